Context: an optimization exercise on an open-source flow, tuned for small area. The choices shown serve that exercise and are no tape-out recipe.
Where RTL was checked, it was by simulation tests only, not by an equivalence proof against the original.
Order is by start time. A run may have started before the one above it ended, and the first run may already hold edits.
The series may have gaps, and a smaller design here may also do less where the tests do not look.
No functional check of the RTL was part of runs 4 to 6.
Power is estimated from default activity; no workload was simulated.

### flow/config.mk
export PLATFORM = sky130hd
export DESIGN_NAME = snn_wrapper
export DESIGN_NICKNAME = snn_wrapper
export VERILOG_FILES = /design/flow/design.v
export SDC_FILE = /design/flow/constraint.sdc
export NUM_CORES = 4
export LEC_CHECK = 0
export CAP_MARGIN = 20
export CORE_MARGIN = 2
export CORE_UTILIZATION = 40
export PLACE_DENSITY = 0.6
export SLEW_MARGIN = 20
export SYNTH_MEMORY_MAX_BITS = 16384
### flow/constraint.sdc
create_clock -name core_clock -period 10.0 [get_ports {clk}]
set_input_delay 2.0000 -clock core_clock [delete_from_list [all_inputs] [get_ports {clk}]]
set_output_delay 2.0000 -clock core_clock [all_outputs]
set_load 0.01 [all_outputs]
### flow/design.v
`timescale 1ns / 1ps
module clock_divider #(
    parameter DIV_FACTOR = 2   
)(
    input wire clk,            
    input wire reset,          
    output reg clk_out        
);
    reg [$clog2(DIV_FACTOR)-1:0] counter; 
    always @(posedge clk) begin
        if (reset) begin
            counter <= 0;
            clk_out <= 0;
        end else begin
            if (clk_out) begin
                clk_out <= 0;
            end else if (counter == DIV_FACTOR - 1) begin
                counter <= 0;
                clk_out <= 1;
            end else begin
                counter <= counter + 1;
            end
        end
    end
endmodule
`timescale 1ns / 1ps
`timescale 1ns / 1ps
module input_layer (
    input sys_clk,              
    input snn_clk,              
    input rst,
    input din,                  
    output reg spike        
);
always @(posedge sys_clk) begin
    if (rst)
        spike <= 0;
    else if (snn_clk)
        spike <= din;   
    else
        spike <= 0;     
end
endmodule
`timescale 1ns / 1ps
module hidden_layer   #(
        parameter SHIFT_VALUE = 2,
        parameter signed THRESHOLD = 100
    )
    (
        input sys_clk,
        input snn_clk,
        input boot_mode,
        input data_ready,
        input rst,
        input signed [15:0] din,
        output reg spike
    );
    localparam signed [20:0] THRESHOLD_S = THRESHOLD;  
    reg signed [20:0] saved_value;
    reg signed [15:0] bias;
    reg signed [20:0] v_mem;
    always @(posedge sys_clk) begin
        if(rst)begin
            saved_value <= 32'sd0;
            v_mem <= 32'sd0;
            spike <= 0;
        end
        else if (boot_mode && data_ready)  bias <= din;      
        else if (snn_clk) begin  
            v_mem <= v_mem + ((saved_value + bias - v_mem) >>> SHIFT_VALUE);
            saved_value <= 32'sd0;
            if (v_mem >= THRESHOLD_S) begin  
                spike <= 1;
                v_mem <= 32'sd0;
            end
            else spike <= 0;
        end      
        else if(data_ready) begin
            spike <= 0;
            saved_value <= saved_value + din;
        end
        else spike <= 0;
    end
endmodule
`timescale 1ns / 1ps
module output_layer
    #(
        parameter SHIFT_VALUE = 2,
        parameter signed THRESHOLD = 100
    )
    (
        input sys_clk,
        input snn_clk,
        input boot_mode,
        input data_ready,
        input rst,
        input signed [15:0] din,
        output reg spike
    );
    localparam signed [20:0] THRESHOLD_S = THRESHOLD;  
    reg signed [20:0] saved_value;
    reg signed [15:0] bias;
    reg signed [20:0] vth;
    always @(posedge sys_clk) begin
        if(rst)begin
            saved_value <= 32'sd0;
            vth <= 32'sd0;
            spike <= 0;
        end
        else if (boot_mode && data_ready) begin
            bias <= din;
        end
        else if (snn_clk) begin
            vth <= vth + ((saved_value + bias - vth) >>> SHIFT_VALUE);  
            saved_value <= 32'sd0;
            if (vth >= THRESHOLD_S) begin
                spike <= 1;
                vth <= 32'sd0;
            end
            else spike <= 0;
        end      
        else if(data_ready) begin
            spike <= 0;
            saved_value <= saved_value + din;
        end
        else spike <= 0;
    end
endmodule
`timescale 1ns / 1ps
module neuron_top #(
        parameter CLK_DIV_FACTOR = 1000,
        parameter NUM_INPUT_NEURONS = 8,
        parameter NUM_HIDDEN_NEURONS = 30,
        parameter NUM_OUTPUT_NEURONS = 4,
        parameter THRESHOLD = 16'h2000,
        parameter SHIFT_VALUE = 7
    )
    (
        input sys_clk,
        input rst,
        input boot_mode,
        input signed [31 :0]  i_output_neurons,
        input signed [31 :0]  i_hidden_neurons,
        input [NUM_INPUT_NEURONS - 1:0]  i_input_neurons,
        input data_ready_a,
        input data_ready_b,
        input data_start_a,
        input data_start_b,
        output [NUM_HIDDEN_NEURONS - 1:0] o_hidden_spike,
        output [NUM_OUTPUT_NEURONS - 1:0] o_output_spike,
        output [NUM_INPUT_NEURONS - 1: 0] o_input_spike
    );
    wire snn_clk;  
    wire spike_o_test;
    reg [63: 0]  i_output_packed;
    reg [479:0]  i_hidden_packed;
    reg hidden_in_filling;
    reg save_data_a;
    always @(posedge sys_clk) begin
        if (rst) begin
            hidden_in_filling <= 0;
            save_data_a <= 0;
        end
        else if(data_start_a) begin
            hidden_in_filling <= 1;
            i_hidden_packed[479:448] <= i_hidden_neurons;
            save_data_a <= 0;
        end 
        else if (data_ready_a) begin
            save_data_a <= 1;
            hidden_in_filling <= 0;       
        end
        else if (hidden_in_filling) begin
            i_hidden_packed <= i_hidden_packed >> 32;
            i_hidden_packed[479:448] <= i_hidden_neurons;
        end
        else save_data_a <= 0;
    end
    reg output_in_filling;
    reg save_data_b;
    always @(posedge sys_clk) begin
        if (rst) begin
            output_in_filling <= 0;
            save_data_b <= 0;
        end
        else if(data_start_b) begin
            output_in_filling <= 1;
            i_output_packed[31: 0] <= i_output_neurons;
            save_data_b <= 0;
        end 
        else if (data_ready_b) begin
            save_data_b <= 1;
            output_in_filling <= 0;       
        end
        else if (output_in_filling) begin
            i_output_packed[63: 32] <= i_output_neurons;
        end
        else save_data_b <= 0;
    end
    genvar i;
    generate
    for (i = 0; i < NUM_OUTPUT_NEURONS; i = i+1) begin
        output_layer
        #(
            .SHIFT_VALUE(SHIFT_VALUE),
            .THRESHOLD(THRESHOLD)
        ) output_neuron_inst
        (
            .sys_clk(sys_clk),
            .snn_clk(snn_clk),
            .boot_mode(boot_mode),
            .data_ready(save_data_b),
            .rst(rst),
            .din(i_output_packed[i*16 + 15 : i*16]),
            .spike(o_output_spike[i])
        );
    end
    for (i = 0; i < NUM_HIDDEN_NEURONS; i = i+1) begin
        hidden_layer
        #(
            .SHIFT_VALUE(SHIFT_VALUE),
            .THRESHOLD(THRESHOLD)
        ) hidden_neuron_inst
        (
            .sys_clk(sys_clk),
            .snn_clk(snn_clk),
            .boot_mode(boot_mode),
            .data_ready(save_data_a),
            .rst(rst),
            .din(i_hidden_packed[i*16 + 15 : i*16]),
            .spike(o_hidden_spike[i])
        );
    end
    for (i = 0; i < NUM_INPUT_NEURONS; i = i+1) begin
        input_layer input_neuron_inst
        (
            .sys_clk(sys_clk),
            .snn_clk(snn_clk),
            .rst(rst),
            .din(i_input_neurons[i]),
            .spike(o_input_spike[i])
        );
    end
    endgenerate
    clock_divider#(
                    .DIV_FACTOR(CLK_DIV_FACTOR)   
    )   clk_div_inst(
                    .clk(sys_clk),            
                    .reset(rst),          
                    .clk_out(snn_clk)        
                    );
endmodule
`timescale 1ns / 1ps
module edge_detection(
    input clk,  
    input rst,  
    input boot_mode,
    input [29:0] hidden_neuron_spike_out,  
    input [7:0] input_neuron_spike_out,    
    output reg [29:0] hidden_layer_edge,  
    output reg [7:0] input_layer_edge     
);
    reg [7:0]  input_prev_state;
    reg [29:0] hidden_prev_state;
    always @(posedge clk) begin
        if(rst) begin
            hidden_layer_edge   <= 0;
            hidden_prev_state   <= 0;
            input_layer_edge    <= 0;
            input_prev_state    <= 0;
        end
        else if (!boot_mode) begin
            hidden_layer_edge <= hidden_neuron_spike_out & ~hidden_prev_state;  
            hidden_prev_state <= hidden_neuron_spike_out;  
            input_layer_edge <= input_neuron_spike_out & ~input_prev_state;  
            input_prev_state <= input_neuron_spike_out;  
        end
    end
endmodule
`timescale 1ns / 1ps
module port_a_addr(
        input clk,
        input rst,
        input boot_mode,  
        input [7:0] edge_detected,
        output reg [9:0] addr_a,
        output reg port_a_start_out,  
        output reg port_a_done  
    );
    reg [7:0] port_a_queue;
    reg start_port_a_access;
    reg port_a_accessing_memory;
    reg [12:0] base_addr;
    reg [7:0] port_a_counter;
    reg [7:0] port_a_outputting_counter;
    reg fetch_start;
    reg fetch_ready;
    always @(posedge clk) begin 
        if(rst) begin
            port_a_counter <= 0;
            port_a_accessing_memory <= 0;
            addr_a <= 0;
            fetch_ready <= 1;
            fetch_start <= 0;
        end 
        else if(fetch_ready) begin
            fetch_ready <= 0;
            fetch_start <= 1;
        end
        else if (start_port_a_access || (boot_mode == 1 && fetch_start)) begin 
            port_a_accessing_memory <= 1;  
            addr_a <= base_addr;  
            port_a_counter <= 1;  
            fetch_start <= 0;
        end
        else if (port_a_counter > 14 || !port_a_accessing_memory) begin
             port_a_counter <= 0;  
             port_a_accessing_memory <= 0;  
             addr_a <= 0;
        end
        else begin
            addr_a <= base_addr + port_a_counter;  
            port_a_counter <= port_a_counter + 1;  
        end
    end
    always @(posedge clk) begin
        if (rst) begin
            port_a_start_out <= 0;
            port_a_done <= 0;
            port_a_outputting_counter <= 0;
        end
        else if(port_a_counter == 2) begin
            port_a_start_out <= 1;
            port_a_done <= 0;
            port_a_outputting_counter <= 1;
        end
        else if (port_a_outputting_counter > 14) begin
            port_a_start_out <= 0;
            port_a_done <= 1;
            port_a_outputting_counter <= 0;
        end
        else if (port_a_outputting_counter != 0) begin
            port_a_start_out <= 0;
            port_a_outputting_counter <= port_a_outputting_counter + 1;
        end
        else begin 
            port_a_done <= 0;
            port_a_outputting_counter <= 0;
            port_a_start_out <= 0;
        end
    end
    always @(posedge clk) begin
        if (rst) begin
                port_a_queue <= 0;
                base_addr <= 120;
                start_port_a_access <= 0;
            end
        else if (edge_detected != 0 && !boot_mode)
            port_a_queue <= port_a_queue | edge_detected;
        else if(!boot_mode && !start_port_a_access && !port_a_accessing_memory && port_a_queue != 0 && !port_a_accessing_memory) begin
            start_port_a_access <= 1;
            casex (port_a_queue)
                8'bxxxxxxx1: begin 
                                base_addr <= 0;
                                port_a_queue[0] <= 0;
                            end
                8'bxxxxxx1x: begin
                                base_addr <= 15;
                                port_a_queue[1] <= 0;
                            end
                8'bxxxxx1xx: begin
                                base_addr <= 30;
                                port_a_queue[2] <= 0;
                            end
                8'bxxxx1xxx: begin 
                                base_addr <= 45;
                                port_a_queue[3] <= 0;
                            end
                8'bxxx1xxxx: begin
                                base_addr <= 60;
                                port_a_queue[4] <= 0;
                            end
                8'bxx1xxxxx: begin 
                                base_addr <= 75;
                                port_a_queue[5] <= 0;
                            end
                8'bx1xxxxxx: begin 
                                base_addr <= 90;
                                port_a_queue[6] <= 0;
                            end
                8'b1xxxxxxx: begin 
                                base_addr <= 105;
                                port_a_queue[7] <= 0;
                            end
                default : base_addr <= 0;
            endcase
        end
        else start_port_a_access <= 0;
    end 
endmodule
`timescale 1ns / 1ps
module port_b_addr(
        input clk,
        input rst,
        input boot_mode,  
        input [29:0] edge_detected,
        output reg [9:0] addr_b,
        output reg port_b_start_out,  
        output reg port_b_done  
    );
    reg [29:0] port_b_queue;
    reg start_port_b_access;
    reg port_b_accessing_memory;
    reg [12:0] base_addr;
    reg [1:0] port_b_counter;
    reg [1:0] port_b_outputting_counter;
    reg fetch_start;
    reg fetch_ready;
    always @(posedge clk) begin
        if(rst) begin
            port_b_counter <= 0;
            port_b_accessing_memory <= 0;
            addr_b <= 0;
            fetch_ready <= 1;
            fetch_start <= 0;
        end
        else if(fetch_ready) begin
            fetch_ready <= 0;
            fetch_start <= 1;
        end
        else if (start_port_b_access || (boot_mode == 1 && fetch_start)) begin
            port_b_accessing_memory <= 1;  
            addr_b <= base_addr;  
            port_b_counter <= 1;  
            fetch_start <= 0;
        end
        else if (port_b_counter > 1 || !port_b_accessing_memory) begin
             port_b_counter <= 0;  
             port_b_accessing_memory <= 0;  
             addr_b <= 0;
        end
        else begin
            addr_b <= base_addr + port_b_counter;  
            port_b_counter <= port_b_counter + 1;  
        end
    end
    always @(posedge clk) begin
        if (rst) begin
            port_b_start_out <= 0;
            port_b_done <= 0;
            port_b_outputting_counter <= 0;
        end
        if(port_b_counter == 2) begin
            port_b_start_out <= 1;
            port_b_done <= 0;
            port_b_outputting_counter <= 1;
        end
        else if (port_b_outputting_counter > 1) begin
            port_b_start_out <= 0;
            port_b_done <= 1;
            port_b_outputting_counter <= 0;
        end
        else if (port_b_outputting_counter != 0) begin
            port_b_outputting_counter <= port_b_outputting_counter + 1;
            port_b_start_out <= 0;
        end
        else begin 
            port_b_done <= 0;
            port_b_outputting_counter <= 0;
            port_b_start_out<= 0;
        end
    end
    always @(posedge clk) begin
        if (rst) begin
            port_b_queue <= 0;
            base_addr <= 60;
            start_port_b_access <= 0;
        end
        else if (edge_detected != 0)
            port_b_queue <= port_b_queue | edge_detected;
    else if(!start_port_b_access && !port_b_accessing_memory && port_b_queue != 0 && !port_b_accessing_memory) begin
        start_port_b_access <= 1;
        casex (port_b_queue)
            30'bxxxxxxxxxxxxxxxxxxxxxxxxxxxxx1: begin
                base_addr <= 0;
                port_b_queue[0] <= 0;
            end
            30'bxxxxxxxxxxxxxxxxxxxxxxxxxxxx1x: begin
                base_addr <= 2;
                port_b_queue[1] <= 0;
            end
            30'bxxxxxxxxxxxxxxxxxxxxxxxxxxx1xx: begin
                base_addr <= 4;
                port_b_queue[2] <= 0;
            end
            30'bxxxxxxxxxxxxxxxxxxxxxxxxxx1xxx: begin
                base_addr <= 6;
                port_b_queue[3] <= 0;
            end
            30'bxxxxxxxxxxxxxxxxxxxxxxxxx1xxxx: begin
                base_addr <= 8;
                port_b_queue[4] <= 0;
            end
            30'bxxxxxxxxxxxxxxxxxxxxxxxx1xxxxx: begin
                base_addr <= 10;
                port_b_queue[5] <= 0;
            end
            30'bxxxxxxxxxxxxxxxxxxxxxxx1xxxxxx: begin
                base_addr <= 12;
                port_b_queue[6] <= 0;
            end
            30'bxxxxxxxxxxxxxxxxxxxxxx1xxxxxxx: begin
                base_addr <= 14;
                port_b_queue[7] <= 0;
            end
            30'bxxxxxxxxxxxxxxxxxxxxx1xxxxxxxx: begin
                base_addr <= 16;
                port_b_queue[8] <= 0;
            end
            30'bxxxxxxxxxxxxxxxxxxxx1xxxxxxxxx: begin
                base_addr <= 18;
                port_b_queue[9] <= 0;
            end
            30'bxxxxxxxxxxxxxxxxxxx1xxxxxxxxxx: begin
                base_addr <= 20;
                port_b_queue[10] <= 0;
            end
            30'bxxxxxxxxxxxxxxxxxx1xxxxxxxxxxx: begin
                base_addr <= 22;
                port_b_queue[11] <= 0;
            end
            30'bxxxxxxxxxxxxxxxxx1xxxxxxxxxxxx: begin
                base_addr <= 24;
                port_b_queue[12] <= 0;
            end
            30'bxxxxxxxxxxxxxxxx1xxxxxxxxxxxxx: begin
                base_addr <= 26;
                port_b_queue[13] <= 0;
            end
            30'bxxxxxxxxxxxxxxx1xxxxxxxxxxxxxx: begin
                base_addr <= 28;
                port_b_queue[14] <= 0;
            end
            30'bxxxxxxxxxxxxxx1xxxxxxxxxxxxxxx: begin
                base_addr <= 30;
                port_b_queue[15] <= 0;
            end
            30'bxxxxxxxxxxxxx1xxxxxxxxxxxxxxxx: begin
                base_addr <= 32;
                port_b_queue[16] <= 0;
            end
            30'bxxxxxxxxxxxx1xxxxxxxxxxxxxxxxx: begin
                base_addr <= 34;
                port_b_queue[17] <= 0;
            end
            30'bxxxxxxxxxxx1xxxxxxxxxxxxxxxxxx: begin
                base_addr <= 36;
                port_b_queue[18] <= 0;
            end
            30'bxxxxxxxxxx1xxxxxxxxxxxxxxxxxxx: begin
                base_addr <= 38;
                port_b_queue[19] <= 0;
            end
            30'bxxxxxxxxx1xxxxxxxxxxxxxxxxxxxx: begin
                base_addr <= 40;
                port_b_queue[20] <= 0;
            end
            30'bxxxxxxxx1xxxxxxxxxxxxxxxxxxxxx: begin
                base_addr <= 42;
                port_b_queue[21] <= 0;
            end
            30'bxxxxxxx1xxxxxxxxxxxxxxxxxxxxxx: begin
                base_addr <= 44;
                port_b_queue[22] <= 0;
            end
            30'bxxxxxx1xxxxxxxxxxxxxxxxxxxxxxx: begin
                base_addr <= 46;
                port_b_queue[23] <= 0;
            end
            30'bxxxxx1xxxxxxxxxxxxxxxxxxxxxxxx: begin
                base_addr <= 48;
                port_b_queue[24] <= 0;
            end
            30'bxxxx1xxxxxxxxxxxxxxxxxxxxxxxxx: begin
                base_addr <= 50;
                port_b_queue[25] <= 0;
            end
            30'bxxx1xxxxxxxxxxxxxxxxxxxxxxxxxx: begin
                base_addr <= 52;
                port_b_queue[26] <= 0;
            end
            30'bxx1xxxxxxxxxxxxxxxxxxxxxxxxxxx: begin
                base_addr <= 54;
                port_b_queue[27] <= 0;
            end
            30'bx1xxxxxxxxxxxxxxxxxxxxxxxxxxxx: begin
                base_addr <= 56;
                port_b_queue[28] <= 0;
            end
            30'b1xxxxxxxxxxxxxxxxxxxxxxxxxxxxx: begin
                base_addr <= 58;
                port_b_queue[29] <= 0;
            end
            default: base_addr <= 0;
            endcase
        end
        else start_port_b_access <= 0;
    end
endmodule
`timescale 1ns / 1ps
module bram_wrapper(
    input clk,
    input [9:0] addr_a,
    input [9:0] addr_b,
    input we,
    output reg [31:0] dout_a,
    output reg [31:0] dout_b
);
    reg [9:0] addr_a_q;
    reg [9:0] addr_b_q;
    function [31:0] rom_word;
        input [9:0] addr;
        begin
            case (addr)
            10'd0: rom_word = 32'h299af70d;
            10'd1: rom_word = 32'hec8602a6;
            10'd2: rom_word = 32'h1c8d1bfd;
            10'd3: rom_word = 32'hf4e30a2a;
            10'd4: rom_word = 32'h1fc71d74;
            10'd5: rom_word = 32'hf204f8f9;
            10'd6: rom_word = 32'h078cfba9;
            10'd7: rom_word = 32'hf92f1c89;
            10'd8: rom_word = 32'hf2c52120;
            10'd9: rom_word = 32'h2dc6f009;
            10'd10: rom_word = 32'h0555f505;
            10'd11: rom_word = 32'hefe004b4;
            10'd12: rom_word = 32'h1f5c09a4;
            10'd13: rom_word = 32'h19d72762;
            10'd14: rom_word = 32'hfaa6f063;
            10'd15: rom_word = 32'h071d05d3;
            10'd16: rom_word = 32'h0ba1fc14;
            10'd17: rom_word = 32'hfb53f09d;
            10'd18: rom_word = 32'h1b91fde4;
            10'd19: rom_word = 32'h276df78d;
            10'd20: rom_word = 32'h25251005;
            10'd21: rom_word = 32'h15f40301;
            10'd22: rom_word = 32'h26e525a4;
            10'd23: rom_word = 32'hf5bb1f8e;
            10'd24: rom_word = 32'hf01c23b6;
            10'd25: rom_word = 32'h0bc916de;
            10'd26: rom_word = 32'h09821888;
            10'd27: rom_word = 32'h01111469;
            10'd28: rom_word = 32'h16dc104d;
            10'd29: rom_word = 32'h1aae1222;
            10'd30: rom_word = 32'hff41f622;
            10'd31: rom_word = 32'h0f9b0fc1;
            10'd32: rom_word = 32'hec83ff76;
            10'd33: rom_word = 32'h00261966;
            10'd34: rom_word = 32'h1d942cc3;
            10'd35: rom_word = 32'h2e45186a;
            10'd36: rom_word = 32'h13c20c00;
            10'd37: rom_word = 32'h2d23ef9a;
            10'd38: rom_word = 32'hf0b620a9;
            10'd39: rom_word = 32'h06f606cc;
            10'd40: rom_word = 32'h07c906ad;
            10'd41: rom_word = 32'h253bfed3;
            10'd42: rom_word = 32'h0d8dffd1;
            10'd43: rom_word = 32'hedec2dc1;
            10'd44: rom_word = 32'h2401f890;
            10'd45: rom_word = 32'hfeae057a;
            10'd46: rom_word = 32'h0b030286;
            10'd47: rom_word = 32'h0daa14cc;
            10'd48: rom_word = 32'h1569fdf0;
            10'd49: rom_word = 32'hffbd1afa;
            10'd50: rom_word = 32'h09ce1efd;
            10'd51: rom_word = 32'h0410262b;
            10'd52: rom_word = 32'h2dbef663;
            10'd53: rom_word = 32'h0b420015;
            10'd54: rom_word = 32'h14d42213;
            10'd55: rom_word = 32'hedbe09ad;
            10'd56: rom_word = 32'h2e9319a7;
            10'd57: rom_word = 32'h1bbf1a34;
            10'd58: rom_word = 32'h29552eb4;
            10'd59: rom_word = 32'h0dbb1631;
            10'd60: rom_word = 32'hff95f500;
            10'd61: rom_word = 32'h2d6413d6;
            10'd62: rom_word = 32'h231b268e;
            10'd63: rom_word = 32'h16d821e2;
            10'd64: rom_word = 32'hfb8a16d6;
            10'd65: rom_word = 32'h00640c52;
            10'd66: rom_word = 32'hfb010d6a;
            10'd67: rom_word = 32'h0a1a173d;
            10'd68: rom_word = 32'h2be1ff5d;
            10'd69: rom_word = 32'h2e4003de;
            10'd70: rom_word = 32'hf97ef5cb;
            10'd71: rom_word = 32'h0e1003f1;
            10'd72: rom_word = 32'hf4251956;
            10'd73: rom_word = 32'hfc05ed64;
            10'd74: rom_word = 32'h12841786;
            10'd75: rom_word = 32'h0df90954;
            10'd76: rom_word = 32'h05220ee8;
            10'd77: rom_word = 32'h1f8bf36d;
            10'd78: rom_word = 32'h10cf23e5;
            10'd79: rom_word = 32'h15290e81;
            10'd80: rom_word = 32'h0fe905d6;
            10'd81: rom_word = 32'hf3722736;
            10'd82: rom_word = 32'hef771a3c;
            10'd83: rom_word = 32'hff93281d;
            10'd84: rom_word = 32'h1e85f92b;
            10'd85: rom_word = 32'h193e1fa4;
            10'd86: rom_word = 32'hf2bc21ee;
            10'd87: rom_word = 32'h1151f7d4;
            10'd88: rom_word = 32'hf944f7c4;
            10'd89: rom_word = 32'h2b64232b;
            10'd90: rom_word = 32'hf82b1bd2;
            10'd91: rom_word = 32'hfb1b0ce7;
            10'd92: rom_word = 32'h1b64178e;
            10'd93: rom_word = 32'heffc2ede;
            10'd94: rom_word = 32'h274cfd16;
            10'd95: rom_word = 32'hfae013cd;
            10'd96: rom_word = 32'h0d711892;
            10'd97: rom_word = 32'hfc6d0dae;
            10'd98: rom_word = 32'hec9d2afd;
            10'd99: rom_word = 32'h128214fe;
            10'd100: rom_word = 32'hf24f0d2f;
            10'd101: rom_word = 32'hed52edf4;
            10'd102: rom_word = 32'h134b136d;
            10'd103: rom_word = 32'hf13f242e;
            10'd104: rom_word = 32'h1c2f0251;
            10'd105: rom_word = 32'h19da16d3;
            10'd106: rom_word = 32'hfdf4fda7;
            10'd107: rom_word = 32'h0a7f0010;
            10'd108: rom_word = 32'hf00c0e63;
            10'd109: rom_word = 32'h29732c42;
            10'd110: rom_word = 32'h041e2899;
            10'd111: rom_word = 32'h0aca063f;
            10'd112: rom_word = 32'h2197fa69;
            10'd113: rom_word = 32'hff551077;
            10'd114: rom_word = 32'h0ffefbb5;
            10'd115: rom_word = 32'h0b030f22;
            10'd116: rom_word = 32'h2216f3d1;
            10'd117: rom_word = 32'h1c7dfd8b;
            10'd118: rom_word = 32'h072a085b;
            10'd119: rom_word = 32'h2e67f239;
            10'd120: rom_word = 32'h0089fa2a;
            10'd121: rom_word = 32'hff9105ea;
            10'd122: rom_word = 32'hf66d02bf;
            10'd123: rom_word = 32'hffcff7df;
            10'd124: rom_word = 32'hf6fafa94;
            10'd125: rom_word = 32'h017cfcc5;
            10'd126: rom_word = 32'hfeccfaf9;
            10'd127: rom_word = 32'h0a70ff72;
            10'd128: rom_word = 32'hfa45f6b9;
            10'd129: rom_word = 32'hfab0f895;
            10'd130: rom_word = 32'hf68b0c56;
            10'd131: rom_word = 32'hfd16fab0;
            10'd132: rom_word = 32'h05c0fb27;
            10'd133: rom_word = 32'h08f00a03;
            10'd134: rom_word = 32'hf94dfb01;
            10'd135: rom_word = 32'heb432aca;
            10'd136: rom_word = 32'h2bc1feb6;
            10'd137: rom_word = 32'hf2f6f861;
            10'd138: rom_word = 32'h0dbbece1;
            10'd139: rom_word = 32'h35f8fec7;
            10'd140: rom_word = 32'hf4b21368;
            10'd141: rom_word = 32'h2e8b0cd4;
            10'd142: rom_word = 32'h242e19b3;
            10'd143: rom_word = 32'hfa09042d;
            10'd144: rom_word = 32'h2baa0ea4;
            10'd145: rom_word = 32'h33e1fd7d;
            10'd146: rom_word = 32'h0ba600b7;
            10'd147: rom_word = 32'h002a29a2;
            10'd148: rom_word = 32'h0cd20bdb;
            10'd149: rom_word = 32'hf8b53670;
            10'd150: rom_word = 32'h20982d2e;
            10'd151: rom_word = 32'h1c6313ba;
            10'd152: rom_word = 32'h35c2e8ed;
            10'd153: rom_word = 32'hf5e2fb46;
            10'd154: rom_word = 32'h3615f3d3;
            10'd155: rom_word = 32'heac5fd41;
            10'd156: rom_word = 32'h0b5d0fd5;
            10'd157: rom_word = 32'h2cedf654;
            10'd158: rom_word = 32'hfed02980;
            10'd159: rom_word = 32'h257b2193;
            10'd160: rom_word = 32'h205d19a7;
            10'd161: rom_word = 32'h35c832bd;
            10'd162: rom_word = 32'h1766f38a;
            10'd163: rom_word = 32'h1e590dcb;
            10'd164: rom_word = 32'hf3f1f511;
            10'd165: rom_word = 32'hfac91169;
            10'd166: rom_word = 32'h3501f329;
            10'd167: rom_word = 32'h0ffe2f52;
            10'd168: rom_word = 32'h3060f1ec;
            10'd169: rom_word = 32'he5d1e70c;
            10'd170: rom_word = 32'heed5060b;
            10'd171: rom_word = 32'h09cd0c7d;
            10'd172: rom_word = 32'hf61a0d38;
            10'd173: rom_word = 32'h1eb2e53d;
            10'd174: rom_word = 32'hedc026bc;
            10'd175: rom_word = 32'hffa82cdc;
            10'd176: rom_word = 32'hea0f312d;
            10'd177: rom_word = 32'hf5b20ff9;
            10'd178: rom_word = 32'h270128c6;
            10'd179: rom_word = 32'h355011ec;
            10'd180: rom_word = 32'h2b0c0f58;
            10'd181: rom_word = 32'hfd9a04ea;
            10'd182: rom_word = 32'hf40133d3;
            10'd183: rom_word = 32'h1fd6f45d;
            10'd184: rom_word = 32'h2fd4fc74;
            10'd185: rom_word = 32'h2749eb3c;
            10'd186: rom_word = 32'hf18c0c4f;
            10'd187: rom_word = 32'h0014f716;
            10'd188: rom_word = 32'hfc100d6a;
            10'd189: rom_word = 32'h1c272650;
            10'd190: rom_word = 32'h176cfbd9;
            10'd191: rom_word = 32'hf42222b5;
            10'd192: rom_word = 32'hfcb608db;
            10'd193: rom_word = 32'hfd34f9ff;
            10'd194: rom_word = 32'h36552fd3;
            10'd195: rom_word = 32'hfb150477;
            10'd196: rom_word = 32'hfabf0120;
            default: rom_word = 32'h00000000;
            endcase
        end
    endfunction
    always @(posedge clk) begin
        addr_a_q <= addr_a;
        addr_b_q <= addr_b;
        dout_a <= rom_word(addr_a_q);
        dout_b <= rom_word(addr_b_q);
    end
endmodule
`timescale 1ns / 1ps
module bram_ctrl_wrapper_24(
    input clk,  
    input rst,  
    input [29:0] hidden_neuron_spike_out,  
    input [7:0] input_neuron_spike_out,    
    input boot_mode,
    output [31:0] dout_a,
    output [31:0] dout_b,
    output port_a_start,
    output port_a_done,
    output port_b_start,
    output port_b_done
);
    parameter BOOT_CYCLES = 100;
    parameter PORTB_ADDR_START = 135;
    wire [29:0]     hidden_layer_edge;
    wire [7:0]      input_layer_edge;
    wire [9:0]     addr_a;
    wire [9:0]     addr_b;
    edge_detection spike_train_edge_detection_inst(
            .clk(clk),                      
            .rst(rst),                      
            .boot_mode(boot_mode),          
            .hidden_neuron_spike_out(hidden_neuron_spike_out),  
            .input_neuron_spike_out(input_neuron_spike_out),   
            .hidden_layer_edge(hidden_layer_edge),        
            .input_layer_edge(input_layer_edge)          
    );
    port_a_addr port_a_addr_inst (
            .clk(clk),  
            .rst(rst),  
            .boot_mode(boot_mode),          
            .edge_detected(input_layer_edge),  
            .addr_a(addr_a),  
            .port_a_start_out(port_a_start),  
            .port_a_done(port_a_done)  
    );
    port_b_addr port_b_addr_inst (
            .clk(clk),  
            .rst(rst),  
            .boot_mode(boot_mode),
            .edge_detected(hidden_layer_edge),  
            .addr_b(addr_b),  
            .port_b_start_out(port_b_start),  
            .port_b_done(port_b_done)  
  );
    wire [9:0] addrb_shifted;
    assign addrb_shifted = addr_b + PORTB_ADDR_START;
      bram_wrapper bram_i
   (.addr_a(addr_a),
    .addr_b(addrb_shifted),
    .clk(clk),
    .dout_a(dout_a),
    .dout_b(dout_b),
    .we(1'b0)
    );
endmodule
`timescale 1ns / 1ps
module snn_wrapper(
        input clk,
        input rst,
        input [7:0] i_input_neurons,
        output [3:0] o_output_spike,
        output [29:0] o_hidden_spike
    );
    parameter CLK_DIV_FACTOR = 1000;
    parameter NUM_INPUT_NEURONS = 8;
    parameter NUM_HIDDEN_NEURONS = 30;
    parameter NUM_OUTPUT_NEURONS = 4;
    parameter THRESHOLD = 16'h1000;
    parameter SHIFT_VALUE = 4;
    wire [7:0] o_input_spike;  
    wire signed [31:0] dout_a;  
    wire signed [31:0] dout_b;  
    wire port_a_start, data_ready_b, port_b_start, data_ready_a;  
    reg boot_mode;
    reg [7:0] boot_counter;
    always @(posedge clk) begin 
        if (rst) begin
            boot_mode <= 1;
            boot_counter <= 0; 
        end
        else if(boot_mode == 1 && boot_counter < 100)
            boot_counter <= boot_counter + 1;
        else begin
            boot_mode <= 0;
            boot_counter <= 0;
        end
    end 
    bram_ctrl_wrapper_24 u_bram_ctrl_wrapper_24 (
    .clk                (clk),                   
    .rst                (rst),                   
    .boot_mode          (boot_mode),              
    .hidden_neuron_spike_out (o_hidden_spike),  
    .input_neuron_spike_out  (o_input_spike),   
    .dout_a                  (dout_a),                 
    .dout_b                  (dout_b),                 
    .port_a_start            (port_a_start),           
    .port_a_done             (data_ready_a),            
    .port_b_start            (port_b_start),           
    .port_b_done             (data_ready_b)             
);
    neuron_top #(
    .CLK_DIV_FACTOR(CLK_DIV_FACTOR),         
    .NUM_INPUT_NEURONS(NUM_INPUT_NEURONS),         
    .NUM_HIDDEN_NEURONS(NUM_HIDDEN_NEURONS),       
    .NUM_OUTPUT_NEURONS(NUM_OUTPUT_NEURONS),         
    .THRESHOLD(THRESHOLD),
    .SHIFT_VALUE(SHIFT_VALUE)
) u_neuron_top (
    .sys_clk(clk),                      
    .rst(rst),                              
    .boot_mode(boot_mode),                  
    .i_output_neurons(dout_b),    
    .i_hidden_neurons(dout_a),    
    .i_input_neurons(i_input_neurons),      
    .data_start_a(port_a_start),            
    .data_ready_a(data_ready_a),           
    .data_start_b(port_b_start),
    .data_ready_b(data_ready_b),
    .o_hidden_spike(o_hidden_spike),        
    .o_output_spike(o_output_spike),        
    .o_input_spike(o_input_spike)           
);
endmodule
### flow/run.sh
#!/bin/bash
# synth_recipe.tcl (not shown) runs the flow's synth.tcl, then flattens the netlist and writes it again
# the make line also repeats each setting of config.mk as NAME=value (left out here)
make -C /OpenROAD-flow-scripts/flow DESIGN_CONFIG=/design/flow/config.mk WORK_HOME=/design/flow/orfs CLKGATE_MAP_FILE= SYNTH_SCRIPT=/design/flow/synth_recipe.tcl finish
==> impl_results.md, run 1 <==
* Clk buf depth at 4
* Hold_buf cts at 0
* Post-synthesis sequential area ratio at 31.43%
* Crit path max-delay family: compound AO/OA/AOI/OAI gates
* Drc violations at 0
* Clk Latency, worst-skew pair at 0.99 ns
* Top cells by area, synth: dfxtp_1 17%, edfxtp_1 15%, ha_1 13%, fa_1 6.9%, inv_1 5.1%
* Vias per cell at 5.587
* Net Sw Power at 8.332 mW
* Vias post-DR at 173842
* Final core occ at 43.92%
* Max H-tree Level at 5
* Post-Syn Area per Cell at 8.643 um^2
* Slowest cell on the critical path: a2111oi_1
* Share of cells above drive strength 1 at 4.336%
* Layout Skew at 0.05935 ns
* Antenna Nets Post-Route at 0
* Max Cap Violations at 0
* Ys async rst share at 0%
* Row count at 265
* Initial core utilization at 40.10%
* Clk pwr share at 44.7%
* Crit share post-route at 58.40%
* WL final at 617900 um
* Worst Tran Pin Value at 1.210 ns
* Commonest non-fill, non-tap cell in the layout: inv_1
* Cells after Synth at 24135
* Core area at 520200 um^2
* Slew headroom at 19.03%
* Number of global-route vias before repair at 167754
* Crit start category: register
* Gp weighted congestion at 1.021
* Worst VDD drop at 136.4 uV
* WL/cell at 19.86 um
* Num ports at 44
* First-pass GRT wire length at 965900 um
* Largest stage delay on the critical path at 0.57 ns
* CP dominant cell by count: a21oi_1
* Die area at 527300 um^2
* DP Wirelength at 440800 um
* DRT iter0 DRCs at 13249
* Pint at 21.27 mW
* HP Class: reg2reg
* Synthesized cell area at 208600 um^2
* Slew Limit Fails at 0
* Crit path cell chain: inv_1 > fa_1 > inv_1 > ha_1 > and3b_1 > o21ai_0 > a21oi_1 > or3_1 > a21o_1 > a21o_1 > a21oi_1 > xnor2_1 > ha_1 > a2111oi_1 > nor4_1 > nor4_1 > o31ai_1 > o41ai_1 > o21ai_0 > xnor2_1 > or3_1 > a21oi_1
* CTS tree: done
* Total clock sinks at 2765
* GR Overflow Total at 0
* Gate power share at 15.0%
* Post-synth top flop: dfxtp_1
* CP arrival at 6.74 ns
* Final setup fails at 0
* CTS resizes at 0
* RSZ-0062 raised after global routing: no
* Crit path required time at 10.90 ns
* Minimum clock period at 5.840 ns
* Setup bufs post-CTS at 0
* Pleak at 97.80 nW
* EDFF count, synth at 1020
* Critical path endpoint category: register
* Clk slew on worst S/H paths at 0.06 ns
* Highest-count cells in the layout ignoring fill and taps: 2854 x inv_1, 2769 x nor2_1, 2111 x ha_1
* Hold WS at 0.3473 ns
* Critical path fanouts, max at 5
* Number of antenna violations at the first check in global routing at 23
* Syn-to-layout area delta at 9.542%
* Height of the chip at 726.2 um
* Power Density at 129.5 nW/um^2
* Seq pwr share at 40.3%
* Final Hold Viols at 0
* Fill cells at 51041
* Top cell type's share of synthesized area at 16.75%
* Total CTS buffers at 340
* Tot GR Track Use at 22.68%
* Setup CP Type: reg2reg
* Buf/Inv on CP at 2
* Fmax at 171.2 MHz
* Count of cell types in the netlist at 97
* #FFs+latches synth at 2765
* Ys Warns at 10
* Root Driver: clkbuf_16
* Status: timing/DRC/antenna clean
* Pre-antenna DRT Iters at 10
* Largest area contributor in the netlist: dfxtp_1
* PortBufs at 43
* Final nets at 26708
* Sw Ratio at 28.15%
* Die width at 726.2 um
* Largest net degree at the start of global routing at 197
-- logic make-up after synthesis --
logic type,share of synthesized area [%]
buf+inv,6.809
compound gates,20.26
flops,31.43
fa+ha+maj,19.52
xor+xnor,6.793
other cells,0.001798
simple gates,14.86
mux,0.3287
-- metrics by stage --
| step | TNS (ns) | cell area, um^2 | setup slack (ns) | power, mW | std cells |
|---|---|---|---|---|---|
| 2_1_floorplan | -2611.24 | 208700 | -6.217 | 15.39 | 24138 |
| 3_3_place_gp | 0 | 216500 | 4.195 | 16.47 | 30467 |
| 3_5_place_dp | 0 | 216500 | 4.212 | 16.50 | 30470 |
| 4_1_cts | 0 | 228400 | 4.178 | 29.89 | 31107 |
| 5_1_grt | 0 | 228500 | 3.646 | 30.86 | 31110 |
| 6_report | 0 | 228500 | 4.160 | 29.60 | 31114 |
-- state kept, by name, summed over array words and instances (netlist names), 7 cells and up, named ones only --
signal and cells:
u_neuron_top.genblk2.hidden_neuron_inst.saved_value 630, u_bram_ctrl_wrapper_24.bram_i.dout_a 30, u_neuron_top.genblk2.hidden_neuron_inst.bias 450, boot_counter 8, u_neuron_top.genblk2.hidden_neuron_inst.spike 30, u_bram_ctrl_wrapper_24.port_a_addr_inst.base_addr 7
u_neuron_top.genblk3.input_neuron_inst.spike 8, u_neuron_top.i_output_packed 60, u_neuron_top.genblk2.hidden_neuron_inst.v_mem 630, u_neuron_top.genblk1.output_neuron_inst.saved_value 84, u_bram_ctrl_wrapper_24.bram_i.addr_a_q 9, u_bram_ctrl_wrapper_24.port_b_addr_inst.addr_b 7
u_bram_ctrl_wrapper_24.port_b_addr_inst.port_b_queue 30, u_bram_ctrl_wrapper_24.port_a_addr_inst.addr_a 9, u_bram_ctrl_wrapper_24.port_a_addr_inst.port_a_counter 8, u_neuron_top.genblk1.output_neuron_inst.bias 60, u_neuron_top.i_hidden_packed 450, u_neuron_top.clk_div_inst.counter 10
u_bram_ctrl_wrapper_24.bram_i.dout_b 30, u_neuron_top.genblk1.output_neuron_inst.vth 84, u_bram_ctrl_wrapper_24.bram_i.addr_b_q 9, u_bram_ctrl_wrapper_24.port_a_addr_inst.port_a_queue 8
-- power groups by stage --
stage | Sequential (mW) | Combinational [mW] | Clock [mW]
4_1_cts | 11.9 | 4.36 | 13.6
5_1_grt | 11.9 | 4.90 | 14.0
6_report | 11.9 | 4.44 | 13.2
2_1_floorplan | 12.1 | 3.28 | 0
3_3_place_gp | 12.2 | 4.30 | 0
3_5_place_dp | 12.2 | 4.33 | 0
-- routing by layer --
metal / up-vias / wire length, um / track usage (%)
met1: 83185 / 277900 / 30.46
met5: - / 88 / 0
met2: 4634 / 273100 / 36.48
met4: 12 / 25330 / 8.259
met3: 1290 / 41540 / 4.050
li1: 84721 / - / -
-- final timing paths --
check / endpoint / slack [ns] / depth (start not counted)
hold reg to reg: u_bram_ctrl_wrapper_24.bram_i.addr_a_q[2]$_DFF_P_ / 0.35 / 0
setup / recovery: register / 4.16 / 22
setup reg to reg: register / 4.16 / 22
hold / removal: u_bram_ctrl_wrapper_24.bram_i.addr_a_q[2]$_DFF_P_ / 0.35 / 0
-- area by class of cell --
| type | count | area, um^2 | area share (%) |
|---|---|---|---|
| well taps | 6942 | 8686 | 3.801 |
| multi-input cells | 17623 | 129100 | 56.49 |
| repair buffers | 275 | 2417 | 1.058 |
| clock inverters | 191 | 2572 | 1.126 |
| clock buffers | 446 | 9356 | 4.095 |
| inverters | 2867 | 10760 | 4.710 |
| diodes | 5 | 12.51 | 0.005475 |
| flip-flops and latches | 2765 | 65610 | 28.71 |
-- Yosys cell counts (178+ instances only) --
cell type     n
inv_1      2854
nor2_1     2805
ha_1       2111
dfxtp_1    1745
a21oi_1    1632
nand2_1    1196
xnor2_1    1103
o21ai_0    1087
edfxtp_1   1020
a22oi_1     907
clkbuf_1    761
nor3_1      722
fa_1        715
xor2_1      515
a21o_1      507
nand3_1     432
a31oi_1     309
nor2b_1     291
o21a_1      272
a211oi_1    257
nand2b_1    245
or3_1       206
and3_1      181
o21bai_1    178
==> inputs of run 2 (changes only) <==
==> flow/design.v (replaced) <==
module lif_serial #(
    parameter N   = 30,    
    parameter W   = 15,    
    parameter NK  = 8,     
    parameter CB  = 4,     
    parameter JB  = 5,
    parameter IB  = 4,
    parameter ANY = 0,     
    parameter ARM0 = 0     
) (
    input               clk,
    input               rst,
    input               fresh,
    input               start,      
    input  [NK-1:0]     g,          
    input  [NK:0]       rom,        
    output reg [JB-1:0] j,
    output reg [IB-1:0] i,
    output              p,          
    output              pwe,
    output              done        
);
    localparam L  = N * W;
    localparam ZI = (12 + 4) % W;   
    reg [L-5:0] F;         
    reg [3:0]   dl;        
    reg         rd_act, wr_act, armed;
    reg [1:0]   wc;        
    reg [CB-1:0] creg;     
    reg         breg;      
    reg         yreg;      
    reg [3:0]   dh;        
    reg         preg;      
    wire bnd  = (i == W - 1);
    wire last = ANY ? (wc == N - 1) : (j == N - 1);
    wire u = (fresh && rd_act) ? (i == 12) : F[0];
    integer k;
    reg [CB:0] col;
    always @* begin
        col = rom[NK];
        for (k = 0; k < NK; k = k + 1)
            col = col + (g[k] & rom[k]);
    end
    wire [CB:0]   sum  = col + ((i == 0) ? {CB{1'b0}} : creg);
    wire [CB-1:0] cnxt = sum[CB:1];
    wire          xb   = sum[0];
    wire [1:0]    ds   = xb + !u + ((i == 0) ? 1'b1 : breg);
    wire [CB+1:0] dhi  = {2'b00, cnxt} - {1'b0, col} + u - 1'b1 + ds[1];
    wire dd = (i < 4) ? dh[i[1:0]] : ds[0];
    wire ud = dl[3];
    wire [1:0] ys = ud + dd + ((i == 4) ? 1'b0 : yreg);
    wire wbit = preg ? (i == ZI) : ys[0];
    wire rin  = wr_act ? wbit : ud;
    generate
        if (W == 15) begin : g15
            assign p = !fresh && !F[11] && F[10];               
        end else begin : g16
            assign p = !fresh && !F[12] && (F[11] || F[10]);    
        end
    endgenerate
    assign pwe  = rd_act && (i == 3);
    assign done = rd_act && bnd && last;
    always @(posedge clk) begin
        F    <= {rin, F[L-5:1]};
        dl   <= {dl[2:0], u};
        creg <= cnxt;
        breg <= ds[1];
        yreg <= ys[1];
        if (bnd) dh <= dhi[3:0];
        if (i == 3) preg <= p;
        if (rst) begin
            i <= 0;
            j <= 0;
            rd_act <= 1'b0;
            wr_act <= 1'b0;
            armed  <= ARM0;
            wc     <= 2'd0;
        end else begin
            i <= bnd ? {IB{1'b0}} : i + 1'b1;
            if (bnd) j <= (j == N - 1) ? {JB{1'b0}} : j + 1'b1;
            if (i == 3) wr_act <= rd_act;
            if (start) armed <= 1'b1;
            if (bnd) begin
                if (ANY) begin
                    if (rd_act) begin
                        wc <= wc + 1'b1;
                        if (last) rd_act <= 1'b0;
                    end else if (armed) begin
                        rd_act <= 1'b1;
                        armed  <= 1'b0;
                        wc     <= 2'd0;
                    end
                end else if (j == N - 1) begin
                    rd_act <= armed;
                    if (armed) armed <= 1'b0;
                end
            end
        end
    end
endmodule
module snn_rom_h(
    input [4:0] j,
    input [3:0] i,
    output reg [8:0] d
);
    always @* begin
        case ({j, i})
        9'd0: d = 9'h083;
        9'd1: d = 9'h1ce;
        9'd2: d = 9'h021;
        9'd3: d = 9'h109;
        9'd4: d = 9'h0ea;
        9'd5: d = 9'h10c;
        9'd6: d = 9'h0ea;
        9'd7: d = 9'h0c2;
        9'd8: d = 9'h07b;
        9'd9: d = 9'h1c5;
        9'd10: d = 9'h09f;
        9'd11: d = 9'h160;
        9'd12: d = 9'h0d5;
        9'd13: d = 9'h015;
        9'd14: d = 9'h015;
        9'd16: d = 9'h176;
        9'd17: d = 9'h0c9;
        9'd18: d = 9'h01a;
        9'd19: d = 9'h1eb;
        9'd20: d = 9'h0b3;
        9'd21: d = 9'h068;
        9'd22: d = 9'h0a4;
        9'd23: d = 9'h1b9;
        9'd24: d = 9'h0b7;
        9'd25: d = 9'h01e;
        9'd26: d = 9'h03e;
        9'd27: d = 9'h0fd;
        9'd28: d = 9'h1dc;
        9'd29: d = 9'h05d;
        9'd30: d = 9'h05c;
        9'd32: d = 9'h0c4;
        9'd33: d = 9'h1d9;
        9'd34: d = 9'h0db;
        9'd35: d = 9'h120;
        9'd36: d = 9'h012;
        9'd37: d = 9'h1e1;
        9'd38: d = 9'h174;
        9'd39: d = 9'h1fd;
        9'd40: d = 9'h194;
        9'd41: d = 9'h03d;
        9'd42: d = 9'h1e6;
        9'd43: d = 9'h0e6;
        9'd44: d = 9'h192;
        9'd45: d = 9'h082;
        9'd46: d = 9'h082;
        9'd48: d = 9'h14e;
        9'd49: d = 9'h06d;
        9'd50: d = 9'h091;
        9'd51: d = 9'h044;
        9'd52: d = 9'h1c4;
        9'd53: d = 9'h0b2;
        9'd54: d = 9'h090;
        9'd55: d = 9'h187;
        9'd56: d = 9'h1fe;
        9'd57: d = 9'h14e;
        9'd58: d = 9'h1b5;
        9'd59: d = 9'h1df;
        9'd60: d = 9'h0c0;
        9'd61: d = 9'h0d1;
        9'd62: d = 9'h0c1;
        9'd64: d = 9'h123;
        9'd65: d = 9'h154;
        9'd66: d = 9'h17f;
        9'd67: d = 9'h17b;
        9'd68: d = 9'h187;
        9'd69: d = 9'h125;
        9'd70: d = 9'h02d;
        9'd71: d = 9'h15b;
        9'd72: d = 9'h065;
        9'd73: d = 9'h175;
        9'd74: d = 9'h05c;
        9'd75: d = 9'h005;
        9'd76: d = 9'h16f;
        9'd77: d = 9'h036;
        9'd78: d = 9'h026;
        9'd80: d = 9'h1b7;
        9'd81: d = 9'h0be;
        9'd82: d = 9'h1c1;
        9'd83: d = 9'h1b9;
        9'd84: d = 9'h092;
        9'd85: d = 9'h1c8;
        9'd86: d = 9'h1c2;
        9'd87: d = 9'h02d;
        9'd88: d = 9'h07a;
        9'd89: d = 9'h1f2;
        9'd90: d = 9'h12d;
        9'd91: d = 9'h0ef;
        9'd92: d = 9'h063;
        9'd93: d = 9'h016;
        9'd94: d = 9'h006;
        9'd96: d = 9'h1a0;
        9'd97: d = 9'h1d5;
        9'd98: d = 9'h166;
        9'd99: d = 9'h141;
        9'd100: d = 9'h148;
        9'd101: d = 9'h0bf;
        9'd102: d = 9'h1fe;
        9'd103: d = 9'h17a;
        9'd104: d = 9'h13e;
        9'd105: d = 9'h1e1;
        9'd106: d = 9'h1ca;
        9'd107: d = 9'h0cf;
        9'd108: d = 9'h00e;
        9'd109: d = 9'h07a;
        9'd110: d = 9'h00a;
        9'd112: d = 9'h12b;
        9'd113: d = 9'h125;
        9'd114: d = 9'h1e4;
        9'd115: d = 9'h1f8;
        9'd116: d = 9'h052;
        9'd117: d = 9'h04d;
        9'd118: d = 9'h179;
        9'd119: d = 9'h173;
        9'd120: d = 9'h14a;
        9'd121: d = 9'h152;
        9'd122: d = 9'h159;
        9'd123: d = 9'h142;
        9'd124: d = 9'h0bb;
        9'd125: d = 9'h0c1;
        9'd126: d = 9'h0c1;
        9'd128: d = 9'h026;
        9'd129: d = 9'h0dc;
        9'd130: d = 9'h153;
        9'd131: d = 9'h00a;
        9'd132: d = 9'h159;
        9'd133: d = 9'h009;
        9'd134: d = 9'h09d;
        9'd135: d = 9'h13e;
        9'd136: d = 9'h043;
        9'd137: d = 9'h13a;
        9'd138: d = 9'h0f7;
        9'd139: d = 9'h1ed;
        9'd140: d = 9'h05b;
        9'd141: d = 9'h0c6;
        9'd142: d = 9'h042;
        9'd144: d = 9'h0ab;
        9'd145: d = 9'h191;
        9'd146: d = 9'h04f;
        9'd147: d = 9'h17a;
        9'd148: d = 9'h18c;
        9'd149: d = 9'h1aa;
        9'd150: d = 9'h1c3;
        9'd151: d = 9'h11d;
        9'd152: d = 9'h0ff;
        9'd153: d = 9'h15b;
        9'd154: d = 9'h16f;
        9'd155: d = 9'h09d;
        9'd156: d = 9'h03d;
        9'd157: d = 9'h0da;
        9'd158: d = 9'h018;
        9'd160: d = 9'h1cb;
        9'd161: d = 9'h034;
        9'd162: d = 9'h16a;
        9'd163: d = 9'h0cd;
        9'd164: d = 9'h0b9;
        9'd165: d = 9'h00d;
        9'd166: d = 9'h17d;
        9'd167: d = 9'h1e9;
        9'd168: d = 9'h060;
        9'd169: d = 9'h048;
        9'd170: d = 9'h138;
        9'd171: d = 9'h19d;
        9'd172: d = 9'h04f;
        9'd173: d = 9'h081;
        9'd174: d = 9'h001;
        9'd176: d = 9'h026;
        9'd177: d = 9'h088;
        9'd178: d = 9'h19f;
        9'd179: d = 9'h1a8;
        9'd180: d = 9'h180;
        9'd181: d = 9'h172;
        9'd182: d = 9'h17c;
        9'd183: d = 9'h068;
        9'd184: d = 9'h12a;
        9'd185: d = 9'h065;
        9'd186: d = 9'h0a6;
        9'd187: d = 9'h06c;
        9'd188: d = 9'h141;
        9'd189: d = 9'h047;
        9'd190: d = 9'h041;
        9'd192: d = 9'h18b;
        9'd193: d = 9'h0f8;
        9'd194: d = 9'h0a0;
        9'd195: d = 9'h199;
        9'd196: d = 9'h1e0;
        9'd197: d = 9'h1b9;
        9'd198: d = 9'h110;
        9'd199: d = 9'h141;
        9'd200: d = 9'h033;
        9'd201: d = 9'h1ab;
        9'd202: d = 9'h0bc;
        9'd203: d = 9'h155;
        9'd204: d = 9'h041;
        9'd205: d = 9'h029;
        9'd206: d = 9'h001;
        9'd208: d = 9'h050;
        9'd209: d = 9'h0a4;
        9'd210: d = 9'h103;
        9'd211: d = 9'h181;
        9'd212: d = 9'h06a;
        9'd213: d = 9'h062;
        9'd214: d = 9'h1e6;
        9'd215: d = 9'h187;
        9'd216: d = 9'h077;
        9'd217: d = 9'h1b5;
        9'd218: d = 9'h14b;
        9'd219: d = 9'h1d0;
        9'd220: d = 9'h036;
        9'd221: d = 9'h030;
        9'd222: d = 9'h030;
        9'd224: d = 9'h099;
        9'd225: d = 9'h14c;
        9'd226: d = 9'h072;
        9'd227: d = 9'h0f5;
        9'd228: d = 9'h134;
        9'd229: d = 9'h1fa;
        9'd230: d = 9'h188;
        9'd231: d = 9'h047;
        9'd232: d = 9'h156;
        9'd233: d = 9'h1bc;
        9'd234: d = 9'h15f;
        9'd235: d = 9'h1e5;
        9'd236: d = 9'h0b9;
        9'd237: d = 9'h08e;
        9'd238: d = 9'h08c;
        9'd240: d = 9'h0e7;
        9'd241: d = 9'h0bd;
        9'd242: d = 9'h0eb;
        9'd243: d = 9'h059;
        9'd244: d = 9'h1b8;
        9'd245: d = 9'h16f;
        9'd246: d = 9'h162;
        9'd247: d = 9'h08a;
        9'd248: d = 9'h0ad;
        9'd249: d = 9'h132;
        9'd250: d = 9'h06e;
        9'd251: d = 9'h17d;
        9'd252: d = 9'h141;
        9'd253: d = 9'h0ef;
        9'd254: d = 9'h061;
        9'd256: d = 9'h1fc;
        9'd257: d = 9'h082;
        9'd258: d = 9'h0fa;
        9'd259: d = 9'h176;
        9'd260: d = 9'h1f8;
        9'd261: d = 9'h1c5;
        9'd262: d = 9'h0d0;
        9'd263: d = 9'h146;
        9'd264: d = 9'h013;
        9'd265: d = 9'h152;
        9'd266: d = 9'h112;
        9'd267: d = 9'h072;
        9'd268: d = 9'h092;
        9'd269: d = 9'h075;
        9'd270: d = 9'h010;
        9'd272: d = 9'h1f3;
        9'd273: d = 9'h02e;
        9'd274: d = 9'h1c5;
        9'd275: d = 9'h042;
        9'd276: d = 9'h0e6;
        9'd277: d = 9'h016;
        9'd278: d = 9'h199;
        9'd279: d = 9'h077;
        9'd280: d = 9'h0ba;
        9'd281: d = 9'h1b9;
        9'd282: d = 9'h0e2;
        9'd283: d = 9'h1f8;
        9'd284: d = 9'h0a7;
        9'd285: d = 9'h0f7;
        9'd286: d = 9'h0e7;
        9'd288: d = 9'h1a9;
        9'd289: d = 9'h07a;
        9'd290: d = 9'h1d6;
        9'd291: d = 9'h075;
        9'd292: d = 9'h1da;
        9'd293: d = 9'h0e2;
        9'd294: d = 9'h054;
        9'd295: d = 9'h1d6;
        9'd296: d = 9'h0b2;
        9'd297: d = 9'h09e;
        9'd298: d = 9'h044;
        9'd299: d = 9'h1a0;
        9'd300: d = 9'h0e1;
        9'd301: d = 9'h0ab;
        9'd302: d = 9'h0a1;
        9'd304: d = 9'h020;
        9'd305: d = 9'h0c5;
        9'd306: d = 9'h0af;
        9'd307: d = 9'h082;
        9'd308: d = 9'h18e;
        9'd309: d = 9'h184;
        9'd310: d = 9'h09d;
        9'd311: d = 9'h1ed;
        9'd312: d = 9'h081;
        9'd313: d = 9'h1f4;
        9'd314: d = 9'h0bd;
        9'd315: d = 9'h1b1;
        9'd316: d = 9'h06a;
        9'd317: d = 9'h013;
        9'd318: d = 9'h002;
        9'd320: d = 9'h05d;
        9'd321: d = 9'h1d2;
        9'd322: d = 9'h16f;
        9'd323: d = 9'h05e;
        9'd324: d = 9'h102;
        9'd325: d = 9'h0ec;
        9'd326: d = 9'h112;
        9'd327: d = 9'h03e;
        9'd328: d = 9'h0f9;
        9'd329: d = 9'h0a6;
        9'd330: d = 9'h1f7;
        9'd331: d = 9'h1e8;
        9'd332: d = 9'h133;
        9'd333: d = 9'h011;
        9'd334: d = 9'h011;
        9'd336: d = 9'h1c7;
        9'd337: d = 9'h1f8;
        9'd338: d = 9'h079;
        9'd339: d = 9'h17e;
        9'd340: d = 9'h039;
        9'd341: d = 9'h038;
        9'd342: d = 9'h057;
        9'd343: d = 9'h10e;
        9'd344: d = 9'h0bf;
        9'd345: d = 9'h1c6;
        9'd346: d = 9'h10d;
        9'd347: d = 9'h0ba;
        9'd348: d = 9'h070;
        9'd349: d = 9'h058;
        9'd350: d = 9'h058;
        9'd352: d = 9'h09c;
        9'd353: d = 9'h02c;
        9'd354: d = 9'h069;
        9'd355: d = 9'h022;
        9'd356: d = 9'h1d5;
        9'd357: d = 9'h179;
        9'd358: d = 9'h0f4;
        9'd359: d = 9'h1ff;
        9'd360: d = 9'h0f8;
        9'd361: d = 9'h194;
        9'd362: d = 9'h045;
        9'd363: d = 9'h14e;
        9'd364: d = 9'h08e;
        9'd365: d = 9'h0e4;
        9'd366: d = 9'h0c4;
        9'd368: d = 9'h00c;
        9'd369: d = 9'h1ce;
        9'd370: d = 9'h1a0;
        9'd371: d = 9'h024;
        9'd372: d = 9'h1fc;
        9'd373: d = 9'h025;
        9'd374: d = 9'h041;
        9'd375: d = 9'h02b;
        9'd376: d = 9'h147;
        9'd377: d = 9'h0b9;
        9'd378: d = 9'h15d;
        9'd379: d = 9'h15b;
        9'd380: d = 9'h020;
        9'd381: d = 9'h0ed;
        9'd382: d = 9'h061;
        9'd384: d = 9'h1c6;
        9'd385: d = 9'h190;
        9'd386: d = 9'h179;
        9'd387: d = 9'h0c2;
        9'd388: d = 9'h03c;
        9'd389: d = 9'h14b;
        9'd390: d = 9'h076;
        9'd391: d = 9'h0a5;
        9'd392: d = 9'h1f5;
        9'd393: d = 9'h16c;
        9'd394: d = 9'h0a6;
        9'd395: d = 9'h19d;
        9'd396: d = 9'h0fe;
        9'd397: d = 9'h0a4;
        9'd398: d = 9'h0a4;
        9'd400: d = 9'h0fe;
        9'd401: d = 9'h048;
        9'd402: d = 9'h09d;
        9'd403: d = 9'h0cd;
        9'd404: d = 9'h0ab;
        9'd405: d = 9'h098;
        9'd406: d = 9'h1e1;
        9'd407: d = 9'h10c;
        9'd408: d = 9'h16f;
        9'd409: d = 9'h049;
        9'd410: d = 9'h195;
        9'd411: d = 9'h08d;
        9'd412: d = 9'h1f9;
        9'd413: d = 9'h010;
        9'd414: d = 9'h010;
        9'd416: d = 9'h186;
        9'd417: d = 9'h1c1;
        9'd418: d = 9'h07a;
        9'd419: d = 9'h0c2;
        9'd420: d = 9'h088;
        9'd421: d = 9'h059;
        9'd422: d = 9'h0b7;
        9'd423: d = 9'h02c;
        9'd424: d = 9'h035;
        9'd425: d = 9'h129;
        9'd426: d = 9'h07d;
        9'd427: d = 9'h19c;
        9'd428: d = 9'h122;
        9'd429: d = 9'h07d;
        9'd430: d = 9'h030;
        9'd432: d = 9'h059;
        9'd433: d = 9'h0c1;
        9'd434: d = 9'h07f;
        9'd435: d = 9'h0c6;
        9'd436: d = 9'h14b;
        9'd437: d = 9'h1c4;
        9'd438: d = 9'h12f;
        9'd439: d = 9'h107;
        9'd440: d = 9'h0ed;
        9'd441: d = 9'h082;
        9'd442: d = 9'h096;
        9'd443: d = 9'h13d;
        9'd444: d = 9'h173;
        9'd445: d = 9'h07c;
        9'd446: d = 9'h074;
        9'd448: d = 9'h1e9;
        9'd449: d = 9'h033;
        9'd450: d = 9'h010;
        9'd451: d = 9'h0a0;
        9'd452: d = 9'h0cc;
        9'd453: d = 9'h0ab;
        9'd454: d = 9'h041;
        9'd455: d = 9'h014;
        9'd456: d = 9'h130;
        9'd457: d = 9'h1fa;
        9'd458: d = 9'h018;
        9'd459: d = 9'h104;
        9'd460: d = 9'h09f;
        9'd461: d = 9'h0a5;
        9'd462: d = 9'h085;
        9'd464: d = 9'h1cc;
        9'd465: d = 9'h0cb;
        9'd466: d = 9'h1f3;
        9'd467: d = 9'h14a;
        9'd468: d = 9'h008;
        9'd469: d = 9'h0eb;
        9'd470: d = 9'h1a0;
        9'd471: d = 9'h01b;
        9'd472: d = 9'h128;
        9'd473: d = 9'h0b3;
        9'd474: d = 9'h0cc;
        9'd475: d = 9'h1eb;
        9'd476: d = 9'h053;
        9'd477: d = 9'h0a5;
        9'd478: d = 9'h001;
        default: d = 9'h0;
        endcase
    end
endmodule
module snn_rom_o(
    input [1:0] j,
    input [3:0] i,
    output reg [30:0] d
);
    always @* begin
        case ({j, i})
        6'd0: d = 31'h712cf436;
        6'd1: d = 31'h64815345;
        6'd2: d = 31'h775e2a3c;
        6'd3: d = 31'h23fee131;
        6'd4: d = 31'h7f3d39a8;
        6'd5: d = 31'h72eca1f2;
        6'd6: d = 31'h69f5ceaf;
        6'd7: d = 31'h30f0714d;
        6'd8: d = 31'h266bd760;
        6'd9: d = 31'h1e232b85;
        6'd10: d = 31'h4dbf4cbc;
        6'd11: d = 31'h2235466f;
        6'd12: d = 31'h6540afa6;
        6'd13: d = 31'h3f1b3ee7;
        6'd14: d = 31'h270a0e26;
        6'd15: d = 31'h270a0e26;
        6'd16: d = 31'h4a06ddb9;
        6'd17: d = 31'h19a9134b;
        6'd18: d = 31'h6d050c82;
        6'd19: d = 31'h0295f85c;
        6'd20: d = 31'h65eb5086;
        6'd21: d = 31'h38391be6;
        6'd22: d = 31'h0347ff27;
        6'd23: d = 31'h01bfaeae;
        6'd24: d = 31'h63f73225;
        6'd25: d = 31'h4319c43b;
        6'd26: d = 31'h3bfb7b0c;
        6'd27: d = 31'h699dcd99;
        6'd28: d = 31'h39f8e3b6;
        6'd29: d = 31'h32f2bebf;
        6'd30: d = 31'h30b28693;
        6'd31: d = 31'h30b28693;
        6'd32: d = 31'h3a92d76a;
        6'd33: d = 31'h36a232e9;
        6'd34: d = 31'h033915b1;
        6'd35: d = 31'h1e5fa1c4;
        6'd36: d = 31'h39cc4669;
        6'd37: d = 31'h451d91bf;
        6'd38: d = 31'h3fe10746;
        6'd39: d = 31'h38a93f7b;
        6'd40: d = 31'h6cd5fecc;
        6'd41: d = 31'h28caa655;
        6'd42: d = 31'h274e4493;
        6'd43: d = 31'h3f641ddb;
        6'd44: d = 31'h4991f20d;
        6'd45: d = 31'h29b9eb83;
        6'd46: d = 31'h0901e303;
        6'd47: d = 31'h0901e303;
        6'd48: d = 31'h60b2d603;
        6'd49: d = 31'h5014217e;
        6'd50: d = 31'h7b523628;
        6'd51: d = 31'h4a54149a;
        6'd52: d = 31'h75065ec6;
        6'd53: d = 31'h5801603e;
        6'd54: d = 31'h290b7d41;
        6'd55: d = 31'h530a49f7;
        6'd56: d = 31'h0b68e533;
        6'd57: d = 31'h69766e31;
        6'd58: d = 31'h3daeab4e;
        6'd59: d = 31'h555a0c73;
        6'd60: d = 31'h3e85eb04;
        6'd61: d = 31'h37ffdb9d;
        6'd62: d = 31'h169e4804;
        6'd63: d = 31'h169e4804;
        default: d = 31'h0;
        endcase
    end
endmodule
`timescale 1ns / 1ps
module snn_wrapper(
        input clk,
        input rst,
        input [7:0] i_input_neurons,
        output [3:0] o_output_spike,
        output [29:0] o_hidden_spike
    );
    reg [9:0] tcnt;
    reg       tick_d;
    wire      tick = (tcnt == 10'd1000);
    always @(posedge clk) begin
        if (rst) begin
            tcnt   <= 10'd0;
            tick_d <= 1'b0;
        end else begin
            tcnt   <= tick ? 10'd0 : tcnt + 1'b1;
            tick_d <= tick;
        end
    end
    reg  [7:0]  in_s;      
    reg  [29:0] hs;        
    reg  [3:0]  os;        
    reg         fresh;     
    always @(posedge clk)
        if (tick) in_s <= i_input_neurons;
    assign o_hidden_spike = hs & {30{tick_d}};
    assign o_output_spike = os & {4{tick_d}};
    wire [1:0]  oj;
    wire [3:0]  oi;
    wire [30:0] orom;
    wire        op, opwe, odone;
    snn_rom_o u_rom_o (.j(oj), .i(oi), .d(orom));
    lif_serial #(.N(4), .W(16), .NK(30), .CB(5), .JB(2), .IB(4), .ANY(1), .ARM0(1)) u_out (
        .clk(clk), .rst(rst), .fresh(fresh),
        .start(tick_d),
        .g(hs & {30{!fresh}}), .rom(orom),
        .j(oj), .i(oi), .p(op), .pwe(opwe), .done(odone)
    );
    wire [4:0]  hj;
    wire [3:0]  hi;
    wire [8:0]  hrom;
    wire        hp, hpwe, hdone;
    snn_rom_h u_rom_h (.j(hj), .i(hi), .d(hrom));
    lif_serial #(.N(30), .W(15), .NK(8), .CB(4), .JB(5), .IB(4), .ANY(0)) u_hid (
        .clk(clk), .rst(rst), .fresh(fresh),
        .start(odone),
        .g(in_s & {8{!fresh}}), .rom(hrom),
        .j(hj), .i(hi), .p(hp), .pwe(hpwe), .done(hdone)
    );
    always @(posedge clk) begin
        if (opwe) os[oj] <= op;
        if (hpwe) hs[hj] <= hp;
        if (rst)
            fresh <= 1'b1;
        else if (hdone)
            fresh <= 1'b0;
    end
endmodule
==> run 2 against run 1 <==
First-iteration DRC count down 77%. Register-to-register slack got worse by 3.5 ns. Sequential power shrank 79%. Still clean. Largest cell class is now flip-flops and latches.
==> impl_results.md, run 2 <==
* Total CTS buffers at 55 (-84%)
* Commonest cells in the netlist: 562 x dfxtp_1, 165 x nand2_1, 154 x a21oi_1, 138 x o21ai_0, 135 x nor2_1
* Core area at 61940 um^2 (-88%)
* Layout Skew at 0.05055 ns (-0.008804 ns)
* Fmax at 107.6 MHz (-37%)
* Top cell type's share of synthesized area at 44.70% (+28 points)
* Slowest cell on the critical path: dfxtp_2
* Pre-antenna DRT Iters at 6 (-4)
* Vias per cell at 6.103 (+9.2%)
* Hold_buf cts at 0 (unchanged)
* DP Wirelength at 68670 um (-84%)
* DRT iter0 DRCs at 3076 (-77%)
* Top cells by area, synth: dfxtp_1 45%, edfxtp_1 6.2%, ha_1 3.6%, a21oi_1 3.1%, fa_1 3.0%
* Ys async rst share at 0% (unchanged)
* Buf/Inv on CP at 4 (+2)
* Setup CP Type: reg2reg
* Crit path max-delay family: adder cells
* EDFF count, synth at 52 (-95%)
* Slew Limit Fails at 0 (unchanged)
* CP arrival at 9.64 ns (+2.90 ns)
* GR Overflow Total at 0 (unchanged)
* Post-Syn Area per Cell at 10.03 um^2 (+16%)
* HP Class: reg2reg
* Critical path endpoint category: register
* Number of global-route vias before repair at 20115 (-88%)
* Root Driver: clkbuf_16
* Final Hold Viols at 0 (unchanged)
* Clk buf depth at 3 (-1)
* Met3 usage at 9.844% (+5.8 points)
* Row count at 91 (-66%)
* Gp weighted congestion at 1.084 (+6.2%)
* Post-synthesis sequential area ratio at 50.90% (+19 points)
* Drc violations at 0 (unchanged)
* Placed Instances at 3303 (-89%)
* Die width at 254.9 um (-65%)
* Total clock sinks at 614 (-78%)
* Largest regs: u_hid.F x446, u_out.F x60, hs x30
* Commonest non-fill, non-tap cell in the layout: dfxtp_1
* Pleak at 11.08 nW (-89%)
* Placed inst area at 26700 um^2 (-88%)
* Count of cell types in the netlist at 98 (+1.0%)
* Status: timing/DRC/antenna clean
* Hold WS at 0.2935 ns (-0.05375 ns)
* First-pass GRT wire length at 140500 um (-85%)
* Max FFs per register at 446
* Slew headroom at 24.94% (+5.9 points)
* PortBufs at 43 (unchanged)
* WL/cell at 28.52 um (+44%)
* Setup tns final at 0 ns (unchanged)
* Most frequent cell after synthesis: dfxtp_1
* Fill cells at 5829 (-89%)
* Number of antenna violations at the first check in global routing at 5 (-78%)
* Clk Latency, worst-skew pair at 0.62 ns (-0.37 ns)
* Num ports at 44 (unchanged)
* Die area at 64950 um^2 (-88%)
* WL final at 97230 um (-84%)
* Met2 Resource Use GR at 40.56% (+4.1 points)
* Met1 usage at 42.43% (+12 points)
* Vias post-DR at 20806 (-88%)
* Highest-count cells in the layout ignoring fill and taps: 553 x dfxtp_1, 165 x nand2_1, 154 x a21oi_1
* Cells after Synth at 2509 (-90%)
* Syn-to-layout area delta at 14.16%
* Largest area contributor in the netlist: dfxtp_1
* Share of cells above drive strength 1 at 11.56% (+7.2 points)
* CP dominant cell by count: fa_1
* Design area at 28740 um^2 (-87%)
* Tot GR Track Use at 29.70% (+7.0 points)
* Initial core utilization at 40.64% (+0.54 points)
* Critical path fanouts, max at 41 (+36)
* Crit path required time at 10.35 ns (-0.55 ns)
* Global routing's busiest layer: met1
* RSZ-0062 raised after global routing: no
* #FFs+latches synth at 614 (-78%)
* Crit share post-route at 92.90% (+35 points)
* Final Instance Count excl. Fillers at 3409 (-89%)
* Minimum clock period at 9.290 ns (+3.450 ns)
* Area taken by multi-input logic gates at 11040 um^2 (-91%)
* Final setup fails at 0 (unchanged)
* Largest stage delay on the critical path at 0.83 ns (+0.26 ns)
* Height of the chip at 254.9 um (-65%)
* Antenna Nets Post-Route at 0 (unchanged)
* Setup bufs post-CTS at 0 (unchanged)
* Ys Warns at 5 (-5)
* Power Density at 184.8 nW/um^2 (+43%)
* Max Cap Violations at 0 (unchanged)
* Largest Register: u_hid.F
* Synthesized cell area at 25170 um^2 (-88%)
* Final nets at 2644 (-90%)
* Sequential cell area at 12830 um^2 (-80%)
* Max H-tree Level at 2 (-3)
* Worst VDD drop at 232.0 uV (+70%)
* Tot Pwr at 5.310 mW (-82%)
* CTS resizes at 0 (unchanged)
* Post-synth top flop: dfxtp_1
* CTS tree: done
* Largest net degree at the start of global routing at 76 (-61%)
* Clk slew on worst S/H paths at 0.06 ns (about the same)
* Crit start category: register
* Worst Tran Pin Value at 1.118 ns (-0.09173 ns)
[run 2: cell families after synthesis]
group	share of synthesized area, %
AO/OA/AOI/OAI	19.35
AND/OR/NAND/NOR	14.13
flip-flops	50.90
buffers and inverters	5.294
adder cells (fa/ha/maj)	6.601
multiplexers	2.471
XOR/XNOR	1.253
[run 2: cell type report]
class / instances / area share [%]
Sequential cell: 614 / 44.65
Clock inverter: 19 / 1.106
Tap cell: 837 / 3.644
Inverter: 95 / 1.241
Timing Repair Buffer: 169 / 4.955
Multi-Input combinational cell: 1589 / 38.43
Clock buffer: 83 / 5.939
Antenna cell: 3 / 0.02613
[run 2: path summary, 6_finish.rpt]
check | startpoint | endpoint | slack [ns] | depth (start not counted)
setup / recovery | u_out.i[3]$_SDFF_PP0_ | u_out.dh[3]$_DFFE_PP_ | 0.71 | 28
hold / removal | u_hid.F[50]$_DFF_P_ | u_hid.F[49]$_DFF_P_ | 0.29 | 0
setup reg to reg | u_out.i[3]$_SDFF_PP0_ | u_out.dh[3]$_DFFE_PP_ | 0.71 | 28
hold reg to reg | u_hid.F[50]$_DFF_P_ | u_hid.F[49]$_DFF_P_ | 0.29 | 0
[run 2: per-stage QoR]
stage          worst slack (ns)  util [%]
2_1_floorplan             1.456         -
3_3_place_gp             0.8076     43.10
3_5_place_dp             0.8371     43.10
4_1_cts                  0.8034     46.37
5_1_grt                  0.2903     46.38
6_report                 0.7101     46.39
[run 2: power by group]
part	internal, mW	leakage (nW)	switching [mW]
clock	1.32	0.989	0.903
sequential	2.48	5.00	0.00849
combinational	0.183	5.09	0.410
total	3.99	11.1	1.32
[run 2: per-layer routing]
metal / part of all wire (%) / vias to the layer above
met3: 13 / 294
met1: 43 / 10059
met2: 39 / 1427
met5: 0.15 / -
li1: - / 9022
met4: 4.8 / 4
==> inputs of run 3 (changes only) <==
--- a/flow/config.mk
+++ b/flow/config.mk
@@ -7,2 +7,3 @@
 export LEC_CHECK = 0
+export ABC_AREA = 1
 export CAP_MARGIN = 20
@@ -10,2 +11,3 @@
 export CORE_UTILIZATION = 40
+export CTS_BUF_LIST = sky130_fd_sc_hd__clkbuf_4
 export PLACE_DENSITY = 0.6
==> run 3 against run 2 <==
Global-route usage increased by 3.0 points. Register-to-register slack improved by 0.07 ns. Final cell count increased by 13%. Clock power decreased by 6%. Clock skew increased by 0.056 ns. Sequential share of layout area increased by 2.2 points. Wire length increased by 1.9%. First-iteration DRC count decreased by 20%. Utilization increased by 0.12 points. Power decreased by 4.4%. Highest routed layer unchanged.
==> impl_results.md, run 3 <==
* Post-synth top flop: dfxtp_1
* Largest net degree at the start of global routing at 46 (-39%)
* Layout Skew at 0.1066 ns (+0.05608 ns)
* Highest routed layer: met5
* CP dominant cell by count: fa_1
* Core area at 58800 um^2 (-5.1%)
* Count of cell types in the netlist at 49 (-50%)
* Post-synthesis sequential area ratio at 53.98% (+3.1 points)
* Largest stage delay on the critical path at 0.65 ns (-0.18 ns)
* Status: timing/DRC/antenna clean
* Hold_buf cts at 0 (unchanged)
* EDFF count, synth at 52 (unchanged)
* Number of antenna violations at the first check in global routing at 8 (+3)
* Commonest cells in the netlist: 713 x nand2_1, 562 x dfxtp_1, 261 x inv_1, 244 x nand3_1, 227 x nor2_1
* Clk Latency, worst-skew pair at 0.98 ns (+0.36 ns)
* Gp weighted congestion at 1.082 (-0.21%)
* Tot GR Track Use at 32.67% (+3.0 points)
* Highest-count cells in the layout ignoring fill and taps: 713 x nand2_1, 558 x dfxtp_1, 259 x inv_1
* Vias per cell at 5.568 (-8.8%)
* Crit path required time at 10.65 ns (+0.30 ns)
* Critical path fanouts, max at 15 (-63%)
* Cells after Synth at 2802 (+12%)
* Max FFs per register at 446 (unchanged)
* PortBufs at 43 (unchanged)
* Most frequent cell after synthesis: nand2_1
* Total CTS buffers at 143 (+160%)
* Minimum clock period at 9.221 ns (-0.06856 ns)
* Worst Tran Pin Value at 1.074 ns (-0.04424 ns)
* Met3 wire length at 10970 um (-12%)
* First-pass GRT wire length at 144200 um (+2.7%)
* Vias post-DR at 21458 (+3.1%)
* Top cells by area, synth: dfxtp_1 47%, nand2_1 11%, edfxtp_1 6.6%, nand3_1 5.1%, inv_1 4.1%
* Root Driver: clkbuf_4
* Pre-antenna DRT Iters at 6 (unchanged)
* Largest Register: u_hid.F
* Share of cells above drive strength 1 at 11.80% (+0.24 points)
* Pleak at 12.45 nW (+12%)
* Final setup fails at 0 (unchanged)
* Antenna Nets Post-Route at 0 (unchanged)
* Max H-tree Level at 4 (+2)
* Fmax at 108.4 MHz (+0.74%)
* Reg2reg setup slack at 0.78 ns (+0.07 ns)
* Worst VDD drop at 194.5 uV (-16%)
* Setup tns final at 0 ns (unchanged)
* CP arrival at 9.88 ns (+0.24 ns)
* Met1 wire length at 41860 um (-0.44%)
* Clk buf depth at 3 (unchanged)
* Total clock sinks at 614 (unchanged)
* Drc violations at 0 (unchanged)
* Final nets at 3085 (+17%)
* HP Class: reg2reg
* CTS resizes at 0 (unchanged)
* Synthesized cell area at 23740 um^2 (-5.7%)
* Setup CP Type: reg2reg
* Commonest non-fill, non-tap cell in the layout: nand2_1
* Buf/Inv on CP at 6 (+2)
* Hold WS at 0.2659 ns (-0.02765 ns)
* WL final at 99080 um (+1.9%)
* Setup bufs post-CTS at 0 (unchanged)
* Max Cap Violations at 0 (unchanged)
* Slew Limit Fails at 0 (unchanged)
* Slew headroom at 27.63% (+2.7 points)
* WL/cell at 25.71 um (-9.9%)
* RSZ-0062 raised after global routing: no
* Num ports at 44 (unchanged)
* Slowest cell on the critical path: dfxtp_1
* Power Density at 185.6 nW/um^2 (+0.42%)
* Height of the chip at 247.6 um (-2.8%)
* DR WL met2 at 38900 um (+2.6%)
* Critical path endpoint category: register
* Syn-to-layout area delta at 15.21%
* Post-Syn Area per Cell at 8.471 um^2 (-16%)
* Top cell type's share of synthesized area at 47.40% (+2.7 points)
* Crit path max-delay family: adder cells
* DP Wirelength at 72070 um (+4.9%)
* Crit share post-route at 92.21% (-0.69 points)
* Ys async rst share at 0% (unchanged)
* Clk slew on worst S/H paths at 0.07 ns (about the same)
* Largest area contributor in the netlist: dfxtp_1
* Largest regs: u_hid.F x446, u_out.F x60, hs x30
* CTS tree: done
* Initial core utilization at 40.37% (-0.27 points)
* Ys Warns at 5 (unchanged)
* #FFs+latches synth at 614 (unchanged)
* Row count at 89 (-2.2%)
* DRT iter0 DRCs at 2450 (-20%)
* Number of global-route vias before repair at 21399 (+6.4%)
* Crit start category: register
* Die area at 61310 um^2 (-5.6%)
* Final Hold Viols at 0 (unchanged)
* GR Overflow Total at 0 (unchanged)
* Die width at 247.6 um (-2.8%)
run 3: cells by family (layout without fill, tap and decap cells):
group / Yosys count / count (layout) / synth area share, %
compound gates: 391 / 391 / 9.151
xor+xnor: 26 / 26 / 1.070
simple gates: 1270 / 1270 / 22.15
buf+inv: 383 / 656 / 6.304
flops: 614 / 614 / 53.98
fa+ha+maj: 110 / 110 / 7.000
mux: 8 / 8 / 0.3479
other cells: 0 / 6 / 0
run 3: path summary, 6_finish.rpt:
path | from | to | cells after the start
max | u_out.i[0]$_SDFF_PP0_ | u_out.dh[3]$_DFFE_PP_ | 32
min | u_hid.F[213]$_DFF_P_ | u_hid.F[212]$_DFF_P_ | 0
max reg2reg | u_out.i[0]$_SDFF_PP0_ | u_out.dh[3]$_DFFE_PP_ | 32
min reg2reg | u_hid.F[213]$_DFF_P_ | u_hid.F[212]$_DFF_P_ | 0
run 3: stage by stage:
stage          area, um^2  power (mW)  util, %  setup WS [ns]  instances
4_1_cts             27330       5.132    46.48         0.8806       3848
3_5_place_dp        25340       3.008    43.10         0.9579       3593
2_1_floorplan       23740       2.796        -          2.033       2802
5_1_grt             27340       5.320    46.50         0.2634       3851
3_3_place_gp        25340       3.028    43.10         0.9169       3593
6_report            27350       5.074    46.51         0.7787       3854
run 3: where the power goes:
group	internal (mW)	switching, mW	total (mW)
Clock	1.11	0.979	2.09
Combinational	0.122	0.375	0.497
Sequential	2.48	0.00859	2.49
run 3: cell type report:
| class | count | area (um^2) |
|---|---|---|
| Antenna cell | 6 | 15.01 |
| Clock buffer | 221 | 1659 |
| Clock inverter | 34 | 330.3 |
| Fill cell | 5840 | 31450 |
| Inverter | 269 | 1011 |
| Multi-Input combinational cell | 1805 | 9445 |
| Sequential cell | 614 | 12820 |
| Tap cell | 773 | 967.2 |
| Timing Repair Buffer | 132 | 1099 |
run 3: worst reg2reg max path: cells and delay by family (launching register included):
family | cells | cell delay, ns
adders and majority gates | 12 | 5.23
buffers and inverters | 6 | 0.86
xor gates and xnor gates | 4 | 0.76
AOI/OAI and AO/OA | 5 | 0.73
DFF | 1 | 0.65
and+or+nand+nor | 5 | 0.65
run 3: per-layer routing:
metal | vias to the layer above | global-route usage (%)
met3 | 417 | 9.699
met4 | 8 | 22.26
met1 | 10126 | 43.72
met2 | 1383 | 45.07
met5 | - | 0
li1 | 9524 | -
==> inputs of run 4 (changes only) <==
--- a/flow/design.v
+++ b/flow/design.v
@@ -1 +1,108 @@
+module snn_csa_h(
+    input  [8:0] b,
+    input  [3:0] c,
+    output [4:0] s
+);
+    wire w1 = b[0] ^ b[1] ^ b[2];
+    wire w2 = (b[0] & (b[1] | b[2])) | (b[1] & b[2]);
+    wire w3 = b[3] ^ b[4] ^ b[5];
+    wire w4 = (b[3] & (b[4] | b[5])) | (b[4] & b[5]);
+    wire w5 = b[6] ^ b[7] ^ b[8];
+    wire w6 = (b[6] & (b[7] | b[8])) | (b[7] & b[8]);
+    wire w7 = c[0] ^ w1 ^ w3;
+    wire w8 = (c[0] & (w1 | w3)) | (w1 & w3);
+    wire w9 = w5 ^ w7;
+    wire w10 = w5 & w7;
+    assign s[0] = w9;
+    wire w11 = c[1] ^ w2 ^ w4;
+    wire w12 = (c[1] & (w2 | w4)) | (w2 & w4);
+    wire w13 = w6 ^ w8 ^ w10;
+    wire w14 = (w6 & (w8 | w10)) | (w8 & w10);
+    wire w15 = w11 ^ w13;
+    wire w16 = w11 & w13;
+    assign s[1] = w15;
+    wire w17 = c[2] ^ w12 ^ w14;
+    wire w18 = (c[2] & (w12 | w14)) | (w12 & w14);
+    wire w19 = w16 ^ w17;
+    wire w20 = w16 & w17;
+    assign s[2] = w19;
+    wire w21 = c[3] ^ w18 ^ w20;
+    wire w22 = (c[3] & (w18 | w20)) | (w18 & w20);
+    assign s[3] = w21;
+    assign s[4] = w22;
+endmodule
+module snn_csa_o(
+    input  [30:0] b,
+    input  [4:0] c,
+    output [5:0] s
+);
+    wire w1 = b[0] ^ b[1] ^ b[2];
+    wire w2 = (b[0] & (b[1] | b[2])) | (b[1] & b[2]);
+    wire w3 = b[3] ^ b[4] ^ b[5];
+    wire w4 = (b[3] & (b[4] | b[5])) | (b[4] & b[5]);
+    wire w5 = b[6] ^ b[7] ^ b[8];
+    wire w6 = (b[6] & (b[7] | b[8])) | (b[7] & b[8]);
+    wire w7 = b[9] ^ b[10] ^ b[11];
+    wire w8 = (b[9] & (b[10] | b[11])) | (b[10] & b[11]);
+    wire w9 = b[12] ^ b[13] ^ b[14];
+    wire w10 = (b[12] & (b[13] | b[14])) | (b[13] & b[14]);
+    wire w11 = b[15] ^ b[16] ^ b[17];
+    wire w12 = (b[15] & (b[16] | b[17])) | (b[16] & b[17]);
+    wire w13 = b[18] ^ b[19] ^ b[20];
+    wire w14 = (b[18] & (b[19] | b[20])) | (b[19] & b[20]);
+    wire w15 = b[21] ^ b[22] ^ b[23];
+    wire w16 = (b[21] & (b[22] | b[23])) | (b[22] & b[23]);
+    wire w17 = b[24] ^ b[25] ^ b[26];
+    wire w18 = (b[24] & (b[25] | b[26])) | (b[25] & b[26]);
+    wire w19 = b[27] ^ b[28] ^ b[29];
+    wire w20 = (b[27] & (b[28] | b[29])) | (b[28] & b[29]);
+    wire w21 = b[30] ^ c[0] ^ w1;
+    wire w22 = (b[30] & (c[0] | w1)) | (c[0] & w1);
+    wire w23 = w3 ^ w5 ^ w7;
+    wire w24 = (w3 & (w5 | w7)) | (w5 & w7);
+    wire w25 = w9 ^ w11 ^ w13;
+    wire w26 = (w9 & (w11 | w13)) | (w11 & w13);
+    wire w27 = w15 ^ w17 ^ w19;
+    wire w28 = (w15 & (w17 | w19)) | (w17 & w19);
+    wire w29 = w21 ^ w23 ^ w25;
+    wire w30 = (w21 & (w23 | w25)) | (w23 & w25);
+    wire w31 = w27 ^ w29;
+    wire w32 = w27 & w29;
+    assign s[0] = w31;
+    wire w33 = c[1] ^ w2 ^ w4;
+    wire w34 = (c[1] & (w2 | w4)) | (w2 & w4);
+    wire w35 = w6 ^ w8 ^ w10;
+    wire w36 = (w6 & (w8 | w10)) | (w8 & w10);
+    wire w37 = w12 ^ w14 ^ w16;
+    wire w38 = (w12 & (w14 | w16)) | (w14 & w16);
+    wire w39 = w18 ^ w20 ^ w22;
+    wire w40 = (w18 & (w20 | w22)) | (w20 & w22);
+    wire w41 = w24 ^ w26 ^ w28;
+    wire w42 = (w24 & (w26 | w28)) | (w26 & w28);
+    wire w43 = w30 ^ w32 ^ w33;
+    wire w44 = (w30 & (w32 | w33)) | (w32 & w33);
+    wire w45 = w35 ^ w37 ^ w39;
+    wire w46 = (w35 & (w37 | w39)) | (w37 & w39);
+    wire w47 = w41 ^ w43 ^ w45;
+    wire w48 = (w41 & (w43 | w45)) | (w43 & w45);
+    assign s[1] = w47;
+    wire w49 = c[2] ^ w34 ^ w36;
+    wire w50 = (c[2] & (w34 | w36)) | (w34 & w36);
+    wire w51 = w38 ^ w40 ^ w42;
+    wire w52 = (w38 & (w40 | w42)) | (w40 & w42);
+    wire w53 = w44 ^ w46 ^ w48;
+    wire w54 = (w44 & (w46 | w48)) | (w46 & w48);
+    wire w55 = w49 ^ w51 ^ w53;
+    wire w56 = (w49 & (w51 | w53)) | (w51 & w53);
+    assign s[2] = w55;
+    wire w57 = c[3] ^ w50 ^ w52;
+    wire w58 = (c[3] & (w50 | w52)) | (w50 & w52);
+    wire w59 = w54 ^ w56 ^ w57;
+    wire w60 = (w54 & (w56 | w57)) | (w56 & w57);
+    assign s[3] = w59;
+    wire w61 = c[4] ^ w58 ^ w60;
+    wire w62 = (c[4] & (w58 | w60)) | (w58 & w60);
+    assign s[4] = w61;
+    assign s[5] = w62;
+endmodule
 module lif_serial #(
@@ -36,10 +143,12 @@
     wire u = (fresh && rd_act) ? (i == 12) : F[0];
-    integer k;
-    reg [CB:0] col;
-    always @* begin
-        col = rom[NK];
-        for (k = 0; k < NK; k = k + 1)
-            col = col + (g[k] & rom[k]);
-    end
-    wire [CB:0]   sum  = col + ((i == 0) ? {CB{1'b0}} : creg);
+    wire [NK:0]   cb   = {rom[NK], g & rom[NK-1:0]};
+    wire [CB-1:0] cin  = (i == 0) ? {CB{1'b0}} : creg;
+    wire [CB:0]   sum;                  
+    generate
+        if (NK == 8) begin : h
+            snn_csa_h u_sum (.b(cb), .c(cin), .s(sum));
+        end else begin : o
+            snn_csa_o u_sum (.b(cb), .c(cin), .s(sum));
+        end
+    endgenerate
     wire [CB-1:0] cnxt = sum[CB:1];
@@ -47,3 +156,3 @@
     wire [1:0]    ds   = xb + !u + ((i == 0) ? 1'b1 : breg);
-    wire [CB+1:0] dhi  = {2'b00, cnxt} - {1'b0, col} + u - 1'b1 + ds[1];
+    wire [CB+1:0] dhi  = {2'b00, creg} - (({1'b0, sum} + 1'b1) >> 1) + u - 1'b1 + ds[1];
     wire dd = (i < 4) ? dh[i[1:0]] : ds[0];
@@ -688,3 +797,3 @@
         if (opwe) os[oj] <= op;
-        if (hpwe) hs[hj] <= hp;
+        if (hpwe) hs <= {hp, hs[29:1]};    
         if (rst)
==> flow/flow/run.sh (new file) <==
#!/bin/bash
# Standard layout, with a smaller port buffer and a clock tree without dummy loads.
set -euo pipefail
bash standard.sh \
  "BUFFER_PORTS_ARGS=-buffer_cell sky130_fd_sc_hd__buf_1" \
  "CTS_ARGS=-sink_clustering_enable -repair_clock_nets -dont_use_dummy_load -buf_list sky130_fd_sc_hd__clkbuf_8 -sink_clustering_size 20 -sink_clustering_max_diameter 60" \
  finish > flow_make.log 2>&1
==> flow/standard.sh (new file) <==
#!/bin/bash
# synth_recipe.tcl (not shown) runs the flow's synth.tcl, then flattens the netlist and writes it again
# the make line also repeats each setting of config.mk as NAME=value (left out here)
make -C /OpenROAD-flow-scripts/flow DESIGN_CONFIG=/design/flow/config.mk WORK_HOME=/design/flow/orfs CLKGATE_MAP_FILE= SYNTH_SCRIPT=/design/flow/synth_recipe.tcl "${@:-finish}"
--- a/flow/config.mk
+++ b/flow/config.mk
@@ -11,3 +11,2 @@
 export CORE_UTILIZATION = 40
-export CTS_BUF_LIST = sky130_fd_sc_hd__clkbuf_4
 export PLACE_DENSITY = 0.6
removed: flow/run.sh
==> run 4 against run 3 <==
Highest routed layer unchanged. Still clean. Critical path type unchanged. Synthesized cell count shrank 6.9%. Clock skew fell by 0.038 ns. Setup slack improved by 0.34 ns. Register-to-register slack improved by 0.34 ns. Sequential share of layout area rose by 5.3 points. Largest cell class unchanged. Utilization down 3.2 points. Area after synthesis fell by 2.9%. Clock power decreased by 48%. Combinational power is 5.6% lower. Flip-flop and latch count is the same. Wire length down 12%. Critical path depth down 4.
==> impl_results.md, run 4 <==
* Status: timing/DRC/antenna clean
* #FFs+latches synth at 614 (unchanged)
* Post-synthesis sequential area ratio at 55.60% (+1.6 points)
* Max H-tree Level at 2 (-2)
* Gp weighted congestion at 1.094 (+1.1%)
* Count of cell types in the netlist at 51 (+4.1%)
* Crit path max-delay family: adder cells
* HP Class: reg2reg
* Synth Area in XOR/XNOR at 0.7222% (-0.35 points)
* Commonest non-fill, non-tap cell in the layout: nand2_1
* Slew Limit Fails at 0 (unchanged)
* Pint at 2.994 mW (-19%)
* Mux contribution to synthesized area at 0% (-0.35 points)
* Setup bufs post-CTS at 0 (unchanged)
* Hold_buf cts at 0 (unchanged)
* GR Overflow Total at 0 (unchanged)
* Vias post-DR at 19126 (-11%)
* Total CTS buffers at 45 (-69%)
* Root Driver: clkbuf_8
* Area share of fa/ha/maj cells after synthesis at 7.092% (+0.092 points)
* Synthesized cell area at 23040 um^2 (-2.9%)
* Highest-count cells in the layout ignoring fill and taps: 647 x nand2_1, 559 x dfxtp_1, 230 x inv_1
* Final nets at 2750 (-11%)
* Height of the chip at 244.0 um (-1.4%)
* Crit share post-route at 88.85% (-3.4 points)
* CTS tree: done
* Fmax at 112.6 MHz (+3.8%)
* Pleak at 10.79 nW (-13%)
* Post-Syn Area per Cell at 8.835 um^2 (+4.3%)
* Worst VDD drop at 153.5 uV (-21%)
* Top cells by area, synth: dfxtp_1 49%, nand2_1 11%, edfxtp_1 6.8%, nand3_1 4.7%, fa_1 4.0%
* Post-synthesis compound-gate area fraction at 8.031% (-1.1 points)
* Setup tns final at 0 ns (unchanged)
* Slowest cell on the critical path: o21ai_0
* Max Cap Violations at 0 (unchanged)
* Largest area contributor in the netlist: dfxtp_1
* Drc violations at 0 (unchanged)
* Net Sw Power at 1.053 mW (-23%)
* EDFF count, synth at 52 (unchanged)
* Die width at 244.0 um (-1.4%)
* Die area at 59540 um^2 (-2.9%)
* Ys async rst share at 0% (unchanged)
* Seq pwr share at 61.5% (+13 points)
* Top cell type's share of synthesized area at 48.83% (+1.4 points)
* Hold WS at 0.2844 ns (+0.01849 ns)
* Largest family of logic cells by synthesized area: simple AND/OR/NAND/NOR gates
* Vias per cell at 5.640 (+1.3%)
* Share of cells above drive strength 1 at 6.072% (-5.7 points)
* Critical path fanouts, max at 13 (-2)
* Initial core utilization at 40.63% (+0.26 points)
* Simple-Gate Fraction of Synth Area at 22.06% (-0.093 points)
* Cells after Synth at 2608 (-6.9%)
* Gate power share at 11.6% (+1.8 points)
* Largest net degree at the start of global routing at 55 (+20%)
* Layout Skew at 0.06856 ns (-0.03807 ns)
* Slew headroom at 29.05% (+1.4 points)
* DRT iter0 DRCs at 2539 (+3.6%)
* Buf/Inv on CP at 8 (+2)
* Worst Tran Pin Value at 1.060 ns (-0.01375 ns)
* Syn-to-layout area delta at 6.668%
* Clk buf depth at 3 (unchanged)
* Pre-antenna DRT Iters at 6 (unchanged)
* CP arrival at 9.26 ns (-0.62 ns)
* Final core occ at 43.34% (-3.2 points)
* CP dominant cell by count: fa_1
* Post-synth top flop: dfxtp_1
* Crit path required time at 10.37 ns (-0.28 ns)
* Num ports at 44 (unchanged)
* N_diodes at 0 (-6)
* Hold_sp: u_hid.F[437]$_DFF_P_
* DP Wirelength at 62130 um (-14%)
* WL final at 86740 um (-12%)
* Number of antenna violations at the first check in global routing at 2 (-6)
* Most frequent cell after synthesis: nand2_1
* Clk slew on worst S/H paths at 0.11 ns (+0.04 ns)
* RSZ-0062 raised after global routing: no
* Crit start category: register
* Tot GR Track Use at 29.02% (-3.6 points)
* Largest Register: u_hid.F
* Row count at 87 (-2.2%)
* Setup CP Type: reg2reg
* PortBufs at 43 (unchanged)
* Placed Instances at 3346 (-6.9%)
* Core area at 56710 um^2 (-3.5%)
* CP startpoint: u_out.i[0]$_SDFF_PP0_
* Clk pwr share at 26.9% (-14 points)
* Total clock sinks at 614 (unchanged)
* CTS resizes at 0 (unchanged)
* Number of global-route vias before repair at 18510 (-14%)
* First-pass GRT wire length at 126800 um (-12%)
* Clk Latency, worst-skew pair at 0.65 ns (-0.33 ns)
* Largest stage delay on the critical path at 0.69 ns (+0.04 ns)
* Commonest cells in the netlist: 647 x nand2_1, 562 x dfxtp_1, 230 x inv_1, 216 x nand3_1, 206 x nor2_1
* Largest regs: u_hid.F x446, u_out.F x60, hs x30
* Critical path endpoint category: register
* Final Instance Count excl. Fillers at 3391 (-12%)
* Minimum clock period at 8.885 ns (-0.3367 ns)
* Final Hold Viols at 0 (unchanged)
* WL/cell at 25.58 um (-0.50%)
* Worst reg2reg path startpoint: u_out.i[0]$_SDFF_PP0_
* Final setup fails at 0 (unchanged)
* Power Density at 164.7 nW/um^2 (-11%)
* Ys Warns at 5 (unchanged)
* Antenna Nets Post-Route at 0 (unchanged)
* Max FFs per register at 446 (unchanged)
* Sw Ratio at 26.01% (-0.84 points)
==> run 4: cell types whose count changed in the layout (fill, tap and decap cells not counted), sizes merged, moves of 24 or more <==
cell           delta
clkinv           -24
nand2            -43
a21oi            -34
o21ai            -31
clkbuf          -176
clkdlybuf4s50    -43
inv              -27
==> run 4: routing by layer <==
layer	track usage, %	routed length, um	vias to the layer above
met5	0	13	-
met4	17.43	6186	2
met3	6.376	9196	357
met2	42.17	35710	1304
met1	39.49	35640	9026
li1	-	-	8437
==> run 4: cell families (layout without fill, tap and decap cells) <==
| group | Yosys count | after routing |
|---|---|---|
| flops | 614 | 614 |
| simple gates | 1191 | 1191 |
| compound gates | 326 | 326 |
| fa+ha+maj | 103 | 103 |
| xor+xnor | 19 | 19 |
| buf+inv | 355 | 382 |
==> run 4: area by class of cell <==
class / instances / area (um^2)
clock buffer: 45 / 619.3
fill: 5702 / 32130
inverter: 248 / 934.6
multi-input combinational: 1639 / 8743
sequential: 614 / 12820
tap: 756 / 945.9
timing repair buffer: 89 / 519.2
==> run 4: worst reg2reg max path, delay by kind of cell, from the launching register on <==
family	cells	cell delay [ns]
DFF	1	0.65
xor gates and xnor gates	3	0.47
AOI/OAI and AO/OA	5	1.42
buffers and inverters	8	0.97
adders and majority gates	12	5.15
==> run 4: per-stage QoR <==
stage / instance area (um^2) / total power [mW] / setup WS [ns]
after floorplan: 23040 / 2.805 / 2.419
after global placement: 23960 / 3.001 / 1.188
after detailed placement: 23960 / 2.981 / 1.226
after CTS: 24580 / 4.079 / 1.205
after global routing: 24580 / 4.222 / 0.6841
final: 24580 / 4.047 / 1.115
==> run 4: final timing paths <==
check,to,slack (ns),cells past startpoint
worst max register to register,u_out.dh[3]$_DFFE_PP_,1.12,28
worst max-delay path,u_out.dh[3]$_DFFE_PP_,1.12,28
worst min register to register,u_hid.F[436]$_DFF_P_,0.28,0
worst min-delay path,u_hid.F[436]$_DFF_P_,0.28,0
==> run 4: power by group through the flow <==
stage               clock [mW]  sequential, mW  combinational (mW)
global placement             0            2.54               0.458
floorplan                    0            2.54               0.264
finish                    1.09            2.49               0.469
global route              1.24            2.49               0.489
detailed placement           0            2.54               0.438
CTS                       1.15            2.49               0.440
==> inputs of run 5 (changes only) <==
--- a/flow/design.v
+++ b/flow/design.v
@@ -1,34 +1 @@
-module snn_csa_h(
-    input  [8:0] b,
-    input  [3:0] c,
-    output [4:0] s
-);
-    wire w1 = b[0] ^ b[1] ^ b[2];
-    wire w2 = (b[0] & (b[1] | b[2])) | (b[1] & b[2]);
-    wire w3 = b[3] ^ b[4] ^ b[5];
-    wire w4 = (b[3] & (b[4] | b[5])) | (b[4] & b[5]);
-    wire w5 = b[6] ^ b[7] ^ b[8];
-    wire w6 = (b[6] & (b[7] | b[8])) | (b[7] & b[8]);
-    wire w7 = c[0] ^ w1 ^ w3;
-    wire w8 = (c[0] & (w1 | w3)) | (w1 & w3);
-    wire w9 = w5 ^ w7;
-    wire w10 = w5 & w7;
-    assign s[0] = w9;
-    wire w11 = c[1] ^ w2 ^ w4;
-    wire w12 = (c[1] & (w2 | w4)) | (w2 & w4);
-    wire w13 = w6 ^ w8 ^ w10;
-    wire w14 = (w6 & (w8 | w10)) | (w8 & w10);
-    wire w15 = w11 ^ w13;
-    wire w16 = w11 & w13;
-    assign s[1] = w15;
-    wire w17 = c[2] ^ w12 ^ w14;
-    wire w18 = (c[2] & (w12 | w14)) | (w12 & w14);
-    wire w19 = w16 ^ w17;
-    wire w20 = w16 & w17;
-    assign s[2] = w19;
-    wire w21 = c[3] ^ w18 ^ w20;
-    wire w22 = (c[3] & (w18 | w20)) | (w18 & w20);
-    assign s[3] = w21;
-    assign s[4] = w22;
-endmodule
 module snn_csa_o(
@@ -107,10 +74,8 @@
 endmodule
-module lif_serial #(
-    parameter N   = 30,    
-    parameter W   = 15,    
-    parameter NK  = 8,     
-    parameter CB  = 4,     
-    parameter JB  = 5,
-    parameter IB  = 4,
-    parameter ANY = 0,     
+module snn_ring #(
+    parameter N    = 30,   
+    parameter W    = 15,   
+    parameter JB   = 5,
+    parameter IB   = 4,
+    parameter ANY  = 0,    
     parameter ARM0 = 0     
@@ -121,43 +86,22 @@
     input               start,      
-    input  [NK-1:0]     g,          
-    input  [NK:0]       rom,        
+    input               wbit,       
     output reg [JB-1:0] j,
     output reg [IB-1:0] i,
+    output              u,          
+    output              ud,         
     output              p,          
-    output              pwe,
-    output              done        
+    output reg          rd,
+    output reg          wr,
+    output              done,       
+    output              wdone       
 );
-    localparam L  = N * W;
-    localparam ZI = (12 + 4) % W;   
+    localparam L = N * W;
     reg [L-5:0] F;         
     reg [3:0]   dl;        
-    reg         rd_act, wr_act, armed;
+    reg         armed;
     reg [1:0]   wc;        
-    reg [CB-1:0] creg;     
-    reg         breg;      
-    reg         yreg;      
-    reg [3:0]   dh;        
-    reg         preg;      
     wire bnd  = (i == W - 1);
     wire last = ANY ? (wc == N - 1) : (j == N - 1);
-    wire u = (fresh && rd_act) ? (i == 12) : F[0];
-    wire [NK:0]   cb   = {rom[NK], g & rom[NK-1:0]};
-    wire [CB-1:0] cin  = (i == 0) ? {CB{1'b0}} : creg;
-    wire [CB:0]   sum;                  
-    generate
-        if (NK == 8) begin : h
-            snn_csa_h u_sum (.b(cb), .c(cin), .s(sum));
-        end else begin : o
-            snn_csa_o u_sum (.b(cb), .c(cin), .s(sum));
-        end
-    endgenerate
-    wire [CB-1:0] cnxt = sum[CB:1];
-    wire          xb   = sum[0];
-    wire [1:0]    ds   = xb + !u + ((i == 0) ? 1'b1 : breg);
-    wire [CB+1:0] dhi  = {2'b00, creg} - (({1'b0, sum} + 1'b1) >> 1) + u - 1'b1 + ds[1];
-    wire dd = (i < 4) ? dh[i[1:0]] : ds[0];
-    wire ud = dl[3];
-    wire [1:0] ys = ud + dd + ((i == 4) ? 1'b0 : yreg);
-    wire wbit = preg ? (i == ZI) : ys[0];
-    wire rin  = wr_act ? wbit : ud;
+    assign u  = (fresh && rd) ? (i == 12) : F[0];
+    assign ud = dl[3];
     generate
@@ -169,19 +113,14 @@
     endgenerate
-    assign pwe  = rd_act && (i == 3);
-    assign done = rd_act && bnd && last;
+    assign done  = rd && bnd && last;
+    assign wdone = wr && !rd && (i == 3);
     always @(posedge clk) begin
-        F    <= {rin, F[L-5:1]};
-        dl   <= {dl[2:0], u};
-        creg <= cnxt;
-        breg <= ds[1];
-        yreg <= ys[1];
-        if (bnd) dh <= dhi[3:0];
-        if (i == 3) preg <= p;
+        F  <= {wr ? wbit : ud, F[L-5:1]};
+        dl <= {dl[2:0], u};
         if (rst) begin
-            i <= 0;
-            j <= 0;
-            rd_act <= 1'b0;
-            wr_act <= 1'b0;
-            armed  <= ARM0;
-            wc     <= 2'd0;
+            i     <= 0;
+            j     <= 0;
+            rd    <= 1'b0;
+            wr    <= 1'b0;
+            armed <= ARM0;
+            wc    <= 2'd0;
         end else begin
@@ -189,3 +128,3 @@
             if (bnd) j <= (j == N - 1) ? {JB{1'b0}} : j + 1'b1;
-            if (i == 3) wr_act <= rd_act;
+            if (i == 3) wr <= rd;
             if (start) armed <= 1'b1;
@@ -193,12 +132,12 @@
                 if (ANY) begin
-                    if (rd_act) begin
+                    if (rd) begin
                         wc <= wc + 1'b1;
-                        if (last) rd_act <= 1'b0;
+                        if (last) rd <= 1'b0;
                     end else if (armed) begin
-                        rd_act <= 1'b1;
-                        armed  <= 1'b0;
-                        wc     <= 2'd0;
+                        rd    <= 1'b1;
+                        armed <= 1'b0;
+                        wc    <= 2'd0;
                     end
                 end else if (j == N - 1) begin
-                    rd_act <= armed;
+                    rd <= armed;
                     if (armed) armed <= 1'b0;
@@ -755,11 +694,12 @@
     reg       tick_d;
-    wire      tick = (tcnt == 10'd1000);
+    wire      tick = (tcnt == 10'h3ac);
     always @(posedge clk) begin
-        if (rst) begin
-            tcnt   <= 10'd0;
+        if (rst || tick)
+            tcnt <= 10'h001;
+        else
+            tcnt <= {tcnt[8:0], tcnt[9] ^ tcnt[6]};
+        if (rst)
             tick_d <= 1'b0;
-        end else begin
-            tcnt   <= tick ? 10'd0 : tcnt + 1'b1;
+        else
             tick_d <= tick;
-        end
     end
@@ -773,12 +713,10 @@
     assign o_output_spike = os & {4{tick_d}};
+    wire        wbit;
     wire [1:0]  oj;
     wire [3:0]  oi;
-    wire [30:0] orom;
-    wire        op, opwe, odone;
-    snn_rom_o u_rom_o (.j(oj), .i(oi), .d(orom));
-    lif_serial #(.N(4), .W(16), .NK(30), .CB(5), .JB(2), .IB(4), .ANY(1), .ARM0(1)) u_out (
-        .clk(clk), .rst(rst), .fresh(fresh),
-        .start(tick_d),
-        .g(hs & {30{!fresh}}), .rom(orom),
-        .j(oj), .i(oi), .p(op), .pwe(opwe), .done(odone)
+    wire        ou, oud, op, ord, owr, owdone;
+    snn_ring #(.N(4), .W(16), .JB(2), .IB(4), .ANY(1), .ARM0(1)) u_oring (
+        .clk(clk), .rst(rst), .fresh(fresh), .start(tick_d), .wbit(wbit),
+        .j(oj), .i(oi), .u(ou), .ud(oud), .p(op), .rd(ord), .wr(owr),
+        .done(), .wdone(owdone)
     );
@@ -786,14 +724,43 @@
     wire [3:0]  hi;
+    wire        hu, hud, hp, hrd, hwr, hdone;
+    snn_ring #(.N(30), .W(15), .JB(5), .IB(4), .ANY(0), .ARM0(0)) u_hring (
+        .clk(clk), .rst(rst), .fresh(fresh), .start(owdone), .wbit(wbit),
+        .j(hj), .i(hi), .u(hu), .ud(hud), .p(hp), .rd(hrd), .wr(hwr),
+        .done(hdone), .wdone()
+    );
+    wire        om   = ord || owr;           
+    wire [3:0]  i    = om ? oi : hi;
+    wire        u    = om ? ou : hu;
+    wire        ud   = om ? oud : hud;
+    wire        bnd  = om ? (oi == 4'd15) : (hi == 4'd14);
+    wire        zi   = om ? (oi == 4'd0) : (hi == 4'd1);    
+    wire [30:0] orom;
     wire [8:0]  hrom;
-    wire        hp, hpwe, hdone;
+    snn_rom_o u_rom_o (.j(oj), .i(oi), .d(orom));
     snn_rom_h u_rom_h (.j(hj), .i(hi), .d(hrom));
-    lif_serial #(.N(30), .W(15), .NK(8), .CB(4), .JB(5), .IB(4), .ANY(0)) u_hid (
-        .clk(clk), .rst(rst), .fresh(fresh),
-        .start(odone),
-        .g(in_s & {8{!fresh}}), .rom(hrom),
-        .j(hj), .i(hi), .p(hp), .pwe(hpwe), .done(hdone)
-    );
+    wire [29:0] og = hs & orom[29:0] & {30{om && !fresh}};
+    wire [7:0]  hg = in_s & hrom[7:0] & {8{!om && !fresh}};
+    wire [30:0] cb = {om ? orom[30] : hrom[8], og[29:8], og[7:0] | hg};
+    reg  [4:0]  creg;      
+    reg         breg;      
+    reg         yreg;      
+    reg  [3:0]  dh;        
+    reg         preg;      
+    wire [4:0]  cin = (i == 4'd0) ? 5'd0 : creg;
+    wire [5:0]  sum;                     
+    snn_csa_o u_sum (.b(cb), .c(cin), .s(sum));
+    wire        xb  = sum[0];
+    wire [1:0]  ds  = xb + !u + ((i == 4'd0) ? 1'b1 : breg);
+    wire [6:0]  dhi = {2'b00, creg} - (({1'b0, sum} + 1'b1) >> 1) + u - 1'b1 + ds[1];
+    wire        dd  = (i < 4'd4) ? dh[i[1:0]] : ds[0];
+    wire [1:0]  ys  = ud + dd + ((i == 4'd4) ? 1'b0 : yreg);
+    assign wbit = preg ? zi : ys[0];
     always @(posedge clk) begin
-        if (opwe) os[oj] <= op;
-        if (hpwe) hs <= {hp, hs[29:1]};    
+        creg <= sum[5:1];
+        breg <= ds[1];
+        yreg <= ys[1];
+        if (bnd) dh <= dhi[3:0];
+        if (i == 4'd3) preg <= om ? op : hp;
+        if (ord && oi == 4'd3) os[oj] <= op;
+        if (hrd && hi == 4'd3) hs <= {hp, hs[29:1]};    
         if (rst)
==> run 5 against run 4 <==
Power down 2.0%. Highest routed layer is now met4. Sequential power down 2%. Combinational power up 3%. Still clean on timing, DRC and antenna.
==> impl_results.md, run 5 <==
* CP arrival at 9.80 ns (+0.54 ns)
* Post-Syn Area per Cell at 8.628 um^2 (-2.3%)
* Post-synthesis sequential area ratio at 56.08% (+0.48 points)
* Slowest cell on the critical path: nand2_1
* Clk Latency, worst-skew pair at 0.64 ns (about the same)
* PortBufs at 43 (unchanged)
* First-pass GRT wire length at 125800 um (-0.83%)
* Worst Tran Pin Value at 1.080 ns (+0.01979 ns)
* Clk buf depth at 3 (unchanged)
* Total CTS buffers at 42 (-6.7%)
* Largest regs: u_hring.F x446, u_oring.F x60, hs x30
* GR Overflow Total at 0 (unchanged)
* Placed inst area at 23420 um^2 (-2.2%)
* Largest area contributor in the netlist: dfxtp_1
* Fill cells at 5598 (-1.8%)
* Hold path endpoint: u_hring.F[347]$_DFF_P_
* Row count at 86 (-1.1%)
* Critical R2R Capture: dh[3]$_DFFE_PP_
* Critical path fanouts, max at 15 (+2)
* Die width at 240.5 um (-1.5%)
* Synthesized cell area at 22360 um^2 (-2.9%)
* Crit path required time at 10.36 ns (about the same)
* Worst VDD drop at 155.5 uV (+1.3%)
* Most frequent cell after synthesis: nand2_1
* Slew headroom at 27.07% (-2.0 points)
* Gp weighted congestion at 1.124 (+2.7%)
* Max H-tree Level at 2 (unchanged)
* Top cell type's share of synthesized area at 49.77% (+0.94 points)
* Commonest cells in the netlist: 655 x nand2_1, 556 x dfxtp_1, 303 x nand3_1, 220 x inv_1, 215 x nor2_1
* Largest net degree at the start of global routing at 47 (-15%)
* CP dominant cell by count: fa_1
* Hold_buf cts at 0 (unchanged)
* Antenna Nets Post-Route at 0 (unchanged)
* Largest stage delay on the critical path at 0.78 ns (+0.09 ns)
* Syn-to-layout area delta at 7.340%
* Setup CP Type: reg2reg
* DP Wirelength at 62900 um (+1.2%)
* Post-synth top flop: dfxtp_1
* Crit start category: register
* Vias post-DR at 19243 (+0.61%)
* Hold_sp: u_hring.F[348]$_DFF_P_
* Setup bufs post-CTS at 0 (unchanged)
* Cells after Synth at 2592 (-0.61%)
* Pleak at 10.60 nW (-1.7%)
* Minimum clock period at 9.436 ns (+0.5517 ns)
* RSZ-0062 raised after global routing: no
* Setup tns final at 0 ns (unchanged)
* Worst reg2reg path startpoint: u_hring.i[1]$_SDFF_PP0_
* Pre-antenna DRT Iters at 8 (+2)
* Number of global-route vias before repair at 18341 (-0.91%)
* Final Hold Viols at 0 (unchanged)
* Top cells by area, synth: dfxtp_1 50%, nand2_1 11%, nand3_1 6.8%, edfxtp_1 6.3%, inv_1 3.7%
* Ys async rst share at 0% (unchanged)
* Final setup fails at 0 (unchanged)
* Vias per cell at 5.697 (+1.0%)
* R2R depth at 34 (+21%)
* EDFF count, synth at 47 (-9.6%)
* Tot Pwr at 3.967 mW (-2.0%)
* #FFs+latches synth at 603 (-1.8%)
* Hold path cells at 0 (unchanged)
* Clk slew on worst S/H paths at 0.10 ns (about the same)
* Layout Skew at 0.1236 ns (+0.05508 ns)
* Final nets at 2720 (-1.1%)
* DRT iter0 DRCs at 2762 (+8.8%)
* Core area at 55200 um^2 (-2.7%)
* Slew Limit Fails at 0 (unchanged)
* CP startpoint: u_hring.i[1]$_SDFF_PP0_
* Power Density at 165.2 nW/um^2 (+0.36%)
* Largest Register: u_hring.F
* Drc violations at 0 (unchanged)
* Tot GR Track Use at 30.05% (+1.0 points)
* Initial core utilization at 40.51% (-0.12 points)
* Die area at 57820 um^2 (-2.9%)
* Design area at 24010 um^2 (-2.3%)
* Num ports at 44 (unchanged)
* Crit share post-route at 94.36% (+5.5 points)
* Highest-count cells in the layout ignoring fill and taps: 655 x nand2_1, 554 x dfxtp_1, 303 x nand3_1
* CTS resizes at 0 (unchanged)
* Final WS setup at 0.5637 ns (-0.5517 ns)
* Root Driver: clkbuf_8
* Critical path endpoint category: register
* HP Class: reg2reg
* Status: timing/DRC/antenna clean
* Share of cells above drive strength 1 at 5.556% (-0.52 points)
* Height of the chip at 240.5 um (-1.5%)
* Place WS at 0.7473 ns (-0.4785 ns)
* Count of cell types in the netlist at 55 (+7.8%)
* CTS tree: done
* Number of antenna violations at the first check in global routing at 3 (+1)
* Reg2reg setup slack at 0.56 ns (-0.55 ns)
* WL/cell at 25.73 um (+0.58%)
* Total clock sinks at 603 (-1.8%)
* Ys Warns at 5 (unchanged)
* Max Cap Violations at 0 (unchanged)
* Commonest non-fill, non-tap cell in the layout: nand2_1
* Max FFs per register at 446 (unchanged)
* WL final at 86920 um (+0.20%)
* Fmax at 106.0 MHz (-5.8%)
==> run 5: changes by cell type after synthesis, sizes merged, moves of 9 or more <==
cell    change
nand3      +87
nor3       +10
fa         -12
nand2      -10
o31ai      +10
inv        -19
o211ai      -9
ha         -11
nand4      -17
o21ai      -24
==> run 5: worst max path at each step <==
stage	end	slack, ns	depth (start not counted)
6_report	dh[3]$_DFFE_PP_	0.56	34
3_5_place_dp	dh[3]$_DFFE_PP_	0.75	34
5_1_grt	dh[3]$_DFFE_PP_	0.39	34
4_1_cts	dh[3]$_DFFE_PP_	0.81	34
3_3_place_gp	dh[3]$_DFFE_PP_	0.82	34
2_1_floorplan	dh[3]$_DFFE_PP_	2.34	36
==> run 5: where the power goes <==
part | internal [mW] | leakage [nW] | switching, mW
Clock | 0.377 | 0.302 | 0.665
Combinational | 0.117 | 5.39 | 0.368
Sequential | 2.43 | 4.91 | 0.00765
==> run 5: per-stage QoR <==
| step | std cells | hold slack, ns | util [%] |
|---|---|---|---|
| 2_1_floorplan | 2592 | 0.3096 | - |
| 5_1_grt | 3377 | 0.2709 | 43.48 |
| 4_1_cts | 3376 | 0.2561 | 43.48 |
| 6_report | 3378 | 0.2658 | 43.49 |
| 3_3_place_gp | 3334 | 0.3098 | 42.43 |
| 3_5_place_dp | 3334 | 0.3121 | 42.43 |
==> run 5: cell type report <==
cell class | count | area (um^2) | share of cell area (%)
multi-input combinational | 1645 | 8398 | 34.98
inverter | 229 | 862.1 | 3.591
clock buffer | 42 | 578.1 | 2.408
antenna | 2 | 5.005 | 0.02085
tap | 748 | 935.9 | 3.899
sequential | 603 | 12540 | 52.26
timing repair buffer | 109 | 681.9 | 2.841
==> run 5: cells by family (layout without fill, tap and decap cells) <==
group | Yosys count | in the layout | synth area share (%)
AND/OR/NAND/NOR | 1264 | 1264 | 23.93
flip-flops | 603 | 603 | 56.08
buffers and inverters | 344 | 380 | 6.412
AO/OA/AOI/OAI | 289 | 289 | 7.480
adder cells (fa/ha/maj) | 80 | 80 | 5.617
XOR/XNOR | 11 | 11 | 0.4308
multiplexers | 1 | 1 | 0.04476
other | 0 | 2 | 0
==> run 5: worst max-delay path, delay by kind of cell, from the launching register on <==
family / cells / cell delay [ns]
adder cells (fa/ha/maj): 12 / 5.07
AND/OR/NAND/NOR: 11 / 2.11
buffers and inverters: 7 / 0.78
flip-flops: 1 / 0.72
XOR/XNOR: 3 / 0.40
AO/OA/AOI/OAI: 1 / 0.19
==> run 5: per-layer routing <==
metal	vias to the layer above	share of wire [%]	global-route usage [%]
li1	8435	-	-
met1	9155	43	43.13
met2	1341	39	40.84
met3	312	12	7.646
met4	0	6.3	16.34
met5	-	0	0
==> inputs of run 6 (changes only) <==
==> flow/flow/run.sh (replaced) <==
#!/bin/bash
# Standard layout, with a smaller port buffer and a clock tree without dummy loads.
set -euo pipefail
bash standard.sh \
  "BUFFER_PORTS_ARGS=-buffer_cell sky130_fd_sc_hd__buf_1" \
  "CTS_ARGS=-sink_clustering_enable -repair_clock_nets -dont_use_dummy_load -buf_list sky130_fd_sc_hd__clkbuf_4 -sink_clustering_size 12 -sink_clustering_max_diameter 60" \
  finish > flow_make.log 2>&1
==> run 6 against run 5 <==
Still clean. Via count grew 0.20%. Global-route usage is essentially flat. Power shrank 3.0%. Area after synthesis is the same. First-iteration DRC count shrank 3.3%. Clock skew grew 0.090 ns. Final cell count grew 0.65%. Sequential share of layout area grew 0.26 points. Setup slack gained 0.18 ns. Critical path type unchanged. Critical endpoint unchanged.
==> impl_results.md, run 6 <==
* Status: timing/DRC/antenna clean
* CP arrival at 9.86 ns (+0.06 ns)
* Pre-antenna DRT Iters at 6 (-2)
* Count of cell types in the netlist at 55 (unchanged)
* Area share of fa/ha/maj cells after synthesis at 5.617% (unchanged)
* Worst reg2reg path startpoint: u_hring.i[1]$_SDFF_PP0_
* Largest stage delay on the critical path at 0.72 ns (-0.06 ns)
* Hold_sp: u_hring.F[91]$_DFF_P_
* Largest Register: u_hring.F
* Fill cells at 5612 (+0.25%)
* Clk buf depth at 3 (unchanged)
* Setup CP Type: reg2reg
* Vias per cell at 5.671 (-0.45%)
* Critical R2R Capture: dh[3]$_DFFE_PP_
* Commonest non-fill, non-tap cell in the layout: nand2_1
* Net Sw Power at 1.026 mW (-1.4%)
* Setup tns final at 0 ns (unchanged)
* Worst Tran Pin Value at 1.055 ns (-0.02471 ns)
* Final WS setup at 0.7435 ns (+0.1799 ns)
* Final nets at 2738 (+0.66%)
* Hold WS at 0.1952 ns (-0.07060 ns)
* Mux contribution to synthesized area at 0.04476% (unchanged)
* Number of global-route vias before repair at 18510 (+0.92%)
* Final setup fails at 0 (unchanged)
* RSZ-0062 raised after global routing: no
* Clk pwr share at 24.1% (-2.2 points)
* Max Cap Violations at 0 (unchanged)
* Setup bufs post-CTS at 0 (unchanged)
* Commonest cells in the netlist: 655 x nand2_1, 556 x dfxtp_1, 303 x nand3_1, 220 x inv_1, 215 x nor2_1
* Die area at 57820 um^2 (unchanged)
* Post-synthesis sequential area ratio at 56.08% (unchanged)
* Initial core utilization at 40.51% (unchanged)
* WL/cell at 25.50 um (-0.90%)
* Crit share post-route at 92.56% (-1.8 points)
* Clk slew on worst S/H paths at 0.11 ns (about the same)
* Ys Warns at 5 (unchanged)
* Gp weighted congestion at 1.124 (unchanged)
* CP startpoint: u_hring.i[1]$_SDFF_PP0_
* Tot Pwr at 3.849 mW (-3.0%)
* Slew Limit Fails at 0 (unchanged)
* Die width at 240.5 um (unchanged)
* Minimum clock period at 9.256 ns (-0.1799 ns)
* Row count at 86 (unchanged)
* Fmax at 108.0 MHz (+1.9%)
* Crit start category: register
* Slew headroom at 28.74% (+1.7 points)
* Share of cells above drive strength 1 at 6.198% (+0.64 points)
* Synth Area in XOR/XNOR at 0.4308% (unchanged)
* Largest net degree at the start of global routing at 47 (unchanged)
* Hold path cells at 0 (unchanged)
* Ys async rst share at 0% (unchanged)
* Pint at 2.823 mW (-3.5%)
* Height of the chip at 240.5 um (unchanged)
* Cells after Synth at 2592 (unchanged)
* Root Driver: clkbuf_4
* HP Class: reg2reg
* Critical path fanouts, max at 15 (unchanged)
* Max FFs per register at 446 (unchanged)
* #FFs+latches synth at 603 (unchanged)
* Largest area contributor in the netlist: dfxtp_1
* Reg2reg setup slack at 0.74 ns (+0.18 ns)
* Tot GR Track Use at 30.05% (about the same)
* Most frequent cell after synthesis: nand2_1
* Post-Syn Area per Cell at 8.628 um^2 (unchanged)
* Final Hold Viols at 0 (unchanged)
* Seq pwr share at 63.4% (+1.9 points)
* Post-synth top flop: dfxtp_1
* CTS tree: done
* Gate power share at 12.5% (+0.3 points)
* Total clock sinks at 603 (unchanged)
* DRT iter0 DRCs at 2671 (-3.3%)
* Sw Ratio at 26.67% (+0.42 points)
* Max H-tree Level at 2 (unchanged)
* Top cell type's share of synthesized area at 49.77% (unchanged)
* EDFF count, synth at 47 (unchanged)
* Simple-Gate Fraction of Synth Area at 23.93% (unchanged)
* Crit path required time at 10.61 ns (+0.25 ns)
* First-pass GRT wire length at 126100 um (+0.29%)
* Layout Skew at 0.2137 ns (+0.09001 ns)
* Hold path endpoint: u_hring.F[90]$_DFF_P_
* Core area at 55200 um^2 (unchanged)
* Total CTS buffers at 60 (+43%)
* Highest-count cells in the layout ignoring fill and taps: 655 x nand2_1, 554 x dfxtp_1, 303 x nand3_1
* Top cells by area, synth: dfxtp_1 50%, nand2_1 11%, nand3_1 6.8%, edfxtp_1 6.3%, inv_1 3.7%
* Largest regs: u_hring.F x446, u_oring.F x60, hs x30
* Slowest cell on the critical path: nand2_1
* Vias post-DR at 19282 (+0.20%)
* Largest family of logic cells by synthesized area: simple AND/OR/NAND/NOR gates
* Place WS at 0.7473 ns (unchanged)
* Post-synthesis compound-gate area fraction at 7.480% (unchanged)
* Worst VDD drop at 150.2 uV (-3.4%)
* PortBufs at 43 (unchanged)
* DP Wirelength at 62900 um (unchanged)
* Syn-to-layout area delta at 6.814%
* CP dominant cell by count: fa_1
* GR Overflow Total at 0 (unchanged)
* Antenna Nets Post-Route at 0 (unchanged)
* Drc violations at 0 (unchanged)
* Clk Latency, worst-skew pair at 0.85 ns (+0.21 ns)
* WL final at 86690 um (-0.26%)
* Critical path endpoint category: register
* Pleak at 10.57 nW (-0.24%)
* Synthesized cell area at 22360 um^2 (unchanged)
* CTS resizes at 0 (unchanged)
* Power Density at 161.1 nW/um^2 (-2.5%)
* Num ports at 44 (unchanged)
* R2R depth at 34 (unchanged)
* Hold_buf cts at 0 (unchanged)
* Number of antenna violations at the first check in global routing at 4 (+1)
## run 6: cell counts after synthesis
Identical to the previous run, type by type.
## run 6: cells by family after synthesis
| logic type | count (synthesis) |
|---|---|
| flip-flops | 603 |
| adder cells (fa/ha/maj) | 80 |
| XOR/XNOR | 11 |
| multiplexers | 1 |
| buffers and inverters | 344 |
| AND/OR/NAND/NOR | 1264 |
| AO/OA/AOI/OAI | 289 |
## run 6: power by group through the flow
stage	combinational, mW	sequential (mW)	clock [mW]
after floorplan	0.264	2.49	0
after global placement	0.469	2.49	0
after detailed placement	0.449	2.49	0
after CTS	0.451	2.44	0.992
after global routing	0.501	2.44	1.08
final	0.481	2.44	0.929
## run 6: through the flow
stage | utilization, % | instance area (um^2) | instances
finish | 43.27 | 23890 | 3400
global route | 43.26 | 23880 | 3397
CTS | 43.25 | 23870 | 3394
detailed placement | 42.43 | 23420 | 3334
global placement | 42.43 | 23420 | 3334
floorplan | - | 22360 | 2592
## run 6: critical path, delay by kind of cell (launching register included)
kind,cells,cell delay (ns)
adder cells (fa/ha/maj),12,5.06
XOR/XNOR,3,0.39
buffers and inverters,7,0.76
AO/OA/AOI/OAI,1,0.19
AND/OR/NAND/NOR,11,2.08
flip-flops,1,0.71
## run 6: cell type report
class                   count  area (um^2)  share of cell area [%]
repair buffers            109        681.9                   2.855
diodes                      6        15.01                 0.06285
clock buffers              60        450.4                   1.886
multi-input cells        1645         8398                   35.16
well taps                 748        935.9                   3.918
inverters                 229        862.1                   3.609
flip-flops and latches    603        12540                   52.51
## run 6: worst max-delay path by stage
stage,cells after the start,to,slack (ns)
global route,34,dh[3]$_DFFE_PP_,0.51
finish,34,dh[3]$_DFFE_PP_,0.74
global placement,34,dh[3]$_DFFE_PP_,0.82
detailed placement,34,dh[3]$_DFFE_PP_,0.75
CTS,34,dh[3]$_DFFE_PP_,0.96
floorplan,36,dh[3]$_DFFE_PP_,2.34
## run 6: metal layers
metal | vias to the layer above | global-route usage (%) | share of wire (%)
met2 | 1281 | 41.07 | 39
met4 | 0 | 15.66 | 5.8
met1 | 9213 | 42.90 | 43
met3 | 295 | 8.152 | 12
met5 | - | 0 | 0
li1 | 8493 | - | -
==> inputs of run 7 (changes only) <==
--- a/flow/design.v
+++ b/flow/design.v
@@ -170,2 +170,3 @@
         9'd14: d = 9'h015;
+        9'd15: d = 9'h015;
         9'd16: d = 9'h176;
@@ -185,2 +186,3 @@
         9'd30: d = 9'h05c;
+        9'd31: d = 9'h05c;
         9'd32: d = 9'h0c4;
@@ -200,2 +202,3 @@
         9'd46: d = 9'h082;
+        9'd47: d = 9'h082;
         9'd48: d = 9'h14e;
@@ -215,2 +218,3 @@
         9'd62: d = 9'h0c1;
+        9'd63: d = 9'h0c1;
         9'd64: d = 9'h123;
@@ -230,2 +234,3 @@
         9'd78: d = 9'h026;
+        9'd79: d = 9'h026;
         9'd80: d = 9'h1b7;
@@ -245,2 +250,3 @@
         9'd94: d = 9'h006;
+        9'd95: d = 9'h006;
         9'd96: d = 9'h1a0;
@@ -260,2 +266,3 @@
         9'd110: d = 9'h00a;
+        9'd111: d = 9'h00a;
         9'd112: d = 9'h12b;
@@ -275,2 +282,3 @@
         9'd126: d = 9'h0c1;
+        9'd127: d = 9'h0c1;
         9'd128: d = 9'h026;
@@ -290,2 +298,3 @@
         9'd142: d = 9'h042;
+        9'd143: d = 9'h042;
         9'd144: d = 9'h0ab;
@@ -305,2 +314,3 @@
         9'd158: d = 9'h018;
+        9'd159: d = 9'h018;
         9'd160: d = 9'h1cb;
@@ -320,2 +330,3 @@
         9'd174: d = 9'h001;
+        9'd175: d = 9'h001;
         9'd176: d = 9'h026;
@@ -335,2 +346,3 @@
         9'd190: d = 9'h041;
+        9'd191: d = 9'h041;
         9'd192: d = 9'h18b;
@@ -350,2 +362,3 @@
         9'd206: d = 9'h001;
+        9'd207: d = 9'h001;
         9'd208: d = 9'h050;
@@ -365,2 +378,3 @@
         9'd222: d = 9'h030;
+        9'd223: d = 9'h030;
         9'd224: d = 9'h099;
@@ -380,2 +394,3 @@
         9'd238: d = 9'h08c;
+        9'd239: d = 9'h08c;
         9'd240: d = 9'h0e7;
@@ -395,2 +410,3 @@
         9'd254: d = 9'h061;
+        9'd255: d = 9'h061;
         9'd256: d = 9'h1fc;
@@ -410,2 +426,3 @@
         9'd270: d = 9'h010;
+        9'd271: d = 9'h010;
         9'd272: d = 9'h1f3;
@@ -425,2 +442,3 @@
         9'd286: d = 9'h0e7;
+        9'd287: d = 9'h0e7;
         9'd288: d = 9'h1a9;
@@ -440,2 +458,3 @@
         9'd302: d = 9'h0a1;
+        9'd303: d = 9'h0a1;
         9'd304: d = 9'h020;
@@ -455,2 +474,3 @@
         9'd318: d = 9'h002;
+        9'd319: d = 9'h002;
         9'd320: d = 9'h05d;
@@ -470,2 +490,3 @@
         9'd334: d = 9'h011;
+        9'd335: d = 9'h011;
         9'd336: d = 9'h1c7;
@@ -485,2 +506,3 @@
         9'd350: d = 9'h058;
+        9'd351: d = 9'h058;
         9'd352: d = 9'h09c;
@@ -500,2 +522,3 @@
         9'd366: d = 9'h0c4;
+        9'd367: d = 9'h0c4;
         9'd368: d = 9'h00c;
@@ -515,2 +538,3 @@
         9'd382: d = 9'h061;
+        9'd383: d = 9'h061;
         9'd384: d = 9'h1c6;
@@ -530,2 +554,3 @@
         9'd398: d = 9'h0a4;
+        9'd399: d = 9'h0a4;
         9'd400: d = 9'h0fe;
@@ -545,2 +570,3 @@
         9'd414: d = 9'h010;
+        9'd415: d = 9'h010;
         9'd416: d = 9'h186;
@@ -560,2 +586,3 @@
         9'd430: d = 9'h030;
+        9'd431: d = 9'h030;
         9'd432: d = 9'h059;
@@ -575,2 +602,3 @@
         9'd446: d = 9'h074;
+        9'd447: d = 9'h074;
         9'd448: d = 9'h1e9;
@@ -590,2 +618,3 @@
         9'd462: d = 9'h085;
+        9'd463: d = 9'h085;
         9'd464: d = 9'h1cc;
@@ -605,2 +634,35 @@
         9'd478: d = 9'h001;
+        9'd479: d = 9'h001;
+        9'd480: d = 9'h099;
+        9'd481: d = 9'h14c;
+        9'd482: d = 9'h072;
+        9'd483: d = 9'h0f5;
+        9'd484: d = 9'h134;
+        9'd485: d = 9'h1fa;
+        9'd486: d = 9'h188;
+        9'd487: d = 9'h047;
+        9'd488: d = 9'h156;
+        9'd489: d = 9'h1bc;
+        9'd490: d = 9'h15f;
+        9'd491: d = 9'h1e5;
+        9'd492: d = 9'h0b9;
+        9'd493: d = 9'h08e;
+        9'd494: d = 9'h08c;
+        9'd495: d = 9'h08c;
+        9'd496: d = 9'h0e7;
+        9'd497: d = 9'h0bd;
+        9'd498: d = 9'h0eb;
+        9'd499: d = 9'h059;
+        9'd500: d = 9'h1b8;
+        9'd501: d = 9'h16f;
+        9'd502: d = 9'h162;
+        9'd503: d = 9'h08a;
+        9'd504: d = 9'h0ad;
+        9'd505: d = 9'h132;
+        9'd506: d = 9'h06e;
+        9'd507: d = 9'h17d;
+        9'd508: d = 9'h141;
+        9'd509: d = 9'h0ef;
+        9'd510: d = 9'h061;
+        9'd511: d = 9'h061;
         default: d = 9'h0;
==> flow/flow/run.sh (replaced) <==
#!/bin/bash
# Standard layout, with a smaller port buffer and a clock tree without dummy loads.
set -euo pipefail
bash standard.sh \
  "BUFFER_PORTS_ARGS=-buffer_cell sky130_fd_sc_hd__buf_1" \
  "CTS_ARGS=-sink_clustering_enable -repair_clock_nets -dont_use_dummy_load -buf_list sky130_fd_sc_hd__clkbuf_8 -sink_clustering_size 20 -sink_clustering_max_diameter 60" \
  finish > flow_make.log 2>&1
==> run 7 against run 6 <==
Flip-flop and latch count unchanged. Critical endpoint unchanged. Wire length up 2.1%. Die area down 0.15%. Largest cell class unchanged. Register-to-register slack worse by 0.09 ns. Area after synthesis down 0.15%. Power up 3.2%.
==> impl_results.md, run 7 <==
* Highest-count cells in the layout ignoring fill and taps: 653 x nand2_1, 553 x dfxtp_1, 298 x nand3_1
* Number of global-route vias before repair at 18295 (-1.2%)
* Largest regs: u_hring.F x446, u_oring.F x60, hs x30
* Minimum clock period at 9.342 ns (+0.08523 ns)
* Crit path max-delay family: adder cells
* Share of cells above drive strength 1 at 6.644% (+0.45 points)
* Commonest non-fill, non-tap cell in the layout: nand2_1
* Final setup fails at 0 (unchanged)
* Max FFs per register at 446 (unchanged)
* Syn-to-layout area delta at 8.797%
* Setup tns final at 0 ns (unchanged)
* Clk slew on worst S/H paths at 0.11 ns (about the same)
* DP Wirelength at 65670 um (+4.4%)
* WL/cell at 25.94 um (+1.7%)
* #FFs+latches synth at 603 (unchanged)
* Slowest cell on the critical path: dfxtp_1
* Post-Syn Area per Cell at 8.612 um^2 (-0.19%)
* DRT iter0 DRCs at 2600 (-2.7%)
* Top cells by area, synth: dfxtp_1 50%, nand2_1 11%, nand3_1 6.7%, edfxtp_1 6.3%, inv_1 4.0%
* Largest area contributor in the netlist: dfxtp_1
* Top cell type's share of synthesized area at 49.85% (+0.075 points)
* Setup CP Type: reg2reg
* Vias post-DR at 19102 (-0.93%)
* Slew headroom at 22.02% (-6.7 points)
* Antenna Nets Post-Route at 0 (unchanged)
* Final nets at 2758 (+0.73%)
* Tot GR Track Use at 30.73% (+0.68 points)
* Setup bufs post-CTS at 0 (unchanged)
* EDFF count, synth at 47 (unchanged)
* Status: timing/DRC/antenna clean
* Power Density at 163.5 nW/um^2 (+1.5%)
* Largest Register: u_hring.F
* Hold WS at 0.2865 ns (+0.09129 ns)
* Mux contribution to synthesized area at 0.08965% (+0.045 points)
* Placed inst area at 23730 um^2 (+1.3%)
* Core area at 55090 um^2 (-0.19%)
* Crit share post-route at 93.42% (+0.85 points)
* CP arrival at 9.67 ns (-0.19 ns)
* PortBufs at 43 (unchanged)
* Worst Tran Pin Value at 1.165 ns (+0.1099 ns)
* Critical path endpoint category: register
* Final Hold Viols at 0 (unchanged)
* Gp weighted congestion at 1.104 (-1.8%)
* Slew Limit Fails at 0 (unchanged)
* Post-synthesis compound-gate area fraction at 7.519% (+0.039 points)
* Crit start category: register
* Tot Pwr at 3.972 mW (+3.2%)
* Initial core utilization at 40.53% (about the same)
* Crit path required time at 10.32 ns (-0.29 ns)
* Root Driver: clkbuf_8
* Height of the chip at 240.3 um (about the same)
* First-pass GRT wire length at 127800 um (+1.3%)
* Clk buf depth at 3 (unchanged)
* Pre-antenna DRT Iters at 6 (unchanged)
* Commonest cells in the netlist: 653 x nand2_1, 556 x dfxtp_1, 298 x nand3_1, 235 x inv_1, 219 x nor2_1
* Count of cell types in the netlist at 48 (-13%)
* Sequential cell area at 12550 um^2 (about the same)
* Layout Skew at 0.1278 ns (-0.08582 ns)
* Drc violations at 0 (unchanged)
* Max Cap Violations at 0 (unchanged)
* CTS resizes at 0 (unchanged)
* Largest stage delay on the critical path at 0.79 ns (+0.07 ns)
* Clk Latency, worst-skew pair at 0.64 ns (-0.21 ns)
* Synthesized cell area at 22330 um^2 (-0.15%)
* RSZ-0062 raised after global routing: no
* Num ports at 44 (unchanged)
* Total CTS buffers at 41 (-32%)
* HP Class: reg2reg
* Largest net degree at the start of global routing at 87 (+85%)
* Largest family of logic cells by synthesized area: simple AND/OR/NAND/NOR gates
* Design area at 24290 um^2 (+1.7%)
* Fill cells at 5540 (-1.3%)
* Post-synth top flop: dfxtp_1
* Pleak at 10.86 nW (+2.7%)
* Max H-tree Level at 2 (unchanged)
* Hold_buf cts at 0 (unchanged)
* Number of antenna violations at the first check in global routing at 6 (+2)
* Worst VDD drop at 199.7 uV (+33%)
* Area share of fa/ha/maj cells after synthesis at 5.738% (+0.12 points)
* Most frequent cell after synthesis: nand2_1
* Critical path fanouts, max at 15 (unchanged)
* Die area at 57730 um^2 (-0.15%)
* WL final at 88540 um (+2.1%)
* CTS tree: done
* Ys Warns at 5 (unchanged)
* Row count at 86 (unchanged)
* Synth Area in XOR/XNOR at 0.3530% (-0.078 points)
* Area taken by multi-input logic gates at 8328 um^2 (-0.83%)
* Vias per cell at 5.597 (-1.3%)
* Fmax at 107.0 MHz (-0.91%)
* Simple-Gate Fraction of Synth Area at 23.51% (-0.43 points)
* Total clock sinks at 603 (unchanged)
* GR Overflow Total at 0 (unchanged)
* Buf/Inv on CP at 9 (+2)
* Die width at 240.3 um (about the same)
* Ys async rst share at 0% (unchanged)
* Cells after Synth at 2593 (+0.039%)
* Post-synthesis sequential area ratio at 56.17% (+0.085 points)
[run 7: final cells by class]
| cell class | instances | area share (%) |
|---|---|---|
| diodes | 1 | 0.01030 |
| clock buffers | 41 | 2.323 |
| inverters | 243 | 3.760 |
| multi-input cells | 1630 | 34.28 |
| flip-flops and latches | 603 | 51.64 |
| well taps | 748 | 3.852 |
| repair buffers | 147 | 4.136 |
[run 7: routing by layer]
| metal | up-vias | GRT usage, % | wire length [um] |
|---|---|---|---|
| met5 | - | 0 | 176 |
| met2 | 1227 | 41.53 | 34290 |
| met1 | 9068 | 43.76 | 38360 |
| met3 | 312 | 9.437 | 10570 |
| met4 | 14 | 15.64 | 5148 |
| li1 | 8481 | - | - |
[run 7: per-stage QoR]
stage | setup WS (ns) | std cells | util [%]
floorplan | 2.136 | 2593 | -
global placement | 0.9331 | 3371 | 43.07
detailed placement | 0.8937 | 3371 | 43.07
CTS | 0.8919 | 3412 | 44.09
global route | 0.3482 | 3412 | 44.09
finish | 0.6583 | 3413 | 44.10
[run 7: cell families after synthesis]
logic type,Yosys count
flops,603
simple gates,1251
mux,2
buf+inv,360
fa+ha+maj,82
compound gates,286
xor+xnor,9
[run 7: path summary, 6_finish.rpt]
kind,from,endpoint,slack [ns],depth (start not counted)
worst max register to register,u_hring.i[1]$_SDFF_PP0_,dh[3]$_DFFE_PP_,0.66,37
worst min-delay path,u_oring.F[57]$_DFF_P_,u_oring.F[56]$_DFF_P_,0.29,0
worst max-delay path,u_hring.i[1]$_SDFF_PP0_,dh[3]$_DFFE_PP_,0.66,37
worst min register to register,u_oring.F[57]$_DFF_P_,u_oring.F[56]$_DFF_P_,0.29,0
[run 7: power breakdown]
part | switching [mW] | total (mW) | internal, mW
clock network | 0.668 | 1.04 | 0.369
logic | 0.373 | 0.498 | 0.124
registers | 0.00603 | 2.44 | 2.43
total | 1.05 | 3.97 | 2.92
==> inputs of run 8 (changes only) <==
==> flow/flow/run.sh (replaced) <==
#!/bin/bash
# Standard layout, with a smaller port buffer and a clock tree without dummy loads.
set -euo pipefail
bash standard.sh \
  "BUFFER_PORTS_ARGS=-buffer_cell sky130_fd_sc_hd__buf_1" \
  "CTS_ARGS=-sink_clustering_enable -repair_clock_nets -dont_use_dummy_load -buf_list sky130_fd_sc_hd__clkbuf_4 -sink_clustering_size 10 -sink_clustering_max_diameter 40" \
  finish > flow_make.log 2>&1
--- a/flow/config.mk
+++ b/flow/config.mk
@@ -8,3 +8,3 @@
 export ABC_AREA = 1
-export CAP_MARGIN = 20
+export CAP_MARGIN = 10
 export CORE_MARGIN = 2
@@ -12,3 +12,3 @@
 export PLACE_DENSITY = 0.6
-export SLEW_MARGIN = 20
+export SLEW_MARGIN = 10
 export SYNTH_MEMORY_MAX_BITS = 16384
==> run 8 against run 7 <==
Power barely moved. Wire length grew 0.29%. Count of clock-buffer cells in the layout up 36. Sequential share of layout area barely moved. First-iteration DRC count up 2.6%. Register-to-register slack better by 0.07 ns. Fmax is 0.72% higher. Combinational power about the same. Flip-flop and latch count unchanged. Clock skew fell by 0.026 ns. Clock power is essentially flat.
==> impl_results.md, run 8 <==
* WL final at 88800 um (+0.29%)
* R2R depth at 37 (unchanged)
* Pleak at 10.92 nW (+0.55%)
* Vias post-DR at 19379 (+1.5%)
* Syn-to-layout area delta at 8.881% (about the same)
* EDFF count, synth at 47 (unchanged)
* Final setup fails at 0 (unchanged)
* Number of global-route vias before repair at 18603 (+1.7%)
* Die area at 57730 um^2 (unchanged)
* Reg2reg setup slack at 0.72 ns (+0.07 ns)
* GR Overflow Total at 0 (unchanged)
* Crit path required time at 10.52 ns (+0.20 ns)
* Post-Syn Area per Cell at 8.612 um^2 (unchanged)
* Count of cell types in the netlist at 48 (unchanged)
* Slew headroom at 13.47% (-8.6 points)
* Cells after Synth at 2593 (unchanged)
* Largest Register: u_hring.F
* Power Density at 163.3 nW/um^2 (-0.13%)
* Drc violations at 0 (unchanged)
* #FFs+latches synth at 603 (unchanged)
* Final nets at 2794 (+1.3%)
* WL/cell at 25.73 um (-0.82%)
* Fill cells at 5555 (+0.27%)
* CP startpoint: u_hring.i[1]$_SDFF_PP0_
* CP arrival at 9.79 ns (+0.12 ns)
* Worst Tran Pin Value at 1.293 ns (+0.1278 ns)
* Most frequent cell after synthesis: nand2_1
* Critical R2R Capture: dh[3]$_DFFE_PP_
* Slew Limit Fails at 0 (unchanged)
* Sequential cell area at 12550 um^2 (unchanged)
* Number of antenna violations at the first check in global routing at 5 (-1)
* Height of the chip at 240.3 um (unchanged)
* Die width at 240.3 um (unchanged)
* Largest area contributor in the netlist: dfxtp_1
* Post-synthesis sequential area ratio at 56.17% (unchanged)
* Pre-antenna DRT Iters at 6 (unchanged)
* Clk slew on worst S/H paths at 0.09 ns (-0.02 ns)
* Vias per cell at 5.615 (+0.33%)
* First-pass GRT wire length at 128300 um (+0.43%)
* Crit start category: register
* Layout Skew at 0.1013 ns (-0.02649 ns)
* Clk Latency, worst-skew pair at 0.79 ns (+0.15 ns)
* Status: timing/DRC/antenna clean
* Largest net degree at the start of global routing at 87 (unchanged)
* Worst reg2reg path startpoint: u_hring.i[1]$_SDFF_PP0_
* Ys Warns at 5 (unchanged)
* Clk buf depth at 3 (unchanged)
* Tot GR Track Use at 30.92% (+0.18 points)
* Synthesized cell area at 22330 um^2 (unchanged)
* Setup tns final at 0 ns (unchanged)
* Hold path endpoint: u_hring.F[407]$_DFF_P_
* Largest regs: u_hring.F x446, u_oring.F x60, hs x30
* Minimum clock period at 9.275 ns (-0.06636 ns)
* Setup CP Type: reg2reg
* Ys async rst share at 0% (unchanged)
* DP Wirelength at 65670 um (unchanged)
* Top cells by area, synth: dfxtp_1 50%, nand2_1 11%, nand3_1 6.7%, edfxtp_1 6.3%, inv_1 4.0%
* Highest-count cells in the layout ignoring fill and taps: 653 x nand2_1, 553 x dfxtp_1, 298 x nand3_1
* Critical path endpoint category: register
* Hold path cells at 0 (unchanged)
* Share of cells above drive strength 1 at 7.889% (+1.2 points)
* Top cell type's share of synthesized area at 49.85% (unchanged)
* Initial core utilization at 40.53% (unchanged)
* RSZ-0062 raised after global routing: no
* Core area at 55090 um^2 (unchanged)
* Max Cap Violations at 0 (unchanged)
* Crit share post-route at 92.75% (-0.66 points)
* Total clock sinks at 603 (unchanged)
* Hold_sp: u_hring.F[408]$_DFF_P_
* Worst VDD drop at 176.7 uV (-12%)
* Commonest non-fill, non-tap cell in the layout: nand2_1
* HP Class: reg2reg
* Tot Pwr at 3.970 mW (about the same)
* Post-synth top flop: dfxtp_1
* Setup bufs post-CTS at 0 (unchanged)
* Commonest cells in the netlist: 653 x nand2_1, 556 x dfxtp_1, 298 x nand3_1, 235 x inv_1, 219 x nor2_1
* DRT iter0 DRCs at 2667 (+2.6%)
* Hold_buf cts at 0 (unchanged)
* Max H-tree Level at 3 (+1)
* CTS tree: done
* Root Driver: clkbuf_4
* Largest stage delay on the critical path at 0.77 ns (-0.02 ns)
* Row count at 86 (unchanged)
* CTS resizes at 0 (unchanged)
* Slowest cell on the critical path: dfxtp_1
* Antenna Nets Post-Route at 0 (unchanged)
* Area taken by multi-input logic gates at 8328 um^2 (unchanged)
* Fmax at 107.8 MHz (+0.72%)
* Num ports at 44 (unchanged)
* Gp weighted congestion at 1.104 (unchanged)
* Total CTS buffers at 77 (+88%)
* Critical path fanouts, max at 15 (unchanged)
* PortBufs at 43 (unchanged)
* Final Hold Viols at 0 (unchanged)
* Max FFs per register at 446 (unchanged)
run 8: cell type report:
cell class / count / area share, %
multi-input cells: 1630 / 34.25
clock buffers: 77 / 2.378
well taps: 748 / 3.849
repair buffers: 147 / 4.132
flip-flops and latches: 603 / 51.60
diodes: 3 / 0.03088
inverters: 243 / 3.757
run 8: how the worst max path moves through the flow:
stage | endpoint | slack (ns) | depth (start not counted)
after floorplan | dh[3]$_DFFE_PP_ | 2.14 | 41
after global placement | dh[3]$_DFFE_PP_ | 0.93 | 37
after detailed placement | dh[3]$_DFFE_PP_ | 0.89 | 37
after CTS | dh[3]$_DFFE_PP_ | 0.94 | 37
after global routing | dh[3]$_DFFE_PP_ | 0.41 | 37
final | dh[3]$_DFFE_PP_ | 0.72 | 37
run 8: report_power, final:
group	switching, mW	internal (mW)
Sequential	0.00590	2.43
Combinational	0.374	0.124
Clock	0.681	0.354
run 8: per-layer routing:
layer / wire [um] / up-vias / track usage, %
met4: 5083 / 6 / 16.07
met2: 34170 / 1366 / 41.29
li1: - / 8593 / -
met1: 38090 / 9119 / 43.43
met3: 11420 / 295 / 10.86
met5: 35 / - / 0
run 8: metrics by stage:
step	std cells	worst slack [ns]	instance area (um^2)	hold slack [ns]	utilization, %
floorplan	2593	2.136	22330	0.3096	-
global placement	3371	0.9331	23730	0.3101	43.07
detailed placement	3371	0.8937	23730	0.3121	43.07
CTS	3448	0.9384	24310	0.2264	44.12
global route	3449	0.4148	24310	0.2260	44.12
finish	3451	0.7247	24310	0.2271	44.13
run 8: critical path: cells and delay by family (launching register included):
family | cells | cell delay (ns)
adders and majority gates | 12 | 4.91
and+or+nand+nor | 12 | 1.80
buffers and inverters | 9 | 0.89
DFF | 1 | 0.77
xor gates and xnor gates | 3 | 0.52
AOI/OAI and AO/OA | 1 | 0.21
run 8: kinds of logic (layout without fill, tap and decap cells):
logic type                 Yosys count  count (layout)  synth area share [%]
AOI/OAI and AO/OA                  286             286                 7.519
xor gates and xnor gates             9               9                0.3530
adders and majority gates           82              82                 5.738
buffers and inverters              360             467                 6.629
DFF                                603             603                 56.17
muxes                                2               2               0.08965
other                                0               3                     0
and+or+nand+nor                   1251            1251                 23.51
==> inputs of run 9 (changes only) <==
==> flow/flow/run.sh (replaced) <==
#!/bin/bash
# Standard layout, with a smaller port buffer and a clock tree without dummy loads.
set -euo pipefail
bash standard.sh \
  "BUFFER_PORTS_ARGS=-buffer_cell sky130_fd_sc_hd__buf_1" \
  "CTS_ARGS=-sink_clustering_enable -repair_clock_nets -dont_use_dummy_load -buf_list sky130_fd_sc_hd__clkbuf_8 -sink_clustering_size 20 -sink_clustering_max_diameter 60" \
  finish > flow_make.log 2>&1
--- a/flow/config.mk
+++ b/flow/config.mk
@@ -7,4 +7,3 @@
 export LEC_CHECK = 0
-export ABC_AREA = 1
-export CAP_MARGIN = 10
+export CAP_MARGIN = 20
 export CORE_MARGIN = 2
@@ -12,3 +11,3 @@
 export PLACE_DENSITY = 0.6
-export SLEW_MARGIN = 10
+export SLEW_MARGIN = 20
 export SYNTH_MEMORY_MAX_BITS = 16384
==> run 9 against run 8 <==
Still clean on timing, DRC and antenna. Power is 2.7% higher. Synthesized cell count is 8.7% lower. Register-to-register slack worse by 0.18 ns. Utilization is 0.61 points lower. Final cell count is 8.7% lower. Combinational power is 18% higher. First-iteration DRC count is 13% higher. Critical path depth is 9 lower. Clock power hardly changed. Wire length is 4.8% higher. Area after synthesis is 5.9% higher. Worst hold slack better by 0.056 ns.
==> impl_results.md, run 9 <==
* Status: timing/DRC/antenna clean
* Fmax at 105.8 MHz (-1.9%)
* Max FFs per register at 446 (unchanged)
* CP arrival at 9.82 ns (+0.03 ns)
* Post-synthesis sequential area ratio at 53.04% (-3.1 points)
* Gate power share at 14.4% (+1.9 points)
* Largest net degree at the start of global routing at 132 (+52%)
* Max H-tree Level at 2 (-1)
* Row count at 89 (+3.5%)
* Design area at 25540 um^2 (+5.0%)
* Crit share post-route at 94.54% (+1.8 points)
* Post-synth top flop: dfxtp_1
* CP dominant cell by count: fa_1
* Hold_buf cts at 0 (unchanged)
* WL final at 93070 um (+4.8%)
* Clk pwr share at 25.6% (-0.5 points)
* Largest stage delay on the critical path at 0.93 ns (+0.16 ns)
* Worst VDD drop at 160.8 uV (-9.0%)
* Final Hold Viols at 0 (unchanged)
* Layout Skew at 0.08127 ns (-0.02007 ns)
* Final setup fails at 0 (unchanged)
* Die area at 61080 um^2 (+5.8%)
* Syn-to-layout area delta at 8.006%
* Tot Pwr at 4.076 mW (+2.7%)
* Top cells by area, synth: dfxtp_1 47%, edfxtp_1 6.0%, a21oi_1 3.6%, o21ai_0 2.9%, fa_1 2.9%
* Count of cell types in the netlist at 92 (+92%)
* Total clock sinks at 603 (unchanged)
* WL/cell at 29.53 um (+15%)
* Final nets at 2467 (-12%)
* Vias post-DR at 20081 (+3.6%)
* First-pass GRT wire length at 135200 um (+5.4%)
* Ys async rst share at 0% (unchanged)
* Vias per cell at 6.371 (+13%)
* Ys Warns at 5 (unchanged)
* GR Overflow Total at 0 (unchanged)
* Worst Tran Pin Value at 1.080 ns (-0.2131 ns)
* Tot GR Track Use at 30.25% (-0.67 points)
* Clk buf depth at 3 (unchanged)
* Commonest non-fill, non-tap cell in the layout: dfxtp_1
* Synthesized cell area at 23650 um^2 (+5.9%)
* Met3 wire length at 11530 um (+1.0%)
* Largest regs: u_hring.F x446, u_oring.F x60, hs x30
* Root Driver: clkbuf_8
* Setup tns final at 0 ns (unchanged)
* Sw Ratio at 26.76% (+0.046 points)
* Die width at 247.1 um (+2.9%)
* CTS resizes at 0 (unchanged)
* Clk Latency, worst-skew pair at 0.63 ns (-0.16 ns)
* EDFF count, synth at 47 (unchanged)
* Max Cap Violations at 0 (unchanged)
* Number of global-route vias before repair at 19045 (+2.4%)
* #FFs+latches synth at 603 (unchanged)
* Slew Limit Fails at 0 (unchanged)
* Seq pwr share at 60.0% (-1.4 points)
* Post-Syn Area per Cell at 9.986 um^2 (+16%)
* Slowest cell on the critical path: a311oi_1
* Highest-count cells in the layout ignoring fill and taps: 547 x dfxtp_1, 171 x a21oi_1, 145 x nand2_1
* Most frequent cell after synthesis: dfxtp_1
* Total CTS buffers at 41 (-47%)
* Cells after Synth at 2368 (-8.7%)
* Height of the chip at 247.1 um (+2.9%)
* Slew headroom at 27.46% (+14 points)
* Gp weighted congestion at 1.067 (-3.3%)
* RSZ-0062 raised after global routing: no
* DR WL met2 at 37230 um (+9.0%)
* Net Sw Power at 1.091 mW (+2.8%)
* Num ports at 44 (unchanged)
* Met1 wire length at 38490 um (+1.1%)
* Power Density at 159.6 nW/um^2 (-2.3%)
* Final core occ at 43.52% (-0.61 points)
* Placed inst area at 24960 um^2 (+5.2%)
* CTS tree: done
* PortBufs at 43 (unchanged)
* Clk slew on worst S/H paths at 0.10 ns (about the same)
* Antenna Nets Post-Route at 0 (unchanged)
* Setup bufs post-CTS at 0 (unchanged)
* Crit start category: register
* Initial core utilization at 40.29% (-0.24 points)
* Largest Register: u_hring.F
* DP Wirelength at 63610 um (-3.1%)
* Highest routed layer: met5
* Pint at 2.985 mW (+2.6%)
* Pre-antenna DRT Iters at 6 (unchanged)
* Setup CP Type: reg2reg
* HP Class: reg2reg
* Largest area contributor in the netlist: dfxtp_1
* Pleak at 9.378 nW (-14%)
* Share of cells above drive strength 1 at 9.524% (+1.6 points)
* Core area at 58690 um^2 (+6.5%)
* Crit path required time at 10.36 ns (-0.16 ns)
* Commonest cells in the netlist: 556 x dfxtp_1, 171 x a21oi_1, 145 x nand2_1, 138 x o21ai_0, 121 x clkbuf_1
* Critical path fanouts, max at 60 (+45)
* Minimum clock period at 9.454 ns (+0.1790 ns)
* Top cell type's share of synthesized area at 47.07% (-2.8 points)
* Number of antenna violations at the first check in global routing at 5 (unchanged)
* DRT iter0 DRCs at 3025 (+13%)
* Critical path endpoint category: register
* Drc violations at 0 (unchanged)
## run 9: cell types whose count changed after synthesis, moves of 53 or more
| cell | change |
|---|---|
| inv_1 | -166 |
| a21oi_1 | +74 |
| and2_1 | +55 |
| nand3_1 | -249 |
| clkbuf_1 | +77 |
| nor2b_1 | +53 |
| nand2_1 | -508 |
| nor2_1 | -99 |
## run 9: kinds of logic (layout without fill, tap and decap cells)
kind of cell    Yosys count  after routing  share of synthesized area [%]
simple gates            644            644                          14.01
flops                   603            603                          53.04
other cells               0              6                              0
fa+ha+maj                82             82                          5.418
mux                      27             27                          1.492
buf+inv                 284            289                          5.048
xor+xnor                 13             13                         0.4815
compound gates          715            715                          20.51
## run 9: area by class of cell
cell class              instances  area, um^2
well taps                     773       967.2
inverters                      75       281.5
multi-input cells            1481        9948
flip-flops and latches        603       12560
diodes                          6       15.01
fillers                      5714       33150
clock buffers                  41       564.3
repair buffers                173        1200
## run 9: final timing paths
kind | startpoint | slack [ns] | endpoint | cells past startpoint
min | u_hring.F[421]$_DFF_P_ | 0.28 | u_hring.F[420]$_DFF_P_ | 0
min reg2reg | u_hring.F[421]$_DFF_P_ | 0.28 | u_hring.F[420]$_DFF_P_ | 0
max reg2reg | u_hring.i[3]$_SDFF_PP0_ | 0.55 | dh[3]$_DFFE_PP_ | 28
max | u_hring.i[3]$_SDFF_PP0_ | 0.55 | dh[3]$_DFFE_PP_ | 28
## run 9: stage by stage
stage	hold slack (ns)	cells	setup WS, ns
after global placement	0.3106	3105	0.8998
after floorplan	0.3096	2368	1.792
after CTS	0.2739	3146	1.170
after global routing	0.2716	3146	0.3234
after detailed placement	0.3121	3105	1.159
final	0.2830	3152	0.5456
## run 9: critical path, delay by kind of cell, from the launching register on
family | cells | cell delay [ns]
DFF | 1 | 0.90
adders and majority gates | 11 | 4.23
xor gates and xnor gates | 2 | 0.26
AOI/OAI and AO/OA | 4 | 1.93
buffers and inverters | 8 | 0.96
and+or+nand+nor | 3 | 0.84
## run 9: layer usage
metal  GRT usage (%)  up-vias
li1                -     8501
met1           41.67     9638
met2           41.98     1517
met3           9.985      421
met4           15.22        4
met5               0        -
## run 9: power groups by stage
stage               clock, mW  combinational [mW]  sequential, mW
CTS                      1.09               0.547            2.45
global placement            0               0.561            2.50
floorplan                   0               0.319            2.49
global route             1.19               0.599            2.45
finish                   1.04               0.588            2.45
detailed placement          0               0.544            2.50
==> inputs of run 10 (changes only) <==
--- a/flow/flow/run.sh
+++ b/flow/flow/run.sh
@@ -1,4 +1,15 @@
 #!/bin/bash
-# Standard layout, with a smaller port buffer and a clock tree without dummy loads.
+# Standard synthesis; its combinational logic re-mapped for area (flow/reabc.tcl);
+# then the standard layout, with a small port buffer and a clock tree without
+# dummy loads.  Each tool's output goes to a log file of its own here.
 set -euo pipefail
+R=orfs/results/$FLOW_PLATFORM/snn_wrapper/base
+bash standard.sh synth > flow_synth.log 2>&1
+cp $R/1_2_yosys.v flow_std_synth.v
+KEEP="sky130_fd_sc_hd__dfxtp_1 sky130_fd_sc_hd__edfxtp_1 sky130_fd_sc_hd__fa_1 sky130_fd_sc_hd__ha_1"
+YOSYS=$(command -v yosys || echo "$FLOW_HOME/../tools/install/yosys/bin/yosys")
+LIB=$FLOW_HOME/platforms/$FLOW_PLATFORM/lib/sky130_fd_sc_hd__tt_025C_1v80.lib \
+NETLIST=$R/1_2_yosys.v TOP=$FLOW_TOP KEEP_CELLS="$KEEP" ABC_SCRIPT=flow/area.abc \
+  "$YOSYS" -c flow/reabc.tcl > flow_reabc.log 2>&1
+rm -f $R/1_synth.odb $R/1_synth.sdc
 bash standard.sh \
==> flow/flow/area.abc (new file) <==
&get -n
&st
&dch -f
&nf -R 1000 -p -F 8 -A 4
&put
==> flow/flow/reabc.tcl (new file) <==
# Re-map the combinational logic of the standard synthesis netlist with an
# area-oriented ABC script.  Flip-flops (and the full/half adder cells) are
# kept as they are, instance for instance, so the registers keep the
# standard synthesis's names and cell types.
set lib $::env(LIB)
set net $::env(NETLIST)
yosys read_liberty -ignore_miss_func $lib
yosys setattr -mod -set blackbox 1 {*}$::env(KEEP_CELLS)
yosys read_verilog $net
yosys hierarchy -top $::env(TOP)
yosys flatten
yosys opt_clean
yosys abc -liberty $lib -dont_use sky130_fd_sc_hd__lpflow_* -dont_use sky130_fd_sc_hd__probe* -script $::env(ABC_SCRIPT)
yosys opt_clean -purge
yosys hilomap -singleton -hicell sky130_fd_sc_hd__conb_1 HI -locell sky130_fd_sc_hd__conb_1 LO
yosys splitnets
yosys opt_clean -purge
yosys stat -liberty $lib
yosys write_verilog -noattr -noexpr -nohex -nodec $net
--- a/flow/config.mk
+++ b/flow/config.mk
@@ -7,2 +7,3 @@
 export LEC_CHECK = 0
+export ABC_AREA = 1
 export CAP_MARGIN = 20
==> run 10 against run 9 <==
Still clean on timing, DRC and antenna. Sequential share of layout area is 1.7 points higher. Setup slack gained 0.21 ns. Clock skew increased by 0.041 ns. Utilization grew 4.4 points.
==> impl_results.md, run 10 <==
* Largest net degree at the start of global routing at 77 (-42%)
* Vias post-DR at 18448 (-8.1%)
* Sw Ratio at 26.21% (-0.55 points)
* Critical path fanouts, max at 17 (-72%)
* Row count at 83 (-6.7%)
* Setup CP Type: reg2reg
* Root Driver: clkbuf_8
* CTS resizes at 0 (unchanged)
* CTS tree: done
* Share of cells above drive strength 1 at 14.14% (+4.6 points)
* Worst Tran Pin Value at 1.001 ns (-0.07855 ns)
* Status: timing/DRC/antenna clean
* GR Overflow Total at 0 (unchanged)
* Hold_sp: u_hring.F[431]$_DFF_P_
* Core area at 51410 um^2 (-12%)
* R2R depth at 36 (+29%)
* Clk slew on worst S/H paths at 0.11 ns (about the same)
* Number of antenna violations at the first check in global routing at 2 (-3)
* DP Wirelength at 63670 um (+0.11%)
* Final WS setup at 0.7516 ns (+0.2060 ns)
* Synthesized cell area at 20820 um^2 (-12%)
* Max H-tree Level at 2 (unchanged)
* Reg2reg setup slack at 0.75 ns (+0.21 ns)
* Fmax at 108.1 MHz (+2.2%)
* CP arrival at 9.66 ns (-0.16 ns)
* Tot Pwr at 4.073 mW (about the same)
* Syn-to-layout area delta at 18.40%
* Antenna Nets Post-Route at 0 (unchanged)
* Max FFs per register at 446 (unchanged)
* Slew headroom at 32.99% (+5.5 points)
* Final Instance Count excl. Fillers at 3065 (-2.8%)
* Highest-count cells in the layout ignoring fill and taps: 550 x dfxtp_1, 279 x buf_4, 217 x nand2_1
* Final setup fails at 0 (unchanged)
* First-pass GRT wire length at 126000 um (-6.8%)
* Cells after Synth at 2014 (-15%)
* DRT iter0 DRCs at 2545 (-16%)
* Die area at 53890 um^2 (-12%)
* Placed Instances at 3022 (-2.7%)
* Seq pwr share at 59.8% (-0.2 points)
* Drc violations at 0 (unchanged)
* HP Class: reg2reg
* Minimum clock period at 9.248 ns (-0.2060 ns)
* Slew Limit Fails at 0 (unchanged)
* Setup tns final at 0 ns (unchanged)
* PortBufs at 43 (unchanged)
* Total CTS buffers at 42 (+2.4%)
* Final Hold Viols at 0 (unchanged)
* Final nets at 2478 (+0.45%)
* Gp weighted congestion at 1.129 (+5.8%)
* Pleak at 9.418 nW (+0.43%)
* Hold path endpoint: u_hring.F[430]$_DFF_P_
* Vias per cell at 6.019 (-5.5%)
* Tot GR Track Use at 32.37% (+2.1 points)
* Power Density at 165.2 nW/um^2 (+3.5%)
* Max Cap Violations at 0 (unchanged)
* Initial core utilization at 40.50% (+0.21 points)
* Critical path endpoint category: register
* Fill cells at 4852 (-15%)
* Clk Latency, worst-skew pair at 0.65 ns (+0.02 ns)
* Commonest non-fill, non-tap cell in the layout: dfxtp_1
* Place WS at 0.7976 ns (-0.3610 ns)
* Num ports at 44 (unchanged)
* Largest Register: u_hring.F
* Worst VDD drop at 193.9 uV (+21%)
* Setup bufs post-CTS at 0 (unchanged)
* Slowest cell on the critical path: fa_1
* Height of the chip at 232.1 um (-6.1%)
* Clk pwr share at 25.9% (+0.3 points)
* Worst reg2reg path startpoint: u_hring.i[0]$_SDFF_PP0_
* Number of global-route vias before repair at 17877 (-6.1%)
* Die width at 232.1 um (-6.1%)
* Design area at 24650 um^2 (-3.5%)
* Pre-antenna DRT Iters at 6 (unchanged)
* WL/cell at 28.72 um (-2.7%)
* Total clock sinks at 603 (unchanged)
* Ys Warns at 5 (unchanged)
* Hold path cells at 0 (unchanged)
* Placed inst area at 24070 um^2 (-3.6%)
* RSZ-0062 raised after global routing: no
* Largest stage delay on the critical path at 0.54 ns (-0.39 ns)
* Largest regs: u_hring.F x446, u_oring.F x60, hs x30
* Hold_buf cts at 0 (unchanged)
* Layout Skew at 0.1223 ns (+0.04106 ns)
* Clk buf depth at 3 (unchanged)
* WL final at 88030 um (-5.4%)
* Crit share post-route at 92.48% (-2.1 points)
* Crit start category: register
* Gate power share at 14.3% (about the same)
* Net Sw Power at 1.068 mW (-2.1%)
* Post-Syn Area per Cell at 10.34 um^2 (+3.5%)
* Critical R2R Capture: dh[3]$_DFFE_PP_
* Pint at 3.006 mW (+0.68%)
* Crit path required time at 10.41 ns (+0.05 ns)
==> run 10: critical path: cells and delay by family, from the launching register on <==
kind                       cells  cell delay (ns)
AOI/OAI and AO/OA              7             1.72
xor gates and xnor gates       3             0.42
adders and majority gates     12             4.76
buffers and inverters         12             1.62
DFF                            1             0.33
and+or+nand+nor                2             0.25
==> run 10: how the worst max path moves through the flow <==
| stage | startpoint | end | slack [ns] |
|---|---|---|---|
| floorplan | u_hring.i[3]$_SDFF_PP0_ | dh[3]$_DFFE_PP_ | 0.13 |
| global placement | u_hring.i[0]$_SDFF_PP0_ | dh[3]$_DFFE_PP_ | 0.70 |
| detailed placement | u_hring.i[0]$_SDFF_PP0_ | dh[3]$_DFFE_PP_ | 0.80 |
| CTS | u_hring.i[0]$_SDFF_PP0_ | dh[3]$_DFFE_PP_ | 0.90 |
| global route | u_hring.i[1]$_SDFF_PP0_ | dh[3]$_DFFE_PP_ | 0.55 |
| finish | u_hring.i[0]$_SDFF_PP0_ | dh[3]$_DFFE_PP_ | 0.75 |
==> run 10: layer usage <==
layer	vias to the layer above	GRT usage, %	part of all wire [%]
met5	-	0	0.015
met1	8841	45.70	43
met4	2	16.17	5.9
li1	7989	-	-
met3	333	11.69	13
met2	1283	43.04	39
==> run 10: layout make-up <==
type / instances / area, um^2 / area share, %
clock buffer: 42 / 578.1 / 2.345
inverter: 69 / 259.0 / 1.051
antenna: 1 / 2.502 / 0.01015
sequential: 603 / 12550 / 50.92
multi-input combinational: 1342 / 8031 / 32.58
tap: 680 / 850.8 / 3.452
timing repair buffer: 328 / 2376 / 9.639
==> run 10: per-stage QoR <==
stage / util (%) / hold slack, ns
final: 47.95 / 0.2898
after global routing: 47.95 / 0.2944
after CTS: 47.94 / 0.2883
after detailed placement: 46.82 / 0.3121
after global placement: 46.82 / 0.3096
after floorplan: - / 0.3096
==> run 10: power groups by stage <==
| stage | Combinational (mW) | Clock (mW) | Sequential [mW] |
|---|---|---|---|
| 6_report | 0.584 | 1.05 | 2.44 |
| 5_1_grt | 0.591 | 1.18 | 2.44 |
| 4_1_cts | 0.543 | 1.10 | 2.44 |
| 3_5_place_dp | 0.540 | 0 | 2.49 |
| 3_3_place_gp | 0.561 | 0 | 2.49 |
| 2_1_floorplan | 0.226 | 0 | 2.50 |
==> inputs of run 11 (changes only) <==
==> flow/flow/run.sh (replaced) <==
#!/bin/bash
# Standard layout, with a smaller port buffer and a clock tree without dummy loads.
set -euo pipefail
bash standard.sh \
  "BUFFER_PORTS_ARGS=-buffer_cell sky130_fd_sc_hd__buf_1" \
  "CTS_ARGS=-sink_clustering_enable -repair_clock_nets -dont_use_dummy_load -buf_list sky130_fd_sc_hd__clkbuf_8 -sink_clustering_size 20 -sink_clustering_max_diameter 60" \
  finish > flow_make.log 2>&1
--- a/flow/config.mk
+++ b/flow/config.mk
@@ -11,2 +11,3 @@
 export CORE_UTILIZATION = 40
+export GPL_TIMING_DRIVEN = 0
 export PLACE_DENSITY = 0.6
removed: flow/flow/area.abc
removed: flow/flow/reabc.tcl
==> run 11 against run 10 <==
The layout now fails its checks (negative setup slack). Worst hold slack lost 0.038 ns. Utilization decreased by 4.2 points. Fmax down 7.6%. Critical path type unchanged. Largest power group unchanged. Highest routed layer unchanged.
==> impl_results.md, run 11 <==
* Status: finished with violations
* SO Viols: negative setup slack
* Tot Pwr at 4.009 mW (-1.6%)
* Sequential cell area at 12540 um^2 (about the same)
* Commonest non-fill, non-tap cell in the layout: nand2_1
* RSZ-0062 raised after global routing: no
* Row count at 86 (+3.6%)
* Vias post-DR at 20220 (+9.6%)
* Max Cap Violations at 0 (unchanged)
* Area taken by multi-input logic gates at 8383 um^2 (+4.4%)
* CP dominant cell by count: inv_1
* #FFs+latches synth at 603
* Hold_buf cts at 0 (unchanged)
* CP arrival at 10.46 ns (+0.80 ns)
* Cells after Synth at 2593 (+29%)
* WL final at 112700 um (+28%)
* Count of cell types in the netlist at 48
* Most frequent cell after synthesis: nand2_1
* Number of global-route vias before repair at 19459 (+8.8%)
* Power Density at 166.2 nW/um^2 (+0.57%)
* Ys Warns at 5 (unchanged)
* Final nets at 2775 (+12%)
* Highest-count cells in the layout ignoring fill and taps: 645 x nand2_1, 555 x dfxtp_1, 297 x nand3_1
* Top cell type's share of synthesized area at 49.85%
* Syn-to-layout area delta at 8.040%
* Root Driver: clkbuf_8
* Height of the chip at 240.3 um (+3.5%)
* Max FFs per register at 446 (unchanged)
* Total clock sinks at 603 (unchanged)
* Post-synth top flop: dfxtp_1
* Drc violations at 0 (unchanged)
* Hold WS at 0.2514 ns (-0.03835 ns)
* Place WS at -0.4447 ns (-1.242 ns)
* Slew Limit Fails at 0 (unchanged)
* Critical path fanouts, max at 9 (-8)
* Die width at 240.3 um (+3.5%)
* Fmax at 99.87 MHz (-7.6%)
* Layout Skew at 0.1215 ns (-0.0008040 ns)
* Critical path endpoint category: register
* Clk Latency, worst-skew pair at 0.68 ns (+0.03 ns)
* Final WS setup at -0.01341 ns (-0.7650 ns)
* WL/cell at 32.85 um (+14%)
* Fill cells at 5405 (+11%)
* Worst reg2reg path startpoint: u_hring.i[1]$_SDFF_PP0_
* CTS tree: done
* Synthesized cell area at 22330 um^2 (+7.3%)
* Gp weighted congestion at 1.073 (-5.0%)
* Final setup fails at 1 (+1)
* Worst VDD drop at 186.4 uV (-3.8%)
* Crit share post-route at 100.1% (+7.6 points)
* Top cells by area, synth: dfxtp_1 50%, nand2_1 11%, nand3_1 6.7%, edfxtp_1 6.3%, inv_1 4.0%
* Number of antenna violations at the first check in global routing at 3 (+1)
* Vias per cell at 5.893 (-2.1%)
* Crit path required time at 10.45 ns (+0.04 ns)
* EDFF count, synth at 47
* Tot GR Track Use at 39.11% (+6.7 points)
* Largest area contributor in the netlist: dfxtp_1
* PortBufs at 42 (-2.3%)
* Pre-antenna DRT Iters at 7 (+1)
* Pleak at 10.71 nW (+14%)
* GR Overflow Total at 0 (unchanged)
* Largest stage delay on the critical path at 0.62 ns (+0.08 ns)
* Slew headroom at 18.52% (-14 points)
* Clk buf depth at 3 (unchanged)
* Num ports at 44 (unchanged)
* Core area at 55090 um^2 (+7.2%)
* Total CTS buffers at 40 (-4.8%)
* Largest Register: u_hring.F
* Die area at 57730 um^2 (+7.1%)
* Minimum clock period at 10.01 ns (+0.7650 ns)
* DP Wirelength at 84700 um (+33%)
* Crit start category: register
* DRT iter0 DRCs at 3171 (+25%)
* Setup CP Type: reg2reg
* Max H-tree Level at 2 (unchanged)
* Placed Instances at 3385 (+12%)
* Clk slew on worst S/H paths at 0.12 ns (about the same)
* Slowest cell on the critical path: fa_1
* Largest regs: u_hring.F x446, u_oring.F x60, hs x30
* Post-synthesis sequential area ratio at 56.17%
* Commonest cells in the netlist: 653 x nand2_1, 556 x dfxtp_1, 298 x nand3_1, 235 x inv_1, 219 x nor2_1
* First-pass GRT wire length at 154300 um (+23%)
* CP startpoint: u_hring.i[1]$_SDFF_PP0_
* Initial core utilization at 40.53% (about the same)
* Hold_sp: u_oring.F[57]$_DFF_P_
* Worst Tran Pin Value at 1.218 ns (+0.2162 ns)
* Antenna Nets Post-Route at 0 (unchanged)
* Final Instance Count excl. Fillers at 3431 (+12%)
* HP Class: reg2reg
* Ys async rst share at 0%
* Share of cells above drive strength 1 at 5.670% (-8.5 points)
* Post-Syn Area per Cell at 8.612 um^2 (-17%)
* Final Hold Viols at 0 (unchanged)
* Largest net degree at the start of global routing at 28 (-64%)
## run 11: path summary, 6_finish.rpt
| check | end | slack [ns] | cells after the start |
|---|---|---|---|
| worst min-delay path | u_oring.F[56]$_DFF_P_ | 0.25 | 0 |
| worst max-delay path | dh[3]$_DFFE_PP_ | -0.01 | 39 |
| worst max register to register | dh[3]$_DFFE_PP_ | -0.01 | 39 |
| worst min register to register | u_oring.F[56]$_DFF_P_ | 0.25 | 0 |
## run 11: critical path: cells and delay by family (launching register included)
family / cells / cell delay, ns
compound gates: 2 / 0.29
xor+xnor: 3 / 0.76
fa+ha+maj: 12 / 5.04
buf+inv: 12 / 1.55
flops: 1 / 0.47
simple gates: 10 / 1.77
## run 11: cells by family (layout without fill, tap and decap cells)
group	after synthesis	count (layout)	synth area share, %
buffers and inverters	360	448	6.629
DFF	603	603	56.17
xor gates and xnor gates	9	9	0.3530
adders and majority gates	82	82	5.738
AOI/OAI and AO/OA	286	286	7.519
other	0	2	0
muxes	2	2	0.08965
and+or+nand+nor	1251	1251	23.51
## run 11: cell type report
cell class / count / area share, %
antenna: 2 / 0.02074
buffer: 117 / 2.375
clock buffer: 40 / 2.282
inverter: 243 / 3.796
multi-input combinational: 1630 / 34.75
sequential: 603 / 51.99
tap: 748 / 3.879
timing repair buffer: 48 / 0.9076
## run 11: through the flow
step / instance area, um^2 / setup TNS [ns] / util (%)
global placement: 23420 / -0.3081 / 42.52
floorplan: 22330 / 0 / -
global route: 24120 / 0 / 43.78
detailed placement: 23470 / -0.4447 / 42.61
CTS: 24080 / 0 / 43.71
finish: 24130 / -0.01341 / 43.79
## run 11: layer usage
layer,track usage [%],wire [um],up-vias
li1,-,-,8532
met1,53.84,46930,9798
met2,55.28,45220,1544
met3,13.13,14340,342
met4,17.64,6179,4
met5,0,23,-
## run 11: repair_timing
item,in CTS,in global routing
setup endpoints to repair,1,1
buffers inserted,4,0
gates resized for setup,8,13
## run 11: power breakdown
part / internal, mW / switching [mW]
logic: 0.114 / 0.406
clock network: 0.361 / 0.687
registers: 2.43 / 0.00874
==> inputs of run 12 (changes only) <==
==> flow/flow/run.sh (replaced) <==
#!/bin/bash
# Standard synthesis; its combinational logic re-mapped for area (flow/reabc.tcl);
# then the standard layout, with a small port buffer and a clock tree without
# dummy loads.  Each tool's output goes to a log file of its own here.
set -euo pipefail
R=orfs/results/$FLOW_PLATFORM/snn_wrapper/base
bash standard.sh synth > flow_synth.log 2>&1
cp $R/1_2_yosys.v flow_std_synth.v
KEEP="sky130_fd_sc_hd__df* sky130_fd_sc_hd__edf* sky130_fd_sc_hd__sdf* sky130_fd_sc_hd__sedf* sky130_fd_sc_hd__dl*"
YOSYS=$(command -v yosys || echo "$FLOW_HOME/../tools/install/yosys/bin/yosys")
LIB=$FLOW_HOME/platforms/$FLOW_PLATFORM/lib/sky130_fd_sc_hd__tt_025C_1v80.lib \
NETLIST=$R/1_2_yosys.v TOP=$FLOW_TOP KEEP_CELLS="$KEEP" ABC_SCRIPT=flow/area.abc \
  "$YOSYS" -c flow/reabc.tcl > flow_reabc.log 2>&1
rm -f $R/1_synth.odb $R/1_synth.sdc
bash standard.sh \
  "BUFFER_PORTS_ARGS=-buffer_cell sky130_fd_sc_hd__buf_1" \
  "CTS_ARGS=-sink_clustering_enable -repair_clock_nets -dont_use_dummy_load -buf_list sky130_fd_sc_hd__clkbuf_8 -sink_clustering_size 16 -sink_clustering_max_diameter 50" \
  finish > flow_make.log 2>&1
==> flow/flow/area.abc (new file) <==
&get -n
&st
&dch -f
&nf -R 1000 -p -F 8 -A 4 -C 32
&put
==> flow/flow/reabc.tcl (new file) <==
# Re-map the combinational logic of the standard synthesis netlist with an
# area-oriented ABC script.  Flip-flops and latches (KEEP_CELLS) are
# kept as they are, instance for instance, so the registers keep the
# standard synthesis's names and cell types.
set lib $::env(LIB)
set net $::env(NETLIST)
yosys read_liberty -ignore_miss_func $lib
yosys setattr -mod -set blackbox 1 {*}$::env(KEEP_CELLS)
yosys read_verilog $net
yosys hierarchy -top $::env(TOP)
yosys flatten
yosys opt_clean
yosys abc -liberty $lib -dont_use sky130_fd_sc_hd__lpflow_* -dont_use sky130_fd_sc_hd__probe* -script $::env(ABC_SCRIPT)
yosys opt_clean -purge
yosys hilomap -singleton -hicell sky130_fd_sc_hd__conb_1 HI -locell sky130_fd_sc_hd__conb_1 LO
yosys splitnets
yosys opt_clean -purge
yosys stat -liberty $lib
yosys write_verilog -noattr -noexpr -nohex -nodec $net
==> run 12 against run 11 <==
Now clean on timing, DRC and antenna. Wire length decreased by 31%. Fmax is 4.6% higher. Flip-flop and latch count is the same. First-iteration DRC count is 26% lower. Utilization increased by 0.73 points. Combinational power is 41% lower. Clock skew fell by 0.043 ns. Clock power is 9.5% higher. Largest power group unchanged.
==> impl_results.md, run 12 <==
* HP Class: reg2reg
* CP arrival at 9.94 ns (-0.52 ns)
* Max H-tree Level at 2 (unchanged)
* Power Density at 175.3 nW/um^2 (+5.5%)
* Height of the chip at 228.8 um (-4.8%)
* Minimum clock period at 9.572 ns (-0.4416 ns)
* Row count at 82 (-4.7%)
* Synthesized cell area at 20210 um^2 (-9.5%)
* Commonest non-fill, non-tap cell in the layout: dfxtp_1
* Vias per cell at 6.143 (+4.2%)
* Critical path endpoint category: register
* Share of cells above drive strength 1 at 5.185% (-0.48 points)
* Largest stage delay on the critical path at 0.92 ns (+0.30 ns)
* PortBufs at 43 (+2.4%)
* Number of global-route vias before repair at 16309 (-16%)
* CTS resizes at 0 (-8)
* Core area at 50070 um^2 (-9.1%)
* Critical path fanouts, max at 26 (+17)
* Final WS setup at 0.4282 ns (+0.4416 ns)
* Crit start category: register
* Hold WS at 0.2711 ns (+0.01969 ns)
* Largest regs: u_hring.F x446, u_oring.F x60, hs x30
* Hold_buf cts at 0 (unchanged)
* Max FFs per register at 446 (unchanged)
* Root Driver: clkbuf_8
* DP Wirelength at 52270 um (-38%)
* First-pass GRT wire length at 112500 um (-27%)
* GR Overflow Total at 0 (unchanged)
* Slew headroom at 18.77% (+0.25 points)
* Die width at 228.8 um (-4.8%)
* Crit path required time at 10.36 ns (-0.09 ns)
* Crit share post-route at 95.72% (-4.4 points)
* Num ports at 44 (unchanged)
* Antenna Nets Post-Route at 0 (unchanged)
* Worst Tran Pin Value at 1.206 ns (-0.01198 ns)
* Place WS at 0.9156 ns (+1.360 ns)
* Total clock sinks at 603 (unchanged)
* Pleak at 7.771 nW (-27%)
* Fmax at 104.5 MHz (+4.6%)
* Layout Skew at 0.07846 ns (-0.04307 ns)
* RSZ-0062 raised after global routing: no
* Final Hold Viols at 0 (unchanged)
* Setup CP Type: reg2reg
* Fill cells at 4901 (-9.3%)
* Total CTS buffers at 53 (+33%)
* Syn-to-layout area delta at 10.28%
* Number of antenna violations at the first check in global routing at 1 (-2)
* Area taken by multi-input logic gates at 7686 um^2 (-8.3%)
* Status: timing/DRC/antenna clean
* Max Cap Violations at 0 (unchanged)
* Post-Syn Area per Cell at 10.24 um^2 (+19%)
* Largest net degree at the start of global routing at 66 (+140%)
* Setup tns final at 0 ns (+0.01341 ns)
* Setup bufs post-CTS at 0 (-4)
* Clk buf depth at 3 (unchanged)
* Largest Register: u_hring.F
* Die area at 52350 um^2 (-9.3%)
* CTS tree: done
* Cells after Synth at 1974 (-24%)
* Pre-antenna DRT Iters at 7 (unchanged)
* Initial core utilization at 40.37% (-0.16 points)
* Final setup fails at 0 (-1)
* Worst VDD drop at 169.4 uV (-9.1%)
* Drc violations at 0 (unchanged)
* Clk Latency, worst-skew pair at 0.64 ns (-0.04 ns)
* Highest-count cells in the layout ignoring fill and taps: 542 x dfxtp_1, 204 x nor2_1, 192 x nand2_1
* Clk slew on worst S/H paths at 0.08 ns (-0.04 ns)
* Ys Warns at 5 (unchanged)
* Sequential cell area at 12580 um^2 (+0.27%)
* Final nets at 2095 (-25%)
* WL final at 77450 um (-31%)
* Slew Limit Fails at 0 (unchanged)
* CP dominant cell by count: xnor2_1
* Final core occ at 44.52% (+0.73 points)
* WL/cell at 28.10 um (-14%)
* DRT iter0 DRCs at 2362 (-26%)
* Vias post-DR at 16929 (-16%)
* Tot GR Track Use at 29.03% (-10 points)
* Slowest cell on the critical path: nor2_1
* Gp weighted congestion at 1.028 (-4.1%)
==> run 12: path summary, 6_finish.rpt <==
kind / start / end / slack [ns] / cells after the start
hold / removal: u_hring.F[75]$_DFF_P_ / u_hring.F[74]$_DFF_P_ / 0.27 / 0
setup / recovery: u_hring.i[1]$_SDFF_PP0_ / dh[3]$_DFFE_PP_ / 0.43 / 31
hold reg to reg: u_hring.F[75]$_DFF_P_ / u_hring.F[74]$_DFF_P_ / 0.27 / 0
setup reg to reg: u_hring.i[1]$_SDFF_PP0_ / dh[3]$_DFFE_PP_ / 0.43 / 31
==> run 12: power by group <==
| group | leakage, nW | internal [mW] | switching (mW) |
|---|---|---|---|
| sequential | 4.91 | 2.43 | 0.0152 |
| combinational | 2.48 | 0.0791 | 0.228 |
| clock | 0.381 | 0.469 | 0.684 |
==> run 12: cell type report <==
type | instances | share of cell area [%]
Antenna cell | 1 | 0.01123
Clock buffer | 53 | 3.272
Inverter | 19 | 0.3311
Multi-Input combinational cell | 1352 | 34.48
Sequential cell | 603 | 56.42
Tap cell | 672 | 3.772
Timing Repair Buffer | 56 | 1.717
==> run 12: critical path: cells and delay by family, from the launching register on <==
family | cells | cell delay (ns)
AND/OR/NAND/NOR | 12 | 4.28
AO/OA/AOI/OAI | 7 | 1.57
adder cells (fa/ha/maj) | 1 | 0.38
flip-flops | 1 | 0.77
XOR/XNOR | 11 | 2.30
==> run 12: metrics by stage <==
| stage | cell area, um^2 | power, mW | std cells |
|---|---|---|---|
| floorplan | 20210 | 2.655 | 1974 |
| global placement | 21220 | 2.794 | 2689 |
| detailed placement | 21560 | 2.787 | 2702 |
| CTS | 22290 | 3.935 | 2755 |
| global route | 22290 | 4.061 | 2756 |
| finish | 22290 | 3.907 | 2756 |
==> run 12: routing by layer <==
layer	routed length (um)	share of wire (%)	global-route usage (%)	up-vias
met3	9414	12	9.706	244
li1	-	-	-	7415
met5	0	0	0	-
met4	3543	4.6	12.11	0
met1	34570	45	42.45	8117
met2	29920	39	38.67	1153
==> inputs of run 13 (changes only) <==
--- a/flow/design.v
+++ b/flow/design.v
@@ -808,3 +808,3 @@
     reg         yreg;      
-    reg  [3:0]  dh;        
+    reg  [2:0]  dh;        
     reg         preg;      
@@ -815,4 +815,4 @@
     wire [1:0]  ds  = xb + !u + ((i == 4'd0) ? 1'b1 : breg);
-    wire [6:0]  dhi = {2'b00, creg} - (({1'b0, sum} + 1'b1) >> 1) + u - 1'b1 + ds[1];
-    wire        dd  = (i < 4'd4) ? dh[i[1:0]] : ds[0];
+    wire [2:0]  dhi = creg[2:0] - ((sum[3:0] + 1'b1) >> 1) + u - 1'b1 + ds[1];
+    wire        dd  = (i < 4'd4) ? dh[(i[1:0] == 2'd3) ? 2'd2 : i[1:0]] : ds[0];
     wire [1:0]  ys  = ud + dd + ((i == 4'd4) ? 1'b0 : yreg);
@@ -823,3 +823,3 @@
         yreg <= ys[1];
-        if (bnd) dh <= dhi[3:0];
+        if (bnd) dh <= dhi;
         if (i == 4'd3) preg <= om ? op : hp;
--- a/flow/config.mk
+++ b/flow/config.mk
@@ -13,2 +13,3 @@
 export PLACE_DENSITY = 0.6
+export SETUP_SLACK_MARGIN = 0.2
 export SLEW_MARGIN = 20
==> run 13 against run 12 <==
Sequential power about the same. Area after synthesis decreased by 0.66%. Die area shrank 0.65%. Sequential share of layout area decreased by 0.098 points. Critical path depth unchanged. Setup slack better by 0.88 ns.
==> impl_results.md, run 13 <==
* Placed inst area at 21570 um^2 (about the same)
* Layout Skew at 0.08721 ns (+0.008747 ns)
* Synthesized cell area at 20080 um^2 (-0.66%)
* Commonest non-fill, non-tap cell in the layout: dfxtp_1
* Row count at 82 (unchanged)
* Die area at 52010 um^2 (-0.65%)
* WL final at 75730 um (-2.2%)
* Clk slew on worst S/H paths at 0.09 ns (about the same)
* Core area at 49860 um^2 (-0.41%)
* WL/cell at 27.64 um (-1.7%)
* PortBufs at 43 (unchanged)
* Ys Warns at 5 (unchanged)
* CTS resizes at 0 (unchanged)
* CP arrival at 9.07 ns (-0.87 ns)
* Critical path fanouts, max at 23 (-12%)
* Design area at 22260 um^2 (-0.13%)
* RSZ-0062 raised after global routing: no
* Setup CP Type: reg2reg
* Initial core utilization at 40.27% (-0.10 points)
* Tot Pwr at 3.891 mW (-0.41%)
* Pre-antenna DRT Iters at 6 (-1)
* Critical path endpoint category: register
* Largest regs: u_hring.F x446, u_oring.F x60, hs x30
* Height of the chip at 228.1 um (-0.33%)
* CP dominant cell by count: nor2_1
* Pleak at 7.906 nW (+1.7%)
* Slowest cell on the critical path: dfxtp_1
* Crit path required time at 10.37 ns (about the same)
* Antenna Nets Post-Route at 0 (unchanged)
* Final nets at 2080 (-0.72%)
* Total CTS buffers at 50 (-5.7%)
* Worst Tran Pin Value at 1.255 ns (+0.04908 ns)
* Max Cap Violations at 0 (unchanged)
* First-pass GRT wire length at 110500 um (-1.8%)
* Power Density at 174.8 nW/um^2 (-0.28%)
* Vias post-DR at 16776 (-0.90%)
* GR Overflow Total at 0 (unchanged)
* CTS tree: done
* Share of cells above drive strength 1 at 5.513% (+0.33 points)
* Crit share post-route at 86.94% (-8.8 points)
* Crit start category: register
* Final setup fails at 0 (unchanged)
* Final Hold Viols at 0 (unchanged)
* Syn-to-layout area delta at 10.87%
* Clk Latency, worst-skew pair at 0.64 ns (about the same)
* Setup bufs post-CTS at 0 (unchanged)
* Vias per cell at 6.123 (-0.33%)
* Highest-count cells in the layout ignoring fill and taps: 543 x dfxtp_1, 187 x nand2_1, 186 x nor2_1
* Hold_buf cts at 0 (unchanged)
* Max H-tree Level at 2 (unchanged)
* Total clock sinks at 602 (-0.17%)
* Gp weighted congestion at 1.020 (-0.74%)
* DRT iter0 DRCs at 2340 (-0.93%)
* Die width at 228.1 um (-0.33%)
* Drc violations at 0 (unchanged)
* Fmax at 115.0 MHz (+10%)
* Slew headroom at 16.24% (-2.5 points)
* Largest stage delay on the critical path at 1.15 ns (+0.23 ns)
* HP Class: reg2reg
* Clk buf depth at 3 (unchanged)
* Number of global-route vias before repair at 16149 (-0.98%)
* Cells after Synth at 1955 (-0.96%)
* Root Driver: clkbuf_8
* Largest net degree at the start of global routing at 63 (-4.5%)
* Minimum clock period at 8.694 ns (-0.8780 ns)
* DP Wirelength at 51620 um (-1.2%)
* Slew Limit Fails at 0 (unchanged)
* Post-Syn Area per Cell at 10.27 um^2 (+0.30%)
* Num ports at 44 (unchanged)
* Tot GR Track Use at 28.47% (-0.56 points)
* Largest Register: u_hring.F
* Max FFs per register at 446 (unchanged)
* Setup tns final at 0 ns (unchanged)
* N_diodes at 0 (-1)
* Worst VDD drop at 172.9 uV (+2.1%)
* Status: timing/DRC/antenna clean
* Number of antenna violations at the first check in global routing at 2 (+1)
==> run 13: worst max-delay path, delay by kind of cell, from the launching register on <==
family / cells / cell delay, ns
AND/OR/NAND/NOR: 16 / 3.72
XOR/XNOR: 10 / 1.99
AO/OA/AOI/OAI: 5 / 1.60
flip-flops: 1 / 1.15
==> run 13: layer usage <==
metal / GRT usage, % / part of all wire, % / up-vias
met1: 39.98 / 43 / 8037
met2: 38.54 / 39 / 1080
met4: 14.20 / 5.1 / 6
met3: 9.713 / 13 / 241
li1: - / - / 7412
met5: 1.379 / 0.16 / -
==> run 13: final cells by class <==
cell class,instances,area [um^2]
Clock buffer,50,688.2
Fill cell,4819,27600
Inverter,15,58.81
Multi-Input combinational cell,1338,7611
Sequential cell,602,12540
Tap cell,672,840.8
Timing Repair Buffer,63,525.5
==> run 13: worst paths after layout <==
path,from,endpoint,slack [ns],depth (start not counted)
worst max-delay path,u_hring.i[0]$_SDFF_PP0_,dh[2]$_DFFE_PP_,1.31,31
worst min register to register,u_oring.F[59]$_DFF_P_,u_oring.F[58]$_DFF_P_,0.28,0
worst max register to register,u_hring.i[0]$_SDFF_PP0_,dh[2]$_DFFE_PP_,1.31,31
worst min-delay path,u_oring.F[59]$_DFF_P_,u_oring.F[58]$_DFF_P_,0.28,0
==> run 13: power breakdown <==
group	internal (mW)	switching [mW]	leakage (nW)	total, mW
Sequential	2.43	0.0203	4.91	2.45
Clock	0.445	0.680	0.359	1.12
Combinational	0.0825	0.236	2.64	0.319
Total	2.95	0.937	7.91	3.89
==> run 13: stage by stage <==
stage	worst slack [ns]	hold WS [ns]	util [%]	cells
finish	1.306	0.2795	44.65	2740
global route	1.068	0.2776	44.65	2740
CTS	1.744	0.2498	44.64	2740
detailed placement	1.714	0.3121	43.26	2690
global placement	-2.377	0.3098	42.28	2670
floorplan	1.985	0.3096	-	1955
==> inputs of run 14 (changes only) <==
--- a/flow/config.mk
+++ b/flow/config.mk
@@ -13,3 +13,2 @@
 export PLACE_DENSITY = 0.6
-export SETUP_SLACK_MARGIN = 0.2
 export SLEW_MARGIN = 20
==> run 14 against run 13 <==
First-iteration DRC count unchanged. Register-to-register slack about the same. Critical path depth unchanged. Sequential share of layout area unchanged. Wire length unchanged. Count of clock-buffer cells in the layout unchanged. Final cell count unchanged. Critical endpoint unchanged.
==> impl_results.md, run 14 <==
* Status: timing/DRC/antenna clean
* Fmax at 115.0 MHz (unchanged)
* Row count at 82 (unchanged)
* Antenna Nets Post-Route at 0 (unchanged)
* Highest-count cells in the layout ignoring fill and taps: 543 x dfxtp_1, 187 x nand2_1, 186 x nor2_1
* Setup CP Type: reg2reg
* Pre-antenna DRT Iters at 6 (unchanged)
* Die area at 52010 um^2 (unchanged)
* Clk Latency, worst-skew pair at 0.64 ns (about the same)
* DP Wirelength at 51620 um (unchanged)
* Syn-to-layout area delta at 10.87% (unchanged)
* Final Instance Count excl. Fillers at 2740 (unchanged)
* HP Class: reg2reg
* Max Cap Violations at 0 (unchanged)
* Setup bufs post-CTS at 0 (unchanged)
* DRT iter0 DRCs at 2340 (unchanged)
* Commonest non-fill, non-tap cell in the layout: dfxtp_1
* Vias per cell at 6.123 (unchanged)
* Clk slew on worst S/H paths at 0.09 ns (about the same)
* RSZ-0062 raised after global routing: no
* Slew Limit Fails at 0 (unchanged)
* Share of cells above drive strength 1 at 5.513% (unchanged)
* Drc violations at 0 (unchanged)
* Vias post-DR at 16776 (unchanged)
* Final Hold Viols at 0 (unchanged)
* Critical path endpoint category: register
* Largest stage delay on the critical path at 1.15 ns (about the same)
* Hold_sp: u_oring.F[59]$_DFF_P_
* Root Driver: clkbuf_8
* Final setup fails at 0 (unchanged)
* Hold path endpoint: u_oring.F[58]$_DFF_P_
* Core area at 49860 um^2 (unchanged)
* Synthesized cell area at 20080 um^2 (unchanged)
* Cells after Synth at 1955 (unchanged)
* Number of global-route vias before repair at 16149 (unchanged)
* Hold_buf cts at 0 (unchanged)
* Max FFs per register at 446 (unchanged)
* CTS tree: done
* R2R depth at 31 (unchanged)
* Worst reg2reg path startpoint: u_hring.i[0]$_SDFF_PP0_
* Clk buf depth at 3 (unchanged)
* Final core occ at 44.65% (unchanged)
* Total CTS buffers at 50 (unchanged)
* PortBufs at 43 (unchanged)
* CP dominant cell by count: nor2_1
* Post-Syn Area per Cell at 10.27 um^2 (unchanged)
* First-pass GRT wire length at 110500 um (unchanged)
* CP arrival at 9.07 ns (about the same)
* Height of the chip at 228.1 um (unchanged)
* Hold path cells at 0 (unchanged)
* Critical path fanouts, max at 23 (unchanged)
* GR Overflow Total at 0 (unchanged)
* Tot GR Track Use at 28.47% (unchanged)
* Pleak at 7.906 nW (unchanged)
* Die width at 228.1 um (unchanged)
* Total clock sinks at 602 (unchanged)
* Slew headroom at 16.24% (unchanged)
* Worst VDD drop at 172.9 uV (unchanged)
* Critical R2R Capture: dh[2]$_DFFE_PP_
* Worst Tran Pin Value at 1.255 ns (unchanged)
* Initial core utilization at 40.27% (unchanged)
* N_diodes at 0 (unchanged)
* Crit start category: register
* Largest net degree at the start of global routing at 63 (unchanged)
* WL/cell at 27.64 um (unchanged)
* Slowest cell on the critical path: dfxtp_1
* Power Density at 174.8 nW/um^2 (unchanged)
* Tot Pwr at 3.891 mW (unchanged)
* Crit path required time at 10.37 ns (about the same)
* CTS resizes at 0 (unchanged)
* Max H-tree Level at 2 (unchanged)
* Final nets at 2080 (unchanged)
* Number of antenna violations at the first check in global routing at 2 (unchanged)
* WL final at 75730 um (unchanged)
* Reg2reg setup slack at 1.31 ns (about the same)
* Largest Register: u_hring.F
* Minimum clock period at 8.694 ns (unchanged)
* Crit share post-route at 86.94% (unchanged)
* Num ports at 44 (unchanged)
* Ys Warns at 5 (unchanged)
* Largest regs: u_hring.F x446, u_oring.F x60, hs x30
* Gp weighted congestion at 1.020 (unchanged)
* Layout Skew at 0.08721 ns (unchanged)
* Placed Instances at 2690 (unchanged)
[run 14: stage by stage]
step / hold WS [ns] / cell area, um^2 / TNS, ns / setup WS (ns)
floorplan: 0.3096 / 20080 / 0 / 1.985
global placement: 0.3098 / 21080 / -20.38 / -2.377
detailed placement: 0.3121 / 21570 / 0 / 1.714
CTS: 0.2498 / 22260 / 0 / 1.744
global route: 0.2776 / 22260 / 0 / 1.068
finish: 0.2795 / 22260 / 0 / 1.306
[run 14: worst max-delay path by stage]
stage                              start              end  slack [ns]  cells past startpoint
2_1_floorplan  u_hring.j[0]$_SDFFE_PP0P_  dh[2]$_DFFE_PP_        1.98                     29
3_3_place_gp     u_hring.i[3]$_SDFF_PP0_  dh[2]$_DFFE_PP_       -2.38                     30
3_5_place_dp     u_hring.i[0]$_SDFF_PP0_  dh[2]$_DFFE_PP_        1.71                     30
4_1_cts          u_hring.i[0]$_SDFF_PP0_  dh[2]$_DFFE_PP_        1.74                     30
5_1_grt          u_hring.i[0]$_SDFF_PP0_  dh[2]$_DFFE_PP_        1.07                     30
6_report         u_hring.i[0]$_SDFF_PP0_  dh[2]$_DFFE_PP_        1.31                     31
[run 14: cell type report]
| class | count | area (um^2) |
|---|---|---|
| clock buffers | 50 | 688.2 |
| well taps | 672 | 840.8 |
| flip-flops and latches | 602 | 12540 |
| multi-input cells | 1338 | 7611 |
| inverters | 15 | 58.81 |
| fillers | 4819 | 27600 |
| repair buffers | 63 | 525.5 |
[run 14: where the power goes]
| part | leakage [nW] | switching (mW) | internal [mW] | total [mW] |
|---|---|---|---|---|
| clock network | 0.359 | 0.680 | 0.445 | 1.12 |
| registers | 4.91 | 0.0203 | 2.43 | 2.45 |
| logic | 2.64 | 0.236 | 0.0825 | 0.319 |
[run 14: worst max-delay path, delay by kind of cell (launching register included)]
| kind | cells | cell delay (ns) |
|---|---|---|
| simple gates | 16 | 3.72 |
| xor+xnor | 10 | 1.99 |
| flops | 1 | 1.15 |
| compound gates | 5 | 1.60 |
[run 14: per-layer routing]
metal	global-route usage (%)	up-vias	wire, um
met5	1.379	-	122
met4	14.20	6	3872
met3	9.713	241	9642
met2	38.54	1080	29620
met1	39.98	8037	32470
li1	-	7412	-
==> inputs of run 15 (changes only) <==
--- a/flow/flow/run.sh
+++ b/flow/flow/run.sh
@@ -16,3 +16,3 @@
   "BUFFER_PORTS_ARGS=-buffer_cell sky130_fd_sc_hd__buf_1" \
-  "CTS_ARGS=-sink_clustering_enable -repair_clock_nets -dont_use_dummy_load -buf_list sky130_fd_sc_hd__clkbuf_8 -sink_clustering_size 16 -sink_clustering_max_diameter 50" \
+  "CTS_ARGS=-sink_clustering_enable -repair_clock_nets -dont_use_dummy_load -buf_list sky130_fd_sc_hd__clkbuf_4 -sink_clustering_size 12 -sink_clustering_max_diameter 40" \
   finish > flow_make.log 2>&1
==> run 15 against run 14 <==
Synthesized cell count is the same. Final cell count grew 0.69%. Critical endpoint unchanged. Largest cell class unchanged. Sequential power is essentially flat. Still clean on timing, DRC and antenna. Setup slack lost 0.11 ns. Clock power shrank 12%. First-iteration DRC count shrank 4.4%. Utilization shrank 0.36 points. Power shrank 3.7%.
==> impl_results.md, run 15 <==
* Crit start category: register
* WL final at 75810 um (+0.10%)
* Pre-antenna DRT Iters at 6 (unchanged)
* Fmax at 113.6 MHz (-1.3%)
* Crit path required time at 10.53 ns (+0.16 ns)
* Final WS setup at 1.195 ns (-0.1111 ns)
* Slew Limit Fails at 0 (unchanged)
* Clk Latency, worst-skew pair at 0.79 ns (+0.15 ns)
* Fill cells at 4850 (+0.64%)
* Pleak at 7.855 nW (-0.65%)
* Number of antenna violations at the first check in global routing at 3 (+1)
* Syn-to-layout area delta at 9.969%
* PortBufs at 43 (unchanged)
* Clk buf depth at 3 (unchanged)
* Max FFs per register at 446 (unchanged)
* DP Wirelength at 51620 um (unchanged)
* HP Class: reg2reg
* Layout Skew at 0.1191 ns (+0.03187 ns)
* Synthesized cell area at 20080 um^2 (unchanged)
* Ys Warns at 5 (unchanged)
* Setup tns final at 0 ns (unchanged)
* Share of cells above drive strength 1 at 6.283% (+0.77 points)
* Core area at 49860 um^2 (unchanged)
* Drc violations at 0 (unchanged)
* Cells after Synth at 1955 (unchanged)
* Worst Tran Pin Value at 1.259 ns (+0.004724 ns)
* Total clock sinks at 602 (unchanged)
* Tot GR Track Use at 28.62% (+0.15 points)
* CP dominant cell by count: nor2_1
* Gp weighted congestion at 1.020 (unchanged)
* Worst VDD drop at 159.8 uV (-7.6%)
* CTS tree: done
* RSZ-0062 raised after global routing: no
* Clk slew on worst S/H paths at 0.12 ns (+0.03 ns)
* Commonest non-fill, non-tap cell in the layout: dfxtp_1
* Crit share post-route at 88.05% (+1.1 points)
* Design area at 22080 um^2 (-0.81%)
* Largest stage delay on the critical path at 1.15 ns (about the same)
* GR Overflow Total at 0 (unchanged)
* Critical path fanouts, max at 23 (unchanged)
* Place WS at 1.714 ns (unchanged)
* Hold_buf cts at 0 (unchanged)
* Worst reg2reg path startpoint: u_hring.i[0]$_SDFF_PP0_
* Hold WS at 0.2173 ns (-0.06223 ns)
* Antenna Nets Post-Route at 0 (unchanged)
* Slowest cell on the critical path: dfxtp_1
* Height of the chip at 228.1 um (unchanged)
* Vias per cell at 6.160 (+0.61%)
* Largest net degree at the start of global routing at 63 (unchanged)
* Placed inst area at 21570 um^2 (unchanged)
* DRT iter0 DRCs at 2237 (-4.4%)
* Largest regs: u_hring.F x446, u_oring.F x60, hs x30
* Die width at 228.1 um (unchanged)
* CTS resizes at 0 (unchanged)
* Max Cap Violations at 0 (unchanged)
* Root Driver: clkbuf_4
* Area taken by multi-input logic gates at 7611 um^2 (unchanged)
* Vias post-DR at 16995 (+1.3%)
* Sequential cell area at 12540 um^2 (unchanged)
* Setup bufs post-CTS at 0 (unchanged)
* Tot Pwr at 3.748 mW (-3.7%)
* Final Hold Viols at 0 (unchanged)
* Critical path endpoint category: register
* Hold_sp: u_hring.F[2]$_DFF_P_
* Slew headroom at 15.92% (-0.32 points)
* Row count at 82 (unchanged)
* Final setup fails at 0 (unchanged)
* CP arrival at 9.33 ns (+0.26 ns)
* First-pass GRT wire length at 110700 um (+0.19%)
* Die area at 52010 um^2 (unchanged)
* Number of global-route vias before repair at 16327 (+1.1%)
* Minimum clock period at 8.805 ns (+0.1111 ns)
* Setup CP Type: reg2reg
* Total CTS buffers at 67 (+34%)
* WL/cell at 27.48 um (-0.59%)
* Highest-count cells in the layout ignoring fill and taps: 543 x dfxtp_1, 187 x nand2_1, 186 x nor2_1
* Power Density at 169.7 nW/um^2 (-2.9%)
* CP startpoint: u_hring.i[0]$_SDFF_PP0_
* Post-Syn Area per Cell at 10.27 um^2 (unchanged)
* Num ports at 44 (unchanged)
* Final nets at 2097 (+0.82%)
* Initial core utilization at 40.27% (unchanged)
* Status: timing/DRC/antenna clean
* Largest Register: u_hring.F
* Max H-tree Level at 3 (+1)
run 15: worst max-delay path, delay by kind of cell, from the launching register on:
kind                      cells  cell delay, ns
AOI/OAI and AO/OA             5            1.62
xor gates and xnor gates     10            2.05
and+or+nand+nor              16            3.74
DFF                           1            1.15
run 15: layout make-up:
cell class	count	share of cell area [%]
diodes	2	0.02266
inverters	15	0.2663
well taps	672	3.808
repair buffers	63	2.380
flip-flops and latches	602	56.78
multi-input cells	1338	34.47
clock buffers	67	2.278
run 15: where the power goes:
group	switching, mW	total (mW)	internal [mW]	leakage [nW]
registers	0.0203	2.45	2.43	4.91
logic	0.236	0.319	0.0826	2.64
clock network	0.671	0.981	0.310	0.308
total	0.927	3.75	2.82	7.86
run 15: per-stage QoR:
step	util, %	cells
final	44.29	2759
after global routing	44.28	2758
after CTS	44.27	2757
after detailed placement	43.26	2690
after global placement	42.28	2670
after floorplan	-	1955
run 15: worst paths after layout:
check	end	slack (ns)	cells after the start
setup / recovery	dh[2]$_DFFE_PP_	1.20	31
hold / removal	u_hring.F[1]$_DFF_P_	0.22	0
setup reg to reg	dh[2]$_DFFE_PP_	1.20	31
hold reg to reg	u_hring.F[1]$_DFF_P_	0.22	0
run 15: metal layers:
metal / part of all wire, % / global-route usage, % / wire length [um] / vias up
met5: 0.16 / 1.379 / 121 / -
met4: 5.3 / 14.87 / 4028 / 6
met3: 12 / 9.888 / 9087 / 257
met2: 39 / 38.52 / 29650 / 1094
met1: 43 / 40.05 / 32920 / 8172
li1: - / - / - / 7466
==> inputs of run 16 (changes only) <==
--- a/flow/flow/run.sh
+++ b/flow/flow/run.sh
@@ -16,3 +16,3 @@
   "BUFFER_PORTS_ARGS=-buffer_cell sky130_fd_sc_hd__buf_1" \
-  "CTS_ARGS=-sink_clustering_enable -repair_clock_nets -dont_use_dummy_load -buf_list sky130_fd_sc_hd__clkbuf_4 -sink_clustering_size 12 -sink_clustering_max_diameter 40" \
+  "CTS_ARGS=-sink_clustering_enable -repair_clock_nets -dont_use_dummy_load -buf_list sky130_fd_sc_hd__clkbuf_8 -sink_clustering_size 16 -sink_clustering_max_diameter 50" \
   finish > flow_make.log 2>&1
--- a/flow/config.mk
+++ b/flow/config.mk
@@ -10,5 +10,5 @@
 export CORE_MARGIN = 2
-export CORE_UTILIZATION = 40
+export CORE_UTILIZATION = 50
 export GPL_TIMING_DRIVEN = 0
-export PLACE_DENSITY = 0.6
+export PLACE_DENSITY = 0.7
 export SLEW_MARGIN = 20
==> run 16 against run 15 <==
Still clean on timing, DRC and antenna. Register-to-register slack got worse by 0.56 ns. Setup slack worse by 0.56 ns. Synthesized cell count unchanged. Sequential share of layout area up 0.12 points. Area after synthesis unchanged. Critical endpoint unchanged. Largest power group unchanged.
==> impl_results.md, run 16 <==
* Status: timing/DRC/antenna clean
* Largest Register: u_hring.F
* Highest-count cells in the layout ignoring fill and taps: 544 x dfxtp_1, 187 x nand2_1, 186 x nor2_1
* Die area at 41780 um^2 (-20%)
* Vias per cell at 6.748 (+9.5%)
* Hold path endpoint: u_hring.F[403]$_DFF_P_
* Max H-tree Level at 2 (-1)
* Hold_sp: u_hring.F[404]$_DFF_P_
* Worst Tran Pin Value at 1.247 ns (-0.01228 ns)
* Ys Warns at 5 (unchanged)
* Largest stage delay on the critical path at 1.06 ns (-0.09 ns)
* Crit share post-route at 93.65% (+5.6 points)
* Tot Pwr at 3.919 mW (+4.6%)
* Critical path fanouts, max at 23 (unchanged)
* Gp weighted congestion at 1.037 (+1.6%)
* Clk slew on worst S/H paths at 0.10 ns (-0.02 ns)
* Critical path endpoint category: register
* PortBufs at 43 (unchanged)
* Height of the chip at 204.4 um (-10%)
* RSZ-0062 raised after global routing: no
* Crit path required time at 10.40 ns (-0.13 ns)
* Final nets at 2077 (-0.95%)
* Largest regs: u_hring.F x446, u_oring.F x60, hs x30
* Minimum clock period at 9.365 ns (+0.5604 ns)
* Final Hold Viols at 0 (unchanged)
* Max FFs per register at 446 (unchanged)
* Tot GR Track Use at 38.29% (+9.7 points)
* CP dominant cell by count: xnor2_1
* HP Class: reg2reg
* Vias post-DR at 17484 (+2.9%)
* GR Overflow Total at 0 (unchanged)
* Power Density at 177.9 nW/um^2 (+4.8%)
* Worst VDD drop at 226.7 uV (+42%)
* Largest net degree at the start of global routing at 77 (+22%)
* Placed Instances at 2540 (-5.6%)
* Design area at 22030 um^2 (-0.22%)
* Slew headroom at 16.85% (+0.93 points)
* Clk Latency, worst-skew pair at 0.65 ns (-0.14 ns)
* DRT iter0 DRCs at 2704 (+21%)
* Core area at 39730 um^2 (-20%)
* Slew Limit Fails at 0 (unchanged)
* Final setup fails at 0 (unchanged)
* CTS tree: done
* Hold_buf cts at 0 (unchanged)
* Placed inst area at 21330 um^2 (-1.1%)
* WL final at 80100 um (+5.7%)
* Setup CP Type: reg2reg
* Antenna Nets Post-Route at 0 (unchanged)
* Fmax at 106.8 MHz (-6.0%)
* Initial core utilization at 50.54% (+10 points)
* Cells after Synth at 1955 (unchanged)
* Total CTS buffers at 49 (-27%)
* Final Instance Count excl. Fillers at 2591 (-6.1%)
* Worst reg2reg path startpoint: u_hring.i[0]$_SDFF_PP0_
* Reg2reg setup slack at 0.63 ns (-0.56 ns)
* CP arrival at 9.77 ns (+0.44 ns)
* Synthesized cell area at 20080 um^2 (unchanged)
* Post-Syn Area per Cell at 10.27 um^2 (unchanged)
* Hold path cells at 0 (unchanged)
* Setup bufs post-CTS at 0 (unchanged)
* R2R depth at 30 (-3.2%)
* Max Cap Violations at 0 (unchanged)
* Pre-antenna DRT Iters at 8 (+2)
* Share of cells above drive strength 1 at 5.182% (-1.1 points)
* Row count at 73 (-11%)
* Total clock sinks at 602 (unchanged)
* DP Wirelength at 54800 um (+6.2%)
* Drc violations at 0 (unchanged)
* Number of antenna violations at the first check in global routing at 2 (-1)
* Commonest non-fill, non-tap cell in the layout: dfxtp_1
* First-pass GRT wire length at 116200 um (+5.0%)
* Slowest cell on the critical path: dfxtp_1
* Layout Skew at 0.05591 ns (-0.06317 ns)
* Clk buf depth at 3 (unchanged)
* Num ports at 44 (unchanged)
* CTS resizes at 0 (unchanged)
* Pleak at 7.882 nW (+0.34%)
* Crit start category: register
* Number of global-route vias before repair at 16932 (+3.7%)
* WL/cell at 30.92 um (+13%)
* Critical R2R Capture: dh[2]$_DFFE_PP_
* Die width at 204.4 um (-10%)
* Root Driver: clkbuf_8
* Syn-to-layout area delta at 9.726%
==> run 16: changes by cell type in the layout (fill, tap and decap cells not counted), moves of 2 or more <==
cell,delta
clkbuf_4,-67
clkbuf_8,+49
and2_1,+2
buf_2,-2
buf_6,-2
==> run 16: where the power goes <==
| part | internal [mW] | switching (mW) |
|---|---|---|
| clock network | 0.437 | 0.712 |
| registers | 2.43 | 0.0201 |
| logic | 0.0835 | 0.239 |
| total | 2.95 | 0.971 |
==> run 16: through the flow <==
stage,util [%],setup slack [ns],hold slack [ns],setup TNS (ns)
floorplan,-,1.985,0.3096,0
global placement,52.60,-2.123,0.3099,-17.33
detailed placement,53.69,1.309,0.3121,0
CTS,55.39,1.202,0.3007,0
global route,55.45,0.4811,0.3059,0
finish,55.46,0.6347,0.3159,0
==> run 16: worst max-delay path by stage <==
stage	cells after the start	slack, ns	end	startpoint
6_report	30	0.63	dh[2]$_DFFE_PP_	u_hring.i[0]$_SDFF_PP0_
5_1_grt	32	0.48	dh[2]$_DFFE_PP_	u_hring.i[0]$_SDFF_PP0_
4_1_cts	33	1.20	dh[2]$_DFFE_PP_	u_hring.i[0]$_SDFF_PP0_
3_5_place_dp	33	1.31	dh[2]$_DFFE_PP_	u_hring.i[0]$_SDFF_PP0_
3_3_place_gp	32	-2.12	dh[2]$_DFFE_PP_	u_hring.i[3]$_SDFF_PP0_
2_1_floorplan	29	1.98	dh[2]$_DFFE_PP_	u_hring.j[0]$_SDFFE_PP0P_
==> run 16: layout make-up <==
class,count,area (um^2)
Inverter,15,58.81
Timing Repair Buffer,61,513.0
Antenna cell,1,2.502
Fill cell,3215,17700
Sequential cell,602,12540
Multi-Input combinational cell,1338,7591
Clock buffer,49,674.4
Tap cell,525,656.9
==> run 16: critical path: cells and delay by family, from the launching register on <==
family,cells,cell delay (ns)
xor gates and xnor gates,8,1.93
and+or+nand+nor,14,3.91
AOI/OAI and AO/OA,8,2.18
DFF,1,1.06
==> run 16: routing by layer <==
metal / global-route usage, % / wire, um / vias to the layer above
li1: - / - / 7395
met1: 52.30 / 32460 / 8438
met2: 54.00 / 32810 / 1341
met3: 13.39 / 10570 / 306
met4: 18.35 / 4237 / 4
met5: 0 / 29 / -
==> inputs of run 17 (changes only) <==
--- a/flow/flow/run.sh
+++ b/flow/flow/run.sh
@@ -16,3 +16,3 @@
   "BUFFER_PORTS_ARGS=-buffer_cell sky130_fd_sc_hd__buf_1" \
-  "CTS_ARGS=-sink_clustering_enable -repair_clock_nets -dont_use_dummy_load -buf_list sky130_fd_sc_hd__clkbuf_8 -sink_clustering_size 16 -sink_clustering_max_diameter 50" \
+  "CTS_ARGS=-sink_clustering_enable -repair_clock_nets -dont_use_dummy_load -buf_list {sky130_fd_sc_hd__clkbuf_4 sky130_fd_sc_hd__clkbuf_8} -sink_clustering_size 10 -sink_clustering_max_diameter 40" \
   finish > flow_make.log 2>&1
--- a/flow/config.mk
+++ b/flow/config.mk
@@ -10,5 +10,5 @@
 export CORE_MARGIN = 2
-export CORE_UTILIZATION = 50
+export CORE_UTILIZATION = 40
 export GPL_TIMING_DRIVEN = 0
-export PLACE_DENSITY = 0.7
+export PLACE_DENSITY = 0.6
 export SLEW_MARGIN = 20
==> run 17 against run 16 <==
Synthesized cell count unchanged. Final cell count up 6.8%. Die area up 24%. Non-clock buffer count up 2. Largest cell class unchanged. Sequential share of layout area down 1.5 points. Flip-flop and latch count unchanged. Sequential power about the same. Critical path type unchanged. Combinational power down 1%. Global-route usage down 9.5 points.
==> impl_results.md, run 17 <==
* Final Hold Viols at 0 (unchanged)
* Max Cap Violations at 0 (unchanged)
* Pleak at 8.093 nW (+2.7%)
* WL/cell at 27.53 um (-11%)
* HP Class: reg2reg
* Syn-to-layout area delta at 12.67%
* Drc violations at 0 (unchanged)
* Largest stage delay on the critical path at 1.15 ns (+0.09 ns)
* Fmax at 114.0 MHz (+6.7%)
* Number of antenna violations at the first check in global routing at 1 (-1)
* Num ports at 44 (unchanged)
* RSZ-0062 raised after global routing: no
* Setup bufs post-CTS at 0 (unchanged)
* Largest regs: u_hring.F x446, u_oring.F x60, hs x30
* Setup CP Type: reg2reg
* Core area at 49860 um^2 (+25%)
* Share of cells above drive strength 1 at 6.686% (+1.5 points)
* Largest Register: u_hring.F
* Slew headroom at 16.06% (-0.80 points)
* Crit start category: register
* Cells after Synth at 1955 (unchanged)
* Placed Instances at 2690 (+5.9%)
* PortBufs at 43 (unchanged)
* Global routing's busiest layer: met1
* Met2 Resource Use GR at 38.95% (-15 points)
* Crit share post-route at 87.74% (-5.9 points)
* Initial core utilization at 40.27% (-10 points)
* Hold_buf cts at 0 (unchanged)
* Vias post-DR at 17032 (-2.6%)
* Pre-antenna DRT Iters at 6 (-2)
* Status: timing/DRC/antenna clean
* Die width at 228.1 um (+12%)
* CTS resizes at 0 (unchanged)
* Minimum clock period at 8.774 ns (-0.5909 ns)
* Clk slew on worst S/H paths at 0.06 ns (-0.04 ns)
* Ys Warns at 5 (unchanged)
* CP dominant cell by count: nor2_1
* Die area at 52010 um^2 (+24%)
* Post-Syn Area per Cell at 10.27 um^2 (unchanged)
* Final core occ at 45.38% (-10 points)
* Gp weighted congestion at 1.020 (-1.6%)
* Worst Tran Pin Value at 1.257 ns (+0.01021 ns)
* Final Instance Count excl. Fillers at 2768 (+6.8%)
* Max H-tree Level at 3 (+1)
* Slew Limit Fails at 0 (unchanged)
* DP Wirelength at 51620 um (-5.8%)
* Height of the chip at 228.1 um (+12%)
* Final setup fails at 0 (unchanged)
* Largest net degree at the start of global routing at 63 (-18%)
* Vias per cell at 6.153 (-8.8%)
* Root Driver: clkbuf_8
* Power Density at 184.6 nW/um^2 (+3.8%)
* Tot GR Track Use at 28.77% (-9.5 points)
* DRT iter0 DRCs at 2363 (-13%)
* Antenna Nets Post-Route at 0 (unchanged)
* Final WS setup at 1.226 ns (+0.5909 ns)
* Critical path endpoint category: register
* Total clock sinks at 602 (unchanged)
* First-pass GRT wire length at 111500 um (-4.0%)
* Max FFs per register at 446 (unchanged)
* CP arrival at 9.15 ns (-0.62 ns)
* Final nets at 2106 (+1.4%)
* Synthesized cell area at 20080 um^2 (unchanged)
* Worst VDD drop at 180.4 uV (-20%)
* Clk Latency, worst-skew pair at 0.63 ns (-0.02 ns)
* Number of global-route vias before repair at 16491 (-2.6%)
* Commonest non-fill, non-tap cell in the layout: dfxtp_1
* CTS tree: done
* Tot Pwr at 4.176 mW (+6.6%)
* Met1 usage at 39.69% (-13 points)
* Clk buf depth at 3 (unchanged)
* WL final at 76210 um (-4.9%)
* Layout Skew at 0.08367 ns (+0.02776 ns)
* Met3 usage at 10.36% (-3.0 points)
* GR Overflow Total at 0 (unchanged)
* Place WS at 1.714 ns (+0.4048 ns)
* Total CTS buffers at 76 (+55%)
* Hold WS at 0.2574 ns (-0.05851 ns)
* Row count at 82 (+12%)
* Slowest cell on the critical path: dfxtp_1
* Highest-count cells in the layout ignoring fill and taps: 543 x dfxtp_1, 187 x nand2_1, 186 x nor2_1
* Critical path fanouts, max at 23 (unchanged)
* Crit path required time at 10.38 ns (-0.02 ns)
[run 17: worst paths after layout]
check,from,slack [ns],end,cells past startpoint
min,u_hring.F[134]$_DFF_P_,0.26,u_hring.F[133]$_DFF_P_,0
max,u_hring.i[0]$_SDFF_PP0_,1.23,dh[2]$_DFFE_PP_,31
min reg2reg,u_hring.F[134]$_DFF_P_,0.26,u_hring.F[133]$_DFF_P_,0
max reg2reg,u_hring.i[0]$_SDFF_PP0_,1.23,dh[2]$_DFFE_PP_,31
[run 17: cell type report]
type / instances / area, um^2
antenna: 2 / 5.005
fill: 4770 / 27240
inverter: 15 / 58.81
sequential: 602 / 12540
tap: 672 / 840.8
multi-input combinational: 1338 / 7611
clock buffer: 76 / 1046
timing repair buffer: 63 / 525.5
[run 17: power breakdown]
group / internal, mW / switching (mW) / total [mW]
Combinational: 0.0825 / 0.236 / 0.319
Clock: 0.672 / 0.735 / 1.41
Sequential: 2.43 / 0.0201 / 2.45
[run 17: metal layers]
metal	vias to the layer above	routed length, um
li1	7461	-
met1	8210	32580
met2	1107	30000
met3	250	9461
met4	4	4060
met5	-	108
[run 17: critical path, delay by kind of cell, from the launching register on]
family	cells	cell delay, ns
and+or+nand+nor	16	3.71
xor gates and xnor gates	10	2.04
AOI/OAI and AO/OA	5	1.65
DFF	1	1.15
[run 17: through the flow]
stage	setup TNS (ns)	area (um^2)
floorplan	0	20080
global placement	-20.38	21080
detailed placement	0	21570
CTS	0	22620
global route	0	22620
finish	0	22630
==> inputs of run 18 (changes only) <==
==> flow/flow/run.sh (replaced) <==
#!/bin/bash
# Standard synthesis (standard.sh synth), unchanged; then its combinational
# logic re-mapped for area by flow/reabc.tcl (registers kept instance for
# instance); then the standard layout (standard.sh finish) of that netlist,
# with buf_1 port buffers and a clock tree without dummy loads.
# Each tool's output goes to a log file of its own in this folder.
set -euo pipefail
R=orfs/results/$FLOW_PLATFORM/snn_wrapper/base
bash standard.sh synth > flow_synth.log 2>&1
cp $R/1_2_yosys.v flow_std_synth.v
KEEP="sky130_fd_sc_hd__df* sky130_fd_sc_hd__edf* sky130_fd_sc_hd__sdf* sky130_fd_sc_hd__sedf* sky130_fd_sc_hd__dl*"
YOSYS=$(command -v yosys || echo "$FLOW_HOME/../tools/install/yosys/bin/yosys")
LIB=$FLOW_HOME/platforms/$FLOW_PLATFORM/lib/sky130_fd_sc_hd__tt_025C_1v80.lib \
NETLIST=$R/1_2_yosys.v TOP=$FLOW_TOP KEEP_CELLS="$KEEP" ABC_SCRIPT=flow/area.abc \
ADDER_MAP=$FLOW_HOME/platforms/$FLOW_PLATFORM/cells_adders_hd.v \
  "$YOSYS" -c flow/reabc.tcl > flow_reabc.log 2>&1
rm -f $R/1_synth.odb $R/1_synth.sdc
bash standard.sh \
  "BUFFER_PORTS_ARGS=-buffer_cell sky130_fd_sc_hd__buf_1" \
  "CTS_ARGS=-sink_clustering_enable -repair_clock_nets -dont_use_dummy_load -buf_list sky130_fd_sc_hd__clkbuf_4 -sink_clustering_size 10 -sink_clustering_max_diameter 35" \
  finish > flow_make.log 2>&1
--- a/flow/flow/reabc.tcl
+++ b/flow/flow/reabc.tcl
@@ -1,5 +1,7 @@
-# Re-map the combinational logic of the standard synthesis netlist with an
-# area-oriented ABC script.  Flip-flops and latches (KEEP_CELLS) are
-# kept as they are, instance for instance, so the registers keep the
-# standard synthesis's names and cell types.
+# Re-map the combinational logic of the standard synthesis netlist for
+# area.  Flip-flops (KEEP_CELLS) are kept as they are, instance for
+# instance, so the registers keep the standard synthesis's names and cell
+# types.  The rest is flattened to gates, its full adders are extracted
+# again onto the platform's adder cells (ADDER_MAP), and ABC maps the
+# remaining logic with an area-oriented script (ABC_SCRIPT).
 set lib $::env(LIB)
@@ -12,2 +14,8 @@
 yosys opt_clean
+yosys techmap
+yosys opt -fast
+yosys extract_fa -fa
+yosys techmap -map $::env(ADDER_MAP)
+yosys opt -fast
+yosys setattr -mod -set blackbox 1 sky130_fd_sc_hd__fa_1
 yosys abc -liberty $lib -dont_use sky130_fd_sc_hd__lpflow_* -dont_use sky130_fd_sc_hd__probe* -script $::env(ABC_SCRIPT)
--- a/flow/config.mk
+++ b/flow/config.mk
@@ -13,2 +13,3 @@
 export PLACE_DENSITY = 0.6
+export SETUP_SLACK_MARGIN = 0.3
 export SLEW_MARGIN = 20
==> run 18 against run 17 <==
Still clean on timing, DRC and antenna. Power down 9.2%. Count of clock-buffer cells in the layout up 3. Clock power decreased by 25%. Global-route usage fell by 0.12 points. First-iteration DRC count shrank 2.9%. Largest power group unchanged. Register-to-register slack worse by 0.67 ns. Sequential power is essentially flat.
==> impl_results.md, run 18 <==
* Status: timing/DRC/antenna clean
* Crit start category: register
* Design area at 22000 um^2 (-2.8%)
* Max Cap Violations at 0 (unchanged)
* Slew Limit Fails at 0 (unchanged)
* Max H-tree Level at 3 (unchanged)
* Root Driver: clkbuf_4
* Placed inst area at 21270 um^2 (-1.4%)
* Total CTS buffers at 79 (+3.9%)
* Pre-antenna DRT Iters at 8 (+2)
* Final setup fails at 0 (unchanged)
* Vias post-DR at 16429 (-3.5%)
* Crit share post-route at 94.47% (+6.7 points)
* Row count at 81 (-1.2%)
* CP dominant cell by count: fa_1
* Crit path max-delay family: adder cells
* Slowest cell on the critical path: nor2_2
* Num ports at 44 (unchanged)
* Minimum clock period at 9.447 ns (+0.6722 ns)
* Number of global-route vias before repair at 15670 (-5.0%)
* Critical path endpoint category: register
* Crit path required time at 10.52 ns (+0.14 ns)
* Setup tns final at 0 ns (unchanged)
* Critical path fanouts, max at 20 (-13%)
* Height of the chip at 227.0 um (-0.46%)
* WL/cell at 27.29 um (-0.88%)
* Clk Latency, worst-skew pair at 0.81 ns (+0.18 ns)
* GR Overflow Total at 0 (unchanged)
* Initial core utilization at 40.55% (+0.28 points)
* Max FFs per register at 446 (unchanged)
* Place WS at 0.09239 ns (-1.622 ns)
* Number of antenna violations at the first check in global routing at 4 (+3)
* DP Wirelength at 48330 um (-6.4%)
* Power Density at 172.4 nW/um^2 (-6.6%)
* Pleak at 7.782 nW (-3.8%)
* Syn-to-layout area delta at 10.60%
* First-pass GRT wire length at 107400 um (-3.7%)
* Largest net degree at the start of global routing at 69 (+9.5%)
* CP arrival at 9.97 ns (+0.82 ns)
* Cells after Synth at 1872 (-4.2%)
* HP Class: reg2reg
* Slew headroom at 21.33% (+5.3 points)
* Commonest non-fill, non-tap cell in the layout: dfxtp_1
* Hold WS at 0.2678 ns (+0.01039 ns)
* Worst Tran Pin Value at 1.165 ns (-0.09222 ns)
* Synthesized cell area at 19890 um^2 (-0.93%)
* Fmax at 105.9 MHz (-7.1%)
* DRT iter0 DRCs at 2295 (-2.9%)
* Largest Register: u_hring.F
* Post-Syn Area per Cell at 10.63 um^2 (+3.5%)
* Tot GR Track Use at 28.64% (-0.12 points)
* Share of cells above drive strength 1 at 7.914% (+1.2 points)
* Highest-count cells in the layout ignoring fill and taps: 542 x dfxtp_1, 178 x nand2_1, 159 x nor2_1
* Hold_buf cts at 0 (unchanged)
* Worst VDD drop at 145.4 uV (-19%)
* Gp weighted congestion at 1.090 (+6.8%)
* Clk buf depth at 3 (unchanged)
* Final WS setup at 0.5535 ns (-0.6722 ns)
* Total clock sinks at 602 (unchanged)
* RSZ-0062 raised after global routing: no
* Die area at 51530 um^2 (-0.92%)
* CTS tree: done
* WL final at 73030 um (-4.2%)
* Ys Warns at 5 (unchanged)
* Clk slew on worst S/H paths at 0.10 ns (+0.04 ns)
* Largest stage delay on the critical path at 0.76 ns (-0.39 ns)
* Layout Skew at 0.06642 ns (-0.01725 ns)
* Final core occ at 44.85% (-0.52 points)
* Setup CP Type: reg2reg
* PortBufs at 43 (unchanged)
* Final Hold Viols at 0 (unchanged)
* Antenna Nets Post-Route at 0 (unchanged)
* Final nets at 2055 (-2.4%)
* Vias per cell at 6.139 (-0.22%)
* Core area at 49050 um^2 (-1.6%)
* Largest regs: u_hring.F x446, u_oring.F x60, hs x30
* Buf/Inv on CP at 5 (+5)
* Die width at 227.0 um (-0.46%)
* Drc violations at 0 (unchanged)
==> run 18: timing repair <==
action                                  CTS  global route
buffers inserted                          0             2
endpoints found under the setup margin    1             2
pin swaps                                 0             1
gates resized for setup                   7            32
==> run 18: final timing paths <==
kind,cells after the start,from,end,slack [ns]
worst min-delay path,0,u_hring.F[212]$_DFF_P_,u_hring.F[211]$_DFF_P_,0.27
worst max-delay path,30,u_hring.i[1]$_SDFF_PP0_,dh[2]$_DFFE_PP_,0.55
worst max register to register,30,u_hring.i[1]$_SDFF_PP0_,dh[2]$_DFFE_PP_,0.55
worst min register to register,0,u_hring.F[212]$_DFF_P_,u_hring.F[211]$_DFF_P_,0.27
==> run 18: power breakdown <==
part           leakage, nW  switching (mW)  internal, mW
sequential            4.91          0.0132          2.43
combinational         2.51           0.217        0.0789
clock                0.363           0.694         0.363
total                 7.78           0.925          2.87
==> run 18: final cells by class <==
class,instances,area [um^2]
fill,4832,27050
sequential,602,12550
antenna,3,7.507
timing repair buffer,58,446.7
tap,664,830.8
multi-input combinational,1229,7417
clock buffer,79,593.1
inverter,41,158.9
==> run 18: layer usage <==
layer | global-route usage (%) | vias up | wire, um
li1 | - | 7101 | -
met1 | 38.32 | 7833 | 29400
met2 | 41.63 | 1163 | 30600
met3 | 7.421 | 328 | 7812
met4 | 17.31 | 4 | 5205
met5 | 0 | - | 21
==> run 18: through the flow <==
| step | std cells | power, mW |
|---|---|---|
| after floorplan | 1872 | 2.642 |
| after global placement | 2579 | 2.768 |
| after detailed placement | 2592 | 2.764 |
| after CTS | 2671 | 3.836 |
| after global routing | 2675 | 3.973 |
| final | 2676 | 3.793 |
==> inputs of run 19 (changes only) <==
--- a/flow/flow/run.sh
+++ b/flow/flow/run.sh
@@ -19,3 +19,3 @@
   "BUFFER_PORTS_ARGS=-buffer_cell sky130_fd_sc_hd__buf_1" \
-  "CTS_ARGS=-sink_clustering_enable -repair_clock_nets -dont_use_dummy_load -buf_list sky130_fd_sc_hd__clkbuf_4 -sink_clustering_size 10 -sink_clustering_max_diameter 35" \
+  "CTS_ARGS=-sink_clustering_enable -repair_clock_nets -dont_use_dummy_load -buf_list sky130_fd_sc_hd__clkbuf_8 -sink_clustering_size 16 -sink_clustering_max_diameter 50" \
   finish > flow_make.log 2>&1
==> run 19 against run 18 <==
Cell area grew 0.29%. Highest routed layer unchanged. Register-to-register slack lost 0.06 ns. Sequential power is essentially flat. Synthesized cell count is the same. Still clean on timing, DRC and antenna.
==> impl_results.md, run 19 <==
* Max Cap Violations at 0 (unchanged)
* Gate power share at 7.6% (-0.2 points)
* Vias per cell at 6.148 (+0.14%)
* Critical path endpoint category: register
* Setup bufs post-CTS at 0 (unchanged)
* Hold_sp: u_hring.F[245]$_DFF_P_
* Core area at 49050 um^2 (unchanged)
* Largest stage delay on the critical path at 0.81 ns (+0.05 ns)
* Final setup fails at 0 (unchanged)
* Hold path endpoint: u_hring.F[244]$_DFF_P_
* Share of cells above drive strength 1 at 6.218% (-1.7 points)
* Crit share post-route at 95.03% (+0.57 points)
* Clk slew on worst S/H paths at 0.09 ns (about the same)
* Gp weighted congestion at 1.090 (unchanged)
* Ys Warns at 5 (unchanged)
* Highest-count cells in the layout ignoring fill and taps: 542 x dfxtp_1, 179 x nand2_1, 161 x nor2_1
* Commonest non-fill, non-tap cell in the layout: dfxtp_1
* Hold path cells at 0 (unchanged)
* Number of global-route vias before repair at 15386 (-1.8%)
* Largest net degree at the start of global routing at 69 (unchanged)
* Status: timing/DRC/antenna clean
* Antenna Nets Post-Route at 0 (unchanged)
* First-pass GRT wire length at 106200 um (-1.1%)
* CTS tree: done
* Worst VDD drop at 122.9 uV (-15%)
* Cells after Synth at 1872 (unchanged)
* Critical R2R Capture: dh[2]$_DFFE_PP_
* WL final at 72380 um (-0.89%)
* Minimum clock period at 9.503 ns (+0.05654 ns)
* DP Wirelength at 48330 um (unchanged)
* Number of antenna violations at the first check in global routing at 4 (unchanged)
* Hold_buf cts at 0 (unchanged)
* Post-Syn Area per Cell at 10.63 um^2 (unchanged)
* Fmax at 105.2 MHz (-0.60%)
* Height of the chip at 227.0 um (unchanged)
* Total CTS buffers at 50 (-37%)
* CP arrival at 9.89 ns (-0.08 ns)
* Largest Register: u_hring.F
* Net Sw Power at 909.4 uW (-1.7%)
* Clk buf depth at 3 (unchanged)
* Total clock sinks at 602 (unchanged)
* Layout Skew at 0.05765 ns (-0.008763 ns)
* Clk Latency, worst-skew pair at 0.63 ns (-0.18 ns)
* GR Overflow Total at 0 (unchanged)
* Max H-tree Level at 2 (-1)
* Tot GR Track Use at 28.26% (-0.38 points)
* Die width at 227.0 um (unchanged)
* Reg2reg setup slack at 0.50 ns (-0.06 ns)
* Largest regs: u_hring.F x446, u_oring.F x60, hs x30
* Root Driver: clkbuf_8
* Final nets at 2024 (-1.5%)
* Area taken by multi-input logic gates at 7406 um^2 (-0.15%)
* Initial core utilization at 40.55% (unchanged)
* Power Density at 174.9 nW/um^2 (+1.4%)
* Pleak at 7.769 nW (-0.18%)
* Slew Limit Fails at 0 (unchanged)
* PortBufs at 43 (unchanged)
* Row count at 81 (unchanged)
* Critical path fanouts, max at 19 (-5.0%)
* Slowest cell on the critical path: nor2_1
* Num ports at 44 (unchanged)
* DRT iter0 DRCs at 2418 (+5.4%)
* Tot Pwr at 3.859 mW (+1.7%)
* Clk pwr share at 29.1% (+1.2 points)
* Sequential cell area at 12550 um^2 (unchanged)
* Seq pwr share at 63.2% (-1.1 points)
* Drc violations at 0 (unchanged)
* CP dominant cell by count: fa_1
* Die area at 51530 um^2 (unchanged)
* Max FFs per register at 446 (unchanged)
* Crit path required time at 10.38 ns (-0.14 ns)
* Fill cells at 4794 (-0.79%)
* RSZ-0062 raised after global routing: no
* Slew headroom at 18.82% (-2.5 points)
* Synthesized cell area at 19890 um^2 (unchanged)
* Pint at 2.949 mW (+2.8%)
* Setup CP Type: reg2reg
* Vias post-DR at 16249 (-1.1%)
* HP Class: reg2reg
* Worst Tran Pin Value at 1.202 ns (+0.03721 ns)
* Hold WS at 0.2906 ns (+0.02281 ns)
* Syn-to-layout area delta at 10.92%
* Pre-antenna DRT Iters at 6 (-2)
* WL/cell at 27.39 um (+0.35%)
* Worst reg2reg path startpoint: u_hring.i[2]$_SDFF_PP0_
* Final Hold Viols at 0 (unchanged)
* Crit start category: register
* Sw Ratio at 23.57% (-0.81 points)
* R2R depth at 29 (-3.3%)
run 19: area by class of cell:
class                      count  share of cell area (%)
multi-input combinational   1229                   33.56
sequential                   602                   56.86
inverter                      41                  0.7202
clock buffer                  50                   3.119
tap                          664                   3.765
antenna                        1                 0.01134
timing repair buffer          56                   1.956
run 19: power groups by stage:
stage | clock, mW | combinational (mW) | sequential [mW]
after floorplan | 0 | 0.149 | 2.49
after global placement | 0 | 0.265 | 2.50
after detailed placement | 0 | 0.270 | 2.49
after CTS | 1.18 | 0.272 | 2.44
after global routing | 1.27 | 0.302 | 2.44
final | 1.12 | 0.295 | 2.44
run 19: critical path: cells and delay by family (launching register included):
kind / cells / cell delay (ns)
AO/OA/AOI/OAI: 5 / 1.45
XOR/XNOR: 4 / 0.66
adder cells (fa/ha/maj): 8 / 3.71
buffers and inverters: 5 / 0.59
flip-flops: 1 / 0.58
AND/OR/NAND/NOR: 7 / 2.29
run 19: worst max path at each step:
stage	start	slack, ns	end	cells after the start
6_report	u_hring.i[2]$_SDFF_PP0_	0.50	dh[2]$_DFFE_PP_	29
5_1_grt	u_hring.i[0]$_SDFF_PP0_	0.31	dh[2]$_DFFE_PP_	31
2_1_floorplan	u_hring.j[0]$_SDFFE_PP0P_	0.57	dh[2]$_DFFE_PP_	29
4_1_cts	u_hring.i[2]$_SDFF_PP0_	0.33	dh[2]$_DFFE_PP_	31
3_5_place_dp	u_hring.i[0]$_SDFF_PP0_	0.09	dh[2]$_DFFE_PP_	31
3_3_place_gp	u_hring.j[0]$_SDFFE_PP0P_	-3.59	dh[2]$_DFFE_PP_	29
run 19: per-stage QoR:
step	std cells	utilization, %	instance area [um^2]	setup slack, ns	setup TNS [ns]
floorplan	1872	-	19890	0.5703	0
global placement	2579	42.58	20890	-3.588	-27.59
detailed placement	2592	43.36	21270	0.09239	0
CTS	2642	44.80	21970	0.3337	0
global route	2643	44.98	22060	0.3052	0
finish	2643	44.98	22060	0.4969	0
run 19: routing by layer:
metal / track usage, % / routed length [um] / up-vias / part of all wire (%)
met5: 0 / 34 / - / 0.047
met4: 16.42 / 5061 / 6 / 7.0
met3: 6.273 / 7169 / 309 / 9.9
met2: 41.35 / 30210 / 1103 / 42
met1: 38.50 / 29910 / 7824 / 41
li1: - / - / 7007 / -
run 19: what timing repair did:
action                                  CTS  global route
gates cloned                              0             0
pin swaps                                 0             0
endpoints found under the setup margin    1             2
gates resized for setup                   6            28
==> inputs of run 20 (changes only) <==
--- a/flow/design.v
+++ b/flow/design.v
@@ -815,4 +815,5 @@
     wire [1:0]  ds  = xb + !u + ((i == 4'd0) ? 1'b1 : breg);
-    wire [2:0]  dhi = creg[2:0] - ((sum[3:0] + 1'b1) >> 1) + u - 1'b1 + ds[1];
-    wire        dd  = (i < 4'd4) ? dh[(i[1:0] == 2'd3) ? 2'd2 : i[1:0]] : ds[0];
+    wire [2:0]  dht = creg[2:0] + u - 1'b1 + ds[1] - xb;
+    wire        dd  = (i == 4'd0) ? dh[0] ^ creg[0] :
+                      (i < 4'd4) ? dh[(i[1:0] == 2'd3) ? 2'd2 : i[1:0]] : ds[0];
     wire [1:0]  ys  = ud + dd + ((i == 4'd4) ? 1'b0 : yreg);
@@ -823,3 +824,4 @@
         yreg <= ys[1];
-        if (bnd) dh <= dhi;
+        if (bnd) dh <= dht;
+        else if (i == 4'd0) dh <= dh - creg[2:0];
         if (i == 4'd3) preg <= om ? op : hp;
--- a/flow/flow/run.sh
+++ b/flow/flow/run.sh
@@ -19,3 +19,3 @@
   "BUFFER_PORTS_ARGS=-buffer_cell sky130_fd_sc_hd__buf_1" \
-  "CTS_ARGS=-sink_clustering_enable -repair_clock_nets -dont_use_dummy_load -buf_list sky130_fd_sc_hd__clkbuf_8 -sink_clustering_size 16 -sink_clustering_max_diameter 50" \
+  "CTS_ARGS=-sink_clustering_enable -repair_clock_nets -dont_use_dummy_load -buf_list sky130_fd_sc_hd__clkbuf_4 -sink_clustering_size 10 -sink_clustering_max_diameter 35" \
   finish > flow_make.log 2>&1
--- a/flow/config.mk
+++ b/flow/config.mk
@@ -13,3 +13,2 @@
 export PLACE_DENSITY = 0.6
-export SETUP_SLACK_MARGIN = 0.3
 export SLEW_MARGIN = 20
==> run 20 against run 19 <==
Fmax fell by 1.7%. Clock power fell by 5%. Clock skew rose by 0.079 ns. Die area rose by 0.45%. Critical path depth fell by 3. Setup slack got worse by 0.17 ns. Via count rose by 0.18%. Final cell count rose by 1.6%.
==> impl_results.md, run 20 <==
* Slew headroom at 13.14% (-5.7 points)
* Setup tns final at 0 ns (unchanged)
* Root Driver: clkbuf_4
* Num ports at 44 (unchanged)
* Vias per cell at 6.061 (-1.4%)
* CP dominant cell by count: fa_1
* CP startpoint: u_hring.i[0]$_SDFF_PP0_
* Share of cells above drive strength 1 at 6.630% (+0.41 points)
* Clk Latency, worst-skew pair at 0.81 ns (+0.18 ns)
* Slew Limit Fails at 0 (unchanged)
* CP arrival at 10.12 ns (+0.23 ns)
* Max Cap Violations at 0 (unchanged)
* Total clock sinks at 602 (unchanged)
* Largest stage delay on the critical path at 0.75 ns (-0.06 ns)
* Crit start category: register
* Gp weighted congestion at 1.019 (-6.6%)
* Hold path cells at 0 (unchanged)
* DRT iter0 DRCs at 2333 (-3.5%)
* Die area at 51760 um^2 (+0.45%)
* CTS resizes at 0 (-6)
* Design area at 21980 um^2 (-0.39%)
* Highest-count cells in the layout ignoring fill and taps: 543 x dfxtp_1, 188 x nor2_1, 170 x nand2_1
* Clk slew on worst S/H paths at 0.09 ns (about the same)
* Total CTS buffers at 81 (+62%)
* Initial core utilization at 40.65% (+0.10 points)
* Row count at 81 (unchanged)
* Largest net degree at the start of global routing at 73 (+5.8%)
* Largest regs: u_hring.F x446, u_oring.F x60, hs x30
* Number of global-route vias before repair at 15499 (+0.73%)
* Status: timing/DRC/antenna clean
* R2R depth at 26 (-10%)
* Max FFs per register at 446 (unchanged)
* Hold_sp: u_hring.F[324]$_DFF_P_
* DP Wirelength at 48760 um (+0.88%)
* Hold path endpoint: u_hring.F[323]$_DFF_P_
* Synthesized cell area at 19980 um^2 (+0.45%)
* Setup CP Type: reg2reg
* WL final at 72760 um (+0.51%)
* Height of the chip at 227.5 um (+0.22%)
* Layout Skew at 0.1363 ns (+0.07866 ns)
* Antenna Nets Post-Route at 0 (unchanged)
* Cells after Synth at 1883 (+0.59%)
* Tot GR Track Use at 28.43% (+0.17 points)
* PortBufs at 43 (unchanged)
* Placed inst area at 21360 um^2 (+0.42%)
* Worst VDD drop at 142.2 uV (+16%)
* Ys Warns at 5 (unchanged)
* Commonest non-fill, non-tap cell in the layout: dfxtp_1
* Final Hold Viols at 0 (unchanged)
* Crit path required time at 10.45 ns (+0.07 ns)
* Pre-antenna DRT Iters at 6 (unchanged)
* Pleak at 7.765 nW (about the same)
* Number of antenna violations at the first check in global routing at 6 (+2)
* Power Density at 176.6 nW/um^2 (+0.99%)
* Worst Tran Pin Value at 1.298 ns (+0.09574 ns)
* Critical path endpoint category: register
* CTS tree: done
* Crit share post-route at 96.69% (+1.7 points)
* Hold_buf cts at 0 (unchanged)
* Critical R2R Capture: dh[2]$_DFFE_PP_
* Setup bufs post-CTS at 0 (unchanged)
* Die width at 227.5 um (+0.22%)
* Critical path fanouts, max at 25 (+6)
* Tot Pwr at 3.882 mW (+0.60%)
* Core area at 49150 um^2 (+0.21%)
* Worst reg2reg path startpoint: u_hring.i[0]$_SDFF_PP0_
* Max H-tree Level at 3 (+1)
* Final nets at 2069 (+2.2%)
* Final setup fails at 0 (unchanged)
* HP Class: reg2reg
* RSZ-0062 raised after global routing: no
* Place WS at 0.09364 ns (+0.001245 ns)
* Post-Syn Area per Cell at 10.61 um^2 (-0.13%)
* Fmax at 103.4 MHz (-1.7%)
* WL/cell at 27.09 um (-1.1%)
* Syn-to-layout area delta at 9.993%
* Vias post-DR at 16279 (+0.18%)
* Clk buf depth at 3 (unchanged)
* Reg2reg setup slack at 0.33 ns (-0.17 ns)
* First-pass GRT wire length at 106300 um (about the same)
* Minimum clock period at 9.669 ns (+0.1657 ns)
* GR Overflow Total at 0 (unchanged)
* Largest Register: u_hring.F
* Slowest cell on the critical path: dfxtp_2
* Final core occ at 44.72% (-0.27 points)
* Final WS setup at 0.3313 ns (-0.1657 ns)
* Drc violations at 0 (unchanged)
==> run 20: where the power goes <==
part / switching (mW) / internal [mW]
Sequential: 0.0175 / 2.43
Combinational: 0.274 / 0.102
Clock: 0.686 / 0.372
==> run 20: routing by layer <==
layer | track usage (%) | vias up | wire (um)
li1 | - | 7140 | -
met5 | 0 | - | 66
met2 | 38.09 | 1029 | 28750
met1 | 40.41 | 7851 | 31720
met4 | 14.23 | 8 | 3874
met3 | 9.628 | 251 | 8355
==> run 20: worst max path at each step <==
stage / endpoint / slack (ns) / cells past startpoint
after global placement: dh[2]$_DFFE_PP_ / -3.64 / 21
after floorplan: creg[3]$_DFF_P_ / 0.84 / 23
after detailed placement: dh[2]$_DFFE_PP_ / 0.09 / 26
final: dh[2]$_DFFE_PP_ / 0.33 / 26
after CTS: dh[2]$_DFFE_PP_ / 0.02 / 26
after global routing: dh[2]$_DFFE_PP_ / 0.02 / 26
==> run 20: per-stage QoR <==
step	std cells	hold slack (ns)
5_1_grt	2686	0.2462
3_5_place_dp	2604	0.3121
3_3_place_gp	2590	0.3108
4_1_cts	2685	0.2469
6_report	2686	0.2634
2_1_floorplan	1883	0.3096
==> run 20: worst max-delay path, delay by kind of cell (launching register included) <==
kind,cells,cell delay [ns]
AND/OR/NAND/NOR,8,2.98
adder cells (fa/ha/maj),6,2.97
AO/OA/AOI/OAI,7,1.63
flip-flops,1,0.75
XOR/XNOR,3,0.71
buffers and inverters,2,0.26
==> run 20: layout make-up <==
cell class | instances | area [um^2]
timing repair buffer | 57 | 444.2
sequential | 602 | 12540
antenna | 1 | 2.502
tap | 664 | 830.8
clock buffer | 81 | 608.1
inverter | 35 | 132.6
multi-input combinational | 1246 | 7418
fill | 4761 | 27170
==> inputs of run 21 (changes only) <==
--- a/flow/config.mk
+++ b/flow/config.mk
@@ -13,2 +13,3 @@
 export PLACE_DENSITY = 0.6
+export SETUP_SLACK_MARGIN = 0.3
 export SLEW_MARGIN = 20
==> run 21 against run 20 <==
Still clean on timing, DRC and antenna. Sequential power barely moved. Register-to-register slack better by 0.20 ns. First-iteration DRC count is 3.8% higher. Combinational power about the same. Area after synthesis stayed put. Clock skew up 0.0046 ns. Worst hold slack improved by 0.0014 ns. Power barely moved. Clock power about the same. Critical endpoint unchanged. Largest cell class unchanged. Highest routed layer unchanged.
==> impl_results.md, run 21 <==
* Slowest cell on the critical path: and2_0
* Drc violations at 0 (unchanged)
* Height of the chip at 227.5 um (unchanged)
* Final Hold Viols at 0 (unchanged)
* Highest-count cells in the layout ignoring fill and taps: 543 x dfxtp_1, 189 x nor2_1, 169 x nand2_1
* Final nets at 2069 (unchanged)
* Number of global-route vias before repair at 15537 (+0.25%)
* Minimum clock period at 9.472 ns (-0.1966 ns)
* Worst VDD drop at 142.2 uV (about the same)
* Largest stage delay on the critical path at 0.87 ns (+0.12 ns)
* Power Density at 176.6 nW/um^2 (about the same)
* Reg2reg setup slack at 0.53 ns (+0.20 ns)
* Slew headroom at 13.07% (-0.062 points)
* GR Overflow Total at 0 (unchanged)
* CP arrival at 9.92 ns (-0.20 ns)
* Total CTS buffers at 81 (unchanged)
* Max H-tree Level at 3 (unchanged)
* Hold WS at 0.2647 ns (+0.001356 ns)
* Die area at 51760 um^2 (unchanged)
* PortBufs at 43 (unchanged)
* DRT iter0 DRCs at 2422 (+3.8%)
* Tot Pwr at 3.883 mW (about the same)
* Largest net degree at the start of global routing at 73 (unchanged)
* Clk buf depth at 3 (unchanged)
* Buf/Inv on CP at 3 (+1)
* Final setup fails at 0 (unchanged)
* Ys Warns at 5 (unchanged)
* Total clock sinks at 602 (unchanged)
* Largest regs: u_hring.F x446, u_oring.F x60, hs x30
* HP Class: reg2reg
* Largest Register: u_hring.F
* Vias per cell at 6.061 (about the same)
* Placed inst area at 21360 um^2 (unchanged)
* CTS tree: done
* Fmax at 105.6 MHz (+2.1%)
* Worst Tran Pin Value at 1.299 ns (+0.0009317 ns)
* Num ports at 44 (unchanged)
* Pleak at 7.766 nW (about the same)
* Row count at 81 (unchanged)
* Core area at 49150 um^2 (unchanged)
* Antenna Nets Post-Route at 0 (unchanged)
* Commonest non-fill, non-tap cell in the layout: dfxtp_1
* Clk Latency, worst-skew pair at 0.81 ns (about the same)
* Crit path required time at 10.45 ns (about the same)
* Critical path endpoint category: register
* Die width at 227.5 um (unchanged)
* First-pass GRT wire length at 106300 um (about the same)
* Placed Instances at 2604 (unchanged)
* Tot GR Track Use at 28.45% (about the same)
* Max Cap Violations at 0 (unchanged)
* Final core occ at 44.73% (about the same)
* Initial core utilization at 40.65% (unchanged)
* Synthesized cell area at 19980 um^2 (unchanged)
* Slew Limit Fails at 0 (unchanged)
* Root Driver: clkbuf_4
* Crit path max-delay family: simple AND/OR/NAND/NOR gates
* Gp weighted congestion at 1.019 (unchanged)
* Cells after Synth at 1883 (unchanged)
* WL/cell at 27.06 um (about the same)
* Max FFs per register at 446 (unchanged)
* Setup CP Type: reg2reg
* Post-Syn Area per Cell at 10.61 um^2 (unchanged)
* Clk slew on worst S/H paths at 0.09 ns (about the same)
* Design area at 21980 um^2 (about the same)
* DP Wirelength at 48760 um (unchanged)
* WL final at 72690 um (about the same)
* Vias post-DR at 16281 (+0.012%)
* RSZ-0062 raised after global routing: no
* CP dominant cell by count: fa_1
* Final Instance Count excl. Fillers at 2686 (unchanged)
* Share of cells above drive strength 1 at 6.630% (unchanged)
* Critical path fanouts, max at 23 (-8.0%)
* Status: timing/DRC/antenna clean
* Setup bufs post-CTS at 0 (unchanged)
* Layout Skew at 0.1409 ns (+0.004630 ns)
* Pre-antenna DRT Iters at 7 (+1)
* Crit start category: register
* Syn-to-layout area delta at 10.02% (about the same)
* Crit share post-route at 94.72% (-2.0 points)
* Number of antenna violations at the first check in global routing at 6 (unchanged)
-- run 21: metrics by stage --
step           setup slack (ns)  TNS, ns
6_report                 0.5279        0
5_1_grt                  0.3235        0
3_5_place_dp            0.09364        0
2_1_floorplan            0.8384        0
3_3_place_gp             -3.639   -36.23
4_1_cts                  0.3738        0
-- run 21: where the power goes --
| part | internal, mW | leakage, nW | total [mW] | switching, mW |
|---|---|---|---|---|
| Clock | 0.372 | 0.373 | 1.06 | 0.685 |
| Combinational | 0.102 | 2.49 | 0.377 | 0.274 |
| Sequential | 2.43 | 4.90 | 2.45 | 0.0175 |
| Total | 2.91 | 7.77 | 3.88 | 0.977 |
-- run 21: path summary, 6_finish.rpt --
kind,start,cells past startpoint,to
worst max register to register,u_hring.i[2]$_SDFF_PP0_,25,dh[2]$_DFFE_PP_
worst min register to register,u_hring.F[302]$_DFF_P_,0,u_hring.F[301]$_DFF_P_
worst min-delay path,u_hring.F[302]$_DFF_P_,0,u_hring.F[301]$_DFF_P_
worst max-delay path,u_hring.i[2]$_SDFF_PP0_,25,dh[2]$_DFFE_PP_
-- run 21: metal layers --
layer	part of all wire, %	track usage, %	wire length [um]
met1	43	40.44	31520
met4	5.4	14.32	3960
met3	12	9.602	8374
met5	0.11	0	80
met2	40	38.10	28760
-- run 21: area by class of cell --
class                   instances  area (um^2)
fillers                      4758        27170
well taps                     664        830.8
repair buffers                 57        444.2
multi-input cells            1246         7423
flip-flops and latches        602        12540
diodes                          1        2.502
inverters                      35        132.6
clock buffers                  81        608.1
-- run 21: repair_timing --
item | 4_1_cts | 5_1_grt
setup endpoints to repair | 4 | 5
endpoints found under the hold margin | 0 | 0
pin swaps | 0 | 0
gates cloned | 0 | 0
resized for setup | 1 | 3
hold buffers | 0 | 0
-- run 21: worst reg2reg max path: cells and delay by family (launching register included) --
family                   cells  cell delay [ns]
flip-flops                   1             0.64
AO/OA/AOI/OAI                6             1.45
adder cells (fa/ha/maj)      6             2.84
XOR/XNOR                     3             0.72
AND/OR/NAND/NOR              7             3.02
buffers and inverters        3             0.54
==> inputs of run 22 (changes only) <==
--- a/flow/config.mk
+++ b/flow/config.mk
@@ -12,3 +12,3 @@
 export GPL_TIMING_DRIVEN = 0
-export PLACE_DENSITY = 0.6
+export PLACE_DENSITY = 0.72
 export SETUP_SLACK_MARGIN = 0.3
==> run 22 against run 21 <==
Register-to-register slack improved by 0.08 ns. Die area is the same. Area after synthesis is the same. Synthesized cell count unchanged. Critical path type unchanged. Highest routed layer unchanged. Final cell count barely moved. Still clean on timing, DRC and antenna.
==> impl_results.md, run 22 <==
* Tot GR Track Use at 29.80% (+1.3 points)
* Core area at 49150 um^2 (unchanged)
* Clk Latency, worst-skew pair at 0.81 ns (about the same)
* HP Class: reg2reg
* Crit path required time at 10.52 ns (+0.07 ns)
* Crit path max-delay family: simple AND/OR/NAND/NOR gates
* Die width at 227.5 um (unchanged)
* Minimum clock period at 9.393 ns (-0.07873 ns)
* WL/cell at 28.34 um (+4.7%)
* Global routing's busiest layer: met1
* Gate power share at 9.8% (about the same)
* GR Overflow Total at 0 (unchanged)
* Initial core utilization at 40.65% (unchanged)
* Largest Register: u_hring.F
* Height of the chip at 227.5 um (unchanged)
* Root Driver: clkbuf_4
* Crit path cell chain: or2_0 > and2_0 > nand2_1 > nand2_1 > nor2_1 > o311ai_0 > o21ai_0 > o22ai_1 > o21bai_1 > a41oi_1 > fa_1 > clkinv_1 > fa_1 > fa_1 > xor2_1 > clkinv_1 > fa_1 > fa_1 > and2_0 > fa_1 > xnor2_1 > xnor2_1 > nor2_1 > a21oi_1
* Crit start category: register
* Max H-tree Level at 3 (unchanged)
* WL final at 76160 um (+4.8%)
* Total clock sinks at 602 (unchanged)
* PortBufs at 43 (unchanged)
* Met1 usage at 42.11% (+1.7 points)
* Largest net degree at the start of global routing at 70 (-4.1%)
* Largest stage delay on the critical path at 1.01 ns (+0.14 ns)
* Layout Skew at 0.1025 ns (-0.03849 ns)
* Placed Instances at 2606 (+0.077%)
* Row count at 81 (unchanged)
* Pleak at 7.768 nW (about the same)
* Crit share post-route at 93.93% (-0.79 points)
* Power Density at 175.8 nW/um^2 (-0.47%)
* Clk slew on worst S/H paths at 0.09 ns (about the same)
* Final setup fails at 0 (unchanged)
* Critical path fanouts, max at 25 (+8.7%)
* Ys Warns at 5 (unchanged)
* Commonest non-fill, non-tap cell in the layout: dfxtp_1
* Number of global-route vias before repair at 15932 (+2.5%)
* Clk pwr share at 26.8% (-0.4 points)
* Num ports at 44 (unchanged)
* Number of antenna violations at the first check in global routing at 4 (-2)
* Met2 Resource Use GR at 41.04% (+2.9 points)
* Critical path endpoint category: register
* Worst VDD drop at 160.8 uV (+13%)
* Hold_buf cts at 0 (unchanged)
* Slew headroom at 19.94% (+6.9 points)
* Slowest cell on the critical path: and2_0
* Synthesized cell area at 19980 um^2 (unchanged)
* First-pass GRT wire length at 110400 um (+3.9%)
* Vias post-DR at 16089 (-1.2%)
* Setup CP Type: reg2reg
* Max Cap Violations at 0 (unchanged)
* Seq pwr share at 63.4% (+0.3 points)
* CP dominant cell by count: fa_1
* Fmax at 106.5 MHz (+0.84%)
* Worst Tran Pin Value at 1.201 ns (-0.09818 ns)
* Status: timing/DRC/antenna clean
* Buf/Inv on CP at 2 (-1)
* DRT iter0 DRCs at 1829 (-24%)
* Largest regs: u_hring.F x446, u_oring.F x60, hs x30
* Vias per cell at 5.988 (-1.2%)
* Die area at 51760 um^2 (unchanged)
* RSZ-0062 raised after global routing: no
* Cells after Synth at 1883 (unchanged)
* Final Instance Count excl. Fillers at 2687 (+0.037%)
* Syn-to-layout area delta at 10.06% (about the same)
* Antenna Nets Post-Route at 0 (unchanged)
* CP arrival at 9.91 ns (about the same)
* Net Sw Power at 977.5 uW (about the same)
* Pre-antenna DRT Iters at 6 (-1)
* Final nets at 2068 (-0.048%)
* Highest-count cells in the layout ignoring fill and taps: 544 x dfxtp_1, 190 x nor2_1, 169 x nand2_1
* Slew Limit Fails at 0 (unchanged)
* Post-Syn Area per Cell at 10.61 um^2 (unchanged)
* Sw Ratio at 25.29% (+0.12 points)
* CTS tree: done
* Met3 usage at 9.112% (-0.49 points)
* Final Hold Viols at 0 (unchanged)
* Tot Pwr at 3.866 mW (-0.43%)
* Clk buf depth at 3 (unchanged)
* Share of cells above drive strength 1 at 6.485% (-0.15 points)
* Setup bufs post-CTS at 0 (unchanged)
* Gp weighted congestion at 0.9961 (-2.2%)
* Total CTS buffers at 77 (-4.9%)
* Pint at 2.888 mW (-0.59%)
* Max FFs per register at 446 (unchanged)
* Drc violations at 0 (unchanged)
* DP Wirelength at 52220 um (+7.1%)
## run 22: area by class of cell
class                           instances  area, um^2
Antenna cell                            3       7.507
Clock buffer                           77       578.1
Fill cell                            4655       27160
Inverter                               35       136.4
Multi-Input combinational cell       1246        7417
Sequential cell                       602       12540
Tap cell                              664       830.8
Timing Repair Buffer                   60       479.2
## run 22: final timing paths
check / from / end / slack, ns / cells past startpoint
min: u_hring.F[286]$_DFF_P_ / u_hring.F[285]$_DFF_P_ / 0.23 / 0
min reg2reg: u_hring.F[286]$_DFF_P_ / u_hring.F[285]$_DFF_P_ / 0.23 / 0
max: u_hring.i[0]$_SDFF_PP0_ / dh[2]$_DFFE_PP_ / 0.61 / 24
max reg2reg: u_hring.i[0]$_SDFF_PP0_ / dh[2]$_DFFE_PP_ / 0.61 / 24
## run 22: per-layer routing
layer / up-vias / part of all wire, %
li1: 7143 / -
met1: 7810 / 45
met2: 905 / 40
met3: 229 / 9.9
met4: 2 / 4.9
met5: - / 0.014
## run 22: repair_timing
action,in CTS,in global routing
setup endpoints to repair,0,2
endpoints found under the hold margin,0,0
gates resized for setup,0,4
## run 22: power by group through the flow
stage / registers [mW] / logic (mW) / clock network [mW]
2_1_floorplan: 2.50 / 0.195 / 0
5_1_grt: 2.45 / 0.391 / 1.18
3_5_place_dp: 2.51 / 0.358 / 0
4_1_cts: 2.45 / 0.359 / 1.09
3_3_place_gp: 2.52 / 0.350 / 0
6_report: 2.45 / 0.378 / 1.04
## run 22: through the flow
| step | hold WS, ns | instance area (um^2) | utilization, % | setup TNS [ns] | setup WS [ns] |
|---|---|---|---|---|---|
| 6_report | 0.2317 | 21990 | 44.74 | 0 | 0.6066 |
| 5_1_grt | 0.2332 | 21990 | 44.74 | 0 | 0.3982 |
| 4_1_cts | 0.2216 | 21970 | 44.69 | 0 | 0.6793 |
| 3_5_place_dp | 0.3121 | 21390 | 43.52 | 0 | 0.6950 |
| 3_3_place_gp | 0.3114 | 20980 | 42.67 | -39.37 | -3.897 |
| 2_1_floorplan | 0.3096 | 19980 | - | 0 | 0.8384 |
==> inputs of run 23 (changes only) <==
--- a/flow/flow/run.sh
+++ b/flow/flow/run.sh
@@ -19,3 +19,3 @@
   "BUFFER_PORTS_ARGS=-buffer_cell sky130_fd_sc_hd__buf_1" \
-  "CTS_ARGS=-sink_clustering_enable -repair_clock_nets -dont_use_dummy_load -buf_list sky130_fd_sc_hd__clkbuf_4 -sink_clustering_size 10 -sink_clustering_max_diameter 35" \
+  "CTS_ARGS=-sink_clustering_enable -repair_clock_nets -dont_use_dummy_load -buf_list sky130_fd_sc_hd__clkbuf_4 -sink_clustering_size 12 -sink_clustering_max_diameter 40" \
   finish > flow_make.log 2>&1
--- a/flow/config.mk
+++ b/flow/config.mk
@@ -12,3 +12,3 @@
 export GPL_TIMING_DRIVEN = 0
-export PLACE_DENSITY = 0.72
+export PLACE_DENSITY = 0.6
 export SETUP_SLACK_MARGIN = 0.3
==> run 23 against run 22 <==
Still clean on timing, DRC and antenna. Critical path depth grew 1. Combinational power is essentially flat. Via count grew 0.96%. Synthesized cell count is the same.
==> impl_results.md, run 23 <==
* Critical path endpoint category: register
* Sw Ratio at 25.15% (-0.13 points)
* Core area at 49150 um^2 (unchanged)
* WL final at 72440 um (-4.9%)
* Largest Register: u_hring.F
* Total CTS buffers at 69 (-10%)
* Net Sw Power at 958.8 uW (-1.9%)
* Cells after Synth at 1883 (unchanged)
* Clk slew on worst S/H paths at 0.11 ns (+0.02 ns)
* CP arrival at 9.94 ns (+0.03 ns)
* Seq pwr share at 64.3% (+0.9 points)
* Gp weighted congestion at 1.019 (+2.3%)
* Pleak at 7.717 nW (-0.67%)
* Fill cells at 4762 (+2.3%)
* Clk pwr share at 25.9% (-0.9 points)
* Initial core utilization at 40.65% (unchanged)
* Minimum clock period at 9.447 ns (+0.05367 ns)
* Slew headroom at 14.66% (-5.3 points)
* Slew Limit Fails at 0 (unchanged)
* GR Overflow Total at 0 (unchanged)
* Ys Warns at 5 (unchanged)
* Worst VDD drop at 141.4 uV (-12%)
* Pint at 2.853 mW (-1.2%)
* Root Driver: clkbuf_4
* Power Density at 174.0 nW/um^2 (-1.0%)
* RSZ-0062 raised after global routing: no
* Clk buf depth at 3 (unchanged)
* Clk Latency, worst-skew pair at 0.80 ns (about the same)
* Final Hold Viols at 0 (unchanged)
* Die width at 227.5 um (unchanged)
* Number of global-route vias before repair at 15409 (-3.3%)
* Fmax at 105.9 MHz (-0.57%)
* Final nets at 2058 (-0.48%)
* DRT iter0 DRCs at 2523 (+38%)
* Num ports at 44 (unchanged)
* Max H-tree Level at 3 (unchanged)
* Largest net degree at the start of global routing at 73 (+4.3%)
* CTS tree: done
* First-pass GRT wire length at 105900 um (-4.1%)
* Total clock sinks at 602 (unchanged)
* Status: timing/DRC/antenna clean
* Commonest non-fill, non-tap cell in the layout: dfxtp_1
* Vias post-DR at 16243 (+0.96%)
* Drc violations at 0 (unchanged)
* Setup CP Type: reg2reg
* Row count at 81 (unchanged)
* Largest regs: u_hring.F x446, u_oring.F x60, hs x30
* Share of cells above drive strength 1 at 6.119% (-0.37 points)
* Worst Tran Pin Value at 1.275 ns (+0.07451 ns)
* HP Class: reg2reg
* Final setup fails at 0 (unchanged)
* Layout Skew at 0.1165 ns (+0.01406 ns)
* Max FFs per register at 446 (unchanged)
* Crit share post-route at 94.47% (+0.54 points)
* Pre-antenna DRT Iters at 6 (unchanged)
* PortBufs at 43 (unchanged)
* Max Cap Violations at 0 (unchanged)
* DP Wirelength at 48760 um (-6.6%)
* Design area at 21910 um^2 (-0.40%)
* Critical path fanouts, max at 23 (-8.0%)
* Antenna Nets Post-Route at 0 (unchanged)
* Syn-to-layout area delta at 9.624%
* Die area at 51760 um^2 (unchanged)
* Vias per cell at 6.072 (+1.4%)
* Crit path required time at 10.49 ns (-0.03 ns)
* Crit start category: register
* Setup tns final at 0 ns (unchanged)
* Post-Syn Area per Cell at 10.61 um^2 (unchanged)
* Number of antenna violations at the first check in global routing at 6 (+2)
* Highest-count cells in the layout ignoring fill and taps: 543 x dfxtp_1, 189 x nor2_1, 169 x nand2_1
* Tot GR Track Use at 28.34% (-1.5 points)
* Synthesized cell area at 19980 um^2 (unchanged)
* WL/cell at 27.08 um (-4.5%)
* Placed inst area at 21360 um^2 (-0.15%)
* Setup bufs post-CTS at 0 (unchanged)
* Height of the chip at 227.5 um (unchanged)
* Gate power share at 9.9% (about the same)
==> run 23: final cells by class <==
type	count	area [um^2]	share of cell area, %
Antenna cell	1	2.502	0.01142
Clock buffer	69	518.0	2.365
Inverter	35	132.6	0.6054
Multi-Input combinational cell	1246	7423	33.89
Sequential cell	602	12540	57.26
Tap cell	664	830.8	3.793
Timing Repair Buffer	58	455.4	2.079
==> run 23: power by group through the flow <==
stage	Sequential (mW)	Combinational [mW]	Clock [mW]
2_1_floorplan	2.50	0.195	0
3_3_place_gp	2.52	0.347	0
3_5_place_dp	2.50	0.352	0
4_1_cts	2.45	0.354	1.06
5_1_grt	2.45	0.388	1.14
6_report	2.45	0.376	0.986
==> run 23: per-stage QoR <==
stage	power, mW	setup slack (ns)	utilization (%)	hold WS [ns]	cells
2_1_floorplan	2.698	0.8384	-	0.3096	1883
3_3_place_gp	2.863	-3.639	42.67	0.3108	2590
3_5_place_dp	2.856	0.09364	43.45	0.3121	2604
4_1_cts	3.859	0.4527	44.51	0.2078	2673
5_1_grt	3.978	0.3342	44.57	0.1933	2675
6_report	3.812	0.5529	44.57	0.2261	2675
==> run 23: path summary, 6_finish.rpt <==
check | startpoint | to | slack [ns] | cells past startpoint
hold / removal | u_oring.F[57]$_DFF_P_ | u_oring.F[56]$_DFF_P_ | 0.23 | 0
hold reg to reg | u_oring.F[57]$_DFF_P_ | u_oring.F[56]$_DFF_P_ | 0.23 | 0
setup / recovery | u_hring.i[2]$_SDFF_PP0_ | dh[2]$_DFFE_PP_ | 0.55 | 25
setup reg to reg | u_hring.i[2]$_SDFF_PP0_ | dh[2]$_DFFE_PP_ | 0.55 | 25
==> run 23: routing by layer <==
metal  up-vias  global-route usage (%)  wire [um]
met4         4                   14.51       3994
met5         -                       0         51
met1      7817                   40.81      31600
met2      1053                   37.79      28470
met3       243                   8.789       8325
li1       7126                       -          -
==> run 23: what timing repair did <==
action	CTS	global route
hold buffers	0	0
setup endpoints to repair	4	5
resized for setup	1	3
==> run 23: worst max-delay path, stage by stage, from the launching register on <==
cell and delay (ns):
dfxtp_2 0.65, buf_16 0.24, or2_0 0.80, and2_0 0.92, nand2_1 0.50, nand2_1 0.47, nor2_1 0.10, o311ai_0 0.43
o21ai_0 0.28, o22ai_1 0.27, o21bai_1 0.11, a41oi_1 0.26, fa_1 0.47, clkinv_1 0.12, fa_1 0.43, fa_1 0.54
xor2_1 0.43, clkinv_1 0.18, fa_1 0.46, fa_1 0.48, and2_0 0.21, fa_1 0.44, xnor2_1 0.14, xnor2_1 0.13
nor2_1 0.08, a21oi_1 0.05
==> inputs of run 24 (changes only) <==
--- a/flow/design.v
+++ b/flow/design.v
@@ -755,3 +755,3 @@
     reg [9:0] tcnt;
-    reg       tick_d;
+    reg       tick_dn;     
     wire      tick = (tcnt == 10'h3ac);
@@ -763,9 +763,9 @@
         if (rst)
-            tick_d <= 1'b0;
+            tick_dn <= 1'b1;
         else
-            tick_d <= tick;
+            tick_dn <= !tick;
     end
     reg  [7:0]  in_s;      
-    reg  [29:0] hs;        
-    reg  [3:0]  os;        
+    reg  [29:0] hsn;       
+    reg  [3:0]  osn;       
     reg         fresh;     
@@ -773,4 +773,4 @@
         if (tick) in_s <= i_input_neurons;
-    assign o_hidden_spike = hs & {30{tick_d}};
-    assign o_output_spike = os & {4{tick_d}};
+    assign o_hidden_spike = ~(hsn | {30{tick_dn}});
+    assign o_output_spike = ~(osn | {4{tick_dn}});
     wire        wbit;
@@ -780,3 +780,3 @@
     snn_ring #(.N(4), .W(16), .JB(2), .IB(4), .ANY(1), .ARM0(1)) u_oring (
-        .clk(clk), .rst(rst), .fresh(fresh), .start(tick_d), .wbit(wbit),
+        .clk(clk), .rst(rst), .fresh(fresh), .start(!tick_dn), .wbit(wbit),
         .j(oj), .i(oi), .u(ou), .ud(oud), .p(op), .rd(ord), .wr(owr),
@@ -802,3 +802,3 @@
     snn_rom_h u_rom_h (.j(hj), .i(hi), .d(hrom));
-    wire [29:0] og = hs & orom[29:0] & {30{om && !fresh}};
+    wire [29:0] og = ~hsn & orom[29:0] & {30{om && !fresh}};
     wire [7:0]  hg = in_s & hrom[7:0] & {8{!om && !fresh}};
@@ -827,4 +827,4 @@
         if (i == 4'd3) preg <= om ? op : hp;
-        if (ord && oi == 4'd3) os[oj] <= op;
-        if (hrd && hi == 4'd3) hs <= {hp, hs[29:1]};    
+        if (ord && oi == 4'd3) osn[oj] <= !op;
+        if (hrd && hi == 4'd3) hsn <= {!hp, hsn[29:1]};    
         if (rst)
==> run 24 against run 23 <==
Area after synthesis is 0.73% lower. Power is 1.1% lower. Flip-flop and latch count stayed put. Setup slack worse by 0.18 ns. Synthesized cell count is 0.85% lower. Critical path type unchanged. Critical endpoint unchanged. Highest routed layer unchanged.
==> impl_results.md, run 24 <==
* Slew headroom at 16.35% (+1.7 points)
* DRT iter0 DRCs at 2280 (-9.6%)
* Number of global-route vias before repair at 15696 (+1.9%)
* Slowest cell on the critical path: nor2_2
* Area taken by multi-input logic gates at 7262 um^2 (-2.2%)
* Worst Tran Pin Value at 1.255 ns (-0.02063 ns)
* Reg2reg setup slack at 0.37 ns (-0.18 ns)
* Gp weighted congestion at 0.9964 (-2.2%)
* Ys Warns at 5 (unchanged)
* Pre-antenna DRT Iters at 8 (+2)
* Max FFs per register at 446 (unchanged)
* Clk buf depth at 3 (unchanged)
* Clk slew on worst S/H paths at 0.10 ns (about the same)
* Vias post-DR at 16186 (-0.35%)
* Antenna Nets Post-Route at 0 (unchanged)
* Height of the chip at 226.7 um (-0.36%)
* Met3 usage at 7.503% (-1.3 points)
* Sequential cell area at 12550 um^2 (about the same)
* Largest regs: u_hring.F x446, u_oring.F x60, hsn x30
* Global routing's busiest layer: met1
* Final Instance Count excl. Fillers at 2662 (-0.49%)
* Crit start category: register
* Clk Latency, worst-skew pair at 0.75 ns (-0.05 ns)
* Critical path endpoint category: register
* Largest net degree at the start of global routing at 67 (-8.2%)
* Drc violations at 0 (unchanged)
* Critical R2R Capture: dh[2]$_DFFE_PP_
* Synthesized cell area at 19840 um^2 (-0.73%)
* CTS tree: done
* R2R depth at 24 (-4.0%)
* DP Wirelength at 50460 um (+3.5%)
* Design area at 21730 um^2 (-0.82%)
* GR Overflow Total at 0 (unchanged)
* Share of cells above drive strength 1 at 6.570% (+0.45 points)
* WL/cell at 27.83 um (+2.8%)
* Post-Syn Area per Cell at 10.63 um^2 (+0.12%)
* Root Driver: clkbuf_4
* Max Cap Violations at 0 (unchanged)
* Layout Skew at 0.08551 ns (-0.03100 ns)
* Final Hold Viols at 0 (unchanged)
* Hold path cells at 0 (unchanged)
* RSZ-0062 raised after global routing: no
* First-pass GRT wire length at 108200 um (+2.1%)
* Hold_buf cts at 0 (unchanged)
* Status: timing/DRC/antenna clean
* Crit path cell chain: nand2b_1 > nor2_2 > nor2_2 > a21oi_1 > a32oi_1 > o21ai_0 > a21oi_1 > a221oi_1 > nor2_1 > a21oi_1 > a32o_1 > fa_1 > fa_1 > fa_1 > xor2_1 > clkinv_1 > fa_1 > fa_1 > and2_0 > fa_1 > xor2_1 > nand2_1 > o21ai_0 > xnor2_1
* Number of antenna violations at the first check in global routing at 4 (-2)
* Final nets at 2042 (-0.78%)
* Largest Register: u_hring.F
* Worst reg2reg path startpoint: u_hring.i[0]$_SDFF_PP0_
* Largest stage delay on the critical path at 0.84 ns (-0.08 ns)
* Placed Instances at 2588 (-0.61%)
* Hold path endpoint: u_hring.F[327]$_DFF_P_
* Met2 Resource Use GR at 39.40% (+1.6 points)
* Setup CP Type: reg2reg
* Total clock sinks at 602 (unchanged)
* Row count at 81 (unchanged)
* Crit path required time at 10.48 ns (about the same)
* Placed inst area at 21170 um^2 (-0.88%)
* Fmax at 103.9 MHz (-1.9%)
* Fill cells at 4697 (-1.4%)
* Max H-tree Level at 3 (unchanged)
* PortBufs at 43 (unchanged)
* Crit share post-route at 96.26% (+1.8 points)
* Pleak at 7.654 nW (-0.81%)
* Hold_sp: u_hring.F[328]$_DFF_P_
* Power Density at 173.5 nW/um^2 (-0.32%)
* CP arrival at 10.10 ns (+0.16 ns)
* Total CTS buffers at 70 (+1.4%)
* Die area at 51390 um^2 (-0.71%)
* Die width at 226.7 um (-0.36%)
* Core area at 48950 um^2 (-0.41%)
* HP Class: reg2reg
* Final setup fails at 0 (unchanged)
* Syn-to-layout area delta at 9.517% (about the same)
* Worst VDD drop at 153.8 uV (+8.8%)
* WL final at 74080 um (+2.3%)
* Minimum clock period at 9.626 ns (+0.1792 ns)
* Highest-count cells in the layout ignoring fill and taps: 542 x dfxtp_1, 227 x nor2_1, 164 x nand2_1
* Initial core utilization at 40.53% (-0.13 points)
* Cells after Synth at 1867 (-0.85%)
* Met1 usage at 41.92% (+1.1 points)
* CP dominant cell by count: fa_1
* Tot GR Track Use at 29.11% (+0.78 points)
* Critical path fanouts, max at 26 (+13%)
* Slew Limit Fails at 0 (unchanged)
* Num ports at 44 (unchanged)
* Vias per cell at 6.080 (+0.14%)
* Commonest non-fill, non-tap cell in the layout: dfxtp_1
run 24: routing by layer:
layer / routed length [um] / part of all wire [%]
met1: 32550 / 44
met2: 29370 / 40
met3: 7969 / 11
met4: 4171 / 5.6
met5: 13 / 0.018
run 24: layout make-up:
cell class | count | share of cell area (%)
sequential | 602 | 57.75
multi-input combinational | 1223 | 33.43
tap | 664 | 3.824
clock buffer | 70 | 2.419
timing repair buffer | 57 | 1.780
inverter | 42 | 0.7544
antenna | 4 | 0.04607
run 24: worst max-delay path by stage:
stage	from	depth (start not counted)	endpoint	slack, ns
CTS	u_hring.i[3]$_SDFF_PP0_	24	dh[2]$_DFFE_PP_	0.32
global route	u_hring.i[1]$_SDFF_PP0_	24	dh[2]$_DFFE_PP_	0.37
floorplan	u_hring.j[0]$_SDFFE_PP0P_	22	dh[2]$_DFFE_PP_	0.86
detailed placement	u_hring.i[3]$_SDFF_PP0_	24	dh[2]$_DFFE_PP_	0.34
finish	u_hring.i[0]$_SDFF_PP0_	24	dh[2]$_DFFE_PP_	0.37
global placement	u_hring.j[0]$_SDFFE_PP0P_	22	dh[2]$_DFFE_PP_	-3.93
run 24: through the flow:
| step | total power [mW] | util [%] | setup TNS (ns) | setup slack [ns] | hold WS, ns |
|---|---|---|---|---|---|
| after CTS | 3.803 | 44.32 | 0 | 0.3167 | 0.2437 |
| after floorplan | 2.667 | - | 0 | 0.8588 | 0.3096 |
| after global routing | 3.922 | 44.37 | 0 | 0.3706 | 0.2609 |
| after detailed placement | 2.810 | 43.25 | 0 | 0.3372 | 0.3121 |
| final | 3.769 | 44.38 | 0 | 0.3738 | 0.2590 |
| after global placement | 2.816 | 42.55 | -38.93 | -3.928 | 0.3123 |
run 24: timing repair:
item	CTS	global route
endpoints found under the setup margin	0	5
setup buffers	0	0
gates resized for setup	0	7
endpoints found under the hold margin	0	0
run 24: worst max-delay path, delay by kind of cell (launching register included):
family / cells / cell delay (ns)
XOR/XNOR: 3 / 0.73
AO/OA/AOI/OAI: 8 / 2.60
AND/OR/NAND/NOR: 6 / 2.20
flip-flops: 1 / 0.77
adder cells (fa/ha/maj): 6 / 2.90
buffers and inverters: 1 / 0.17
run 24: power by group:
group / total [mW] / internal [mW] / switching, mW
sequential: 2.45 / 2.43 / 0.0207
combinational: 0.323 / 0.0853 / 0.238
clock: 0.991 / 0.323 / 0.668

-- separate check: timing with driven ports --
How much do the figures lean on ideal ports? The routed layouts below were timed once more, with nothing changed but the port constraints. Step 1 sets driving cells, clkbuf_16 on the clock port and buf_2 on the other inputs (assumed; they add their load-dependent delay and slew). Step 2 adds t to the input delays and takes it off the output delays; t is the mean of the earliest and latest rising clock arrival at the registers after step 1. Input paths then give back, and output paths get back, about the clock's delay inside the block. a / b / c = ideal / step 1 / step 2; a / b = the first two.
run | t (ns) | setup WS [ns] | clock arrival spread, ns | worst register clock-pin slew, ns | worst data-port slew with drivers (ns)
run 1 | 1.085 | 4.160 / 4.160 / 4.160 | 0.070 / 0.070 | 0.08 / 0.08 | 0.08
run 2 | 0.649 | 0.710 / 0.710 / 0.710 | 0.053 / 0.053 | 0.07 / 0.07 | 0.06
run 3 | 0.977 | 0.779 / 0.779 / 0.779 | 0.124 / 0.124 | 0.07 / 0.07 | 0.06
run 4 | 0.647 | 1.115 / 1.115 / 1.115 | 0.108 / 0.109 | 0.11 / 0.11 | 0.04
run 5 | 0.637 | 0.564 / 0.564 / 0.564 | 0.125 / 0.124 | 0.11 / 0.11 | 0.04
run 6 | 0.786 | 0.744 / 0.744 / 0.744 | 0.248 / 0.248 | 0.12 / 0.12 | 0.04
run 7 | 0.628 | 0.658 / 0.658 / 0.658 | 0.129 / 0.129 | 0.12 / 0.12 | 0.04
run 8 | 0.771 | 0.725 / 0.725 / 0.725 | 0.149 / 0.149 | 0.11 / 0.11 | 0.04
run 9 | 0.647 | 0.546 / 0.546 / 0.546 | 0.083 / 0.083 | 0.11 / 0.11 | 0.06
run 10 | 0.643 | 0.752 / 0.752 / 0.752 | 0.124 / 0.124 | 0.11 / 0.11 | 0.05
run 11 | 0.677 | -0.013 / -0.013 / -0.013 | 0.124 / 0.124 | 0.12 / 0.12 | 0.09
run 12 | 0.646 | 0.428 / 0.428 / 0.428 | 0.098 / 0.098 | 0.09 / 0.09 | 0.04
run 13 | 0.651 | 1.306 / 1.306 / 1.306 | 0.088 / 0.087 | 0.10 / 0.10 | 0.04
run 14 | 0.651 | 1.306 / 1.306 / 1.306 | 0.088 / 0.087 | 0.10 / 0.10 | 0.04
run 15 | 0.780 | 1.195 / 1.195 / 1.195 | 0.120 / 0.120 | 0.12 / 0.12 | 0.04
run 16 | 0.669 | 0.635 / 0.635 / 0.635 | 0.058 / 0.058 | 0.10 / 0.10 | 0.04
run 17 | 0.643 | 1.226 / 1.226 / 1.226 | 0.086 / 0.086 | 0.07 / 0.07 | 0.04
run 18 | 0.829 | 0.553 / 0.553 / 0.553 | 0.078 / 0.078 | 0.10 / 0.10 | 0.04
run 19 | 0.655 | 0.497 / 0.497 / 0.497 | 0.058 / 0.058 | 0.09 / 0.09 | 0.04
run 20 | 0.788 | 0.331 / 0.331 / 0.331 | 0.142 / 0.142 | 0.10 / 0.10 | 0.05
run 21 | 0.788 | 0.528 / 0.528 / 0.528 | 0.147 / 0.147 | 0.10 / 0.10 | 0.05
run 22 | 0.800 | 0.607 / 0.607 / 0.607 | 0.117 / 0.117 | 0.11 / 0.11 | 0.03
run 23 | 0.760 | 0.553 / 0.553 / 0.553 | 0.169 / 0.169 | 0.12 / 0.12 | 0.05
run 24 | 0.777 | 0.374 / 0.374 / 0.374 | 0.120 / 0.119 | 0.12 / 0.12 | 0.04
